Context: an optimization exercise on an open-source flow, tuned for small area. The choices shown serve that exercise and are no tape-out recipe. Where RTL was checked, it was by simulation tests only, not by an equivalence proof against the original. The runs stand in the order in which they began. Some may have run side by side, so a run need not build on the results above it, and the first need not be the original design. Some runs may be left out. An edit can pass the tests and still lose a function that they never use. Function not checked in runs 4 to 8: the RTL went through the layout flow alone. Power figures rest on the tool's default switching activity, not on a simulated workload.

<file path="design/flow/config.mk">
export PLATFORM = sky130hd
export DESIGN_NAME = main
export DESIGN_NICKNAME = main
export VERILOG_FILES = /design/flow/design.v
export SDC_FILE = /design/flow/constraint.sdc
export NUM_CORES = 4
export LEC_CHECK = 0
export CAP_MARGIN = 20
export CORE_MARGIN = 2
export CORE_UTILIZATION = 40
export SLEW_MARGIN = 20
</file>
<file path="design/flow/constraint.sdc">
create_clock -name core_clock -period 20.0 [get_ports {clk}]
set_input_delay 4.0000 -clock core_clock [delete_from_list [all_inputs] [get_ports {clk}]]
set_output_delay 4.0000 -clock core_clock [all_outputs]
set_load 0.01 [all_outputs]
</file>
<file path="design/flow/design.v">
`timescale 1ns / 1ps
module clockDivider
	#(parameter div = 25000000)
	(
		input clk,
		input rst,
		output reg slow_clk
    );
localparam nbits = clog2b(div);
reg [nbits-1:0] cnt;
wire comp;
assign comp = (cnt == (div - 1));
always @(posedge clk, posedge rst) begin
	if(rst)
		cnt <= {nbits{1'b0}};
	else if(comp)
		cnt <= {nbits{1'b0}};
	else
		cnt <= cnt + 1;
end
always @(posedge clk, posedge rst) begin
	if(rst) slow_clk <= 1'b0;
	else if(comp)
		slow_clk <= 1'b1;
	else 
		slow_clk <= 1'b0;
end
function integer clog2b;
input reg[31:0] val;
begin
val = val - 1;
for(clog2b=0; val > 0; clog2b = clog2b + 1)
	val = val >> 1;
end
endfunction
endmodule
`timescale 1ns / 1ps
module Decoder(
	 input clk,
	 input en,
	 input rst,
	 input [3:0] row,
	 output reg [3:0] Col,
	 output reg [4:0] DecodeOut
    );
reg [2:0] Column;
reg [2:0] nextColumn;
reg state;
reg [4:0] CurrentKey;
	always @(posedge clk, posedge rst) begin
			if(rst)
				begin
					Column <= 3'd0; 
					nextColumn <= 3'd0;
					state <= 1'b1;
					CurrentKey <= 16;
					Col <= 4'b1111;
					DecodeOut <= 16;
				end
			else if(en)
			begin
				if(state) begin
					Column <= nextColumn;
					case(nextColumn)
						3'd0: Col <= 4'b0111;
						3'd1: Col <= 4'b1011;
						3'd2: Col <= 4'b1101;
						3'd3: Col <= 4'b1110;
						3'd4: 
						begin
							DecodeOut <= CurrentKey;
							CurrentKey <= 16;
							Column <= 3'd0;
						end
					endcase
				end
				else begin
					case (Column)
						3'd0:
							case(row)
								4'b0111: CurrentKey <= 1;
								4'b1011: CurrentKey <= 4;
								4'b1101: CurrentKey <= 7;
								4'b1110: CurrentKey <= 0;
							endcase
						3'd1:
							case(row)
								4'b0111: CurrentKey <= 2;
								4'b1011: CurrentKey <= 5;
								4'b1101: CurrentKey <= 8;
								4'b1110: CurrentKey <= 15;
							endcase
						3'd2:
							case(row)
								4'b0111: CurrentKey <= 3;
								4'b1011: CurrentKey <= 6;
								4'b1101: CurrentKey <= 9;
								4'b1110: CurrentKey <= 14;
							endcase
						3'd3:
							case(row)
								4'b0111: CurrentKey <= 10;
								4'b1011: CurrentKey <= 11;
								4'b1101: CurrentKey <= 12;
								4'b1110: CurrentKey <= 13;
							endcase
					endcase
					nextColumn <= nextColumn + 1;
				end
				state <= ~state;
			end
	end
endmodule
`timescale 1ns / 1ps
module KeyLedDisplay(
		input [1:0] ST,
		input [2:0] ST_L,
		output reg [6:0] segOut
    );
always @*
	if(ST == 2'd0)
	begin
		if(ST_L == 3'd0)
			segOut <= 7'd1;
		else
			segOut <= 7'd3;
	end
	else
		segOut <= 7'd0;
endmodule
`timescale 1ns / 1ps
module StateMachine
#(parameter waiter = 32)
(
			input [4:0] key,
			input clk,
			input en,
			input rst,
			input end_obl,
			output reg [1:0] ST,
			output reg [1:0] index,
			output reg [2:0] ST_L
    );
localparam nbits = clog2b(waiter) + 1;
reg [nbits - 1:0] cnt;
wire comp;
assign comp = (cnt >= (waiter - 1));	 
always @(posedge clk, posedge rst)
begin
	if(rst) begin
		ST <= 2'd0;
		ST_L <= 3'd0;
		index <= 2'd0;
		cnt <= {nbits{1'b0}};
	end
	else if(en) begin		
	case(ST)
		2'd3: begin
			cnt <= cnt + 1;
			if(comp) begin
				ST <= key == 16 ? 2'd0 : 2'd3;
				cnt  <= cnt <= {nbits{1'b0}};
			end end
		2'd0:
			begin
				if(key == 10)
				begin
					ST <= 2'd3;
					ST_L <= ST_L == 3'd0 ? 3'd1 : 3'd0;
					index <= 2'd0;
				end
				else if(key >= 0 && key <= 9)
				begin
					ST <= 2'd3;
					index <= index + 1;
				end
				else if(key != 16)
				begin
				ST <= 2'd1;
				index <= 2'd0;
					case(key)
						11:
							ST_L <= 3'd0;
						12:
							ST_L <= 3'd1;
						13:
							ST_L <= 3'd4;
						14:
							ST_L <= 3'd3;
						15:
							ST_L <= 3'd2;
					endcase
				end	
			end
		2'd1: begin
			cnt <= cnt + 1;
			if(comp) begin
			ST <= key == 16 ? 2'd2 : 2'd1;
			cnt <= cnt <= {nbits{1'b0}};
			end end
		2'd2:
			if(key == 16 && end_obl) begin
				ST <= 2'd0;
				ST_L <= 3'd0;
			end
			else
			ST <= 2'd2;
	endcase
	end
end
function integer clog2b;
input reg[31:0] val;
begin
val = val - 1;
for(clog2b=0; val > 0; clog2b = clog2b + 1)
	val = val >> 1;
end
endfunction
endmodule
`timescale 1ns / 1ps
module enabler(
		input [1:0] ST,
		input [2:0] ST_L,
		output en
    );
assign en = ST == 2'd0 && (ST_L == 3'd0 || ST_L == 3'd1);
endmodule
`timescale 1ns / 1ps
module bcd2bin(
		input [3:0] N1, N2, N3, N4,
		output [13:0] out
    );
assign out = N1 * 1000 + N2 * 100 + N3 * 10 + N4;
endmodule
`timescale 1ns / 1ps
module bin2bcd(
	input [13:0] bin,
	output reg [3:0] thousands, hundreds, tens, ones
    );
integer i;
always @* begin
	thousands = 4'd0;
	hundreds = 4'd0;
	tens = 4'd0;
	ones = 4'd0;
	for(i = 13; i >= 0; i = i-1) begin
		if(thousands >= 5)
			thousands = thousands + 3;
		if(hundreds >= 5)
			hundreds = hundreds + 3;
		if(tens >= 5)
			tens = tens + 3;
		if(ones >= 5)
			ones = ones + 3;
		thousands = thousands << 1;
		thousands[0] = hundreds[3];
		hundreds = hundreds << 1;
		hundreds[0] = tens[3];
		tens = tens << 1;
		tens[0] = ones[3];
		ones = ones << 1;
		ones[0] = bin[i];
	end
end
endmodule
`timescale 1ns / 1ps
module Calkko(
		input [3:0] A1,A2,A3,A4,
		input [3:0] B1,B2,B3,B4,
		input [1:0] ST,
		input [2:0] ST_L,
		output set,
		output reg [15:0] number
    );
wire [13:0] binaryA, binaryB;
reg [13:0] binaryResult;
assign set = ST == 2'd2;
wire [3:0] BCD1, BCD2, BCD3, BCD4;
bcd2bin bikko( .N1(A1), .N2(A2), .N3(A3), .N4(A4), .out(binaryA));
bcd2bin akko( .N1(B1), .N2(B2), .N3(B3), .N4(B4), .out(binaryB));
bin2bcd resultto (.bin(binaryResult), 
.thousands(BCD1), .hundreds(BCD2), .tens(BCD3), .ones(BCD4));
always @* begin
	if(set) begin
		case(ST_L) 
			3'd0:
				binaryResult <= binaryA + binaryB;
			3'd1:
				binaryResult <= binaryA - binaryB;
			3'd2:
				binaryResult <= binaryA ^ binaryB;
			3'd4: 
				binaryResult <= binaryA & binaryB;
			3'd3: binaryResult <= binaryA | binaryB;
			default:
				binaryResult <= 14'd0;
		endcase
		number[15:12] <= BCD4;
				number[11:8] <= BCD3;
				number [7:4] <= BCD2;
				number[3:0] <= BCD1;
	end
	else 
	begin
		number <= 16'd0;
		binaryResult <= 14'd0;
	end
end
endmodule
`timescale 1ns / 1ps
module Numerator(
		input [1:0] index,
		input enabled,
		input [4:0] key,
		input [2:0] ST_L,
		input clk,
		input en,
		input rst,
		output reg [3:0] A1,A2,A3,A4,B1,B2,B3,B4
		,
		input set,
		input [15:0] setVal 
    );
always @(posedge clk, posedge rst)
begin
	if(rst)
	begin
		A1 <= 4'd0;
		A2 <= 4'd0;
		A3 <= 4'd0;
		A4 <= 4'd0;
		B1 <= 4'd0;
		B2 <= 4'd0;
		B3 <= 4'd0;
		B4 <= 4'd0;
	end
	else if(!en) begin
	end
	else if(set) begin
		A1 <= setVal[3:0];
		A2 <= setVal[7:4];
		A3 <= setVal[11:8];
		A4 <= setVal[15:12];
		B1 <= 4'd0;
		B2 <= 4'd0;
		B3 <= 4'd0;
		B4 <= 4'd0;
	end
	else if(enabled == 1'b1 && key >= 0 && key <= 9 && (ST_L == 3'd0 || ST_L == 3'd1))
	begin
		case(index)
			2'd0: if(ST_L == 3'd0) A1 <= key[3:0]; else B1 <= key[3:0];
			2'd1: if(ST_L == 3'd0) A2 <= key[3:0]; else B2 <= key[3:0];
			2'd2: if(ST_L == 3'd0) A3 <= key[3:0]; else B3 <= key[3:0];
			2'd3: if(ST_L == 3'd0) A4 <= key[3:0]; else B4 <= key[3:0];
		endcase	
	end	
end
endmodule
`timescale 1ns / 1ps
module  kikko
#(parameter div = 100, parameter waiter = 32)
(
		input clk,					 
		input rst,
		input [3:0] row ,
		output [3:0] col ,
		output [1:0] ST,
		output [2:0] ST_L,
		output [3:0] A1,A2,A3,A4,
							  B1,B2,B3,B4,
		output [6:0] leds,
		output [1:0] index
    );
	 wire [4:0] key;
	 wire [15:0] number;
	 wire slow_clk, enableWriting, set;
	 clockDivider #(.div(div)) clokko(
		.clk(clk),
		.rst(rst),
		.slow_clk(slow_clk)
	);
	Decoder C0(
			.clk(clk), .en(slow_clk),
			.rst(rst),
			.row(row),
			.Col(col),
			.DecodeOut(key)
	);
	KeyLedDisplay display(.ST(ST), .ST_L(ST_L),
	.segOut(leds));
	StateMachine #(.waiter(waiter)) stateMachine(
			.key(key),
			.clk(clk), .en(slow_clk),
			.rst(rst),
			.end_obl(1'b1),
			.ST(ST),
			.index(index),
			.ST_L(ST_L)
		);
		enabler enabled(
		.ST(ST),
		.ST_L(ST_L),
		.en(enableWriting)
		);
		Calkko Calkko(
		.A1(A1), .A2(A2), .A3(A3), .A4(A4),
		.B1(B1), .B2(B2), .B3(B3), .B4(B4),
		.ST(ST),
		.ST_L(ST_L),
		.set(set),
		.number(number)
		);
		Numerator Numerator(
			.index(index),
			.enabled(enableWriting),
			.key(key),
			.ST_L(ST_L),
			.clk(clk), .en(slow_clk),
			.rst(rst),
			.A1(A1), .A2(A2), .A3(A3), .A4(A4),
			.B1(B1), .B2(B2), .B3(B3), .B4(B4),
			.set(set),
			.setVal(number)
		);
endmodule
`timescale 1ns / 1ps
module main_controller(
			input rst, clk, en,
			input lcd_finish,
			output reg mode,
			output reg data_sel, db_sel, lcd_enable, reg_sel,
			output reg [1:0] lcd_cnt
    );
reg [2:0] st, nst;
localparam
idle = 3'd0,
init = 3'd1,
addr = 3'd2,
addr1 = 3'd3,
refr = 3'd4,
refr1 = 3'd5;
localparam
LCD_INIT = 1,
LCD_REF = 0,
REF_DATA_NO = 4;
always @(posedge clk, posedge rst)
begin
	if(rst)
	begin
		st <= idle;
	end
	else if(en)
	begin
		st <= nst;
	end
end
always @*
begin
lcd_enable = 1'b0;
db_sel = 1'b1;
lcd_cnt = 2'd3;
data_sel = 1'b0;
reg_sel = 1'b0;
data_sel = 1'b0; 
mode = LCD_INIT;
	case(st) 
	idle:
	begin
		lcd_enable = 1'b1;
	end
	init: begin
	end
	addr:
	begin
				lcd_enable = 1'b1;
				db_sel = 1'b0;
				lcd_cnt = 2'd0;
	end
	addr1:
	begin
		db_sel = 1'b0;
		lcd_cnt = 2'd0;
	end
	refr:
	begin
		lcd_enable = 1'b1;
		reg_sel = 1'b1;
		data_sel = 1'b1;
		mode = LCD_REF;
	end
	refr1:
	begin
		reg_sel = ~lcd_finish;
		data_sel = 1'b1;
		mode = LCD_REF;
	end
	endcase
end
always @* begin
	nst <= idle;
	case(st)
		idle: nst <= init;
		init: nst <= lcd_finish ? addr : init;
		addr: nst <= addr1;
		addr1: nst <= lcd_finish ? refr : addr1;
		refr: 	nst <= refr1;
		refr1: nst <= lcd_finish ? addr : refr1;
	endcase
end
endmodule
`timescale 1ns / 1ps
module LCD_init_refresh(
			input clk, rst, en,
			input wr_finish, input lcd_enable, input [1:0] lcd_cnt, input mode, 
			output reg lcd_finish, output reg wr_enable, output reg [1:0] init_sel, output reg [1:0] mux_sel
    );
reg [1:0] st, nst;
localparam
idle = 2'd0,
data = 2'd1,
data1 = 2'd2,
endlcd = 2'd3;	 
always @(posedge clk, posedge rst)
begin
	if(rst) begin
		st <= idle;
		init_sel <= 2'd0;
		mux_sel <= 2'd0;
	end
	else if(en)
		begin
			st <= nst;
			case(st)
				idle: 
					if(mode)
						init_sel <= lcd_cnt;
					else
						mux_sel <= lcd_cnt;
				endlcd:
					if(mode)
					begin
						if(init_sel != 2'd0)
							init_sel <= init_sel - 1;
					end
					else if (mux_sel != 2'd0)
						mux_sel <= mux_sel - 1;
			endcase
		end
end
always @*
begin
lcd_finish = 1'b0;
wr_enable = 0;
case(st)
	data:
		wr_enable = 1'b1;
	endlcd: begin
	if(mode == 1'b1)
	begin
		if( init_sel == 2'd0)
			lcd_finish = 1'b1; 
	end
	else if(mux_sel == 2'd0)
			lcd_finish = 1'b1;
	end
endcase
end
always @*
	case(st)
		idle:
			if(lcd_enable)
				begin
					nst <= data;
				end
			else
				nst <= idle;
		data:
			nst <= data1;
		data1:
			if(wr_finish) 
				nst <= endlcd;
			else
				nst <= data1;
		endlcd:
			case(mode)
			 1'b0:
			 begin
				if(mux_sel > 2'd0)
					nst <= data;
				else
					nst <= idle;
			 end
			 1'b1:
				if(init_sel > 2'd0)
					nst <= data;
				else
					nst <= idle;
			 endcase
	endcase
endmodule
`timescale 1ns / 1ps
module write_cycle(
		input rst, clk, en,
		input wr_enable, reg_sel,
		output reg e_out, wr_finish,
		output rs_out, rw_out
    );
reg [1:0] st, nst;
localparam
idle = 2'd0,
init = 2'd1,
eout = 2'd2,
endwr = 2'd3;
always @(posedge clk, posedge rst)
begin
	if(rst)
		st <= idle;
	else if(en)
		st <= nst;
end
always @*
	case(st)
		idle: if(wr_enable) nst = init; else nst = idle;
		init: nst =eout;
		eout: nst = endwr;
		endwr: nst = idle;
endcase
always @*
begin
wr_finish = 1'b0;
	case(st)
		idle: begin e_out = 1'b0; end
		init: begin e_out = 1'b1; end
		eout: begin e_out = 1'b1; end
		endwr: begin
			e_out = 1'b0;
			wr_finish = 1'b1;
		end
endcase
end
assign rw_out = 1'b0;
assign rs_out = reg_sel;
endmodule
`timescale 1ns / 1ps
module LCD_dp(
			input [1:0] init_sel, input data_sel, DB_sel,
			input [1:0] state, input [2:0] statelocal, input [1:0] index,
			input [3:0] A1, input [3:0] A2, input [3:0] A3, input [3:0] A4,
			input [3:0] B1, input [3:0] B2, input [3:0] B3, input [3:0] B4,
			input [1:0] inputIndex, input blink,
			output reg [7:0] DB_out
    );
localparam [5:0] clear = 6'd1;
localparam [5:0] displayOn = 6'b001110;
localparam [5:0] entryMode = 6'b000110;
localparam [5:0] functionSet = 6'b111000;
reg [5:0] init_out;
reg [7:0] mux_out;
reg [7:0] data_out;
reg [3:0] num_out;
reg [3:0] A_out;
reg [3:0] B_out;
reg [7:0] OP_out;
always @*
	case(init_sel)
	2'd0: init_out = clear;
	2'd1: init_out = displayOn;
	2'd2: init_out = entryMode;
	2'd3: init_out = functionSet;
	endcase
always @*
	case(state)
	2'd0: 
	begin
		if((2'd3 - index) == inputIndex && blink)
			mux_out = 8'h20;
		else
			mux_out = {4'h3, num_out};
	end
	2'd1: mux_out = OP_out;
	default: mux_out = 8'h20;
	endcase
always @*
	case(statelocal)
	3'd0: num_out = A_out;
	3'd1: num_out = B_out;
	default: num_out = A_out;
	endcase
always @*
	case(index)
	2'd0: begin A_out = A4; B_out = B4; end
	2'd1: begin A_out = A3; B_out = B3; end
	2'd2: begin A_out = A2; B_out = B2; end
	2'd3: begin A_out = A1; B_out = B1; end
	endcase
always @*
	case(statelocal)
	3'd0:
		case(index)
		2'd2: OP_out = 8'h41;
		2'd0, 2'd1: OP_out = 8'h44;
		default: OP_out = 8'h20;
		endcase
	3'd1:
		case(index)
		2'd2: OP_out = 8'h53;
		2'd1: OP_out = 8'h55;
		2'd0: OP_out = 8'h42;
		default: OP_out = 8'h20;
		endcase
	3'd4:
		case(index)
		2'd2: OP_out = 8'h41;
		2'd1: OP_out = 8'h4e;
		2'd0: OP_out = 8'h44;
		default: OP_out = 8'h20;
		endcase
	3'd3: 
		case(index)
		2'd1: OP_out = 8'h4f;
		2'd0: OP_out = 8'h52;
		default: OP_out = 8'h20;
		endcase
	3'd2: 
		case(index)
		2'd2: OP_out = 8'h58;
		2'd1: OP_out = 8'h4f;
		2'd0: OP_out = 8'h52;
		default: OP_out = 8'h20;
		endcase
	default: OP_out = 8'h20;
	endcase
always @*
	case(data_sel)
	1'b0: data_out = init_out;
	1'b1: data_out = mux_out;
	endcase
always @*
	case(DB_sel)
	1'b0: DB_out = 8'hcc;
	1'b1: DB_out = data_out;
	endcase
endmodule
`timescale 1ns / 1ps
module main
#(parameter div = 16)
( input rst, input clk,
input [3:0] row,
output [3:0] col,	
output rw_out, output rs_out, output e_out, output [7:0] db_out,
		output [6:0] leds
);
localparam bcd1 = 4'd0, bcd2 = 4'd1, bcd3 = 4'd2, bcd4 = 4'd3;
wire [1:0] lcd_cnt;
wire [1:0] init_sel, mux_sel;
wire [1:0] ST;
wire  [2:0] ST_L;
wire  [3:0] A1,A2,A3,A4,
				B1,B2,B3,B4;
wire [1:0] index;
reg blink;
wire blinkClock;
wire slow_clk;
wire lcd_finish, data_sel, db_sel, lcd_enable, mode, reg_sel;
wire wr_finish, wr_enable;
always @(posedge clk, posedge rst)
begin
	if(rst)
		blink <= 1'b0;
	else if(blinkClock)
	blink <= ~blink;
end
kikko #(.div(100), .waiter(32)) kikko(
	.clk(clk),
	.rst(rst),
	.row(row),
	.col(col),
	.ST(ST),
	.ST_L(ST_L),
	.A1(A1), .A2(A2), .A3(A3), .A4(A4),
	.B1(B1), .B2(B2), .B3(B3), .B4(B4),
	.leds(leds),
	.index(index)
);
clockDivider #(.div(div)) clokko 
(
.clk(clk),
.rst(rst),
.slow_clk(slow_clk)
);
clockDivider #(.div(5000)) blinkko 
(
.clk(clk),
.rst(rst),
.slow_clk(blinkClock)
);
main_controller main_controller(
.rst(rst), .clk(clk), .en(slow_clk),
.lcd_finish(lcd_finish),
.data_sel(data_sel),
.db_sel(db_sel),
.lcd_enable(lcd_enable),
.mode(mode),
.reg_sel(reg_sel),
.lcd_cnt(lcd_cnt)
);
LCD_init_refresh lir(
.clk(clk), .en(slow_clk), .rst(rst),
.wr_finish(wr_finish),
.lcd_enable(lcd_enable),
.lcd_cnt(lcd_cnt),
.mode(mode),
.lcd_finish(lcd_finish),
.wr_enable(wr_enable),
.init_sel(init_sel),
.mux_sel(mux_sel)
);
write_cycle wr(
	.rst(rst), .clk(clk), .en(slow_clk),
	.wr_enable(wr_enable),
	.reg_sel(reg_sel),
	.e_out(e_out),
	.wr_finish(wr_finish),
	.rs_out(rs_out),
	.rw_out(rw_out)
);
LCD_dp ldp(
.init_sel(init_sel),
.data_sel(data_sel),
.DB_sel(db_sel),
.state(ST),
.statelocal(ST_L),
.index(mux_sel),
.A1(A1), .A2(A2), .A3(A3), .A4(A4),
.B1(B1), .B2(B2), .B3(B3), .B4(B4),
.inputIndex(index), .blink(blink),
.DB_out(db_out)
);
endmodule
</file>
<file path="design/flow/run.sh">
#!/bin/bash
# synth_recipe.tcl (not shown) runs the flow's synth.tcl, then flattens the netlist and writes it again
# the make line also repeats each setting of config.mk as NAME=value (left out here)
make -C /OpenROAD-flow-scripts/flow DESIGN_CONFIG=/design/flow/config.mk WORK_HOME=/design/flow/orfs CLKGATE_MAP_FILE= SYNTH_SCRIPT=/design/flow/synth_recipe.tcl finish
</file>
==> flow_metrics.tcl, run 1 <==
set metrics [dict create \
    path_max_fanout 7 \
    fin_nets 2022 \
    finalHoldViolCount 0 \
    min_period_over_period_pct 85.0 \
    grt_start_max_net_pins 60 \
    finClkSkew_ps 10.4 \
    synth_area_per_cell_um2 8.27 \
    cts_resized 0 \
    clock_latency_ps 370 \
    cp-end-kind "register" \
    core_area_um2 36300 \
    cp_data_required_time_ps 20290 \
    seqCellArea_um2 2640 \
    hp-class "reg -> reg" \
    io-pin-count 28 \
    grt_pass1_wl_um 62400 \
    arrival_ps 17300 \
    crit_path_start_kind "register" \
    track_usage_pct 19.8 \
    drc 0 \
    critical_path_buf_inv_count 11 \
    insertedDiodeCount 0 \
    cp_slowest_cell "fa_1" \
    cts_tree "yes" \
    clk_pin_slew_worst_paths_ps 90 \
    layout-drive-gt1-share_pct 8.06 \
    worst-setup-path-type "reg -> reg" \
    synth-async-reset-ratio_pct 100 \
    dp_hpwl_um 29600 \
    grt_overflow 0 \
    syn-instance-count 1767 \
    ys_types 131 \
    crit_family "compound AO/OA/AOI/OAI gates" \
    finalSetupTns_ps 0 \
    vias_per_cell 5.71 \
    ys_seq_elements 105 \
    finalSetupViolCount 0 \
    nFillCells 3669 \
    max_stage_delay_ps 680 \
    cts_hold_buf 0 \
    ys.flop_type "dfrtp_1" \
    die_x_um 195 \
    fp-row-count 70 \
    synth_top_area_share_pct 18.2 \
    cts_num_sinks 105 \
    yosysWarnings 14 \
    clock_path_buffers 2 \
    routed_wl_um 37500 \
    cts_buffers 9 \
    synth_edf_count 0 \
    ctsHtreeMaxLevel 3 \
    initial_core_util_pct 40.3 \
    critPathMostFrequentCell "ha_1" \
    wl_per_cell_um 16.7 \
    fmax_ghz 0.0588 \
    ctsRootBufferMaster "clkbuf_16" \
    multi_input_area_um2 11100 \
    die_h_um 195 \
    dieArea_um2 38100 \
    worst_pin_slew_ps 1020 \
    status "finished clean" \
    port_buffers 21 \
    synth_area_um2 14600 \
    via_count 12792 \
    dr.pass1.iters 5 \
    synth_area_leaders "ha_1 18%, dfrtp_1 17%, fa_1 4.8%" \
    cts_setup_buffers 0 \
    relSlewSlack_pct 32.2 \
    place_congestion 0.910 \
    area_delta_synth_final_pct 6.78 \
    period_minus_slack_ps 17010 \
    grt_pass1_vias 12460 \
    cap_violations 0 \
    antenna_found_initial 0 \
    maxSlewViolCount 0 \
    grt_setup_unrepaired "no" \
    synth_seq_area_share_pct 18.0 \
    drt-initial-drc-count 784 \
    detail-route-antenna-nets 0 \
    yosysTopAreaCell "ha_1" \
]
==> Yosys cell counts, types with 5 or more instances <==
| cell | n |
|---|---|
| o31ai_1 | 13 |
| nor2_1 | 152 |
| a21boi_0 | 5 |
| o211a_1 | 5 |
| and2_2 | 5 |
| a211oi_2 | 6 |
| a31oi_1 | 25 |
| a22o_1 | 5 |
| nand2_1 | 144 |
| mux2_2 | 22 |
| a21o_1 | 24 |
| nand2b_1 | 19 |
| a2bb2oi_1 | 7 |
| a21oi_1 | 105 |
| and2_1 | 8 |
| o221ai_1 | 8 |
| a211o_1 | 9 |
| clkbuf_1 | 32 |
| a211oi_1 | 28 |
| o21ai_1 | 22 |
| nor2b_1 | 27 |
| xor2_1 | 30 |
| a221oi_1 | 7 |
| o22ai_1 | 6 |
| and3_1 | 13 |
| nor4_1 | 7 |
| dfstp_2 | 7 |
| o211ai_1 | 19 |
| xnor2_1 | 53 |
| dfrtp_1 | 98 |
| mux2i_1 | 21 |
| or3_1 | 8 |
| o21ai_0 | 125 |
| nand4_1 | 12 |
| inv_1 | 173 |
| a22oi_1 | 5 |
| o21bai_1 | 6 |
| nand3_1 | 34 |
| buf_4 | 8 |
| or2_2 | 5 |
| o21a_1 | 21 |
| ha_1 | 212 |
| nor3_1 | 32 |
| fa_1 | 35 |
| nor3b_1 | 5 |
==> per-stage QoR <==
step                utilization [%]  setup slack (ps)  area [µm²]  hold WS (ps)  std cells
floorplan                         -              4800       14600           417       1772
global placement               42.2              3700       15300           424       2226
detailed placement             42.2              3100       15300           427       2226
CTS                            43.0              3060       15600           447       2242
global route                   43.0              1670       15600           480       2242
finish                         43.0              2990       15600           446       2242
==> registers in the layout (all words and copies together) (netlist names), 3 cells and up <==
name                     flops
kikko.C0.Col                 4
kikko.Numerator.A2           4
kikko.clokko.cnt             7
kikko.Numerator.B3           4
kikko.stateMachine.cnt       6
clokko.cnt                   4
kikko.Numerator.A3           4
kikko.stateMachine.ST_L      3
kikko.Numerator.A1           4
main_controller.st           3
kikko.Numerator.B4           4
kikko.C0.nextColumn          3
kikko.Numerator.B1           4
kikko.C0.DecodeOut           5
blinkko.cnt                 13
kikko.Numerator.B2           4
kikko.Numerator.A4           4
kikko.C0.Column              3
kikko.C0.CurrentKey          5
==> layout make-up <==
class	instances	area share [%]
Tap cell	468	3.75
Timing Repair Buffer	31	1.83
Inverter	178	4.31
Clock inverter	7	0.585
Multi-Input combinational cell	1444	71.2
Sequential cell	105	16.9
Clock buffer	9	1.44
==> worst paths after layout <==
check                                           start                     to  slack [ps]  cells after the start
worst min register to register       blinkko.slow_clk                  blink         450                      1
worst max register to register  kikko.Numerator.B1[1]  kikko.Numerator.A3[0]        2990                     73
worst max-delay path            kikko.Numerator.B1[1]  kikko.Numerator.A3[0]        2990                     73
min in group asynchronous                         rst        lir.init_sel[1]        4070                      2
worst min-delay path                 blinkko.slow_clk                  blink         450                      1
max in group asynchronous                         rst    kikko.clokko.cnt[2]       14740                      3
==> routing by layer <==
layer	wire length, µm	up-vias	track usage, %
li1	-	6375	-
met3	1740	46	2.54
met5	0	-	0
met2	17200	260	33.6
met1	17900	6111	26.8
met4	701	0	5.00
==> cells in the final DEF, fill, tap and decap left out, drive strengths merged, types with 8 or more instances in the layout <==
cell type	synthesis	layout
nor2b	27	27
o21ai	153	153
a21oi	109	109
or2	11	11
ha	212	212
nand2	146	146
a21o	26	26
o31ai	13	13
inv	176	179
a221oi	10	10
nor3	33	33
a211o	9	9
nand3	34	34
a211oi	35	35
xnor2	55	55
o221ai	10	10
nor4	8	8
a2bb2oi	8	8
o211ai	19	19
mux2	23	23
xor2	32	32
a31oi	26	26
mux2i	22	22
clkdlybuf4s50	0	21
and3	13	13
and2	15	15
buf	12	10
fa	35	35
nand4	12	12
dfrtp	98	98
or3	8	8
o21a	21	21
nand2b	19	19
nor2	153	153
clkbuf	33	9
==> logic make-up after synthesis <==
logic type | after synthesis | synth area share, %
xor gates and xnor gates | 90 | 5.97
other | 1 | 0.0257
and+or+nand+nor | 503 | 16.4
muxes | 46 | 3.48
buffers and inverters | 223 | 6.07
adders and majority gates | 248 | 23.0
AOI/OAI and AO/OA | 551 | 27.0
DFF | 105 | 18.0
Power of run 1 is not shown: the default activity estimate is doubtful for this run.
==> run 2, diff against run 1 <==
==> design/flow/design.v (replaced) <==
`timescale 1ns / 1ps
module main
#(parameter div = 16)
( input rst, input clk,
  input [3:0] row,
  output [3:0] col,
  output rw_out, output rs_out, output e_out, output [7:0] db_out,
  output [6:0] leds
);
reg [6:0] c100;
reg [3:0] c16;
wire ktick = c100[6] & c100[5] & ~c100[2] & c100[1] & c100[0];    
wire t0 = c100[6] & c100[5] & c100[2];                            
wire ltick = (c16 == 4'd0) & ~t0;
always @(posedge clk, posedge rst)
	if (rst) begin
		c100 <= 7'h7f;
		c16 <= 4'd0;
	end else begin
		c100 <= ktick ? 7'd0 : c100 + 7'd1;
		c16 <= c16 + 4'd1;
	end
reg [3:0] p;
reg [4:0] c25;
reg blink;
wire fresh = c25[4] & c25[3] & c25[0];                           
wire c25wrap = c25[4] & c25[3] & ~c25[0];                        
wire c25is23 = c25[4] & ~c25[3] & c25[2] & c25[1] & c25[0];
always @(posedge clk, posedge rst)
	if (rst) begin
		p <= 4'd0;
		c25 <= 5'h1f;
		blink <= 1'b0;
	end else if (ktick) begin
		p <= p + 4'd1;
		c25 <= c25wrap ? 5'd0 : c25 + 5'd1;
		if (p[0] & c25is23)
			blink <= ~blink;
	end
reg [4:0] ck, key;
reg [4:0] samp;
always @* begin
	samp = ck;
	case (p)
	4'd1, 4'd9:
		case (row)
		4'b0111: samp = 1;
		4'b1011: samp = 4;
		4'b1101: samp = 7;
		4'b1110: samp = 0;
		endcase
	4'd3:
		case (row)
		4'b0111: samp = 2;
		4'b1011: samp = 5;
		4'b1101: samp = 8;
		4'b1110: samp = 15;
		endcase
	4'd5:
		case (row)
		4'b0111: samp = 3;
		4'b1011: samp = 6;
		4'b1101: samp = 9;
		4'b1110: samp = 14;
		endcase
	4'd7:
		case (row)
		4'b0111: samp = 10;
		4'b1011: samp = 11;
		4'b1101: samp = 12;
		4'b1110: samp = 13;
		endcase
	4'd8: samp = 16;
	default: ;
	endcase
end
always @(posedge clk, posedge rst)
	if (rst) begin
		ck <= 16;
		key <= 16;
	end else if (ktick) begin
		ck <= samp;
		if (p == 4'd8)
			key <= ck;
	end
assign col = fresh ? 4'b1111 :
             (p == 4'd1 || p == 4'd2) ? 4'b0111 :
             (p == 4'd3 || p == 4'd4) ? 4'b1011 :
             (p == 4'd5 || p == 4'd6) ? 4'b1101 : 4'b1110;
reg [1:0] ST;
reg [2:0] ST_L;
reg [1:0] index;
reg half;
wire key_none = (key == 16);
wire key_digit = (key <= 5'd9);
wire comp = (p == 4'd9) & half;
always @(posedge clk, posedge rst)
	if (rst) begin
		ST <= 2'd0;
		ST_L <= 3'd0;
		index <= 2'd0;
		half <= 1'b0;
	end else if (ktick) begin
		if ((ST == 2'd3 || ST == 2'd1) && p == 4'd9)
			half <= ~half;
		case (ST)
		2'd3:
			if (comp && key_none) ST <= 2'd0;
		2'd0:
			if (key == 10) begin
				ST <= 2'd3;
				ST_L <= (ST_L == 3'd0) ? 3'd1 : 3'd0;
				index <= 2'd0;
			end else if (key_digit) begin
				ST <= 2'd3;
				index <= index + 2'd1;
			end else if (!key_none) begin
				ST <= 2'd1;
				index <= 2'd0;
				case (key)
				11: ST_L <= 3'd0;
				12: ST_L <= 3'd1;
				13: ST_L <= 3'd4;
				14: ST_L <= 3'd3;
				15: ST_L <= 3'd2;
				default: ;
				endcase
			end
		2'd1:
			if (comp && key_none) ST <= 2'd2;
		2'd2:
			if (key_none) begin
				ST <= 2'd0;
				ST_L <= 3'd0;
			end
		endcase
	end
assign leds = {5'd0, (ST == 2'd0) && (ST_L != 3'd0), ST == 2'd0};
reg [15:0] A, B;         
reg carry;
wire obl = (ST == 2'd2);
wire ph1 = obl & (c100[6:4] == 3'b001);
wire ph2 = obl & (c100[6:4] == 3'b010);
wire [3:0] k = c100[3:0];
wire sub = (ST_L == 3'd1);
wire a = A[0];
wire b = B[0];
wire bb = b ^ sub;
wire sum = a ^ bb ^ carry;
reg rop;
always @*
	case (ST_L)
	3'd0, 3'd1: rop = sum;
	3'd2: rop = a ^ b;
	3'd3: rop = a | b;
	3'd4: rop = a & b;
	default: rop = 1'b0;
	endcase
wire r = rop & ~(k[3] & k[2] & k[1]);
function [3:0] sub3;     
	input [3:0] d;
	input en;
	sub3 = (en && d[3]) ? d - 4'd3 : d;
endfunction
function [3:0] add3;     
	input [3:0] d;
	add3 = (d >= 4'd5) ? d + 4'd3 : d;
endfunction
wire [15:0] Ash = {1'b0, A[15:1]};
wire [15:0] A1n = {Ash[15:12], sub3(Ash[11:8], 1'b1), sub3(Ash[7:4], 1'b1), sub3(Ash[3:0], 1'b1)};
wire [15:0] Bsh = {r, B[15:1]};
wire [15:0] B1n = {Bsh[15:12], sub3(Bsh[11:8], k[3:2] == 2'b00), sub3(Bsh[7:4], ~k[3]),
                   sub3(Bsh[3:0], ~(k[3] & k[2]))};
wire [15:0] Ac = {add3(A[15:12]), add3(A[11:8]), add3(A[7:4]), add3(A[3:0])};
wire [15:0] A2n = {Ac[14:0], B[15]};
wire [15:0] B2n = {B[14:0], 1'b0};
wire wr = ktick && ST == 2'd0 && key_digit && ST_L[2:1] == 2'b00;
wire wrA = wr & ~ST_L[0];
wire wrB = wr & ST_L[0];
always @(posedge clk, posedge rst)
	if (rst) begin
		A <= 16'd0;
		B <= 16'd0;
	end else if (ph1) begin
		A <= A1n;
		B <= B1n;
	end else if (ph2) begin
		A <= A2n;
		B <= B2n;
	end else begin
		if (wrA)
			case (index)
			2'd0: A[15:12] <= key[3:0];
			2'd1: A[11:8] <= key[3:0];
			2'd2: A[7:4] <= key[3:0];
			2'd3: A[3:0] <= key[3:0];
			endcase
		if (wrB)
			case (index)
			2'd0: B[15:12] <= key[3:0];
			2'd1: B[11:8] <= key[3:0];
			2'd2: B[7:4] <= key[3:0];
			2'd3: B[3:0] <= key[3:0];
			endcase
	end
always @(posedge clk)
	carry <= ph1 ? ((a & bb) | (a & carry) | (bb & carry)) : sub;
reg [1:0] g;
reg [2:0] s;
reg [1:0] jj;
wire s_last = s[2] & ~s[1];
wire g_end = s_last & (jj == 2'd0);
always @(posedge clk, posedge rst)
	if (rst) begin
		g <= 2'd0;
		s <= 3'b000;
		jj <= 2'd0;
	end else if (ltick) begin
		if (g_end) begin
			s <= 3'b000;
			g <= (g == 2'd1) ? 2'd2 : 2'd1;
			jj <= (g == 2'd1) ? 2'd0 : 2'd1;
		end else if (s_last) begin
			s <= 3'b001;
			jj <= jj - 2'd1;
		end else begin
			s <= {s[1:0], ~s[2]};
			if (s == 3'b000)
				jj <= jj - 2'd1;
		end
	end
assign e_out = s[1] & s[0];
assign rw_out = 1'b0;
assign rs_out = (g == 2'd2) & ~g_end;
reg [7:0] init_out, op_out, mux_out;
wire [15:0] N = ST_L[0] ? B : A;
reg [3:0] num;
always @*
	case (jj)
	2'd0: num = N[3:0];
	2'd1: num = N[7:4];
	2'd2: num = N[11:8];
	2'd3: num = N[15:12];
	endcase
always @*
	case (jj)
	2'd0: init_out = 8'h01;
	2'd1: init_out = 8'h0e;
	2'd2: init_out = 8'h06;
	2'd3: init_out = 8'h38;
	endcase
always @*
	case (ST_L)
	3'd0: op_out = (jj == 2'd2) ? 8'h41 : (jj == 2'd3) ? 8'h20 : 8'h44;
	3'd1: op_out = (jj == 2'd2) ? 8'h53 : (jj == 2'd1) ? 8'h55 :
	                  (jj == 2'd0) ? 8'h42 : 8'h20;
	3'd4: op_out = (jj == 2'd2) ? 8'h41 : (jj == 2'd1) ? 8'h4e :
	                  (jj == 2'd0) ? 8'h44 : 8'h20;
	3'd3:  op_out = (jj == 2'd1) ? 8'h4f : (jj == 2'd0) ? 8'h52 : 8'h20;
	3'd2: op_out = (jj == 2'd2) ? 8'h58 : (jj == 2'd1) ? 8'h4f :
	                  (jj == 2'd0) ? 8'h52 : 8'h20;
	default: op_out = 8'h20;
	endcase
always @*
	case (ST)
	2'd0: mux_out = (jj == ~index && blink) ? 8'h20 : {4'h3, num};
	2'd1: mux_out = op_out;
	default: mux_out = 8'h20;
	endcase
assign db_out = (g == 2'd1) ? 8'hcc : (g == 2'd0) ? init_out : mux_out;
endmodule
==> flow_metrics.tcl, run 2 <==
set metrics [dict create \
    status "finished clean" \
    wl_per_cell_um 18.8 \
    track_usage_pct 20.7 \
    grt_pass1_vias 4827 \
    grt_setup_unrepaired "no" \
    ctsHtreeMaxLevel 3 \
    synthMostInstantiatedCell "dfrtp_1" \
    cts_tree "yes" \
    synth_area_per_cell_um2 8.88 \
    post_dp_cell_area_um2 6280 \
    min_to "ck[4]" \
    insertedDiodeCount 0 \
    final_cell_mix "64 x dfrtp_1, 60 x nand2_1, 48 x a21oi_1" \
    synthXorXnorAreaFrac_pct 5.38 \
    ctsRootBufferMaster "clkbuf_16" \
    globalRouteMet1Util_pct 28.4 \
    clock_latency_ps 350 \
    hp-class "reg -> reg" \
    startpoint "jj[1]" \
    ys_seq_elements 79 \
    cts_hold_buf 0 \
    synth_top_family_by_area "compound AO/OA/AOI/OAI gates" \
    design_area_um2 6590 \
    dp_slack_ps 13450 \
    hold-path-cell-count 2 \
    reg2reg_to "B[15]" \
    maxSlewViolCount 0 \
    synth_area_um2 6020 \
    synth_seq_area_share_pct 33.0 \
    port_buffers 21 \
    die_x_um 127 \
    drt-initial-drc-count 498 \
    reg.largest.list "A (16), B (16), c100 (7)" \
    dr.pass1.iters 7 \
    dieArea_um2 16000 \
    whs_ps 475 \
    worst-setup-path-type "reg -> out" \
    layout-drive-gt1-share_pct 12.1 \
    grt_overflow 0 \
    synth_area_leaders "dfrtp_1 27%, ha_1 7.7%, dfstp_2 6.1%" \
    final_common_cell "dfrtp_1" \
    relSlewSlack_pct 25.3 \
    synth.mux.area_fraction_pct 8.54 \
    synth_compound_area_share_pct 22.5 \
    period_minus_slack_ps 6970 \
    cap_violations 0 \
    via_count 5188 \
    grtUsageMet3_pct 4.56 \
    r2r-start "ST_L[0]" \
    max_stage_delay_ps 590 \
    met2_usage_pct 32.5 \
    io-pin-count 28 \
    cts_buffers 9 \
    path_max_fanout 14 \
    busiest_layer "met2" \
    vias_per_cell 6.03 \
    ys_types 74 \
    crit_path_start_kind "register" \
    detail-route-antenna-nets 0 \
    finalSetupTns_ps 0 \
    die_h_um 127 \
    clk_pin_slew_worst_paths_ps 70 \
    dp_hpwl_um 11200 \
    yosysWarnings 1 \
    cp-end-kind "primary output" \
    antenna_found_initial 0 \
    fp-row-count 44 \
    synth_top_area_share_pct 26.6 \
    core_area_um2 14600 \
    nFillCells 1422 \
    multi_input_area_um2 3720 \
    synth_common_cells "64 x dfrtp_1, 60 x nand2_1, 48 x a21oi_1" \
    final.setup.worst_slack_ps 13030 \
    place_congestion 0.879 \
    finClkSkew_ps 9.00 \
    fmax_ghz 0.143 \
    finalSetupViolCount 0 \
    yosysTopAreaCell "dfrtp_1" \
    min_period_over_period_pct 34.8 \
    synth_edf_count 0 \
    fin_nets 715 \
    seqCellArea_um2 1990 \
    cts_setup_buffers 0 \
    synth-simple-area-share_pct 16.9 \
    cts_num_sinks 79 \
    synth-adder-area-share_pct 8.02 \
    arrival_ps 2970 \
    worst_pin_slew_ps 1120 \
    synth-async-reset-ratio_pct 98.7 \
    initial_core_util_pct 41.1 \
    reg2reg_depth 8 \
    grt_start_max_net_pins 79 \
    drc 0 \
    area_delta_synth_final_pct 9.54 \
    routed_wl_um 16200 \
    ys.flop_type "dfrtp_1" \
    clock_path_buffers 2 \
    finalHoldViolCount 0 \
    cp_data_required_time_ps 16000 \
    cp_cell_sequence "inv_1 > ha_1 > a21oi_1 > a221o_1 > o21ai_0 > a22oi_1 > o32ai_1 > clkdlybuf4s50_1" \
    min-delay-start "ck[4]" \
    syn-instance-count 678 \
    cp_slowest_cell "clkdlybuf4s50_1" \
    grt_pass1_wl_um 26400 \
    cts_resized 0 \
    worst-r2r-setup-slack_ps 17120 \
]
==> run 2: cell types whose count changed in the layout (fill, tap and decap cells not counted), sizes merged, moves of 22 or more <==
| cell | delta |
|---|---|
| nor3 | -24 |
| xnor2 | -36 |
| nor2 | -111 |
| dfrtp | -34 |
| inv | -144 |
| nand2 | -86 |
| ha | -175 |
| a21o | -22 |
| fa | -34 |
| a21oi | -60 |
| o21ai | -109 |
| a211oi | -28 |
==> run 2: how the worst max path moves through the flow <==
stage	to	slack, ps	depth (start not counted)
after floorplan	A[0]	14030	1
after global placement	db_out[2]	13500	8
after detailed placement	db_out[1]	13450	8
after CTS	db_out[2]	13070	8
after global routing	db_out[2]	12820	8
final	db_out[2]	13030	8
==> run 2: final cells by class <==
cell class	instances	area share (%)
flip-flops and latches	79	30.2
well taps	184	3.49
clock inverters	7	1.31
repair buffers	23	3.47
multi-input cells	527	56.4
inverters	31	1.78
clock buffers	9	3.42
==> run 2: logic make-up after synthesis <==
kind of cell / after synthesis
fa+ha+maj: 38
compound gates: 201
xor+xnor: 37
flops: 79
buf+inv: 77
mux: 46
other cells: 1
simple gates: 199
==> run 2: metrics by stage <==
step	utilization (%)	std cells
floorplan	-	683
global placement	42.9	844
detailed placement	42.9	844
CTS	45.0	860
global route	45.0	860
finish	45.0	860
==> run 2: critical path: cells and delay by family (launching register included) <==
kind | cells | cell delay (ps)
compound gates | 5 | 990
buf+inv | 2 | 700
fa+ha+maj | 1 | 470
flops | 1 | 460
==> run 2: metal layers <==
layer / share of wire, % / vias to the layer above
met5: 0 / -
met4: 2.7 / 0
met3: 5.2 / 34
met2: 46 / 166
met1: 46 / 2545
li1: - / 2443
Power of run 2 is not shown: the default activity estimate is doubtful for this run.
==> run 3, diff against run 2 <==
--- a/design/flow/design.v
+++ b/design/flow/design.v
@@ -137,13 +137,19 @@
 	end
 assign leds = {5'd0, (ST == 2'd0) && (ST_L != 3'd0), ST == 2'd0};
-reg [15:0] A, B;         
+reg [15:0] X, Y;         
 reg carry;
+reg pend;
 wire obl = (ST == 2'd2);
-wire ph1 = obl & (c100[6:4] == 3'b001);
-wire ph2 = obl & (c100[6:4] == 3'b010);
+wire win1 = (c100[6:4] == 3'b001);
+wire win2 = (c100[6:4] == 3'b010);
+wire ph1 = obl & win1;
+wire ph2 = obl & win2;
 wire [3:0] k = c100[3:0];
+wire rot = pend & win1;
+wire rot_wr = rot & key_digit;
+wire rot_sw = rot & ~key_digit;
 wire sub = (ST_L == 3'd1);
-wire a = A[0];
-wire b = B[0];
+wire a = X[0];
+wire b = Y[0];
 wire bb = b ^ sub;
 wire sum = a ^ bb ^ carry;
@@ -158,52 +164,48 @@
 	endcase
 wire r = rop & ~(k[3] & k[2] & k[1]);
-function [3:0] sub3;     
+function [3:0] half4;
+	input in;
+	input [2:0] x;
+	input en;
+	half4 = (in & en) ? {x[2] | (x[1] & x[0]), ~(x[2] | (x[1] & x[0])), x[1] ^ x[0], ~x[0]}
+	                  : {in, x};
+endfunction
+function [3:0] dbl4;
 	input [3:0] d;
-	input en;
-	sub3 = (en && d[3]) ? d - 4'd3 : d;
+	input in;
+	dbl4 = {(d >= 4'd5) ? d[2:0] - 3'd5 : d[2:0], in};
 endfunction
-function [3:0] add3;     
-	input [3:0] d;
-	add3 = (d >= 4'd5) ? d + 4'd3 : d;
-endfunction
-wire [15:0] Ash = {1'b0, A[15:1]};
-wire [15:0] A1n = {Ash[15:12], sub3(Ash[11:8], 1'b1), sub3(Ash[7:4], 1'b1), sub3(Ash[3:0], 1'b1)};
-wire [15:0] Bsh = {r, B[15:1]};
-wire [15:0] B1n = {Bsh[15:12], sub3(Bsh[11:8], k[3:2] == 2'b00), sub3(Bsh[7:4], ~k[3]),
-                   sub3(Bsh[3:0], ~(k[3] & k[2]))};
-wire [15:0] Ac = {add3(A[15:12]), add3(A[11:8]), add3(A[7:4]), add3(A[3:0])};
-wire [15:0] A2n = {Ac[14:0], B[15]};
-wire [15:0] B2n = {B[14:0], 1'b0};
-wire wr = ktick && ST == 2'd0 && key_digit && ST_L[2:1] == 2'b00;
-wire wrA = wr & ~ST_L[0];
-wire wrB = wr & ST_L[0];
-always @(posedge clk, posedge rst)
-	if (rst) begin
-		A <= 16'd0;
-		B <= 16'd0;
-	end else if (ph1) begin
-		A <= A1n;
-		B <= B1n;
-	end else if (ph2) begin
-		A <= A2n;
-		B <= B2n;
+wire [1:0] q = {index[1] ^ index[0], index[0]};
+wire ins = (k[3:2] == q) ? key[k[1:0]] : X[0];
+wire xtop = ph1 ? 1'b0 : rot_sw ? Y[0] : ins;
+wire ytop = ph1 ? r : X[0];
+wire [15:0] Xr = {xtop, X[15:13], half4(X[12], X[11:9], ph1), half4(X[8], X[7:5], ph1),
+                  half4(X[4], X[3:1], ph1)};
+wire [15:0] Yr = {ytop, Y[15:13], half4(Y[12], Y[11:9], ph1 & (k[3:2] == 2'b00)),
+                  half4(Y[8], Y[7:5], ph1 & ~k[3]), half4(Y[4], Y[3:1], ph1 & ~(k[3] & k[2]))};
+wire [15:0] Xl = {dbl4(X[15:12], X[11] | X[10] & (X[9] | X[8])), dbl4(X[11:8], X[7] | X[6] & (X[5] | X[4])),
+                  dbl4(X[7:4], X[3] | X[2] & (X[1] | X[0])), dbl4(X[3:0], Y[15])};
+wire [15:0] Yl = {Y[14:0], 1'b0};
+always @(posedge clk, posedge rst)
+	if (rst) begin
+		X <= 16'd0;
+		Y <= 16'd0;
 	end else begin
-		if (wrA)
-			case (index)
-			2'd0: A[15:12] <= key[3:0];
-			2'd1: A[11:8] <= key[3:0];
-			2'd2: A[7:4] <= key[3:0];
-			2'd3: A[3:0] <= key[3:0];
-			endcase
-		if (wrB)
-			case (index)
-			2'd0: B[15:12] <= key[3:0];
-			2'd1: B[11:8] <= key[3:0];
-			2'd2: B[7:4] <= key[3:0];
-			2'd3: B[3:0] <= key[3:0];
-			endcase
+		if (ph1 | rot)
+			X <= Xr;
+		else if (ph2)
+			X <= Xl;
+		if (ph1 | rot_sw)
+			Y <= Yr;
+		else if (ph2)
+			Y <= Yl;
 	end
 always @(posedge clk)
 	carry <= ph1 ? ((a & bb) | (a & carry) | (bb & carry)) : sub;
+always @(posedge clk, posedge rst)
+	if (rst)
+		pend <= 1'b0;
+	else if (ktick)
+		pend <= (ST == 2'd0) & (key_digit | key == 10 | (~key_none & ST_L[0]));
 reg [1:0] g;
 reg [2:0] s;
@@ -234,5 +236,5 @@
 assign rs_out = (g == 2'd2) & ~g_end;
 reg [7:0] init_out, op_out, mux_out;
-wire [15:0] N = ST_L[0] ? B : A;
+wire [15:0] N = X;
 reg [3:0] num;
 always @*
==> flow_metrics.tcl, run 3 <==
set metrics [dict create \
    synth_area_um2 5640 \
    die_x_um 123 \
    grt_start_max_net_pins 80 \
    yosysWarnings 1 \
    utilization_pct 45.1 \
    grt_pass1_wl_um 22400 \
    synth_area_per_cell_um2 8.85 \
    reg.largest.list "X (16), Y (16), c100 (7)" \
    final_common_cell "dfrtp_1" \
    ctsHtreeMaxLevel 3 \
    hp-class "reg -> reg" \
    pwr_density_cell_nw_per_um2 56.5 \
    cts_setup_buffers 0 \
    grt_pass1_vias 4470 \
    synth-async-reset-ratio_pct 98.8 \
    place_congestion 0.890 \
    synth_top_area_share_pct 28.8 \
    dr.pass1.iters 7 \
    clock_path_buffers 2 \
    io-pin-count 28 \
    ctsRootBufferMaster "clkbuf_16" \
    cap_violations 0 \
    cp_data_required_time_ps 16000 \
    worst_pin_slew_ps 805 \
    worstSetupEndpoint "db_out[1]" \
    ys_types 73 \
    power_mw 0.352 \
    cts_resized 0 \
    finalHoldViolCount 0 \
    post_dp_cell_area_um2 5900 \
    grt_overflow 0 \
    yosysTopAreaCell "dfrtp_1" \
    layout.cells.non_filler 816 \
    drt-initial-drc-count 462 \
    ys_seq_elements 80 \
    fp-row-count 43 \
    arrival_ps 2770 \
    via_count 4655 \
    grt_setup_unrepaired "no" \
    cts_tree "yes" \
    detail-route-antenna-nets 0 \
    worst-setup-path-type "reg -> out" \
    synth_seq_area_share_pct 35.7 \
    fmax_ghz 0.148 \
    irDropWorstVdd_uv 36.4 \
    p_leak_nw 2.74 \
    status "finished clean" \
    cts_num_sinks 80 \
    clk_pin_slew_worst_paths_ps 60 \
    drc 0 \
    track_usage_pct 18.7 \
    antenna_found_initial 0 \
    dp_slack_ps 13610 \
    worst-r2r-setup-slack_ps 17220 \
    syn-instance-count 637 \
    path_max_fanout 18 \
    finalSetupTns_ps 0 \
    reg2reg_to "Y[11]" \
    dp_hpwl_um 9020 \
    dieArea_um2 15100 \
    hold-path-cell-count 2 \
    cp-end-kind "primary output" \
    ys.flop_type "dfrtp_1" \
    wl_per_cell_um 16.0 \
    reg2reg_depth 5 \
    die_h_um 123 \
    final_cell_mix "65 x dfrtp_1, 56 x nand2_1, 48 x o21ai_0" \
    design_area_um2 6230 \
    initial_core_util_pct 40.8 \
    finalSetupViolCount 0 \
    r2r-start "ST[1]" \
    core_area_um2 13800 \
    fin_nets 671 \
    period_minus_slack_ps 6770 \
    maxSlewViolCount 0 \
    synth_common_cells "65 x dfrtp_1, 56 x nand2_1, 49 x o21ai_0" \
    clock_latency_ps 350 \
    routed_wl_um 13000 \
    dpl.cell_count 800 \
    whs_ps 466 \
    port_buffers 21 \
    layout-drive-gt1-share_pct 10.7 \
    cts_buffers 9 \
    insertedDiodeCount 0 \
    relSlewSlack_pct 46.2 \
    synthMostInstantiatedCell "dfrtp_1" \
    area_delta_synth_final_pct 10.5 \
    min_period_over_period_pct 33.9 \
    crit_path_start_kind "register" \
    finClkSkew_ps 9.28 \
    cts_hold_buf 0 \
    synth_area_leaders "dfrtp_1 29%, ha_1 7.3%, dfstp_2 6.5%" \
    startpoint "jj[0]" \
    synth_edf_count 0 \
    vias_per_cell 5.70 \
    final.setup.worst_slack_ps 13230 \
]
## run 3: layout make-up
type | count | area, µm²
multi-input cells | 480 | 3290
inverters | 35 | 133
repair buffers | 25 | 244
clock inverters | 3 | 65.1
fillers | 1350 | 7600
flip-flops and latches | 80 | 2010
well taps | 180 | 225
clock buffers | 13 | 260
## run 3: cell families after synthesis
kind of cell | synth area share [%]
other cells | 0.0665
flops | 35.7
simple gates | 17.8
compound gates | 20.5
mux | 7.74
xor+xnor | 4.19
fa+ha+maj | 7.68
buf+inv | 6.39
## run 3: worst max-delay path: stages, from the launching register on
cell	delay, ps
dfrtp_1	450
inv_1	160
ha_1	520
o21ba_2	220
a2bb2oi_1	70
o22ai_1	150
a22oi_1	120
a21oi_1	190
clkdlybuf4s50_1	550
## run 3: per-layer routing
| layer | vias up | share of wire (%) | wire length (µm) | global-route usage, % |
|---|---|---|---|---|
| met3 | 13 | 4.2 | 541 | 3.95 |
| li1 | 2280 | - | - | - |
| met5 | - | 0 | 0 | 0 |
| met2 | 106 | 47 | 6130 | 29.8 |
| met1 | 2256 | 48 | 6190 | 25.5 |
| met4 | 0 | 1.2 | 155 | 5.46 |
## run 3: worst min-delay path by stage
| stage | from | slack (ps) | to |
|---|---|---|---|
| after CTS | ck[4] | 470 | ck[4] |
| after global routing | ck[4] | 490 | ck[4] |
| after floorplan | c16[0] | 440 | c16[0] |
| after detailed placement | half | 460 | half |
| final | ck[4] | 470 | ck[4] |
| after global placement | c16[0] | 460 | c16[0] |
## run 3: report_power, final
part | switching (mW) | internal, mW | leakage [nW]
registers | 0 | 0.162 | 1.04
logic | 0.00563 | 0.00209 | 1.54
clock network | 0.0662 | 0.116 | 0.160
total | 0.0718 | 0.280 | 2.74
==> run 4, diff against run 3 <==
--- a/design/flow/design.v
+++ b/design/flow/design.v
@@ -13,4 +13,7 @@
 wire t0 = c100[6] & c100[5] & c100[2];                            
 wire ltick = (c16 == 4'd0) & ~t0;
+wire win1 = (c100[6:4] == 3'b001);
+wire win2 = (c100[6:4] == 3'b010);
+wire [3:0] k = c100[3:0];
 always @(posedge clk, posedge rst)
 	if (rst) begin
@@ -38,49 +41,21 @@
 			blink <= ~blink;
 	end
-reg [4:0] ck, key;
-reg [4:0] samp;
-always @* begin
-	samp = ck;
-	case (p)
-	4'd1, 4'd9:
-		case (row)
-		4'b0111: samp = 1;
-		4'b1011: samp = 4;
-		4'b1101: samp = 7;
-		4'b1110: samp = 0;
+reg [4:0] K;
+reg [2:0] Q;
+wire rowv = (row == 4'b0111) | (row == 4'b1011) | (row == 4'b1101) | (row == 4'b1110);
+wire [1:0] rowi = {~row[1] | ~row[0], ~row[2] | ~row[0]};
+always @(posedge clk, posedge rst)
+	if (rst) begin
+		K <= 5'd0;
+		Q <= 3'd0;
+	end else if (ktick) begin
+		case (p)
+		4'd1, 4'd9: if (rowv) Q <= {1'b1, rowi};
+		4'd3: K <= rowv ? {3'b101, rowi} : {Q[2], 2'b00, Q[1:0]};
+		4'd5: if (rowv) K <= {3'b110, rowi};
+		4'd7: if (rowv) K <= {3'b111, rowi};
+		4'd8: Q <= 3'd0;
+		default: ;
 		endcase
-	4'd3:
-		case (row)
-		4'b0111: samp = 2;
-		4'b1011: samp = 5;
-		4'b1101: samp = 8;
-		4'b1110: samp = 15;
-		endcase
-	4'd5:
-		case (row)
-		4'b0111: samp = 3;
-		4'b1011: samp = 6;
-		4'b1101: samp = 9;
-		4'b1110: samp = 14;
-		endcase
-	4'd7:
-		case (row)
-		4'b0111: samp = 10;
-		4'b1011: samp = 11;
-		4'b1101: samp = 12;
-		4'b1110: samp = 13;
-		endcase
-	4'd8: samp = 16;
-	default: ;
-	endcase
-end
-always @(posedge clk, posedge rst)
-	if (rst) begin
-		ck <= 16;
-		key <= 16;
-	end else if (ktick) begin
-		ck <= samp;
-		if (p == 4'd8)
-			key <= ck;
 	end
 assign col = fresh ? 4'b1111 :
@@ -88,11 +63,33 @@
              (p == 4'd3 || p == 4'd4) ? 4'b1011 :
              (p == 4'd5 || p == 4'd6) ? 4'b1101 : 4'b1110;
+wire [1:0] kc = K[3:2];
+wire [1:0] kr = K[1:0];
+wire key_none = ~K[4];
+wire key_A = K[4] & (kc == 2'd3) & (kr == 2'd0);
+wire key_digit = K[4] & (kc != 2'd3) & ~((kc != 2'd0) & (kr == 2'd3));
+reg [3:0] kval;
+always @*
+	case ({kc, kr})
+	4'h0: kval = 4'd1;  4'h1: kval = 4'd4;  4'h2: kval = 4'd7;  4'h3: kval = 4'd0;
+	4'h4: kval = 4'd2;  4'h5: kval = 4'd5;  4'h6: kval = 4'd8;
+	4'h8: kval = 4'd3;  4'h9: kval = 4'd6;  4'ha: kval = 4'd9;
+	default: kval = 4'd0;
+	endcase
+reg [2:0] kop;
+always @*
+	case ({kc, kr})
+	4'hd: kop = 3'd0;
+	4'he: kop = 3'd1;
+	4'hf: kop = 3'd4;
+	4'hb: kop = 3'd3;
+	4'h7: kop = 3'd2;
+	default: kop = 3'd0;
+	endcase
 reg [1:0] ST;
 reg [2:0] ST_L;
 reg [1:0] index;
 reg half;
-wire key_none = (key == 16);
-wire key_digit = (key <= 5'd9);
-wire comp = (p == 4'd9) & half;
+wire p9 = (p == 4'd9);
+wire comp = p9 & half;
 always @(posedge clk, posedge rst)
 	if (rst) begin
@@ -102,5 +99,5 @@
 		half <= 1'b0;
 	end else if (ktick) begin
-		if ((ST == 2'd3 || ST == 2'd1) && p == 4'd9)
+		if ((ST == 2'd3 || ST == 2'd1) && p9)
 			half <= ~half;
 		case (ST)
@@ -108,22 +105,17 @@
 			if (comp && key_none) ST <= 2'd0;
 		2'd0:
-			if (key == 10) begin
-				ST <= 2'd3;
-				ST_L <= (ST_L == 3'd0) ? 3'd1 : 3'd0;
-				index <= 2'd0;
-			end else if (key_digit) begin
-				ST <= 2'd3;
-				index <= index + 2'd1;
-			end else if (!key_none) begin
-				ST <= 2'd1;
-				index <= 2'd0;
-				case (key)
-				11: ST_L <= 3'd0;
-				12: ST_L <= 3'd1;
-				13: ST_L <= 3'd4;
-				14: ST_L <= 3'd3;
-				15: ST_L <= 3'd2;
-				default: ;
-				endcase
+			if (p9) begin
+				if (key_A) begin
+					ST <= 2'd3;
+					ST_L <= {2'b00, ~ST_L[0]};
+					index <= 2'd0;
+				end else if (key_digit) begin
+					ST <= 2'd3;
+					index <= index + 2'd1;
+				end else if (!key_none) begin
+					ST <= 2'd1;
+					index <= 2'd0;
+					ST_L <= kop;
+				end
 			end
 		2'd1:
@@ -136,14 +128,11 @@
 		endcase
 	end
-assign leds = {5'd0, (ST == 2'd0) && (ST_L != 3'd0), ST == 2'd0};
+assign leds = {5'd0, (ST == 2'd0) && ST_L[0], ST == 2'd0};
 reg [15:0] X, Y;         
 reg carry;
 reg pend;
 wire obl = (ST == 2'd2);
-wire win1 = (c100[6:4] == 3'b001);
-wire win2 = (c100[6:4] == 3'b010);
 wire ph1 = obl & win1;
 wire ph2 = obl & win2;
-wire [3:0] k = c100[3:0];
 wire rot = pend & win1;
 wire rot_wr = rot & key_digit;
@@ -176,6 +165,10 @@
 	dbl4 = {(d >= 4'd5) ? d[2:0] - 3'd5 : d[2:0], in};
 endfunction
+function ge5;
+	input [3:0] d;
+	ge5 = d[3] | d[2] & (d[1] | d[0]);
+endfunction
 wire [1:0] q = {index[1] ^ index[0], index[0]};
-wire ins = (k[3:2] == q) ? key[k[1:0]] : X[0];
+wire ins = (k[3:2] == q) ? kval[k[1:0]] : X[0];
 wire xtop = ph1 ? 1'b0 : rot_sw ? Y[0] : ins;
 wire ytop = ph1 ? r : X[0];
@@ -184,6 +177,6 @@
 wire [15:0] Yr = {ytop, Y[15:13], half4(Y[12], Y[11:9], ph1 & (k[3:2] == 2'b00)),
                   half4(Y[8], Y[7:5], ph1 & ~k[3]), half4(Y[4], Y[3:1], ph1 & ~(k[3] & k[2]))};
-wire [15:0] Xl = {dbl4(X[15:12], X[11] | X[10] & (X[9] | X[8])), dbl4(X[11:8], X[7] | X[6] & (X[5] | X[4])),
-                  dbl4(X[7:4], X[3] | X[2] & (X[1] | X[0])), dbl4(X[3:0], Y[15])};
+wire [15:0] Xl = {dbl4(X[15:12], ge5(X[11:8])), dbl4(X[11:8], ge5(X[7:4])),
+                  dbl4(X[7:4], ge5(X[3:0])), dbl4(X[3:0], Y[15])};
 wire [15:0] Yl = {Y[14:0], 1'b0};
 always @(posedge clk, posedge rst)
@@ -196,8 +189,5 @@
 		else if (ph2)
 			X <= Xl;
-		if (ph1 | rot_sw)
-			Y <= Yr;
-		else if (ph2)
-			Y <= Yl;
+		if (ph1 | rot_sw) Y <= Yr; else if (ph2) Y <= Yl;
 	end
 always @(posedge clk)
@@ -207,5 +197,5 @@
 		pend <= 1'b0;
 	else if (ktick)
-		pend <= (ST == 2'd0) & (key_digit | key == 10 | (~key_none & ST_L[0]));
+		pend <= (ST == 2'd0) & p9 & (key_digit | key_A | (~key_none & ST_L[0]));
 reg [1:0] g;
 reg [2:0] s;
@@ -236,12 +226,11 @@
 assign rs_out = (g == 2'd2) & ~g_end;
 reg [7:0] init_out, op_out, mux_out;
-wire [15:0] N = X;
 reg [3:0] num;
 always @*
 	case (jj)
-	2'd0: num = N[3:0];
-	2'd1: num = N[7:4];
-	2'd2: num = N[11:8];
-	2'd3: num = N[15:12];
+	2'd0: num = X[3:0];
+	2'd1: num = X[7:4];
+	2'd2: num = X[11:8];
+	2'd3: num = X[15:12];
 	endcase
 always @*
--- a/design/flow/config.mk
+++ b/design/flow/config.mk
@@ -9,3 +9,4 @@
 export CORE_MARGIN = 2
 export CORE_UTILIZATION = 40
+export CTS_BUF_LIST = sky130_fd_sc_hd__clkbuf_8
 export SLEW_MARGIN = 20
==> flow_metrics.tcl, run 4 <==
set metrics [dict create \
    status "finished clean" \
    track_usage_pct 18.3 \
    synth_edf_count 0 \
    worst-setup-path-type "reg -> out" \
    max_stage_delay_ps 560 \
    synth_area_leaders "dfrtp_1 29%, ha_1 8.2%, dfstp_2 5.6%" \
    synth_seq_area_share_pct 34.7 \
    grt_start_max_net_pins 78 \
    finalHoldViolCount 0 \
    worst-r2r-setup-slack_ps 17460 \
    initial_core_util_pct 40.9 \
    clock_latency_ps 370 \
    io-pin-count 28 \
    path_max_fanout 18 \
    yosysWarnings 1 \
    cts_setup_buffers 0 \
    cts_num_sinks 78 \
    die_x_um 123 \
    dr.pass1.iters 6 \
    min_period_over_period_pct 34.8 \
    cts_hold_buf 0 \
    cts_buffers 9 \
    dieArea_um2 15100 \
    antenna_found_initial 0 \
    reg.largest.list "X (16), Y (16), c100 (7)" \
    critPathMostFrequentCell "o21ai_0" \
    cp-end-kind "primary output" \
    ctsHtreeMaxLevel 3 \
    reg2reg_to "Y[15]" \
    ys_seq_elements 78 \
    ys_types 71 \
    hold-path-cell-count 2 \
    drt-initial-drc-count 349 \
    yosysTopAreaCell "dfrtp_1" \
    r2r-start "ST[1]" \
    synth_area_per_cell_um2 8.62 \
    syn-instance-count 657 \
    port_buffers 21 \
    final_cell_mix "73 x nand2_1, 65 x dfrtp_1, 52 x o21ai_0" \
    routed_wl_um 13100 \
    post_dp_cell_area_um2 5940 \
    dp_hpwl_um 9240 \
    min_to "c25[1]" \
    die_h_um 123 \
    fmax_ghz 0.144 \
    maxSlewViolCount 0 \
    drc 0 \
    insertedDiodeCount 0 \
    ctsRootBufferMaster "clkbuf_8" \
    finalSetupViolCount 0 \
    grt_pass1_wl_um 21900 \
    cp_data_required_time_ps 16000 \
    grt_overflow 0 \
    final_common_cell "nand2_1" \
    min-delay-start "c25[1]" \
    finalSetupTns_ps 0 \
    synth_top_area_share_pct 28.7 \
    cap_violations 0 \
    place_congestion 0.853 \
    clock_path_buffers 2 \
    synth_area_um2 5660 \
    layout-drive-gt1-share_pct 8.90 \
    area_delta_synth_final_pct 9.13 \
    irDropWorstVdd_uv 34.1 \
    fin_nets 702 \
    arrival_ps 2950 \
    vias_per_cell 5.59 \
    grt_pass1_vias 4426 \
    detail-route-antenna-nets 0 \
    cp_slowest_cell "clkdlybuf4s50_1" \
    synth-async-reset-ratio_pct 98.7 \
    cp_cell_sequence "inv_1 > ha_1 > o21ai_0 > a2111oi_0 > o21ai_0 > o21ai_0 > clkdlybuf4s50_1" \
    worst_pin_slew_ps 1060 \
    cts_resized 0 \
    pwr_density_cell_nw_per_um2 49.3 \
    design_area_um2 6180 \
    hp-class "reg -> reg" \
    finClkSkew_ps 12.6 \
    grt_setup_unrepaired "no" \
    core_area_um2 13800 \
    fp-row-count 43 \
    relSlewSlack_pct 29.2 \
    reg2reg_depth 5 \
    clk_pin_slew_worst_paths_ps 80 \
    wl_per_cell_um 15.6 \
    cts_tree "yes" \
    ys.flop_type "dfrtp_1" \
    synth_common_cells "73 x nand2_1, 65 x dfrtp_1, 53 x o21ai_0" \
    via_count 4711 \
    crit_path_start_kind "register" \
    period_minus_slack_ps 6950 \
    p_leak_nw 2.65 \
    synthMostInstantiatedCell "nand2_1" \
]
run 4: cell count changes after synthesis, sizes merged, moves of 4 or more:
| cell | delta |
|---|---|
| a21o | -4 |
| and3 | -4 |
| buf | +7 |
| clkbuf | -15 |
| ha | +4 |
| mux2 | -6 |
| nand2 | +17 |
| nand2b | +4 |
| nand3 | +9 |
| nor2 | +7 |
| o21ai | +4 |
| o32ai | +4 |
run 4: worst max-delay path by stage:
stage | start | endpoint | slack, ps | cells past startpoint
final | jj[0] | db_out[4] | 13050 | 7
after global routing | jj[0] | db_out[4] | 12790 | 7
after CTS | jj[0] | db_out[4] | 13040 | 7
after detailed placement | jj[0] | db_out[4] | 13460 | 7
after global placement | jj[0] | db_out[4] | 13500 | 7
after floorplan | rst | K[0] | 14050 | 1
run 4: cell type report:
class                           instances  area [µm²]
Clock inverter                          5        81.3
Inverter                               38         143
Timing Repair Buffer                   24         236
Tap cell                              180         225
Multi-Input combinational cell        507        3380
Clock buffer                           11         151
Fill cell                            1355        7650
Sequential cell                        78        1960
run 4: where the power goes:
part,internal [mW],switching (mW)
logic,0.00196,0.00538
clock network,0.0771,0.0626
registers,0.158,0
run 4: critical path, delay by kind of cell (launching register included):
family                   cells  cell delay, ps
flip-flops                   1             470
adder cells (fa/ha/maj)      1             520
buffers and inverters        2             700
AO/OA/AOI/OAI                4             910
run 4: routing by layer:
layer | up-vias | GRT usage [%] | part of all wire [%]
met5 | - | 0 | 0
met3 | 13 | 4.24 | 3.9
li1 | 2346 | - | -
met1 | 2254 | 24.5 | 49
met4 | 0 | 4.90 | 1.3
met2 | 98 | 29.8 | 46
run 4: cells by family after synthesis:
kind of cell,synth area share [%]
mux,5.77
other cells,0.0662
flops,34.7
fa+ha+maj,8.71
buf+inv,6.08
simple gates,20.9
compound gates,19.9
xor+xnor,3.87
run 4: stage by stage:
stage | power (mW) | utilization [%] | setup slack (ps) | hold WS [ps] | instances
finish | 0.305 | 44.7 | 13050 | 474 | 843
floorplan | 0.166 | - | 14050 | 442 | 662
detailed placement | 0.168 | 43.0 | 13460 | 465 | 827
CTS | 0.310 | 44.7 | 13040 | 477 | 843
global placement | 0.168 | 43.0 | 13500 | 456 | 827
global route | 0.317 | 44.7 | 12790 | 498 | 843
==> run 5, diff against run 4 <==
==> design/flow/flow/run.sh (new file) <==
#!/bin/bash
# Layout flow: the standard synthesis with an area-oriented ABC mapping
# script in place of ORFS's delay-oriented one (flow/synth.tcl), then the standard flow's
# standard layout for every later step.  Each tool's output goes to a log here.
set -euo pipefail
W=$PWD
export MY_ABC_SCRIPT=$W/flow/area.abc
export FLOW_SYNTH_TCL=$W/synth_recipe.tcl
bash standard.sh SYNTH_SCRIPT=$W/flow/synth.tcl synth > $W/flow_synth.log 2>&1
# Clock tree: no dummy loads, mid-size buffers; every register is still
# clocked through the tree with balanced insertion delay.
bash standard.sh "CTS_ARGS=-sink_clustering_enable -repair_clock_nets -dont_use_dummy_load -buf_list sky130_fd_sc_hd__clkbuf_8" > $W/flow_layout.log 2>&1
==> design/flow/flow/area.abc (new file) <==
strash; &get -n; &st; &synch2; &dch -f; &nf -R 1000; &put
==> design/flow/flow/synth.tcl (new file) <==
# synth_recipe.tcl (the standard synthesis script) with one change: ORFS's
# synth.tcl is run with the ABC mapping script replaced by flow/area.abc.
# Everything before and after ABC, and so every register, is unchanged.
set f [open $::env(FLOW_SYNTH_TCL) r]; set bs [read $f]; close $f
set f [open $::env(SCRIPTS_DIR)/synth.tcl r]; set st [read $f]; close $f
set pre {source $::env(SCRIPTS_DIR)/synth_preamble.tcl}
set n [string first $pre $st]
if { $n < 0 } { error "synth_preamble not found in synth.tcl" }
set st [string map [list $pre "$pre\nset abc_args \[lreplace \$abc_args 1 1 \$::env(MY_ABC_SCRIPT)\]"] $st]
set src {source $::env(SCRIPTS_DIR)/synth.tcl}
if { [string first $src $bs] < 0 } { error "synth.tcl not sourced in synth_recipe.tcl" }
set bs [string map [list $src $st] $bs]
eval $bs
==> design/flow/standard.sh (new file) <==
#!/bin/bash
# synth_recipe.tcl (not shown) runs the flow's synth.tcl, then flattens the netlist and writes it again
# the make line also repeats each setting of config.mk as NAME=value (left out here)
make -C /OpenROAD-flow-scripts/flow DESIGN_CONFIG=/design/flow/config.mk WORK_HOME=/design/flow/orfs CLKGATE_MAP_FILE= SYNTH_SCRIPT=/design/flow/synth_recipe.tcl "${@:-finish}"
--- a/design/flow/config.mk
+++ b/design/flow/config.mk
@@ -9,4 +9,3 @@
 export CORE_MARGIN = 2
 export CORE_UTILIZATION = 40
-export CTS_BUF_LIST = sky130_fd_sc_hd__clkbuf_8
 export SLEW_MARGIN = 20
removed: design/flow/run.sh
==> flow_metrics.tcl, run 5 <==
set metrics [dict create \
    grt_overflow 0 \
    period_minus_slack_ps 6780 \
    relSlewSlack_pct 28.9 \
    synth_area_leaders "dfrtp_1 33%, ha_1 9.3%, dfstp_2 6.3%" \
    synth_area_per_cell_um2 8.68 \
    finalSetupTns_ps 0 \
    grt_setup_unrepaired "no" \
    die_h_um 116 \
    worst_pin_slew_ps 1060 \
    utilization_pct 45.9 \
    whs_ps 479 \
    nFillCells 1190 \
    hp-class "reg -> reg" \
    cp_slowest_cell "dfrtp_1" \
    dp_hpwl_um 8260 \
    critPathMostFrequentCell "o21ai_0" \
    cp_cell_sequence "clkinv_1 > ha_1 > o21ai_0 > nor3_1 > a211oi_1 > o21ai_0 > a22o_1 > clkdlybuf4s50_1" \
    synth-async-reset-ratio_pct 98.7 \
    reg.largest.list "X (16), Y (16), c100 (7)" \
    dieArea_um2 13400 \
    yosysWarnings 1 \
    ys.flop_type "dfrtp_1" \
    min_to "c16[3]" \
    final_cell_mix "73 x nand2_1, 65 x dfrtp_1, 62 x a21oi_1" \
    cp_data_required_time_ps 16000 \
    initial_core_util_pct 41.3 \
    finalSetupViolCount 0 \
    min_period_over_period_pct 33.9 \
    finalHoldViolCount 0 \
    layout-drive-gt1-share_pct 4.43 \
    port_buffers 21 \
    cts_hold_buf 0 \
    hold-path-cell-count 1 \
    fin_nets 655 \
    critical_path_buf_inv_count 2 \
    drc 0 \
    grt_pass1_wl_um 20200 \
    r2r-start "ST[0]" \
    cts_tree "yes" \
    clock_path_buffers 2 \
    layout.cells.non_filler 777 \
    grt_start_max_net_pins 78 \
    reg2reg_depth 7 \
    io-pin-count 28 \
    cp-end-kind "primary output" \
    clock_latency_ps 370 \
    max_stage_delay_ps 470 \
    grt_pass1_vias 4240 \
    ctsHtreeMaxLevel 3 \
    die_x_um 116 \
    fmax_ghz 0.148 \
    place_congestion 0.872 \
    yosysTopAreaCell "dfrtp_1" \
    ctsRootBufferMaster "clkbuf_8" \
    wl_per_cell_um 15.0 \
    path_max_fanout 17 \
    crit_family "compound AO/OA/AOI/OAI gates" \
    ys_types 50 \
    antenna_found_initial 0 \
    crit_path_start_kind "register" \
    detail-route-antenna-nets 0 \
    synthMostInstantiatedCell "nand2_1" \
    arrival_ps 2780 \
    fp-row-count 40 \
    cts_buffers 9 \
    routed_wl_um 11600 \
    maxSlewViolCount 0 \
    min-delay-start "c16[3]" \
    cts_setup_buffers 0 \
    synth_seq_area_share_pct 39.2 \
    dpl.cell_count 768 \
    synth_edf_count 0 \
    cap_violations 0 \
    synth_top_area_share_pct 32.5 \
    worst-setup-path-type "reg -> out" \
    track_usage_pct 19.0 \
    clk_pin_slew_worst_paths_ps 80 \
    core_area_um2 12100 \
    cts_resized 0 \
    synth_area_um2 5000 \
    final_common_cell "nand2_1" \
    status "finished clean" \
    syn-instance-count 576 \
    area_delta_synth_final_pct 11.2 \
    insertedDiodeCount 0 \
    synth_common_cells "73 x nand2_1, 65 x dfrtp_1, 62 x a21oi_1" \
    vias_per_cell 5.59 \
    finClkSkew_ps 25.7 \
    worst-r2r-setup-slack_ps 16920 \
    drt-initial-drc-count 252 \
    via_count 4340 \
    ys_seq_elements 78 \
    cts_num_sinks 78 \
    dr.pass1.iters 7 \
    reg2reg_to "X[4]" \
]
==> run 5: layout make-up <==
type                       count  area (µm²)  area share, %
multi-input combinational    468        2910           52.3
sequential                    78        1960           35.3
timing repair buffer          25         244           4.39
tap                          168         210           3.78
clock buffer                   9         124           2.23
inverter                      29         110           1.98
==> run 5: routing by layer <==
metal	GRT usage, %	vias to the layer above	wire [µm]
met5	0	-	0
met4	8.49	0	271
met3	3.03	21	319
met2	30.4	77	5300
met1	25.5	2095	5730
li1	-	2147	-
==> run 5: per-stage QoR <==
step                worst slack (ps)  area [µm²]
global route                   13020        5560
finish                         13220        5560
floorplan                      14310        5020
CTS                            13230        5550
detailed placement             13610        5430
global placement               13700        5430
==> run 5: worst max-delay path by stage <==
stage / start / end / slack [ps] / cells after the start
global placement: jj[0] / db_out[1] / 13700 / 8
CTS: jj[0] / db_out[1] / 13230 / 8
finish: jj[0] / db_out[1] / 13220 / 8
global route: jj[0] / db_out[1] / 13020 / 8
floorplan: jj[0] / db_out[1] / 14310 / 7
detailed placement: jj[0] / db_out[1] / 13610 / 8
==> run 5: worst reg2reg max path, cell delays in order (launching register included) <==
cell and delay, ps:
dfrtp_1 570, nor2b_1 190, nand2_1 280, nand2_1 290, nor2_1 880, clkinv_1 380, o311ai_0 200, o21ai_0 130
==> run 5: logic make-up (layout without fill, tap and decap cells) <==
kind of cell	count (synthesis)	in the layout	synth area share (%)
DFF	78	78	39.2
adders and majority gates	38	38	9.66
other	1	6	0.0750
muxes	15	15	3.05
AOI/OAI and AO/OA	184	184	22.3
and+or+nand+nor	203	203	18.7
buffers and inverters	35	63	3.08
xor gates and xnor gates	22	22	3.85
Power of run 5 is not shown: the default activity estimate is doubtful for this run.
==> run 6, diff against run 5 <==
==> design/flow/flow/run.sh (replaced) <==
#!/bin/bash
# Layout flow: the standard synthesis with an area-oriented ABC mapping
# script in place of ORFS's delay-oriented one (flow/synth.tcl), then the standard flow's
# standard layout for every later step, with two changes:
#  - port buffers are the smallest buffer (every port still gets one);
#  - the clock tree uses mid-size buffers and no dummy loads (every register
#    is still clocked through the tree, insertion delay balanced by CTS).
# Each tool's output goes to a log file here.
set -euo pipefail
W=$PWD
export MY_ABC_SCRIPT=$W/flow/area.abc
export FLOW_SYNTH_TCL=$W/synth_recipe.tcl
CTS="$(cat $W/flow/cts_args)"
bash standard.sh SYNTH_SCRIPT=$W/flow/synth.tcl synth > $W/flow_synth.log 2>&1
bash standard.sh "BUFFER_PORTS_ARGS=-buffer_cell sky130_fd_sc_hd__buf_1" "CTS_ARGS=$CTS" > $W/flow_layout.log 2>&1
==> design/flow/flow/cts_args (new file) <==
-sink_clustering_enable -repair_clock_nets -dont_use_dummy_load -buf_list sky130_fd_sc_hd__clkbuf_8 -sink_clustering_size 30 -sink_clustering_max_diameter 150
--- a/design/flow/config.mk
+++ b/design/flow/config.mk
@@ -8,4 +8,4 @@
 export CAP_MARGIN = 20
 export CORE_MARGIN = 2
-export CORE_UTILIZATION = 40
+export CORE_UTILIZATION = 60
 export SLEW_MARGIN = 20
==> flow_metrics.tcl, run 6 <==
set metrics [dict create \
    status "finished clean" \
    grt_pass1_wl_um 18600 \
    synth_area_per_cell_um2 8.68 \
    insertedDiodeCount 0 \
    startpoint "jj[0]" \
    maxSlewViolCount 0 \
    grt_start_max_net_pins 78 \
    dp_hpwl_um 7710 \
    r2r-start "ST[1]" \
    p_leak_nw 2.30 \
    clk_pin_slew_worst_paths_ps 80 \
    cp_slowest_cell "dfrtp_1" \
    synth_seq_area_share_pct 39.2 \
    yosysWarnings 1 \
    synth-async-reset-ratio_pct 98.7 \
    fin_nets 655 \
    crit_family "compound AO/OA/AOI/OAI gates" \
    worst-r2r-setup-slack_ps 16960 \
    dpl.cell_count 705 \
    ys_types 50 \
    cp_cell_sequence "clkinv_1 > ha_1 > o21ai_0 > nor3_1 > a211oi_1 > o21ai_0 > a22o_1 > buf_1" \
    drc 0 \
    critical_path_buf_inv_count 2 \
    synth_edf_count 0 \
    antenna_found_initial 0 \
    finClkSkew_ps 34.8 \
    period_minus_slack_ps 6370 \
    synthMostInstantiatedCell "nand2_1" \
    cap_violations 0 \
    fp-row-count 33 \
    clock_path_buffers 2 \
    synth_top_area_share_pct 32.5 \
    cts_num_sinks 78 \
    clock_latency_ps 350 \
    finalHoldViolCount 0 \
    dr.pass1.iters 5 \
    synth_common_cells "73 x nand2_1, 65 x dfrtp_1, 62 x a21oi_1" \
    grt_setup_unrepaired "no" \
    worst-setup-path-type "reg -> out" \
    min_period_over_period_pct 31.9 \
    hp-class "reg -> reg" \
    synth_area_um2 5000 \
    synth_area_leaders "dfrtp_1 33%, ha_1 9.3%, dfstp_2 6.3%" \
    arrival_ps 2370 \
    cts_buffers 9 \
    track_usage_pct 25.8 \
    layout-drive-gt1-share_pct 4.43 \
    die_h_um 95.3 \
    whs_ps 474 \
    cp_data_required_time_ps 16000 \
    io-pin-count 28 \
    place_congestion 0.909 \
    cts_tree "yes" \
    cts_hold_buf 0 \
    grt_pass1_vias 3964 \
    initial_core_util_pct 61.5 \
    cts_setup_buffers 0 \
    vias_per_cell 6.11 \
    worst_pin_slew_ps 1010 \
    core_area_um2 8130 \
    area_delta_synth_final_pct 6.93 \
    min-delay-start "c16[3]" \
    cts_resized 0 \
    finalSetupViolCount 0 \
    port_buffers 21 \
    final_cell_mix "73 x nand2_1, 65 x dfrtp_1, 62 x a21oi_1" \
    layout.cells.non_filler 714 \
    critPathMostFrequentCell "o21ai_0" \
    routed_wl_um 10900 \
    yosysTopAreaCell "dfrtp_1" \
    crit_path_start_kind "register" \
    drt-initial-drc-count 245 \
    fmax_ghz 0.157 \
    path_max_fanout 17 \
    wl_per_cell_um 15.3 \
    final_common_cell "nand2_1" \
    cp-end-kind "primary output" \
    ctsRootBufferMaster "clkbuf_8" \
    ys_seq_elements 78 \
    max_stage_delay_ps 460 \
    ctsHtreeMaxLevel 3 \
    reg.largest.list "X (16), Y (16), c100 (7)" \
    syn-instance-count 576 \
    via_count 4363 \
    irDropWorstVdd_uv 27.7 \
    detail-route-antenna-nets 0 \
    ys.flop_type "dfrtp_1" \
    finalSetupTns_ps 0 \
    power_mw 0.254 \
    dieArea_um2 9080 \
    die_x_um 95.3 \
    pwr_density_cell_nw_per_um2 47.4 \
    grt_overflow 0 \
    relSlewSlack_pct 32.1 \
]
[run 6: cell counts after synthesis]
No cell type changed its count.
[run 6: where the power goes]
| part | leakage [nW] | switching (mW) | internal (mW) | total (mW) |
|---|---|---|---|---|
| Clock | 0.0647 | 0.0499 | 0.0402 | 0.0901 |
| Sequential | 1.02 | 0 | 0.158 | 0.158 |
| Combinational | 1.22 | 0.00471 | 0.00102 | 0.00574 |
| Total | 2.30 | 0.0546 | 0.199 | 0.254 |
[run 6: kinds of logic (layout without fill, tap and decap cells)]
| logic type | Yosys count | after routing | synth area share (%) |
|---|---|---|---|
| adder cells (fa/ha/maj) | 38 | 38 | 9.66 |
| buffers and inverters | 35 | 63 | 3.08 |
| other | 1 | 6 | 0.0750 |
| multiplexers | 15 | 15 | 3.05 |
| AO/OA/AOI/OAI | 184 | 184 | 22.3 |
| flip-flops | 78 | 78 | 39.2 |
| AND/OR/NAND/NOR | 203 | 203 | 18.7 |
| XOR/XNOR | 22 | 22 | 3.85 |
[run 6: per-layer routing]
layer / part of all wire, % / GRT usage, % / vias up
li1: - / - / 2155
met1: 49 / 37.1 / 2089
met2: 46 / 40.7 / 99
met4: 1.9 / 8.94 / 0
met5: 0 / 0 / -
met3: 3.7 / 2.92 / 20
[run 6: path summary, 6_finish.rpt]
check / to / cells past startpoint
worst max register to register: X[15] / 7
worst min-delay path: c16[3] / 1
min in group asynchronous: Y[8] / 3
max in group asynchronous: K[2] / 3
worst max-delay path: db_out[1] / 8
worst min register to register: c16[3] / 1
[run 6: through the flow]
stage	utilization [%]	cell area, µm²	setup WS (ps)
after floorplan	-	5020	14310
after global placement	64.2	5220	14100
after detailed placement	64.2	5220	14010
after CTS	65.7	5340	13640
after global routing	65.7	5350	13340
final	65.7	5350	13630
[run 6: layout make-up]
type / count / area (µm²)
Clock buffer: 9 / 124
Fill cell: 718 / 2790
Inverter: 29 / 109
Multi-Input combinational cell: 468 / 2910
Sequential cell: 78 / 1960
Tap cell: 105 / 131
Timing Repair Buffer: 25 / 113
==> run 7, diff against run 6 <==
--- a/design/flow/design.v
+++ b/design/flow/design.v
@@ -13,7 +13,4 @@
 wire t0 = c100[6] & c100[5] & c100[2];                            
 wire ltick = (c16 == 4'd0) & ~t0;
-wire win1 = (c100[6:4] == 3'b001);
-wire win2 = (c100[6:4] == 3'b010);
-wire [3:0] k = c100[3:0];
 always @(posedge clk, posedge rst)
 	if (rst) begin
@@ -133,12 +130,19 @@
 reg pend;
 wire obl = (ST == 2'd2);
-wire ph1 = obl & win1;
-wire ph2 = obl & win2;
-wire rot = pend & win1;
+wire w1 = (c100[6:4] == 3'd1);
+wire w2 = (c100[6:4] == 3'd2);
+wire w3 = (c100[6:4] == 3'd3);
+wire w4 = (c100[6:4] == 3'd4);
+wire [3:0] k = c100[3:0];
+wire rot = pend & w1;
 wire rot_wr = rot & key_digit;
 wire rot_sw = rot & ~key_digit;
+wire half_x = obl & (w1 | w3);           
+wire swap = obl & w2 | rot_sw;           
+wire calc = obl & w3;
+wire dd = obl & w4;
 wire sub = (ST_L == 3'd1);
-wire a = X[0];
-wire b = Y[0];
+wire a = Y[0];
+wire b = X[0];
 wire bb = b ^ sub;
 wire sum = a ^ bb ^ carry;
@@ -171,10 +175,9 @@
 wire [1:0] q = {index[1] ^ index[0], index[0]};
 wire ins = (k[3:2] == q) ? kval[k[1:0]] : X[0];
-wire xtop = ph1 ? 1'b0 : rot_sw ? Y[0] : ins;
-wire ytop = ph1 ? r : X[0];
-wire [15:0] Xr = {xtop, X[15:13], half4(X[12], X[11:9], ph1), half4(X[8], X[7:5], ph1),
-                  half4(X[4], X[3:1], ph1)};
-wire [15:0] Yr = {ytop, Y[15:13], half4(Y[12], Y[11:9], ph1 & (k[3:2] == 2'b00)),
-                  half4(Y[8], Y[7:5], ph1 & ~k[3]), half4(Y[4], Y[3:1], ph1 & ~(k[3] & k[2]))};
+wire xtop = swap ? Y[0] : (obl & w1) ? X[0] : (obl & w3) ? 1'b0 : ins;
+wire ytop = calc ? r : X[0];
+wire [15:0] Xr = {xtop, X[15:13], half4(X[12], X[11:9], half_x & (k[3:2] == 2'b00)),
+                  half4(X[8], X[7:5], half_x & ~k[3]), half4(X[4], X[3:1], half_x & ~(k[3] & k[2]))};
+wire [15:0] Yr = {ytop, Y[15:1]};
 wire [15:0] Xl = {dbl4(X[15:12], ge5(X[11:8])), dbl4(X[11:8], ge5(X[7:4])),
                   dbl4(X[7:4], ge5(X[3:0])), dbl4(X[3:0], Y[15])};
@@ -185,12 +188,15 @@
 		Y <= 16'd0;
 	end else begin
-		if (ph1 | rot)
+		if (half_x | swap | rot_wr)
 			X <= Xr;
-		else if (ph2)
+		else if (dd)
 			X <= Xl;
-		if (ph1 | rot_sw) Y <= Yr; else if (ph2) Y <= Yl;
+		if (swap | calc)
+			Y <= Yr;
+		else if (dd)
+			Y <= Yl;
 	end
 always @(posedge clk)
-	carry <= ph1 ? ((a & bb) | (a & carry) | (bb & carry)) : sub;
+	carry <= calc ? ((a & bb) | (a & carry) | (bb & carry)) : sub;
 always @(posedge clk, posedge rst)
 	if (rst)
==> flow_metrics.tcl, run 7 <==
set metrics [dict create \
    status "finished clean" \
    place_congestion 0.846 \
    critical_path_buf_inv_count 2 \
    grt_overflow 0 \
    grt_pass1_wl_um 19000 \
    cts_buffers 9 \
    wl_per_cell_um 15.4 \
    critPathMostFrequentCell "a21oi_1" \
    syn-instance-count 579 \
    fp-row-count 33 \
    synth_top_area_share_pct 33.0 \
    grt_pass1_vias 4061 \
    detail-route-antenna-nets 0 \
    p_leak_nw 2.18 \
    r2r-start "K[1]" \
    cp_slowest_cell "ha_1" \
    finalSetupViolCount 0 \
    clk_pin_slew_worst_paths_ps 60 \
    cp_data_required_time_ps 16000 \
    dp_hpwl_um 7780 \
    synthMostInstantiatedCell "nand2_1" \
    clock_latency_ps 360 \
    ctsHtreeMaxLevel 3 \
    final_cell_mix "81 x nand2_1, 65 x dfrtp_1, 56 x o21ai_0" \
    fin_nets 656 \
    port_buffers 21 \
    io-pin-count 28 \
    cp_cell_sequence "clkinv_1 > ha_1 > a21oi_1 > a2111oi_0 > a31oi_1 > nor2_1 > a21oi_1 > o21ai_0 > buf_1" \
    crit_path_start_kind "register" \
    arrival_ps 2450 \
    insertedDiodeCount 0 \
    crit_family "compound AO/OA/AOI/OAI gates" \
    dr.pass1.iters 5 \
    worst-r2r-setup-slack_ps 16860 \
    reg2reg_depth 8 \
    irDropWorstVdd_uv 46.4 \
    area_delta_synth_final_pct 7.53 \
    vias_per_cell 6.06 \
    core_area_um2 8090 \
    die_x_um 94.7 \
    clock_path_buffers 2 \
    reg.largest.list "X (16), Y (16), c100 (7)" \
    ys.flop_type "dfrtp_1" \
    cts_setup_buffers 0 \
    design_area_um2 5300 \
    pwr_density_cell_nw_per_um2 49.2 \
    grt_setup_unrepaired "no" \
    finalSetupTns_ps 0 \
    relSlewSlack_pct 28.7 \
    ctsRootBufferMaster "clkbuf_8" \
    startpoint "jj[0]" \
    synth_area_leaders "dfrtp_1 33%, ha_1 8.6%, dfstp_2 6.4%" \
    path_max_fanout 18 \
    reg2reg_to "Y[14]" \
    worst-setup-path-type "reg -> out" \
    worstSetupPathDepth 9 \
    period_minus_slack_ps 6450 \
    worstSetupEndpoint "db_out[1]" \
    synth-async-reset-ratio_pct 98.7 \
    synth_edf_count 0 \
    post_dp_cell_area_um2 5150 \
    finClkSkew_ps 39.6 \
    min_period_over_period_pct 32.3 \
    cap_violations 0 \
    ys_seq_elements 78 \
    synth_seq_area_share_pct 39.8 \
    synth_common_cells "81 x nand2_1, 65 x dfrtp_1, 56 x o21ai_0" \
    yosysTopAreaCell "dfrtp_1" \
    dieArea_um2 8960 \
    via_count 4354 \
    maxSlewViolCount 0 \
    max_stage_delay_ps 500 \
    synth_area_per_cell_um2 8.52 \
    cp-end-kind "primary output" \
    worst_pin_slew_ps 1070 \
    initial_core_util_pct 60.9 \
    cts_resized 0 \
    layout-drive-gt1-share_pct 4.57 \
    cts_tree "yes" \
    die_h_um 94.7 \
    track_usage_pct 26.7 \
    cts_hold_buf 0 \
    fmax_ghz 0.155 \
    ys_types 49 \
    yosysWarnings 1 \
    drc 0 \
    routed_wl_um 11100 \
    hp-class "reg -> reg" \
    grt_start_max_net_pins 78 \
    antenna_found_initial 0 \
    final_common_cell "nand2_1" \
    drt-initial-drc-count 191 \
    finalHoldViolCount 0 \
    synth_area_um2 4930 \
    cts_num_sinks 78 \
]
[run 7: cell types whose count changed in the layout (fill, tap and decap cells not counted), sizes merged, moves of 5 or more]
cell / change
nand3: +26
nor3: -10
nand2: +8
a221o: -6
o211ai: +6
a21oi: -21
nor2: +8
clkinv: +5
o311ai: +6
mux2i: -5
[run 7: cells by family (layout without fill, tap and decap cells)]
kind of cell | after synthesis | after routing | share of synthesized area, %
XOR/XNOR | 18 | 18 | 3.20
multiplexers | 11 | 11 | 2.31
AND/OR/NAND/NOR | 226 | 226 | 20.6
AO/OA/AOI/OAI | 170 | 170 | 21.5
adder cells (fa/ha/maj) | 35 | 35 | 9.03
flip-flops | 78 | 78 | 39.8
other | 1 | 6 | 0.0760
buffers and inverters | 40 | 69 | 3.50
[run 7: area by class of cell]
cell class                 instances  area, µm²
inverter                          34        128
tap                              105        131
clock buffer                       9        124
timing repair buffer              26        136
sequential                        78       1960
multi-input combinational        466       2820
fill                             732       2790
[run 7: worst register-to-register path, stage by stage (launching register included)]
cell and delay (ps):
dfrtp_1 420, ha_1 240, o21ai_0 100, nand3_1 230, a32oi_1 260, nor2_1 120, nand2b_1 440, nor2_1 940
o21ai_0 230
[run 7: how the worst min path moves through the flow]
stage           from  depth (start not counted)     to  slack, ps
2_1_floorplan  blink                          1  blink        440
6_report        half                          1   half        480
3_5_place_dp    pend                          2   pend        470
4_1_cts        Y[13]                          2  Y[12]        480
5_1_grt         half                          1   half        500
3_3_place_gp    pend                          2   pend        460
[run 7: per-stage QoR]
stage	power [mW]	hold slack (ps)	setup slack, ps	utilization, %	instances
detailed placement	0.171	470	13930	63.7	708
global placement	0.171	461	13960	63.7	708
finish	0.261	477	13550	65.5	718
global route	0.270	500	13290	65.5	718
floorplan	0.169	439	14010	-	584
CTS	0.262	476	13560	65.2	717
[run 7: report_power, final]
group | switching (mW) | leakage (nW) | total [mW] | internal [mW]
registers | 0.000671 | 0.997 | 0.159 | 0.158
clock network | 0.0520 | 0.0647 | 0.0923 | 0.0403
logic | 0.00701 | 1.12 | 0.0100 | 0.00299
[run 7: layer usage]
layer  vias up  part of all wire [%]  global-route usage [%]
li1       2160                     -                       -
met5         -                     0                       0
met1      2081                    48                    37.4
met2       103                    47                    43.4
met3        10                   4.2                    4.47
met4         0                   1.0                    6.28
==> run 8, diff against run 7 <==
==> design/flow/design.v (replaced) <==
`timescale 1ns / 1ps
module main
#(parameter div = 16)
( input rst, input clk,
  input [3:0] row,
  output [3:0] col,
  output rw_out, output rs_out, output e_out, output [7:0] db_out,
  output [6:0] leds
);
reg [3:0] c16;
reg [4:0] c25;
reg [2:0] wb;
wire t0 = c25[4] & c25[3] & c25[0];                              
wire c25wrap = c25[4] & c25[3] & ~c25[0];                        
wire ktick = (c16[1:0] == 2'd0) & c25wrap;                       
wire ltick = (c16 == 4'd0) & ~t0;
wire [3:0] k = c16;
always @(posedge clk, posedge rst)
	if (rst) begin
		c16 <= 4'd0;
		c25 <= 5'h1f;
		wb <= 3'd0;
	end else begin
		c16 <= c16 + 4'd1;
		c25 <= c25wrap ? 5'd0 : c25 + 5'd1;
		if (ktick)
			wb <= 3'd0;
		else if (c16 == 4'd15)
			wb <= wb + 3'd1;
	end
reg [3:0] pc;            
reg [4:0] m25;
reg blink;
wire fresh = m25[4] & m25[3] & m25[0];                           
wire m25wrap = m25[4] & m25[3] & ~m25[0];                        
wire m25is23 = m25[4] & ~m25[3] & m25[2] & m25[1] & m25[0];
always @(posedge clk, posedge rst)
	if (rst) begin
		pc <= 4'd0;
		m25 <= 5'h1f;
		blink <= 1'b0;
	end else if (ktick) begin
		pc <= pc - 4'd1;
		m25 <= m25wrap ? 5'd0 : m25 + 5'd1;
		if (pc[0] & m25is23)
			blink <= ~blink;
	end
reg [4:0] K;
reg [2:0] Q;
wire rowv = (row == 4'b0111) | (row == 4'b1011) | (row == 4'b1101) | (row == 4'b1110);
wire [1:0] rowi = {~row[1] | ~row[0], ~row[2] | ~row[0]};
always @(posedge clk, posedge rst)
	if (rst) begin
		K <= 5'd0;
		Q <= 3'd0;
	end else if (ktick) begin
		case (pc)
		4'd15, 4'd7: if (rowv) Q <= {1'b1, rowi};
		4'd13: K <= rowv ? {3'b101, rowi} : {Q[2], 2'b00, Q[1:0]};
		4'd11: if (rowv) K <= {3'b110, rowi};
		4'd9: if (rowv) K <= {3'b111, rowi};
		4'd8: Q <= 3'd0;
		default: ;
		endcase
	end
assign col = fresh ? 4'b1111 :
             (pc[3:1] == 3'b111) ? 4'b0111 :
             (pc[3:1] == 3'b110) ? 4'b1011 :
             (pc[3:1] == 3'b101) ? 4'b1101 : 4'b1110;
wire [1:0] kc = K[3:2];
wire [1:0] kr = K[1:0];
wire key_none = ~K[4];
wire key_A = K[4] & (kc == 2'd3) & (kr == 2'd0);
wire key_digit = K[4] & (kc != 2'd3) & ~((kc != 2'd0) & (kr == 2'd3));
reg [3:0] kval;
always @*
	case ({kc, kr})
	4'h0: kval = 4'd1;  4'h1: kval = 4'd4;  4'h2: kval = 4'd7;  4'h3: kval = 4'd0;
	4'h4: kval = 4'd2;  4'h5: kval = 4'd5;  4'h6: kval = 4'd8;
	4'h8: kval = 4'd3;  4'h9: kval = 4'd6;  4'ha: kval = 4'd9;
	default: kval = 4'd0;
	endcase
reg [2:0] kop;
always @*
	case ({kc, kr})
	4'hd: kop = 3'd0;
	4'he: kop = 3'd1;
	4'hf: kop = 3'd4;
	4'hb: kop = 3'd3;
	4'h7: kop = 3'd2;
	default: kop = 3'd0;
	endcase
reg [1:0] ST;
reg [2:0] ST_L;
reg [1:0] index;
reg half;
wire p9 = (pc == 4'd7);      
wire comp = p9 & half;
always @(posedge clk, posedge rst)
	if (rst) begin
		ST <= 2'd0;
		ST_L <= 3'd0;
		index <= 2'd0;
		half <= 1'b0;
	end else if (ktick) begin
		if ((ST == 2'd3 || ST == 2'd1) && p9)
			half <= ~half;
		case (ST)
		2'd3:
			if (comp && key_none) ST <= 2'd0;
		2'd0:
			if (p9) begin
				if (key_A) begin
					ST <= 2'd3;
					ST_L <= {2'b00, ~ST_L[0]};
					index <= 2'd0;
				end else if (key_digit) begin
					ST <= 2'd3;
					index <= index + 2'd1;
				end else if (!key_none) begin
					ST <= 2'd1;
					index <= 2'd0;
					ST_L <= kop;
				end
			end
		2'd1:
			if (comp && key_none) ST <= 2'd2;
		2'd2:
			if (key_none) begin
				ST <= 2'd0;
				ST_L <= 3'd0;
			end
		endcase
	end
assign leds = {5'd0, (ST == 2'd0) && ST_L[0], ST == 2'd0};
reg [15:0] X, Y;         
reg carry;
reg pend;
wire obl = (ST == 2'd2);
wire b1 = (wb == 3'd1);
wire b2 = (wb == 3'd2);
wire b3 = (wb == 3'd3);
wire b4 = (wb == 3'd4);
wire b5 = (wb == 3'd5);
wire rot = pend & b1;
wire rot_wr = rot & key_digit;
wire rot_sw = rot & ~key_digit;
wire swap = obl & (b2 | b5) | rot_sw;    
wire halfy = obl & (b1 | b3);            
wire calc = obl & b3;
wire dd = obl & b4;
wire sub = (ST_L == 3'd1);
wire a = Y[0];
wire b = X[0];
wire bb = b ^ sub;
wire sum = a ^ bb ^ carry;
reg rop;
always @*
	case (ST_L)
	3'd0, 3'd1: rop = sum;
	3'd2: rop = a ^ b;
	3'd3: rop = a | b;
	3'd4: rop = a & b;
	default: rop = 1'b0;
	endcase
wire r = rop & ~(k[3] & k[2] & k[1]);
function [3:0] half4;
	input in;
	input [2:0] x;
	input en;
	half4 = (in & en) ? {x[2] | (x[1] & x[0]), ~(x[2] | (x[1] & x[0])), x[1] ^ x[0], ~x[0]}
	                  : {in, x};
endfunction
function [3:0] dbl4;
	input [3:0] d;
	input in;
	dbl4 = {d[3] & d[0] | d[2] & ~d[1] & ~d[0],
	        d[3] & ~d[0] | ~d[2] & d[1] | d[2] & d[1] & d[0],
	        d[3] & ~d[0] | ~d[3] & ~d[2] & d[0] | d[2] & d[1] & ~d[0],
	        in};
endfunction
function ge5;
	input [3:0] d;
	ge5 = d[3] | d[2] & (d[1] | d[0]);
endfunction
wire [1:0] q = {index[1] ^ index[0], index[0]};
wire ins = (k[3:2] == q) ? kval[k[1:0]] : X[0];
wire xtop = swap ? Y[0] : calc ? r : ins;
wire selR = swap | calc | rot_wr;
wire selH = ~selR & ~dd;
wire ytop = swap ? X[0] : (obl & b3) ? 1'b0 : Y[0];
wire [15:0] Yr = {ytop, Y[15:13], half4(Y[12], Y[11:9], halfy & (k[3:2] == 2'b00)),
                  half4(Y[8], Y[7:5], halfy & ~k[3]), half4(Y[4], Y[3:1], halfy & ~(k[3] & k[2]))};
wire [15:0] Yl = {dbl4(Y[15:12], ge5(Y[11:8])), dbl4(Y[11:8], ge5(Y[7:4])),
                  dbl4(Y[7:4], ge5(Y[3:0])), dbl4(Y[3:0], X[15])};
always @(posedge clk, posedge rst)
	if (rst) begin
		X <= 16'd0;
		Y <= 16'd0;
	end else begin
		X <= ({16{selR}} & {xtop, X[15:1]}) | ({16{dd}} & {X[14:0], 1'b0}) | ({16{selH}} & X);
		Y <= dd ? Yl : Yr;
	end
always @(posedge clk)
	carry <= calc ? ((a & bb) | (a & carry) | (bb & carry)) : sub;
always @(posedge clk, posedge rst)
	if (rst)
		pend <= 1'b0;
	else if (ktick)
		pend <= (ST == 2'd0) & p9 & (key_digit | key_A | (~key_none & ST_L[0]));
reg [1:0] g;
reg [2:0] s;
reg [1:0] jj;
wire s_last = s[2] & ~s[1];
wire g_end = s_last & (jj == 2'd0);
always @(posedge clk, posedge rst)
	if (rst) begin
		g <= 2'd0;
		s <= 3'b000;
		jj <= 2'd0;
	end else if (ltick) begin
		if (g_end) begin
			s <= 3'b000;
			g <= (g == 2'd1) ? 2'd2 : 2'd1;
			jj <= (g == 2'd1) ? 2'd0 : 2'd1;
		end else if (s_last) begin
			s <= 3'b001;
			jj <= jj - 2'd1;
		end else begin
			s <= {s[1:0], ~s[2]};
			if (s == 3'b000)
				jj <= jj - 2'd1;
		end
	end
assign e_out = s[1] & s[0];
assign rw_out = 1'b0;
assign rs_out = (g == 2'd2) & ~g_end;
wire G0 = ~g[1] & ~g[0];
wire G1 = g[0];
wire G2 = g[1];
reg [3:0] num;
always @*
	case (jj)
	2'd0: num = X[3:0];
	2'd1: num = X[7:4];
	2'd2: num = X[11:8];
	2'd3: num = X[15:12];
	endcase
reg [4:0] L;
reg lv;
always @*
	case ({ST_L, jj})
	{3'd0, 2'd2}: {lv, L} = 6'h21;                            
	{3'd0, 2'd1}, {3'd0, 2'd0}: {lv, L} = 6'h24;           
	{3'd1, 2'd2}: {lv, L} = 6'h33;                            
	{3'd1, 2'd1}: {lv, L} = 6'h35;                            
	{3'd1, 2'd0}: {lv, L} = 6'h22;                            
	{3'd2, 2'd2}: {lv, L} = 6'h38;                            
	{3'd2, 2'd1}, {3'd3, 2'd1}: {lv, L} = 6'h2f;            
	{3'd2, 2'd0}, {3'd3, 2'd0}: {lv, L} = 6'h32;            
	{3'd4, 2'd2}: {lv, L} = 6'h21;                            
	{3'd4, 2'd1}: {lv, L} = 6'h2e;                            
	{3'd4, 2'd0}: {lv, L} = 6'h24;                            
	default: {lv, L} = 6'h00;
	endcase
wire dig = G2 & (ST == 2'd0) & ~(jj == ~index & blink);
wire ltr = G2 & (ST == 2'd1) & lv;
wire j12 = jj[1] ^ jj[0];
assign db_out[7] = G1;
assign db_out[6] = G1 | ltr;
assign db_out[5] = G0 & jj[1] & jj[0] | G2 & ~ltr;
assign db_out[4] = G0 & jj[1] & jj[0] | dig | ltr & L[4];
assign db_out[3] = G1 | G0 & jj[0] | dig & num[3] | ltr & L[3];
assign db_out[2] = G1 | G0 & j12 | dig & num[2] | ltr & L[2];
assign db_out[1] = G0 & j12 | dig & num[1] | ltr & L[1];
assign db_out[0] = G0 & ~jj[1] & ~jj[0] | dig & num[0] | ltr & L[0];
endmodule
==> design/flow/flow/cts_args (replaced) <==
-sink_clustering_enable -repair_clock_nets -dont_use_dummy_load -buf_list sky130_fd_sc_hd__clkbuf_4 sky130_fd_sc_hd__clkbuf_8 -sink_clustering_size 10 -sink_clustering_max_diameter 60
--- a/design/flow/config.mk
+++ b/design/flow/config.mk
@@ -8,4 +8,4 @@
 export CAP_MARGIN = 20
 export CORE_MARGIN = 2
-export CORE_UTILIZATION = 60
+export CORE_UTILIZATION = 70
 export SLEW_MARGIN = 20
==> flow_metrics.tcl, run 8 <==
set metrics [dict create \
    ys_seq_elements 79 \
    synth-async-reset-ratio_pct 98.7 \
    place_congestion 0.916 \
    synth_area_um2 4660 \
    dp_hpwl_um 6860 \
    synth_area_leaders "dfrtp_1 37%, ha_1 8.3%, nand2_1 6.3%" \
    die_x_um 85.6 \
    ys_types 53 \
    status "stopped before the end" \
    yosysWarnings 1 \
    synthMostInstantiatedCell "nand2_1" \
    fp-row-count 29 \
    synth_area_per_cell_um2 8.84 \
    ys.flop_type "dfrtp_1" \
    synth_top_area_share_pct 36.5 \
    io-pin-count 28 \
    port_buffers 21 \
    yosysTopAreaCell "dfrtp_1" \
    synth_seq_area_share_pct 42.6 \
    die_h_um 85.6 \
    dp_slack_ps 13800 \
    synth_edf_count 0 \
    syn-instance-count 527 \
    initial_core_util_pct 72.9 \
    stop_error "[ERROR STA-0564] clock_tree_synthesis positional arguments not supported." \
    stop_stage "4_1_cts" \
    synth_common_cells "78 x nand2_1, 68 x dfrtp_1, 49 x o21ai_0" \
]
-- run 8: cell count changes after synthesis, sizes merged, moves of 6 or more --
cell / delta
a21oi: +7
o21ai: -7
a22oi: +15
nor2: -11
xnor2: -6
nand3: -20
-- run 8: kinds of logic after synthesis --
logic type,after synthesis,share of synthesized area [%]
buffers and inverters,36,3.46
muxes,10,2.28
AOI/OAI and AO/OA,162,21.6
other,1,0.0805
xor gates and xnor gates,13,2.44
DFF,79,42.6
adders and majority gates,32,8.76
and+or+nand+nor,194,18.7
-- run 8: power by group through the flow --
stage	logic, mW	clock network (mW)	registers (mW)
2_1_floorplan	0.00759	0	0.164
3_3_place_gp	0.00906	0	0.164
3_5_place_dp	0.00925	0	0.164
-- run 8: worst min-delay path by stage --
stage	cells after the start	endpoint
floorplan	2	Q[1]
global placement	1	half
detailed placement	2	Q[1]
-- run 8: metrics by stage --
step / area (µm²) / cells / hold WS (ps)
2_1_floorplan: 4680 / 532 / 443
3_3_place_gp: 4810 / 625 / 460
3_5_place_dp: 4810 / 625 / 472
==> run 9, diff against run 8 <==
--- a/design/flow/design.v
+++ b/design/flow/design.v
@@ -175,8 +175,15 @@
 	input [3:0] d;
 	input in;
-	dbl4 = {d[3] & d[0] | d[2] & ~d[1] & ~d[0],
-	        d[3] & ~d[0] | ~d[2] & d[1] | d[2] & d[1] & d[0],
-	        d[3] & ~d[0] | ~d[3] & ~d[2] & d[0] | d[2] & d[1] & ~d[0],
-	        in};
+	reg [2:0] m;
+	begin
+		case (d)
+		4'd1, 4'd6: m = 3'd1;
+		4'd2, 4'd7: m = 3'd2;
+		4'd3, 4'd8: m = 3'd3;
+		4'd4, 4'd9: m = 3'd4;
+		default: m = 3'd0;
+		endcase
+		dbl4 = {m, in};
+	end
 endfunction
 function ge5;
--- a/design/flow/flow/run.sh
+++ b/design/flow/flow/run.sh
@@ -6,10 +6,25 @@
 #  - the clock tree uses mid-size buffers and no dummy loads (every register
 #    is still clocked through the tree, insertion delay balanced by CTS).
+# The standard synthesis is run first as a reference: if the registers of
+# the area-oriented synthesis (instance names and cell types) differ from
+# it in any way, the standard synthesis is used instead.
 # Each tool's output goes to a log file here.
 set -euo pipefail
 W=$PWD
+R=$W/orfs/results/${FLOW_PLATFORM}/main/base
 export MY_ABC_SCRIPT=$W/flow/area.abc
 export FLOW_SYNTH_TCL=$W/synth_recipe.tcl
 CTS="$(cat $W/flow/cts_args)"
+
+regs() { grep -E '^ *sky130_fd_sc_hd__(df|edf|sdf|dl)[a-z]*_[0-9]+ ' "$1" | awk '{print $1, $2}' | sort; }
+
+bash standard.sh synth > $W/flow_synth_std.log 2>&1
+cp $R/1_2_yosys.v $W/std_1_2_yosys.v
+rm -f $R/1_2_yosys.v $R/1_2_yosys.sdc $R/1_synth.odb $R/1_synth.sdc
 bash standard.sh SYNTH_SCRIPT=$W/flow/synth.tcl synth > $W/flow_synth.log 2>&1
+if ! diff <(regs $W/std_1_2_yosys.v) <(regs $R/1_2_yosys.v) > $W/flow_regs_diff.log 2>&1; then
+	echo "registers differ from the standard synthesis; using it" >> $W/flow_regs_diff.log
+	rm -f $R/1_2_yosys.v $R/1_2_yosys.sdc $R/1_synth.odb $R/1_synth.sdc
+	bash standard.sh synth > $W/flow_synth_fallback.log 2>&1
+fi
 bash standard.sh "BUFFER_PORTS_ARGS=-buffer_cell sky130_fd_sc_hd__buf_1" "CTS_ARGS=$CTS" > $W/flow_layout.log 2>&1
==> design/flow/flow/cts_args (replaced) <==
-sink_clustering_enable -repair_clock_nets -dont_use_dummy_load -buf_list sky130_fd_sc_hd__clkbuf_4 -sink_buffer_max_cap_derate 0.5
==> flow_metrics.tcl, run 9 <==
set metrics [dict create \
    via_count 4046 \
    cp_data_required_time_ps 16000 \
    fp-row-count 29 \
    p_leak_nw 2.16 \
    nFillCells 495 \
    swShare_pct 22.6 \
    r2r-start "wb[1]" \
    worst-setup-path-type "reg -> out" \
    dr.pass1.iters 10 \
    finalSetupViolCount 0 \
    fin_nets 599 \
    final_cell_mix "84 x nand2_1, 68 x dfrtp_1, 59 x o21ai_0" \
    finalSetupTns_ps 0 \
    ctsHtreeMaxLevel 3 \
    seq_power_share_pct 67.7 \
    die_x_um 85.8 \
    dpl.cell_count 632 \
    io-pin-count 28 \
    p_int_mw 0.184 \
    crit_path_start_kind "register" \
    synth_area_leaders "dfrtp_1 36%, ha_1 6.9%, nand2_1 6.7%" \
    synth_edf_count 0 \
    fmax_ghz 0.156 \
    worst_pin_slew_ps 973 \
    place_congestion 0.892 \
    ys_seq_elements 79 \
    synth_top_area_share_pct 36.3 \
    max_stage_delay_ps 520 \
    synth_seq_area_share_pct 42.3 \
    clock_latency_ps 410 \
    grt_pass1_vias 3612 \
    clk_pin_slew_worst_paths_ps 100 \
    grt_overflow 0 \
    relSlewSlack_pct 34.9 \
    grt_setup_unrepaired "no" \
    dieArea_um2 7370 \
    p_sw_mw 0.0537 \
    status "finished clean" \
    cp_slowest_cell "dfrtp_1" \
    combPwrFrac_pct 4.1 \
    grt_pass1_wl_um 16300 \
    die_h_um 85.8 \
    yosysTopAreaCell "dfrtp_1" \
    cts_setup_buffers 0 \
    cts_num_sinks 79 \
    critPathMostFrequentCell "o21ai_0" \
    ctsRootBufferMaster "clkbuf_4" \
    drt-initial-drc-count 275 \
    arrival_ps 2430 \
    yosysWarnings 1 \
    final_common_cell "nand2_1" \
    clock_power_share_pct 28.2 \
    layout.cells.non_filler 641 \
    detail-route-antenna-nets 0 \
    irDropWorstVdd_uv 41.2 \
    port_buffers 21 \
    insertedDiodeCount 0 \
    syn-instance-count 533 \
    period_minus_slack_ps 6430 \
    layout-drive-gt1-share_pct 4.08 \
    dp_hpwl_um 7030 \
    synth_area_um2 4690 \
    ys.flop_type "dfrtp_1" \
    synth-async-reset-ratio_pct 98.7 \
    cp-end-kind "primary output" \
    cts_resized 0 \
    synth_common_cells "84 x nand2_1, 68 x dfrtp_1, 59 x o21ai_0" \
    vias_per_cell 6.31 \
    track_usage_pct 27.6 \
    drc 0 \
    core_area_um2 6420 \
    cts_tree "yes" \
    cp_cell_sequence "clkinv_1 > ha_1 > a222oi_1 > o21ai_0 > a221oi_1 > o21ai_0 > buf_1" \
    min-delay-start "half" \
    cap_violations 0 \
    finalHoldViolCount 0 \
    hp-class "reg -> reg" \
    routed_wl_um 9790 \
    path_max_fanout 9 \
    wl_per_cell_um 15.3 \
    cts_hold_buf 0 \
    synth_area_per_cell_um2 8.80 \
    clock_path_buffers 2 \
    startpoint "jj[0]" \
    synthMostInstantiatedCell "nand2_1" \
    pwr_density_cell_nw_per_um2 48.3 \
    maxSlewViolCount 0 \
    reg.largest.list "X (16), Y (16)" \
    cts_buffers 9 \
    final.setup.worst_slack_ps 13570 \
    dp_slack_ps 14000 \
    area_delta_synth_final_pct 4.94 \
    finClkSkew_ps 26.0 \
    initial_core_util_pct 73.0 \
    grt_start_max_net_pins 79 \
    antenna_found_initial 0 \
    min_period_over_period_pct 32.2 \
    ys_types 54 \
]
run 9: critical path: cells and delay by family, from the launching register on:
kind            cells  cell delay [ps]
compound gates      4              840
flops               1              520
buf+inv             2              340
fa+ha+maj           1              340
run 9: cells by family after synthesis:
group | share of synthesized area [%]
muxes | 1.79
other | 0.0800
buffers and inverters | 2.72
and+or+nand+nor | 20.6
adders and majority gates | 7.58
AOI/OAI and AO/OA | 22.3
DFF | 42.3
xor gates and xnor gates | 2.62
run 9: final timing paths:
check | to | depth (start not counted) | slack (ps)
setup reg to reg | X[13] | 8 | 17180
min in group asynchronous | g[0] | 3 | 3850
hold reg to reg | half | 1 | 480
max in group asynchronous | X[15] | 3 | 15530
hold / removal | half | 1 | 480
setup / recovery | db_out[3] | 7 | 13570
run 9: layer usage:
layer | share of wire, % | up-vias | wire (µm) | global-route usage [%]
met5 | 0 | - | 0 | 0
met4 | 2.3 | 0 | 222 | 11.5
met3 | 3.9 | 21 | 379 | 3.27
met2 | 48 | 103 | 4730 | 45.7
met1 | 46 | 1930 | 4460 | 37.1
li1 | - | 1992 | - | -
run 9: stage by stage:
step / hold slack, ps / area (µm²) / power (mW) / utilization [%]
after global placement: 454 / 4850 / 0.173 / 75.6
final: 476 / 4920 / 0.238 / 76.6
after detailed placement: 460 / 4850 / 0.174 / 75.6
after floorplan: 441 / 4710 / 0.172 / -
after global routing: 485 / 4920 / 0.246 / 76.6
after CTS: 476 / 4920 / 0.239 / 76.6
run 9: area by class of cell:
cell class                 instances  area (µm²)  share of cell area, %
multi-input combinational        432        2590                   52.7
sequential                        79        1980                   40.3
timing repair buffer              24         101                   2.06
tap                               77        96.3                   1.96
inverter                          20        75.1                   1.53
clock buffer                       9        67.6                   1.37
run 9: power groups by stage:
stage / combinational (mW) / sequential [mW] / clock (mW)
floorplan: 0.00817 / 0.164 / 0
global placement: 0.00958 / 0.164 / 0
detailed placement: 0.00985 / 0.164 / 0
CTS: 0.00989 / 0.161 / 0.0684
global route: 0.0114 / 0.161 / 0.0733
finish: 0.00976 / 0.161 / 0.0671
==> run 10, diff against run 9 <==
==> design/flow/flow/cts_args (replaced) <==
-sink_clustering_enable -repair_clock_nets -dont_use_dummy_load -buf_list sky130_fd_sc_hd__clkbuf_8
==> flow_metrics.tcl, run 10 <==
set metrics [dict create \
    io-pin-count 28 \
    die_h_um 85.8 \
    fp-row-count 29 \
    whs_ps 470 \
    track_usage_pct 27.8 \
    cp_slowest_cell "dfrtp_1" \
    fmax_ghz 0.157 \
    cts_buffers 9 \
    vias_per_cell 6.35 \
    drt-initial-drc-count 324 \
    core_area_um2 6420 \
    ctsHtreeMaxLevel 3 \
    synth_top_area_share_pct 36.3 \
    yosysWarnings 1 \
    cts_resized 0 \
    irDropWorstVdd_uv 41.3 \
    routed_wl_um 9940 \
    grt_pass1_wl_um 16400 \
    syn-instance-count 533 \
    final.setup.worst_slack_ps 13640 \
    synth_common_cells "84 x nand2_1, 68 x dfrtp_1, 59 x o21ai_0" \
    clock_latency_ps 340 \
    cts_hold_buf 0 \
    worst-r2r-setup-slack_ps 17210 \
    seqCellArea_um2 1980 \
    final_cell_mix "84 x nand2_1, 68 x dfrtp_1, 59 x o21ai_0" \
    synth_area_leaders "dfrtp_1 36%, ha_1 6.9%, nand2_1 6.7%" \
    finClkSkew_ps 16.9 \
    synth-async-reset-ratio_pct 98.7 \
    synth_edf_count 0 \
    final_common_cell "nand2_1" \
    synth_area_per_cell_um2 8.80 \
    critPathMostFrequentCell "o21ai_0" \
    ys_seq_elements 79 \
    swShare_pct 21.7 \
    arrival_ps 2360 \
    dp_hpwl_um 7030 \
    seq_power_share_pct 62.0 \
    period_minus_slack_ps 6360 \
    cts_setup_buffers 0 \
    p_leak_nw 2.18 \
    dr.pass1.iters 17 \
    cts_tree "yes" \
    multi_input_area_um2 2590 \
    dieArea_um2 7370 \
    synth_seq_area_share_pct 42.3 \
    cp_data_required_time_ps 16000 \
    fin_nets 599 \
    status "finished clean" \
    max_stage_delay_ps 510 \
    combPwrFrac_pct 3.8 \
    grt_setup_unrepaired "no" \
    drc 0 \
    initial_core_util_pct 73.0 \
    ys_types 54 \
    ys.flop_type "dfrtp_1" \
    detail-route-antenna-nets 0 \
    reg2reg_depth 8 \
    r2r-start "wb[1]" \
    min_period_over_period_pct 31.8 \
    cap_violations 0 \
    worstSetupEndpoint "db_out[3]" \
    reg2reg_to "X[14]" \
    maxSlewViolCount 0 \
    pwr_density_cell_nw_per_um2 52.1 \
    synthMostInstantiatedCell "nand2_1" \
    wl_per_cell_um 15.5 \
    layout-drive-gt1-share_pct 4.08 \
    cts_num_sinks 79 \
    hp-class "reg -> reg" \
    crit_path_start_kind "register" \
    dp_slack_ps 14000 \
    die_x_um 85.8 \
    yosysTopAreaCell "dfrtp_1" \
    worst_pin_slew_ps 966 \
    path_max_fanout 9 \
    via_count 4071 \
    grt_pass1_vias 3654 \
    p_int_mw 0.203 \
    cp_cell_sequence "clkinv_1 > ha_1 > a222oi_1 > o21ai_0 > a221oi_1 > o21ai_0 > buf_1" \
    nFillCells 484 \
    cp-end-kind "primary output" \
    grt_overflow 0 \
    startpoint "jj[0]" \
    design_area_um2 4980 \
    place_congestion 0.892 \
    clock_path_buffers 2 \
    finalSetupViolCount 0 \
    grt_start_max_net_pins 79 \
    relSlewSlack_pct 35.3 \
    worst-setup-path-type "reg -> out" \
    reg.largest.list "X (16), Y (16)" \
    p_sw_mw 0.0562 \
    ctsRootBufferMaster "clkbuf_8" \
    clock_power_share_pct 34.2 \
    area_delta_synth_final_pct 6.14 \
    clk_pin_slew_worst_paths_ps 60 \
    min-delay-start "half" \
    finalSetupTns_ps 0 \
    insertedDiodeCount 0 \
    finalHoldViolCount 0 \
    post_dp_cell_area_um2 4850 \
    port_buffers 21 \
    antenna_found_initial 0 \
    synth_area_um2 4690 \
]
run 10: cell families (layout without fill, tap and decap cells):
logic type / count (synthesis) / after routing / share of synthesized area (%)
and+or+nand+nor: 210 / 210 / 20.6
AOI/OAI and AO/OA: 166 / 166 / 22.3
DFF: 79 / 79 / 42.3
adders and majority gates: 28 / 28 / 7.58
buffers and inverters: 27 / 53 / 2.72
xor gates and xnor gates: 14 / 14 / 2.62
muxes: 8 / 8 / 1.79
other: 1 / 6 / 0.0800
run 10: worst min path at each step:
stage            end  slack [ps]  cells after the start
6_report        half         470                      1
5_1_grt         half         480                      1
4_1_cts         half         470                      1
3_5_place_dp    half         460                      1
3_3_place_gp    half         450                      1
2_1_floorplan  blink         440                      1
run 10: critical path: cells and delay by family, from the launching register on:
kind	cells	cell delay [ps]
AO/OA/AOI/OAI	4	840
flip-flops	1	510
buffers and inverters	2	340
adder cells (fa/ha/maj)	1	330
run 10: through the flow:
step / utilization, % / std cells / total power, mW
after floorplan: - / 538 / 0.172
after global placement: 75.6 / 632 / 0.173
after detailed placement: 75.6 / 632 / 0.174
after CTS: 77.5 / 641 / 0.261
after global routing: 77.5 / 641 / 0.267
final: 77.5 / 641 / 0.259
run 10: final cells by class:
| cell class | instances | share of cell area, % |
|---|---|---|
| repair buffers | 24 | 2.04 |
| flip-flops and latches | 79 | 39.9 |
| clock buffers | 9 | 2.49 |
| inverters | 20 | 1.51 |
| multi-input cells | 432 | 52.1 |
| well taps | 77 | 1.94 |
run 10: per-layer routing:
layer | up-vias | wire length (µm) | GRT usage (%)
met5 | - | 0 | 0
met4 | 0 | 206 | 11.4
met3 | 19 | 359 | 3.56
met2 | 100 | 4820 | 45.9
met1 | 1961 | 4550 | 37.4
li1 | 1991 | - | -
run 10: power by group through the flow:
stage          sequential [mW]  clock (mW)  combinational (mW)
3_5_place_dp             0.164           0             0.00985
3_3_place_gp             0.164           0             0.00958
4_1_cts                  0.161      0.0901             0.00990
5_1_grt                  0.161      0.0951              0.0114
2_1_floorplan            0.164           0             0.00817
6_report                 0.161      0.0888             0.00977
==> run 11, diff against run 10 <==
--- a/design/flow/flow/run.sh
+++ b/design/flow/flow/run.sh
@@ -4,4 +4,5 @@
 # standard layout for every later step, with two changes:
 #  - port buffers are the smallest buffer (every port still gets one);
+#  - one tie cell drives all constant outputs;
 #  - the clock tree uses mid-size buffers and no dummy loads (every register
 #    is still clocked through the tree, insertion delay balanced by CTS).
@@ -28,3 +29,3 @@
 	bash standard.sh synth > $W/flow_synth_fallback.log 2>&1
 fi
-bash standard.sh "BUFFER_PORTS_ARGS=-buffer_cell sky130_fd_sc_hd__buf_1" "CTS_ARGS=$CTS" > $W/flow_layout.log 2>&1
+bash standard.sh SKIP_REPAIR_TIE_FANOUT=1 "BUFFER_PORTS_ARGS=-buffer_cell sky130_fd_sc_hd__buf_1" "CTS_ARGS=$CTS" > $W/flow_layout.log 2>&1
==> design/flow/flow/cts_args (replaced) <==
-sink_clustering_enable -repair_clock_nets -dont_use_dummy_load -buf_list sky130_fd_sc_hd__clkbuf_4 -sink_buffer_max_cap_derate 0.5
==> flow_metrics.tcl, run 11 <==
set metrics [dict create \
    antenna_found_initial 0 \
    synth_top_family_by_area "compound AO/OA/AOI/OAI gates" \
    layout-drive-gt1-share_pct 4.11 \
    place_congestion 0.881 \
    grt_overflow 0 \
    finClkSkew_ps 31.3 \
    wl_met1_um 4460 \
    whs_ps 489 \
    synthXorXnorAreaFrac_pct 2.62 \
    fp-row-count 29 \
    hp-class "reg -> reg" \
    synth_edf_count 0 \
    cts_hold_buf 0 \
    grt_pass1_wl_um 16100 \
    track_usage_pct 27.1 \
    grt_start_max_net_pins 79 \
    wl_met3_um 313 \
    synth_top_area_share_pct 36.3 \
    syn-instance-count 533 \
    max_stage_delay_ps 520 \
    arrival_ps 2500 \
    p_leak_nw 2.14 \
    io-pin-count 28 \
    die_x_um 85.8 \
    cts_setup_buffers 0 \
    cts_buffers 9 \
    cts_num_sinks 79 \
    ctsHtreeMaxLevel 3 \
    clock_power_share_pct 28.4 \
    path_max_fanout 9 \
    ys.flop_type "dfrtp_1" \
    fin_nets 594 \
    detail-route-antenna-nets 0 \
    period_minus_slack_ps 6500 \
    ctsRootBufferMaster "clkbuf_4" \
    clock_latency_ps 420 \
    pwr_density_cell_nw_per_um2 48.6 \
    cp_data_required_time_ps 16000 \
    seqCellArea_um2 1980 \
    synth_area_per_cell_um2 8.80 \
    ys_types 54 \
    insertedDiodeCount 0 \
    dr.pass1.iters 6 \
    synth_area_um2 4690 \
    swShare_pct 22.8 \
    synth_area_leaders "dfrtp_1 36%, ha_1 6.9%, nand2_1 6.7%" \
    utilization_pct 76.3 \
    combPwrFrac_pct 4.1 \
    crit_path_start_kind "register" \
    synth_compound_area_share_pct 22.3 \
    maxSlewViolCount 0 \
    dr_wl_met2_um 4570 \
    seq_power_share_pct 67.5 \
    cap_violations 0 \
    area_delta_synth_final_pct 4.54 \
    relSlewSlack_pct 35.5 \
    synth-simple-area-share_pct 20.6 \
    worst-setup-path-type "reg -> out" \
    grt_setup_unrepaired "no" \
    port_buffers 21 \
    die_h_um 85.8 \
    min-delay-start "Q[1]" \
    synth_seq_area_share_pct 42.3 \
    synth.mux.area_fraction_pct 1.79 \
    finalSetupViolCount 0 \
    synth-adder-area-share_pct 7.58 \
    cp-end-kind "primary output" \
    vias_per_cell 6.31 \
    cts_resized 0 \
    status "finished clean" \
    grt_pass1_vias 3635 \
    critical_path_buf_inv_count 2 \
    reg.largest.list "X (16), Y (16)" \
    r2r-start "wb[1]" \
    ys_seq_elements 79 \
    multi_input_area_um2 2580 \
    via_count 4014 \
    drc 0 \
    startpoint "jj[0]" \
    final_cell_mix "84 x nand2_1, 68 x dfrtp_1, 59 x o21ai_0" \
    wl_per_cell_um 14.9 \
    yosysTopAreaCell "dfrtp_1" \
    synthMostInstantiatedCell "nand2_1" \
    dieArea_um2 7370 \
    drt-initial-drc-count 235 \
    fmax_ghz 0.154 \
    nFillCells 473 \
    finalSetupTns_ps 0 \
    p_sw_mw 0.0542 \
    crit_family "compound AO/OA/AOI/OAI gates" \
    final_common_cell "nand2_1" \
    finalHoldViolCount 0 \
    yosysWarnings 1 \
    p_int_mw 0.184 \
    irDropWorstVdd_uv 34.9 \
    cp_slowest_cell "dfrtp_1" \
    core_area_um2 6420 \
    routed_wl_um 9470 \
    worst_pin_slew_ps 967 \
    clock_path_buffers 2 \
    dp_hpwl_um 6760 \
    critPathMostFrequentCell "o21ai_0" \
    synth-async-reset-ratio_pct 98.7 \
    synth_common_cells "84 x nand2_1, 68 x dfrtp_1, 59 x o21ai_0" \
    routed.top_layer "met4" \
    min_period_over_period_pct 32.5 \
    clk_pin_slew_worst_paths_ps 110 \
    initial_core_util_pct 73.0 \
    cp_cell_sequence "clkinv_1 > ha_1 > a222oi_1 > o21ai_0 > a221oi_1 > o21ai_0 > buf_1" \
    cts_tree "yes" \
]
==> run 11: cell counts after synthesis <==
No cell type changed its count.
==> run 11: worst reg2reg max path, delay by kind of cell, from the launching register on <==
kind	cells	cell delay [ps]
compound gates	4	560
flops	1	400
simple gates	2	1360
fa+ha+maj	1	220
buf+inv	1	110
==> run 11: layout make-up <==
type	count	area share [%]
flip-flops and latches	79	40.5
inverters	20	1.53
repair buffers	24	2.07
clock buffers	9	1.38
well taps	77	1.97
multi-input cells	427	52.6
==> run 11: stage by stage <==
step           cells  power, mW  instance area [µm²]  setup slack, ps
3_5_place_dp     627      0.174                 4830            13980
4_1_cts          636      0.239                 4900            13520
6_report         636      0.238                 4900            13500
5_1_grt          636      0.245                 4900            13340
3_3_place_gp     627      0.173                 4830            14060
2_1_floorplan    533      0.172                 4690            14300
==> run 11: kinds of logic (layout without fill, tap and decap cells) <==
group | after synthesis | count (layout)
and+or+nand+nor | 210 | 210
muxes | 8 | 8
AOI/OAI and AO/OA | 166 | 166
DFF | 79 | 79
other | 1 | 1
adders and majority gates | 28 | 28
buffers and inverters | 27 | 53
xor gates and xnor gates | 14 | 14
==> run 11: worst paths after layout <==
kind / endpoint / slack [ps] / depth (start not counted)
min in group asynchronous: s[0] / 3830 / 3
setup / recovery: db_out[2] / 13500 / 7
max in group asynchronous: K[4] / 15510 / 3
setup reg to reg: X[1] / 17240 / 8
hold reg to reg: Q[1] / 490 / 2
hold / removal: Q[1] / 490 / 2
==> run 11: layer usage <==
layer / up-vias / global-route usage [%]
met5: - / 0
met4: 0 / 8.80
met3: 13 / 3.46
met2: 88 / 44.2
met1: 1920 / 37.9
li1: 1993 / -
==> run 11: power by group through the flow <==
stage | logic (mW) | clock network [mW] | registers (mW)
detailed placement | 0.00993 | 0 | 0.164
CTS | 0.00995 | 0.0682 | 0.161
global route | 0.0113 | 0.0729 | 0.161
global placement | 0.00961 | 0 | 0.164
finish | 0.00986 | 0.0675 | 0.161
floorplan | 0.00817 | 0 | 0.164
==> run 12, diff against run 11 <==
--- a/design/flow/flow/run.sh
+++ b/design/flow/flow/run.sh
@@ -2,5 +2,5 @@
 # Layout flow: the standard synthesis with an area-oriented ABC mapping
 # script in place of ORFS's delay-oriented one (flow/synth.tcl), then the standard flow's
-# standard layout for every later step, with two changes:
+# standard layout for every later step, with these changes:
 #  - port buffers are the smallest buffer (every port still gets one);
 #  - one tie cell drives all constant outputs;
==> flow_metrics.tcl, run 12 <==
set metrics [dict create \
    synth_edf_count 0 \
    worst-setup-path-type "reg -> out" \
    synth_area_um2 4690 \
    final.setup.worst_slack_ps 13500 \
    p_sw_mw 0.0542 \
    synthMostInstantiatedCell "nand2_1" \
    dp_hpwl_um 6760 \
    cap_violations 0 \
    port_buffers 21 \
    design_area_um2 4900 \
    seq_power_share_pct 67.5 \
    initial_core_util_pct 73.0 \
    place_congestion 0.881 \
    relSlewSlack_pct 35.5 \
    cts_tree "yes" \
    dieArea_um2 7370 \
    cp_slowest_cell "dfrtp_1" \
    synth_area_per_cell_um2 8.80 \
    p_int_mw 0.184 \
    path_max_fanout 9 \
    final_cell_mix "84 x nand2_1, 68 x dfrtp_1, 59 x o21ai_0" \
    layout-drive-gt1-share_pct 4.11 \
    finalSetupViolCount 0 \
    synth_common_cells "84 x nand2_1, 68 x dfrtp_1, 59 x o21ai_0" \
    cp_cell_sequence "clkinv_1 > ha_1 > a222oi_1 > o21ai_0 > a221oi_1 > o21ai_0 > buf_1" \
    irDropWorstVdd_uv 34.9 \
    critical_path_buf_inv_count 2 \
    ctsRootBufferMaster "clkbuf_4" \
    finalSetupTns_ps 0 \
    track_usage_pct 27.1 \
    wl_per_cell_um 14.9 \
    core_area_um2 6420 \
    cts_hold_buf 0 \
    synth_seq_area_share_pct 42.3 \
    dp_slack_ps 13980 \
    maxSlewViolCount 0 \
    syn-instance-count 533 \
    insertedDiodeCount 0 \
    cts_num_sinks 79 \
    synth_area_leaders "dfrtp_1 36%, ha_1 6.9%, nand2_1 6.7%" \
    area_delta_synth_final_pct 4.54 \
    fin_nets 594 \
    detail-route-antenna-nets 0 \
    die_x_um 85.8 \
    cts_buffers 9 \
    max_stage_delay_ps 520 \
    dr.pass1.iters 6 \
    power_mw 0.238 \
    cp-end-kind "primary output" \
    synth_top_area_share_pct 36.3 \
    whs_ps 489 \
    nFillCells 473 \
    status "finished clean" \
    antenna_found_initial 0 \
    die_h_um 85.8 \
    swShare_pct 22.8 \
    crit_family "compound AO/OA/AOI/OAI gates" \
    cts_resized 0 \
    cp_data_required_time_ps 16000 \
    clock_path_buffers 2 \
    clock_latency_ps 420 \
    pwr_density_cell_nw_per_um2 48.6 \
    drc 0 \
    finClkSkew_ps 31.3 \
    finalHoldViolCount 0 \
    io-pin-count 28 \
    grt_pass1_vias 3635 \
    crit_path_start_kind "register" \
    yosysWarnings 1 \
    fmax_ghz 0.154 \
    vias_per_cell 6.31 \
    ys.flop_type "dfrtp_1" \
    ctsHtreeMaxLevel 3 \
    multi_input_area_um2 2580 \
    yosysTopAreaCell "dfrtp_1" \
    p_leak_nw 2.14 \
    final_common_cell "nand2_1" \
    worst_pin_slew_ps 967 \
    seqCellArea_um2 1980 \
    routed_wl_um 9470 \
    cts_setup_buffers 0 \
    reg.largest.list "X (16), Y (16)" \
    worst-r2r-setup-slack_ps 17240 \
    grt_start_max_net_pins 79 \
    combPwrFrac_pct 4.1 \
    clk_pin_slew_worst_paths_ps 110 \
    ys_types 54 \
    fp-row-count 29 \
    grt_overflow 0 \
    grt_setup_unrepaired "no" \
    drt-initial-drc-count 235 \
    post_dp_cell_area_um2 4830 \
    arrival_ps 2500 \
    via_count 4014 \
    grt_pass1_wl_um 16100 \
    hp-class "reg -> reg" \
    critPathMostFrequentCell "o21ai_0" \
    synth-async-reset-ratio_pct 98.7 \
    clock_power_share_pct 28.4 \
    ys_seq_elements 79 \
    min_period_over_period_pct 32.5 \
    period_minus_slack_ps 6500 \
]
==> run 12: cell counts after synthesis <==
Identical to the previous run, type by type.
==> run 12: power by group through the flow <==
stage,Combinational (mW),Sequential (mW),Clock (mW)
2_1_floorplan,0.00817,0.164,0
3_3_place_gp,0.00961,0.164,0
3_5_place_dp,0.00993,0.164,0
4_1_cts,0.00995,0.161,0.0682
5_1_grt,0.0113,0.161,0.0729
6_report,0.00986,0.161,0.0675
==> run 12: logic make-up (layout without fill, tap and decap cells) <==
kind of cell	count (synthesis)	in the layout	share of synthesized area, %
simple gates	210	210	20.6
other cells	1	1	0.0800
compound gates	166	166	22.3
flops	79	79	42.3
mux	8	8	1.79
xor+xnor	14	14	2.62
buf+inv	27	53	2.72
fa+ha+maj	28	28	7.58
==> run 12: routing by layer <==
layer	global-route usage (%)	vias up	routed length, µm	share of wire, %
met5	0	-	0	0
li1	-	1993	-	-
met1	37.9	1920	4460	47
met2	44.2	88	4570	48
met4	8.80	0	129	1.4
met3	3.46	13	313	3.3
==> run 12: worst min-delay path, cell delays in order, from the launching register on <==
cell	delay, ps
dfrtp_1	350
nand2_1	40
o21ai_0	60
==> run 12: metrics by stage <==
stage | instances | util [%]
2_1_floorplan | 533 | -
3_3_place_gp | 627 | 75.3
3_5_place_dp | 627 | 75.3
4_1_cts | 636 | 76.3
5_1_grt | 636 | 76.3
6_report | 636 | 76.3
==> run 12: path summary, 6_finish.rpt <==
kind	start	end	depth (start not counted)
worst max-delay path	jj[0]	db_out[2]	7
worst min-delay path	Q[1]	Q[1]	2
worst max register to register	wb[1]	X[1]	8
worst min register to register	Q[1]	Q[1]	2
max in group asynchronous	rst	K[4]	3
min in group asynchronous	rst	s[0]	3
==> run 12: cell type report <==
| class | count | share of cell area (%) |
|---|---|---|
| clock buffer | 9 | 1.38 |
| tap | 77 | 1.97 |
| sequential | 79 | 40.5 |
| timing repair buffer | 24 | 2.07 |
| multi-input combinational | 427 | 52.6 |
| inverter | 20 | 1.53 |
==> run 13, diff against run 12 <==
--- a/design/flow/design.v
+++ b/design/flow/design.v
@@ -24,8 +24,5 @@
 		c16 <= c16 + 4'd1;
 		c25 <= c25wrap ? 5'd0 : c25 + 5'd1;
-		if (ktick)
-			wb <= 3'd0;
-		else if (c16 == 4'd15)
-			wb <= wb + 3'd1;
+		wb <= ktick ? 3'd0 : wb + {2'd0, c16 == 4'd15};
 	end
 reg [3:0] pc;            
@@ -40,9 +37,8 @@
 		m25 <= 5'h1f;
 		blink <= 1'b0;
-	end else if (ktick) begin
-		pc <= pc - 4'd1;
-		m25 <= m25wrap ? 5'd0 : m25 + 5'd1;
-		if (pc[0] & m25is23)
-			blink <= ~blink;
+	end else begin
+		pc <= pc - {3'd0, ktick};
+		m25 <= (ktick & m25wrap) ? 5'd0 : m25 + {4'd0, ktick};
+		blink <= blink ^ (ktick & pc[0] & m25is23);
 	end
 reg [4:0] K;
@@ -103,8 +99,9 @@
 		index <= 2'd0;
 		half <= 1'b0;
-	end else if (ktick) begin
-		if ((ST == 2'd3 || ST == 2'd1) && p9)
-			half <= ~half;
-		case (ST)
+	end else begin
+		half <= half ^ (ktick & (ST == 2'd3 || ST == 2'd1) & p9);
+		index <= (ktick & (ST == 2'd0) & p9 & ~key_none & ~key_digit) ? 2'd0 :
+		         index + {1'b0, ktick & (ST == 2'd0) & p9 & key_digit};
+		if (ktick) case (ST)
 		2'd3:
 			if (comp && key_none) ST <= 2'd0;
@@ -114,11 +111,8 @@
 					ST <= 2'd3;
 					ST_L <= {2'b00, ~ST_L[0]};
-					index <= 2'd0;
 				end else if (key_digit) begin
 					ST <= 2'd3;
-					index <= index + 2'd1;
 				end else if (!key_none) begin
 					ST <= 2'd1;
-					index <= 2'd0;
 					ST_L <= kop;
 				end
==> flow_metrics.tcl, run 13 <==
set metrics [dict create \
    wl_per_cell_um 15.3 \
    syn-instance-count 514 \
    initial_core_util_pct 72.0 \
    reg2reg_depth 8 \
    final.setup.worst_slack_ps 13470 \
    fin_nets 573 \
    cp-end-kind "primary output" \
    min-delay-start "Q[0]" \
    p_leak_nw 2.06 \
    final_cell_mix "71 x nand2_1, 68 x dfrtp_1, 54 x nor2_1" \
    clock_path_buffers 2 \
    crit_path_start_kind "register" \
    pwr_density_cell_nw_per_um2 48.5 \
    worst-setup-path-type "reg -> out" \
    cts_num_sinks 79 \
    whs_ps 490 \
    drt-initial-drc-count 292 \
    layout.cells.non_filler 617 \
    fp-row-count 29 \
    hold-path-cell-count 1 \
    ys_types 49 \
    place_congestion 0.863 \
    antenna_found_initial 0 \
    finalSetupViolCount 0 \
    finalHoldViolCount 0 \
    area_delta_synth_final_pct 4.76 \
    min_to "Q[0]" \
    yosysTopAreaCell "dfrtp_1" \
    port_buffers 21 \
    dpl.cell_count 608 \
    dieArea_um2 7200 \
    design_area_um2 4790 \
    path_max_fanout 9 \
    worst-r2r-setup-slack_ps 17340 \
    period_minus_slack_ps 6530 \
    synth_area_um2 4570 \
    min_period_over_period_pct 32.7 \
    dp_hpwl_um 6740 \
    insertedDiodeCount 0 \
    cts_buffers 9 \
    relSlewSlack_pct 32.6 \
    synth_top_area_share_pct 37.2 \
    dr.pass1.iters 5 \
    worst_pin_slew_ps 1010 \
    grt_overflow 0 \
    cts_setup_buffers 0 \
    finClkSkew_ps 19.2 \
    drc 0 \
    status "finished clean" \
    clk_pin_slew_worst_paths_ps 110 \
    arrival_ps 2530 \
    via_count 3891 \
    synthMostInstantiatedCell "nand2_1" \
    core_area_um2 6350 \
    cp_data_required_time_ps 16000 \
    cap_violations 0 \
    grt_pass1_vias 3679 \
    synth-async-reset-ratio_pct 98.7 \
    grt_setup_unrepaired "no" \
    grt_start_max_net_pins 79 \
    reg2reg_to "ST_L[1]" \
    detail-route-antenna-nets 0 \
    r2r-start "c25[3]" \
    final_common_cell "nand2_1" \
    ys_seq_elements 79 \
    cts_resized 0 \
    grt_pass1_wl_um 16500 \
    dp_slack_ps 14020 \
    synth_edf_count 0 \
    ctsHtreeMaxLevel 3 \
    utilization_pct 75.5 \
    synth_area_leaders "dfrtp_1 37%, ha_1 6.6%, nand2_1 5.8%" \
    synth_area_per_cell_um2 8.90 \
    track_usage_pct 28.2 \
    cts_hold_buf 0 \
    nFillCells 455 \
    ctsRootBufferMaster "clkbuf_4" \
    post_dp_cell_area_um2 4720 \
    fmax_ghz 0.153 \
    routed_wl_um 9460 \
    vias_per_cell 6.31 \
    power_mw 0.233 \
    maxSlewViolCount 0 \
    die_x_um 84.8 \
    io-pin-count 28 \
    layout-drive-gt1-share_pct 4.44 \
    finalSetupTns_ps 0 \
    synth_seq_area_share_pct 43.4 \
    hp-class "reg -> reg" \
    die_h_um 84.8 \
    cts_tree "yes" \
    synth_common_cells "71 x nand2_1, 68 x dfrtp_1, 54 x nor2_1" \
    clock_latency_ps 420 \
    reg.largest.list "X (16), Y (16)" \
    ys.flop_type "dfrtp_1" \
    irDropWorstVdd_uv 33.9 \
    yosysWarnings 1 \
]
run 13: cell types whose count changed in the layout (fill, tap and decap cells not counted), moves of 5 or more:
cell	before	now
nand2_1	84	71
o21ai_0	59	46
nand3_1	18	23
a211oi_1	1	9
clkinv_1	19	24
nor2_1	48	54
a21oi_1	33	27
o21a_1	9	2
a221oi_1	5	0
a31oi_1	8	13
run 13: worst max-delay path by stage:
stage                       start        end  slack (ps)
after CTS                   jj[1]  db_out[3]       13530
after global placement    ST_L[0]  db_out[2]       14140
final                       jj[1]  db_out[3]       13470
after global routing        jj[1]  db_out[3]       13340
after detailed placement    jj[1]  db_out[3]       14020
after floorplan             jj[0]  db_out[3]       14370
run 13: cell type report:
type / count / area (µm²) / area share (%)
Clock buffer: 9 / 67.6 / 1.41
Tap cell: 77 / 96.3 / 2.01
Sequential cell: 79 / 1980 / 41.4
Multi-Input combinational cell: 403 / 2450 / 51.1
Inverter: 25 / 93.8 / 1.96
Timing Repair Buffer: 24 / 101 / 2.11
run 13: worst max-delay path, stage by stage, from the launching register on:
cell,delay [ps]
dfrtp_1,530
clkinv_1,250
ha_1,340
nand3_1,130
o21ai_0,110
a31oi_1,210
nor2_1,60
a211oi_1,220
o21ai_0,120
buf_1,140
run 13: power breakdown:
part / switching (mW) / internal [mW] / leakage, nW
clock: 0.0466 / 0.0210 / 0.0414
combinational: 0.00451 / 0.000859 / 1.01
sequential: 0 / 0.160 / 1.01
total: 0.0511 / 0.182 / 2.06
run 13: cell families after synthesis:
logic type      synth area share [%]
mux                             1.83
buf+inv                         3.20
simple gates                    20.5
compound gates                  20.8
other cells                   0.0820
flops                           43.4
xor+xnor                        3.25
fa+ha+maj                       7.00
run 13: per-layer routing:
| metal | up-vias | global-route usage (%) | wire, µm |
|---|---|---|---|
| met5 | - | 0 | 0 |
| met4 | 0 | 11.0 | 178 |
| met3 | 20 | 4.18 | 411 |
| met2 | 125 | 46.1 | 4530 |
| met1 | 1817 | 38.3 | 4340 |
| li1 | 1929 | - | - |
==> run 14, diff against run 13 <==
--- a/design/flow/design.v
+++ b/design/flow/design.v
@@ -43,18 +43,16 @@
 	end
 reg [4:0] K;
-reg [2:0] Q;
 wire rowv = (row == 4'b0111) | (row == 4'b1011) | (row == 4'b1101) | (row == 4'b1110);
 wire [1:0] rowi = {~row[1] | ~row[0], ~row[2] | ~row[0]};
 always @(posedge clk, posedge rst)
-	if (rst) begin
+	if (rst)
 		K <= 5'd0;
-		Q <= 3'd0;
-	end else if (ktick) begin
+	else if (ktick) begin
 		case (pc)
-		4'd15, 4'd7: if (rowv) Q <= {1'b1, rowi};
-		4'd13: K <= rowv ? {3'b101, rowi} : {Q[2], 2'b00, Q[1:0]};
+		4'd7: K <= {rowv, 2'b00, rowi};
+		4'd15: if (rowv) K <= {3'b100, rowi};
+		4'd13: if (rowv) K <= {3'b101, rowi};
 		4'd11: if (rowv) K <= {3'b110, rowi};
 		4'd9: if (rowv) K <= {3'b111, rowi};
-		4'd8: Q <= 3'd0;
 		default: ;
 		endcase
@@ -120,9 +118,8 @@
 		2'd1:
 			if (comp && key_none) ST <= 2'd2;
-		2'd2:
-			if (key_none) begin
-				ST <= 2'd0;
-				ST_L <= 3'd0;
-			end
+		2'd2: begin
+			ST <= 2'd0;
+			ST_L <= 3'd0;
+		end
 		endcase
 	end
@@ -138,6 +135,5 @@
 wire b5 = (wb == 3'd5);
 wire rot = pend & b1;
-wire rot_wr = rot & key_digit;
-wire rot_sw = rot & ~key_digit;
+wire rot_sw = rot;
 wire swap = obl & (b2 | b5) | rot_sw;    
 wire halfy = obl & (b1 | b3);            
@@ -185,8 +181,9 @@
 	ge5 = d[3] | d[2] & (d[1] | d[0]);
 endfunction
-wire [1:0] q = {index[1] ^ index[0], index[0]};
-wire ins = (k[3:2] == q) ? kval[k[1:0]] : X[0];
-wire xtop = swap ? Y[0] : calc ? r : ins;
-wire selR = swap | calc | rot_wr;
+wire xtop = swap ? Y[0] : r;
+wire selR = swap | calc;
+wire wr = ktick & (ST == 2'd0) & p9 & key_digit;
+wire [3:0] wrd = {4{wr}} & {index == 2'd0, index == 2'd1, index == 2'd2, index == 2'd3};
+wire [15:0] wrm = {{4{wrd[3]}}, {4{wrd[2]}}, {4{wrd[1]}}, {4{wrd[0]}}};
 wire selH = ~selR & ~dd;
 wire ytop = swap ? X[0] : (obl & b3) ? 1'b0 : Y[0];
@@ -200,5 +197,5 @@
 		Y <= 16'd0;
 	end else begin
-		X <= ({16{selR}} & {xtop, X[15:1]}) | ({16{dd}} & {X[14:0], 1'b0}) | ({16{selH}} & X);
+		X <= ({16{selR}} & {xtop, X[15:1]}) | ({16{dd}} & {X[14:0], 1'b0}) | ({16{selH}} & ~wrm & X) | (wrm & {4{kval}});
 		Y <= dd ? Yl : Yr;
 	end
@@ -209,5 +206,5 @@
 		pend <= 1'b0;
 	else if (ktick)
-		pend <= (ST == 2'd0) & p9 & (key_digit | key_A | (~key_none & ST_L[0]));
+		pend <= (ST == 2'd0) & p9 & (key_A | (~key_none & ~key_digit & ST_L[0]));
 reg [1:0] g;
 reg [2:0] s;
==> flow_metrics.tcl, run 14 <==
set metrics [dict create \
    place_congestion 1.02 \
    cp_data_required_time_ps 16000 \
    die_h_um 84.2 \
    period_minus_slack_ps 6680 \
    finalHoldViolCount 0 \
    area_delta_synth_final_pct 4.72 \
    finalSetupViolCount 0 \
    ys.flop_type "dfrtp_1" \
    synth_area_um2 4500 \
    reg2reg_to "X[15]" \
    cp_cell_sequence "ha_1 > a21oi_1 > a21oi_1 > or4_1 > a21oi_1 > o21ai_0 > nand2_1 > buf_1" \
    yosysTopAreaCell "dfrtp_1" \
    cts_num_sinks 76 \
    r2r-start "c25[3]" \
    syn-instance-count 505 \
    synth_common_cells "65 x dfrtp_1, 62 x o21ai_0, 52 x nand2_1" \
    worst-r2r-setup-slack_ps 17350 \
    fp-row-count 29 \
    detail-route-antenna-nets 0 \
    grt_start_max_net_pins 76 \
    grt_overflow 0 \
    layout-drive-gt1-share_pct 4.53 \
    ctsRootBufferMaster "clkbuf_4" \
    ys_types 48 \
    antenna_found_initial 0 \
    dr.pass1.iters 6 \
    drt-initial-drc-count 319 \
    multi_input_area_um2 2450 \
    grt_setup_unrepaired "no" \
    io-pin-count 28 \
    synth_area_leaders "dfrtp_1 36%, o21ai_0 6.9%, ha_1 6.7%" \
    cp-end-kind "primary output" \
    fmax_ghz 0.150 \
    min-delay-start "blink" \
    finClkSkew_ps 34.9 \
    status "finished clean" \
    port_buffers 21 \
    arrival_ps 2680 \
    core_area_um2 6280 \
    synth_top_area_share_pct 36.1 \
    clk_pin_slew_worst_paths_ps 120 \
    cts_tree "yes" \
    clock_latency_ps 440 \
    synth-async-reset-ratio_pct 98.7 \
    synthMostInstantiatedCell "dfrtp_1" \
    synth_edf_count 0 \
    maxSlewViolCount 0 \
    min_period_over_period_pct 33.4 \
    vias_per_cell 6.54 \
    track_usage_pct 30.5 \
    max_stage_delay_ps 540 \
    final_cell_mix "65 x dfrtp_1, 62 x o21ai_0, 52 x nand2_1" \
    cts_resized 0 \
    yosysWarnings 1 \
    die_x_um 84.2 \
    synth_seq_area_share_pct 42.4 \
    ys_seq_elements 76 \
    cts_setup_buffers 0 \
    dp_hpwl_um 7490 \
    fin_nets 563 \
    insertedDiodeCount 0 \
    worst-setup-path-type "reg -> out" \
    final_common_cell "dfrtp_1" \
    synth_area_per_cell_um2 8.92 \
    initial_core_util_pct 71.8 \
    grt_pass1_wl_um 17300 \
    seqCellArea_um2 1910 \
    critPathMostFrequentCell "a21oi_1" \
    cts_buffers 9 \
    nFillCells 468 \
    grt_pass1_vias 3644 \
    dp_slack_ps 13850 \
    cp_slowest_cell "or4_1" \
    finalSetupTns_ps 0 \
    routed_wl_um 10300 \
    cts_hold_buf 0 \
    worst_pin_slew_ps 915 \
    dieArea_um2 7090 \
    cap_violations 0 \
    hold-path-cell-count 1 \
    relSlewSlack_pct 39.0 \
    wl_per_cell_um 16.9 \
    crit_path_start_kind "register" \
    reg.largest.list "X (16), Y (16)" \
    via_count 3969 \
    final.setup.worst_slack_ps 13320 \
    hp-class "reg -> reg" \
    min_to "blink" \
    path_max_fanout 10 \
    drc 0 \
    ctsHtreeMaxLevel 3 \
    reg2reg_depth 11 \
    clock_path_buffers 2 \
]
==> run 14: cell count changes in the layout (fill, tap and decap cells not counted), sizes merged, moves of 3 or more <==
cell / delta
a211oi: -9
nor2: -6
a31oi: +11
mux2: +3
o31ai: -3
nor2b: -4
nand2: -19
o22ai: +5
o21ai: +16
a22o: +11
o211ai: +4
a22oi: -15
dfrtp: -3
==> run 14: area by class of cell <==
type                            instances  share of cell area [%]
Sequential cell                        76                    40.5
Inverter                               26                    2.07
Tap cell                               77                    2.04
Multi-Input combinational cell        396                    52.0
Clock buffer                            9                    1.43
Timing Repair Buffer                   23                    1.99
==> run 14: logic make-up after synthesis <==
kind of cell	synth area share, %
simple gates	18.2
compound gates	22.9
flops	42.4
buf+inv	3.33
fa+ha+maj	7.11
xor+xnor	3.11
mux	2.83
other cells	0.0833
==> run 14: metrics by stage <==
stage               hold slack, ps  area [µm²]  std cells  utilization [%]
detailed placement             482        4650        598             74.0
floorplan                      442        4500        505                -
global route                   522        4720        607             75.1
CTS                            498        4710        607             75.1
global placement               468        4650        598             74.0
finish                         493        4720        607             75.1
==> run 14: critical path: cells and delay by family (launching register included) <==
family                   cells  cell delay, ps
flip-flops                   1             520
AO/OA/AOI/OAI                4             550
adder cells (fa/ha/maj)      1             330
AND/OR/NAND/NOR              2             660
buffers and inverters        1             170
==> run 14: routing by layer <==
metal	vias up	track usage, %	wire length, µm
met5	-	0	0
met1	1857	42.6	4620
met4	0	14.2	338
li1	1913	-	-
met2	165	47.3	4710
met3	34	4.52	611
==> run 14: worst max-delay path by stage <==
stage	from	endpoint	slack (ps)	depth (start not counted)
CTS	jj[1]	db_out[1]	13360	8
global route	jj[1]	db_out[1]	13170	8
floorplan	jj[1]	db_out[4]	14240	5
detailed placement	jj[1]	db_out[1]	13850	8
finish	jj[1]	db_out[1]	13320	8
global placement	jj[1]	db_out[1]	13920	8
Power of run 14 is not shown: the default activity estimate is doubtful for this run.
==> run 15, diff against run 14 <==
--- a/design/flow/design.v
+++ b/design/flow/design.v
@@ -45,17 +45,10 @@
 wire rowv = (row == 4'b0111) | (row == 4'b1011) | (row == 4'b1101) | (row == 4'b1110);
 wire [1:0] rowi = {~row[1] | ~row[0], ~row[2] | ~row[0]};
+wire ksamp = ktick & pc[0] & (pc[3] | pc[2] & pc[1]) & (rowv | ~pc[3]);
 always @(posedge clk, posedge rst)
 	if (rst)
 		K <= 5'd0;
-	else if (ktick) begin
-		case (pc)
-		4'd7: K <= {rowv, 2'b00, rowi};
-		4'd15: if (rowv) K <= {3'b100, rowi};
-		4'd13: if (rowv) K <= {3'b101, rowi};
-		4'd11: if (rowv) K <= {3'b110, rowi};
-		4'd9: if (rowv) K <= {3'b111, rowi};
-		default: ;
-		endcase
-	end
+	else if (ksamp)
+		K <= {rowv, ~pc[2:1], rowi};
 assign col = fresh ? 4'b1111 :
              (pc[3:1] == 3'b111) ? 4'b0111 :
@@ -134,7 +127,5 @@
 wire b4 = (wb == 3'd4);
 wire b5 = (wb == 3'd5);
-wire rot = pend & b1;
-wire rot_sw = rot;
-wire swap = obl & (b2 | b5) | rot_sw;    
+wire swap = obl & (b2 | b5) | pend & b1;    
 wire halfy = obl & (b1 | b3);            
 wire calc = obl & b3;
==> flow_metrics.tcl, run 15 <==
set metrics [dict create \
    cp_slowest_cell "dfrtp_1" \
    synth_common_cells "65 x dfrtp_1, 63 x o21ai_0, 55 x nand2_1" \
    critical_path_buf_inv_count 2 \
    initial_core_util_pct 71.7 \
    critPathMostFrequentCell "o21ai_0" \
    hold-path-cell-count 1 \
    place_congestion 0.922 \
    track_usage_pct 29.9 \
    yosysTopAreaCell "dfrtp_1" \
    cts_buffers 9 \
    dieArea_um2 7080 \
    cts_setup_buffers 0 \
    antenna_found_initial 0 \
    cts_hold_buf 0 \
    status "finished clean" \
    r2r-start "c25[3]" \
    drt-initial-drc-count 278 \
    worst_pin_slew_ps 927 \
    ys_types 50 \
    ys_seq_elements 76 \
    synth_top_area_share_pct 36.2 \
    insertedDiodeCount 0 \
    fmax_ghz 0.151 \
    hp-class "reg -> reg" \
    clock_latency_ps 440 \
    wl_per_cell_um 16.8 \
    cp-end-kind "primary output" \
    final_common_cell "dfrtp_1" \
    syn-instance-count 501 \
    grt_overflow 0 \
    period_minus_slack_ps 6620 \
    synth_seq_area_share_pct 42.4 \
    grt_pass1_vias 3676 \
    worst-setup-path-type "reg -> out" \
    synthMostInstantiatedCell "dfrtp_1" \
    min_period_over_period_pct 33.1 \
    synth_edf_count 0 \
    grt_start_max_net_pins 76 \
    core_area_um2 6280 \
    finalSetupViolCount 0 \
    yosysWarnings 1 \
    cts_resized 0 \
    reg.largest.list "X (16), Y (16)" \
    io-pin-count 28 \
    ctsRootBufferMaster "clkbuf_4" \
    crit_family "compound AO/OA/AOI/OAI gates" \
    relSlewSlack_pct 38.2 \
    cp_cell_sequence "clkinv_1 > ha_1 > a222oi_1 > o21ai_0 > a221oi_1 > o21ai_0 > buf_1" \
    layout-drive-gt1-share_pct 4.74 \
    worst-r2r-setup-slack_ps 17350 \
    die_x_um 84.2 \
    clk_pin_slew_worst_paths_ps 90 \
    fin_nets 560 \
    via_count 3914 \
    cap_violations 0 \
    drc 0 \
    min_to "half" \
    reg2reg_to "X[15]" \
    crit_path_start_kind "register" \
    design_area_um2 4720 \
    synth_area_leaders "dfrtp_1 36%, o21ai_0 7.0%, ha_1 6.7%" \
    grt_setup_unrepaired "no" \
    min-delay-start "half" \
    cp_data_required_time_ps 16000 \
    synth_area_um2 4500 \
    finalHoldViolCount 0 \
    routed_wl_um 10100 \
    final_cell_mix "65 x dfrtp_1, 63 x o21ai_0, 55 x nand2_1" \
    dp_hpwl_um 7220 \
    ctsHtreeMaxLevel 3 \
    area_delta_synth_final_pct 4.98 \
    fp-row-count 29 \
    die_h_um 84.2 \
    utilization_pct 75.2 \
    synth-async-reset-ratio_pct 98.7 \
    finalSetupTns_ps 0 \
    max_stage_delay_ps 550 \
    synth_area_per_cell_um2 8.98 \
    reg2reg_depth 9 \
    post_dp_cell_area_um2 4640 \
    ys.flop_type "dfrtp_1" \
    dr.pass1.iters 6 \
    port_buffers 21 \
    cts_tree "yes" \
    arrival_ps 2620 \
    maxSlewViolCount 0 \
    clock_path_buffers 2 \
    path_max_fanout 10 \
    detail-route-antenna-nets 0 \
    grt_pass1_wl_um 17200 \
    vias_per_cell 6.48 \
    cts_num_sinks 76 \
    finClkSkew_ps 32.0 \
]
-- run 15: changes by cell type after synthesis, sizes merged, moves of 4 or more --
cell and delta:
a31oi -7, nor2 -5, clkinv +4, mux2 +4
o31ai +4
-- run 15: worst max path at each step --
stage	startpoint	to	cells past startpoint
5_1_grt	jj[1]	db_out[2]	7
2_1_floorplan	jj[0]	db_out[2]	6
6_report	jj[0]	db_out[2]	7
3_5_place_dp	jj[0]	db_out[2]	7
3_3_place_gp	jj[0]	db_out[2]	7
4_1_cts	jj[0]	db_out[2]	7
-- run 15: kinds of logic after synthesis --
| family | count (synthesis) | synth area share, % |
|---|---|---|
| AOI/OAI and AO/OA | 158 | 21.9 |
| xor gates and xnor gates | 17 | 3.31 |
| adders and majority gates | 25 | 7.12 |
| buffers and inverters | 37 | 3.67 |
| DFF | 76 | 42.4 |
| muxes | 15 | 3.62 |
| other | 1 | 0.0833 |
| and+or+nand+nor | 172 | 17.9 |
-- run 15: layout make-up --
type,instances,area (µm²)
Sequential cell,76,1910
Inverter,30,113
Clock buffer,9,67.6
Fill cell,485,1550
Multi-Input combinational cell,388,2440
Timing Repair Buffer,24,101
Tap cell,77,96.3
-- run 15: layer usage --
metal	GRT usage (%)	share of wire, %	up-vias
met2	46.2	46	166
met1	42.3	45	1841
met5	0	0	-
met4	11.9	2.0	0
li1	-	-	1889
met3	5.60	7.4	18
-- run 15: stage by stage --
stage	hold slack, ps	instances	setup WS, ps
global route	541	604	13280
finish	485	604	13380
CTS	485	603	13420
detailed placement	468	594	13900
global placement	478	594	14000
floorplan	442	501	14340
Power of run 15 is not shown: the default activity estimate is doubtful for this run.
==> run 16, diff against run 15 <==
==> design/flow/flow/cts_args (replaced) <==
-sink_clustering_enable -repair_clock_nets -dont_use_dummy_load -buf_list sky130_fd_sc_hd__clkbuf_8
==> flow_metrics.tcl, run 16 <==
set metrics [dict create \
    period_minus_slack_ps 6570 \
    grt_start_max_net_pins 76 \
    ctsHtreeMaxLevel 3 \
    max_stage_delay_ps 550 \
    finalSetupViolCount 0 \
    synth_top_area_share_pct 36.2 \
    arrival_ps 2570 \
    cp_slowest_cell "dfrtp_1" \
    reg2reg_to "X[15]" \
    cp-end-kind "primary output" \
    final_cell_mix "65 x dfrtp_1, 63 x o21ai_0, 55 x nand2_1" \
    min-delay-start "half" \
    insertedDiodeCount 0 \
    cts_hold_buf 0 \
    area_delta_synth_final_pct 6.23 \
    ys.flop_type "dfrtp_1" \
    wl_per_cell_um 16.8 \
    design_area_um2 4780 \
    critPathMostFrequentCell "o21ai_0" \
    die_x_um 84.2 \
    fp-row-count 29 \
    layout-drive-gt1-share_pct 4.74 \
    initial_core_util_pct 71.7 \
    status "finished clean" \
    grt_pass1_wl_um 17200 \
    worst-setup-path-type "reg -> out" \
    core_area_um2 6280 \
    post_dp_cell_area_um2 4640 \
    finalSetupTns_ps 0 \
    ctsRootBufferMaster "clkbuf_8" \
    synth_area_um2 4500 \
    path_max_fanout 10 \
    layout.cells.non_filler 604 \
    hold-path-cell-count 1 \
    cap_violations 0 \
    ys_types 50 \
    fin_nets 560 \
    min_period_over_period_pct 32.9 \
    yosysWarnings 1 \
    crit_path_start_kind "register" \
    vias_per_cell 6.50 \
    synth_area_leaders "dfrtp_1 36%, o21ai_0 7.0%, ha_1 6.7%" \
    antenna_found_initial 0 \
    worst_pin_slew_ps 919 \
    routed_wl_um 10100 \
    clock_latency_ps 360 \
    die_h_um 84.2 \
    dr.pass1.iters 6 \
    synth-async-reset-ratio_pct 98.7 \
    cts_num_sinks 76 \
    grt_overflow 0 \
    synth_area_per_cell_um2 8.98 \
    dieArea_um2 7080 \
    finClkSkew_ps 20.4 \
    yosysTopAreaCell "dfrtp_1" \
    finalHoldViolCount 0 \
    detail-route-antenna-nets 0 \
    port_buffers 21 \
    io-pin-count 28 \
    synth_common_cells "65 x dfrtp_1, 63 x o21ai_0, 55 x nand2_1" \
    cts_setup_buffers 0 \
    relSlewSlack_pct 38.7 \
    grt_pass1_vias 3684 \
    reg2reg_depth 9 \
    cts_buffers 9 \
    maxSlewViolCount 0 \
    cts_resized 0 \
    final_common_cell "dfrtp_1" \
    fmax_ghz 0.152 \
    dp_hpwl_um 7220 \
    dpl.cell_count 594 \
    ys_seq_elements 76 \
    drt-initial-drc-count 284 \
    grt_setup_unrepaired "no" \
    track_usage_pct 30.0 \
    synthMostInstantiatedCell "dfrtp_1" \
    nFillCells 478 \
    min_to "half" \
    drc 0 \
    place_congestion 0.922 \
    reg.largest.list "X (16), Y (16)" \
    synth_seq_area_share_pct 42.4 \
    hp-class "reg -> reg" \
    cts_tree "yes" \
    cp_cell_sequence "clkinv_1 > ha_1 > a222oi_1 > o21ai_0 > a221oi_1 > o21ai_0 > buf_1" \
    syn-instance-count 501 \
    synth_edf_count 0 \
    clk_pin_slew_worst_paths_ps 60 \
    worst-r2r-setup-slack_ps 17320 \
    clock_path_buffers 2 \
    r2r-start "c25[3]" \
    via_count 3926 \
    cp_data_required_time_ps 16000 \
]
-- run 16: cell counts after synthesis --
No cell type changed its count.
-- run 16: critical path: cells and delay by family (launching register included) --
family,cells,cell delay (ps)
compound gates,4,1000
flops,1,550
fa+ha+maj,1,320
buf+inv,2,350
-- run 16: worst max-delay path by stage --
stage	depth (start not counted)	slack [ps]	startpoint	end
floorplan	6	14340	jj[0]	db_out[2]
global placement	7	14000	jj[0]	db_out[2]
detailed placement	7	13900	jj[0]	db_out[2]
CTS	7	13510	jj[0]	db_out[2]
global route	7	13360	jj[1]	db_out[2]
finish	7	13430	jj[0]	db_out[2]
-- run 16: layout make-up --
type / count / area, µm² / share of cell area [%]
flip-flops and latches: 76 / 1910 / 39.9
clock buffers: 9 / 124 / 2.59
multi-input cells: 388 / 2440 / 51.0
inverters: 30 / 113 / 2.36
well taps: 77 / 96.3 / 2.02
repair buffers: 24 / 101 / 2.12
-- run 16: routing by layer --
metal | GRT usage (%) | vias to the layer above | wire (µm)
li1 | - | 1895 | -
met1 | 42.4 | 1841 | 4540
met2 | 46.5 | 172 | 4650
met3 | 6.88 | 18 | 788
met4 | 9.68 | 0 | 152
met5 | 0 | - | 0
-- run 16: kinds of logic after synthesis --
family / Yosys count / synth area share, %
flip-flops: 76 / 42.4
multiplexers: 15 / 3.62
buffers and inverters: 37 / 3.67
adder cells (fa/ha/maj): 25 / 7.12
AO/OA/AOI/OAI: 158 / 21.9
other: 1 / 0.0833
XOR/XNOR: 17 / 3.31
AND/OR/NAND/NOR: 172 / 17.9
-- run 16: per-stage QoR --
stage	util (%)	hold slack (ps)	setup slack, ps
3_3_place_gp	73.9	478	14000
2_1_floorplan	-	442	14340
5_1_grt	76.1	536	13360
4_1_cts	75.9	480	13510
6_report	76.1	481	13430
3_5_place_dp	73.9	468	13900
Power of run 16 is not shown: the default activity estimate is doubtful for this run.
==> run 17, diff against run 16 <==
--- a/design/flow/design.v
+++ b/design/flow/design.v
@@ -9,8 +9,8 @@
 );
 reg [3:0] c16;
-reg [4:0] c25;
+reg [4:0] lf;
 reg [2:0] wb;
-wire t0 = c25[4] & c25[3] & c25[0];                              
-wire c25wrap = c25[4] & c25[3] & ~c25[0];                        
+wire t0 = (lf[3:0] == 4'd0);                                     
+wire c25wrap = (lf == 5'b01001);                                 
 wire ktick = (c16[1:0] == 2'd0) & c25wrap;                       
 wire ltick = (c16 == 4'd0) & ~t0;
@@ -19,9 +19,9 @@
 	if (rst) begin
 		c16 <= 4'd0;
-		c25 <= 5'h1f;
+		lf <= 5'd0;
 		wb <= 3'd0;
 	end else begin
 		c16 <= c16 + 4'd1;
-		c25 <= c25wrap ? 5'd0 : c25 + 5'd1;
+		lf <= c25wrap ? 5'b00001 : {lf[3:0], ~(lf[4] ^ lf[2])};
 		wb <= ktick ? 3'd0 : wb + {2'd0, c16 == 4'd15};
 	end
==> design/flow/flow/cts_args (replaced) <==
-sink_clustering_enable -repair_clock_nets -dont_use_dummy_load -buf_list {sky130_fd_sc_hd__clkbuf_4 sky130_fd_sc_hd__clkbuf_8}
==> flow_metrics.tcl, run 17 <==
set metrics [dict create \
    layout-drive-gt1-share_pct 3.73 \
    fp-row-count 29 \
    crit_path_start_kind "register" \
    nFillCells 467 \
    ys.flop_type "dfrtp_1" \
    grt_setup_unrepaired "no" \
    drc 0 \
    relSlewSlack_pct 38.4 \
    finalHoldViolCount 0 \
    dr.pass1.iters 5 \
    grt_overflow 0 \
    grt_pass1_wl_um 16900 \
    core_area_um2 6240 \
    grt_start_max_net_pins 76 \
    area_delta_synth_final_pct 5.90 \
    cp_data_required_time_ps 16000 \
    arrival_ps 2410 \
    finClkSkew_ps 25.5 \
    critical_path_buf_inv_count 2 \
    synth_top_area_share_pct 39.5 \
    cts_num_sinks 76 \
    vias_per_cell 6.49 \
    clock_latency_ps 350 \
    synth-simple-area-share_pct 19.1 \
    io-pin-count 28 \
    period_minus_slack_ps 6410 \
    final_common_cell "dfrtp_1" \
    synth_seq_area_share_pct 42.9 \
    fin_nets 542 \
    hp-class "reg -> reg" \
    drt-initial-drc-count 328 \
    cts_resized 0 \
    reg2reg_to "X[0]" \
    ys_seq_elements 76 \
    crit_family "compound AO/OA/AOI/OAI gates" \
    ctsRootBufferMaster "clkbuf_8" \
    ys_types 53 \
    track_usage_pct 29.9 \
    synth_common_cells "70 x dfrtp_1, 51 x nor2_1, 45 x o21ai_0" \
    cp_slowest_cell "dfrtp_1" \
    r2r-start "lf[2]" \
    die_x_um 83.6 \
    worst-setup-path-type "reg -> out" \
    reg2reg_depth 7 \
    synth_edf_count 0 \
    synth-async-reset-ratio_pct 98.7 \
    fmax_ghz 0.156 \
    maxSlewViolCount 0 \
    max_stage_delay_ps 520 \
    synth-adder-area-share_pct 6.94 \
    hold-path-cell-count 0 \
    yosysWarnings 1 \
    routed_wl_um 9940 \
    cts_hold_buf 0 \
    cts_setup_buffers 0 \
    cp-end-kind "primary output" \
    place_congestion 0.988 \
    port_buffers 21 \
    cts_buffers 9 \
    min-delay-start "lf[1]" \
    initial_core_util_pct 71.1 \
    grt_pass1_vias 3537 \
    die_h_um 83.6 \
    reg.largest.list "X (16), Y (16)" \
    synth_area_um2 4440 \
    yosysTopAreaCell "dfrtp_1" \
    path_max_fanout 10 \
    final_cell_mix "70 x dfrtp_1, 50 x nor2_1, 45 x o21ai_0" \
    worst_pin_slew_ps 924 \
    status "finished clean" \
    dp_hpwl_um 7000 \
    ctsHtreeMaxLevel 3 \
    critPathMostFrequentCell "o21ai_0" \
    detail-route-antenna-nets 0 \
    antenna_found_initial 0 \
    synth_area_leaders "dfrtp_1 39%, ha_1 6.5%, o21ai_0 5.1%" \
    synthXorXnorAreaFrac_pct 3.36 \
    synth.mux.area_fraction_pct 3.39 \
    syn-instance-count 487 \
    min_period_over_period_pct 32.0 \
    clock_path_buffers 2 \
    synth_compound_area_share_pct 20.6 \
    cts_tree "yes" \
    seqCellArea_um2 1900 \
    dieArea_um2 6990 \
    cp_cell_sequence "clkinv_1 > ha_1 > a222oi_1 > o21ai_0 > a221oi_1 > o21ai_0 > buf_1" \
    via_count 3807 \
    finalSetupTns_ps 0 \
    cap_violations 0 \
    finalSetupViolCount 0 \
    wl_per_cell_um 16.9 \
    clk_pin_slew_worst_paths_ps 90 \
    min_to "lf[2]" \
    synth_top_family_by_area "compound AO/OA/AOI/OAI gates" \
    multi_input_area_um2 2380 \
    insertedDiodeCount 0 \
    synthMostInstantiatedCell "dfrtp_1" \
    synth_area_per_cell_um2 9.11 \
    worst-r2r-setup-slack_ps 17090 \
]
-- run 17: cell count changes after synthesis, sizes merged, moves of 3 or more --
cell	change
a31oi	-11
a22oi	+15
a21oi	-4
a222oi	-3
a22o	-10
dfrtp	+5
dfstp	-5
o21ai	-18
o211ai	+15
clkinv	-3
or3	-3
nor2	+8
nand3	+7
nand2	-13
-- run 17: layer usage --
metal	vias to the layer above	share of wire, %	GRT usage, %
met5	-	0	0
met4	0	1.7	10.9
met3	17	5.4	4.55
met2	130	48	47.5
met1	1830	45	42.0
li1	1830	-	-
-- run 17: area by class of cell --
class / instances / area share, %
Clock buffer: 9 / 2.64
Inverter: 27 / 2.16
Multi-Input combinational cell: 375 / 50.6
Sequential cell: 76 / 40.5
Tap cell: 77 / 2.05
Timing Repair Buffer: 23 / 2.00
-- run 17: logic make-up after synthesis --
group | after synthesis
flip-flops | 76
other | 1
adder cells (fa/ha/maj) | 24
buffers and inverters | 36
AO/OA/AOI/OAI | 142
AND/OR/NAND/NOR | 177
multiplexers | 14
XOR/XNOR | 17
-- run 17: how the worst max path moves through the flow --
stage          start  cells past startpoint  slack (ps)        end
2_1_floorplan  jj[1]                      6       14300  db_out[2]
3_3_place_gp   jj[1]                      7       14040  db_out[2]
3_5_place_dp   jj[1]                      7       14000  db_out[2]
4_1_cts        jj[1]                      7       13620  db_out[2]
5_1_grt        jj[1]                      7       13400  db_out[3]
6_report       jj[1]                      7       13590  db_out[2]
-- run 17: worst register-to-register path: cells and delay by family, from the launching register on --
kind               cells  cell delay [ps]
DFF                    1              440
and+or+nand+nor        5             1900
AOI/OAI and AO/OA      2              390
-- run 17: metrics by stage --
| stage | instances | cell area [µm²] | setup WS [ps] | hold WS [ps] | util, % |
|---|---|---|---|---|---|
| 3_5_place_dp | 578 | 4570 | 14000 | 425 | 73.2 |
| 3_3_place_gp | 578 | 4570 | 14040 | 401 | 73.2 |
| 6_report | 587 | 4700 | 13590 | 437 | 75.3 |
| 2_1_floorplan | 487 | 4440 | 14300 | 442 | - |
| 4_1_cts | 587 | 4690 | 13620 | 443 | 75.2 |
| 5_1_grt | 587 | 4700 | 13400 | 466 | 75.3 |
Power of run 17 is not shown: the default activity estimate is doubtful for this run.
==> run 18, diff against run 17 <==
==> design/flow/flow/cts_args (replaced) <==
-sink_clustering_enable -repair_clock_nets -dont_use_dummy_load -buf_list sky130_fd_sc_hd__buf_6
==> flow_metrics.tcl, run 18 <==
set metrics [dict create \
    status "finished clean" \
    cts_num_sinks 76 \
    routed_wl_um 9840 \
    cts_buffers 9 \
    cp_data_required_time_ps 16000 \
    utilization_pct 74.9 \
    initial_core_util_pct 71.1 \
    synth_top_area_share_pct 39.5 \
    track_usage_pct 29.7 \
    arrival_ps 2390 \
    detail-route-antenna-nets 0 \
    crit_path_start_kind "register" \
    finalSetupViolCount 0 \
    yosysWarnings 1 \
    cts_resized 0 \
    antenna_found_initial 0 \
    grt_start_max_net_pins 76 \
    wl_per_cell_um 16.8 \
    drc 0 \
    synth_area_leaders "dfrtp_1 39%, ha_1 6.5%, o21ai_0 5.1%" \
    insertedDiodeCount 0 \
    ys_seq_elements 76 \
    synth-async-reset-ratio_pct 98.7 \
    grt_setup_unrepaired "no" \
    clock_latency_ps 330 \
    reg.largest.list "X (16), Y (16)" \
    relSlewSlack_pct 38.6 \
    syn-instance-count 487 \
    worst-setup-path-type "reg -> out" \
    place_congestion 0.988 \
    ys_types 53 \
    synth_common_cells "70 x dfrtp_1, 51 x nor2_1, 45 x o21ai_0" \
    nFillCells 472 \
    vias_per_cell 6.50 \
    dr.pass1.iters 5 \
    final_common_cell "dfrtp_1" \
    layout-drive-gt1-share_pct 3.73 \
    port_buffers 21 \
    core_area_um2 6240 \
    drt-initial-drc-count 377 \
    synthMostInstantiatedCell "dfrtp_1" \
    area_delta_synth_final_pct 5.39 \
    fmax_ghz 0.156 \
    clock_path_buffers 2 \
    grt_overflow 0 \
    final_cell_mix "70 x dfrtp_1, 50 x nor2_1, 45 x o21ai_0" \
    fin_nets 542 \
    finalSetupTns_ps 0 \
    grt_pass1_vias 3504 \
    cap_violations 0 \
    worst-r2r-setup-slack_ps 17110 \
    die_x_um 83.6 \
    yosysTopAreaCell "dfrtp_1" \
    synth_seq_area_share_pct 42.9 \
    die_h_um 83.6 \
    clk_pin_slew_worst_paths_ps 90 \
    maxSlewViolCount 0 \
    synth_area_per_cell_um2 9.11 \
    cts_tree "yes" \
    ctsRootBufferMaster "buf_6" \
    io-pin-count 28 \
    fp-row-count 29 \
    synth_area_um2 4440 \
    period_minus_slack_ps 6390 \
    finClkSkew_ps 28.0 \
    finalHoldViolCount 0 \
    ys.flop_type "dfrtp_1" \
    dp_hpwl_um 7000 \
    whs_ps 440 \
    synth_edf_count 0 \
    cp-end-kind "primary output" \
    ctsHtreeMaxLevel 3 \
    worst_pin_slew_ps 921 \
    dieArea_um2 6990 \
    min_period_over_period_pct 32.0 \
    cts_hold_buf 0 \
    via_count 3813 \
    cts_setup_buffers 0 \
    hp-class "reg -> reg" \
    grt_pass1_wl_um 16800 \
    path_max_fanout 10 \
]
[run 18: cell counts after synthesis]
No cell type changed its count.
[run 18: final timing paths]
kind,to,depth (start not counted),startpoint
worst max-delay path,db_out[3],7,jj[1]
max in group asynchronous,X[1],3,rst
worst min-delay path,lf[2],0,lf[1]
worst max register to register,X[0],7,lf[2]
worst min register to register,lf[2],0,lf[1]
min in group asynchronous,lf[1],3,rst
[run 18: area by class of cell]
cell class / instances / area, µm² / area share [%]
Clock buffer: 9 / 101 / 2.17
Tap cell: 77 / 96.3 / 2.06
Inverter: 27 / 101 / 2.17
Multi-Input combinational cell: 375 / 2380 / 50.9
Timing Repair Buffer: 23 / 93.8 / 2.01
Sequential cell: 76 / 1900 / 40.7
[run 18: critical path: stages (launching register included)]
cell	delay, ps
dfrtp_1	530
clkinv_1	210
ha_1	310
a222oi_1	330
o21ai_0	120
a221oi_1	340
nand2_1	110
buf_1	130
[run 18: cells by family after synthesis]
| group | count (synthesis) | synth area share [%] |
|---|---|---|
| adder cells (fa/ha/maj) | 24 | 6.94 |
| XOR/XNOR | 17 | 3.36 |
| flip-flops | 76 | 42.9 |
| AO/OA/AOI/OAI | 142 | 20.6 |
| buffers and inverters | 36 | 3.64 |
| AND/OR/NAND/NOR | 177 | 19.1 |
| multiplexers | 14 | 3.39 |
| other | 1 | 0.0845 |
[run 18: metrics by stage]
stage | instances | instance area (µm²) | worst slack (ps)
floorplan | 487 | 4440 | 14300
global placement | 578 | 4570 | 14040
detailed placement | 578 | 4570 | 14000
CTS | 587 | 4670 | 13650
global route | 587 | 4670 | 13430
finish | 587 | 4670 | 13610
[run 18: routing by layer]
layer  share of wire, %  track usage [%]  routed length, µm  vias up
met3                5.2             4.65                511       16
met4                1.8             11.3                176        0
li1                   -                -                  -     1832
met5                  0                0                  0        -
met1                 45             41.7               4440     1827
met2                 48             46.9               4720      138
Power of run 18 is not shown: the default activity estimate is doubtful for this run.
==> run 19, diff against run 18 <==
--- a/design/flow/flow/run.sh
+++ b/design/flow/flow/run.sh
@@ -5,6 +5,7 @@
 #  - port buffers are the smallest buffer (every port still gets one);
 #  - one tie cell drives all constant outputs;
-#  - the clock tree uses mid-size buffers and no dummy loads (every register
-#    is still clocked through the tree, insertion delay balanced by CTS).
+#  - the clock tree uses mid-size buffers (flow/cts_args) and no dummy loads
+#    (every register is still clocked through the tree, insertion delay
+#    balanced by CTS).
 # The standard synthesis is run first as a reference: if the registers of
 # the area-oriented synthesis (instance names and cell types) differ from
==> design/flow/flow/area.abc (replaced) <==
strash; &get -n; &st; &synch2; &dch -f; &nf -R 1000; &put; strash; &get -n; &st; &deepsyn -T 60; &dch -f; &nf -R 1000; &put
==> flow_metrics.tcl, run 19 <==
set metrics [dict create \
    clk_pin_slew_worst_paths_ps 80 \
    synth_area_leaders "dfrtp_1 41%, ha_1 6.7%, nand2_1 5.7%" \
    synth_compound_area_share_pct 18.5 \
    design_area_um2 4510 \
    cts_resized 0 \
    arrival_ps 2570 \
    grt_overflow 0 \
    drt-initial-drc-count 299 \
    synth_top_area_share_pct 40.9 \
    dr.pass1.iters 9 \
    detail-route-antenna-nets 0 \
    clock_path_buffers 2 \
    synth_top_family_by_area "simple AND/OR/NAND/NOR gates" \
    grt_pass1_vias 3350 \
    initial_core_util_pct 72.3 \
    ys_types 50 \
    synth.mux.area_fraction_pct 1.73 \
    syn-instance-count 460 \
    cp-end-kind "primary output" \
    finalHoldViolCount 0 \
    cts_num_sinks 76 \
    area_delta_synth_final_pct 5.47 \
    critPathMostFrequentCell "a21oi_1" \
    fp-row-count 28 \
    vias_per_cell 6.58 \
    cp_slowest_cell "dfrtp_1" \
    routed_wl_um 9420 \
    dieArea_um2 6750 \
    max_stage_delay_ps 470 \
    track_usage_pct 30.3 \
    cts_setup_buffers 0 \
    clock_latency_ps 320 \
    synth_seq_area_share_pct 44.5 \
    post_dp_cell_area_um2 4410 \
    synth-async-reset-ratio_pct 98.7 \
    ctsHtreeMaxLevel 3 \
    utilization_pct 76.2 \
    relSlewSlack_pct 38.3 \
    multi_input_area_um2 2250 \
    reg.largest.list "X (16), Y (16)" \
    layout.cells.non_filler 558 \
    ys.flop_type "dfrtp_1" \
    die_x_um 82.2 \
    layout-drive-gt1-share_pct 3.73 \
    io-pin-count 28 \
    core_area_um2 5920 \
    ys_seq_elements 76 \
    cap_violations 0 \
    wl_per_cell_um 16.9 \
    hp-class "reg -> reg" \
    cts_tree "yes" \
    synth_common_cells "70 x dfrtp_1, 65 x nand2_1, 44 x nor2_1" \
    status "finished clean" \
    cp_data_required_time_ps 16000 \
    drc 0 \
    insertedDiodeCount 0 \
    finClkSkew_ps 20.0 \
    nFillCells 428 \
    yosysTopAreaCell "dfrtp_1" \
    cp_cell_sequence "ha_1 > a21oi_1 > a21oi_1 > nor3b_1 > and2_0 > a22o_1 > a222oi_1 > nand4_1 > buf_1" \
    grt_start_max_net_pins 76 \
    path_max_fanout 8 \
    final_cell_mix "70 x dfrtp_1, 65 x nand2_1, 44 x nor2_1" \
    synthMostInstantiatedCell "dfrtp_1" \
    synth_area_per_cell_um2 9.30 \
    place_congestion 0.928 \
    worst_pin_slew_ps 926 \
    finalSetupTns_ps 0 \
    dp_hpwl_um 6750 \
    synth_edf_count 0 \
    synth-simple-area-share_pct 22.0 \
    final_common_cell "dfrtp_1" \
    synth-adder-area-share_pct 7.19 \
    fmax_ghz 0.152 \
    fin_nets 515 \
    cts_buffers 9 \
    finalSetupViolCount 0 \
    port_buffers 21 \
    yosysWarnings 1 \
    period_minus_slack_ps 6570 \
    maxSlewViolCount 0 \
    grt_pass1_wl_um 15500 \
    synthXorXnorAreaFrac_pct 2.87 \
    seqCellArea_um2 1900 \
    via_count 3670 \
    dpl.cell_count 549 \
    crit_path_start_kind "register" \
    antenna_found_initial 0 \
    grt_setup_unrepaired "no" \
    synth_area_um2 4280 \
    worst-setup-path-type "reg -> out" \
    die_h_um 82.2 \
    min_period_over_period_pct 32.8 \
    ctsRootBufferMaster "buf_6" \
    critical_path_buf_inv_count 1 \
    crit_family "compound AO/OA/AOI/OAI gates" \
    cts_hold_buf 0 \
]
[run 19: stage by stage]
step | worst slack [ps] | hold slack, ps
after detailed placement | 13850 | 383
after global routing | 13210 | 428
after floorplan | 14190 | 435
final | 13430 | 401
after CTS | 13490 | 403
after global placement | 13940 | 377
[run 19: area by class of cell]
cell class | instances | share of cell area (%)
well taps | 75 | 2.08
clock buffers | 9 | 2.25
repair buffers | 23 | 2.08
flip-flops and latches | 76 | 42.2
multi-input cells | 355 | 49.8
inverters | 20 | 1.66
[run 19: path summary, 6_finish.rpt]
kind                            slack, ps  start  depth (start not counted)   endpoint
worst max register to register      16910  lf[2]                          8      X[15]
max in group asynchronous           15450    rst                          3       X[2]
worst min register to register        400  lf[1]                          0      lf[2]
worst min-delay path                  400  lf[1]                          0      lf[2]
min in group asynchronous            3930    rst                          3      lf[2]
worst max-delay path                13430  jj[0]                          9  db_out[0]
[run 19: logic make-up after synthesis]
| logic type | count (synthesis) |
|---|---|
| simple gates | 198 |
| flops | 76 |
| compound gates | 111 |
| fa+ha+maj | 24 |
| xor+xnor | 14 |
| other cells | 1 |
| buf+inv | 29 |
| mux | 7 |
[run 19: layer usage]
metal	GRT usage [%]	part of all wire, %
met1	38.1	43
met2	51.3	49
met3	5.65	6.1
met4	13.2	1.5
met5	0	0
Power of run 19 is not shown: the default activity estimate is doubtful for this run.
==> run 20, diff against run 19 <==
==> design/flow/flow/area.abc (replaced) <==
strash; &get -n; &st; &synch2; &dch -f; &nf -R 1000; &put; strash; &get -n; &st; &deepsyn -T 150; &dch -f; &nf -R 1000; &put
==> flow_metrics.tcl, run 20 <==
set metrics [dict create \
    core_area_um2 5890 \
    ys_types 55 \
    ys_seq_elements 76 \
    period_minus_slack_ps 6530 \
    ys.flop_type "dfrtp_1" \
    grt_pass1_vias 3517 \
    detail-route-antenna-nets 0 \
    fmax_ghz 0.153 \
    hp-class "reg -> reg" \
    crit_family "compound AO/OA/AOI/OAI gates" \
    die_h_um 82.0 \
    initial_core_util_pct 72.4 \
    worst-setup-path-type "reg -> out" \
    finalSetupViolCount 0 \
    cts_hold_buf 0 \
    grt_start_max_net_pins 76 \
    vias_per_cell 6.74 \
    crit_path_start_kind "register" \
    cap_violations 0 \
    design_area_um2 4490 \
    synth_area_leaders "dfrtp_1 41%, ha_1 6.8%, nand2_1 6.0%" \
    routed_wl_um 10300 \
    grt_pass1_wl_um 16400 \
    worst_pin_slew_ps 1030 \
    layout-drive-gt1-share_pct 3.73 \
    cts_tree "yes" \
    worstSetupPathDepth 7 \
    synth-async-reset-ratio_pct 98.7 \
    synth_common_cells "70 x dfrtp_1, 68 x nand2_1, 41 x nor2_1" \
    layout.cells.non_filler 558 \
    finClkSkew_ps 34.1 \
    fp-row-count 28 \
    cp_cell_sequence "clkinv_1 > ha_1 > a222oi_1 > o22ai_1 > a2111oi_0 > o21ai_0 > buf_1" \
    place_congestion 0.939 \
    clock_latency_ps 320 \
    cp_slowest_cell "dfrtp_1" \
    synth_area_um2 4260 \
    final_cell_mix "70 x dfrtp_1, 68 x nand2_1, 41 x nor2_1" \
    post_dp_cell_area_um2 4390 \
    synth_seq_area_share_pct 44.7 \
    area_delta_synth_final_pct 5.49 \
    min_period_over_period_pct 32.6 \
    cts_num_sinks 76 \
    max_stage_delay_ps 540 \
    cts_resized 0 \
    dieArea_um2 6730 \
    finalSetupTns_ps 0 \
    io-pin-count 28 \
    path_max_fanout 10 \
    port_buffers 21 \
    cp_data_required_time_ps 16000 \
    reg.largest.list "X (16), Y (16)" \
    status "finished clean" \
    ctsRootBufferMaster "buf_6" \
    antenna_found_initial 0 \
    synth_edf_count 0 \
    insertedDiodeCount 0 \
    synth_top_area_share_pct 41.1 \
    final_common_cell "dfrtp_1" \
    dpl.cell_count 549 \
    syn-instance-count 460 \
    cts_buffers 9 \
    yosysWarnings 1 \
    arrival_ps 2530 \
    drt-initial-drc-count 426 \
    critical_path_buf_inv_count 2 \
    fin_nets 515 \
    drc 0 \
    die_x_um 82.0 \
    wl_per_cell_um 18.5 \
    yosysTopAreaCell "dfrtp_1" \
    clk_pin_slew_worst_paths_ps 100 \
    synthMostInstantiatedCell "dfrtp_1" \
    track_usage_pct 32.4 \
    maxSlewViolCount 0 \
    relSlewSlack_pct 30.5 \
    dp_hpwl_um 7250 \
    grt_setup_unrepaired "no" \
    via_count 3763 \
    finalHoldViolCount 0 \
    cp-end-kind "primary output" \
    dr.pass1.iters 6 \
    clock_path_buffers 2 \
    ctsHtreeMaxLevel 3 \
    cts_setup_buffers 0 \
    reg2reg_depth 8 \
    hold-path-cell-count 0 \
    grt_overflow 0 \
    synth_area_per_cell_um2 9.26 \
]
run 20: cell types whose count changed after synthesis, moves of 3 or more:
cell and delta:
nor2_1 -3, a22oi_1 +3, o21ai_0 +5, o311a_1 -3, nand3_1 -5, nand2_1 +3, mux2i_1 -3, and2_0 -3
nand4_1 -6, o31ai_1 +3, a22o_1 -3, nand2b_1 -4, clkinv_1 +3
run 20: kinds of logic after synthesis:
| family | count (synthesis) | synth area share, % |
|---|---|---|
| simple gates | 187 | 20.6 |
| compound gates | 120 | 19.6 |
| buf+inv | 32 | 3.44 |
| fa+ha+maj | 24 | 7.22 |
| xor+xnor | 16 | 3.29 |
| flops | 76 | 44.7 |
| other cells | 1 | 0.0880 |
| mux | 4 | 1.03 |
run 20: area by class of cell:
type | count | area (µm²)
Timing Repair Buffer | 23 | 93.8
Inverter | 23 | 86.3
Clock buffer | 9 | 101
Multi-Input combinational cell | 352 | 2220
Tap cell | 75 | 93.8
Fill cell | 413 | 1390
Sequential cell | 76 | 1900
run 20: path summary, 6_finish.rpt:
check | start | to | slack [ps]
max | jj[1] | db_out[3] | 13470
min | lf[1] | lf[2] | 410
max reg2reg | lf[2] | X[15] | 16800
min reg2reg | lf[1] | lf[2] | 410
max in group asynchronous | rst | Y[12] | 15420
min in group asynchronous | rst | pc[1] | 3940
run 20: routing by layer:
layer,vias to the layer above,wire [µm],global-route usage [%]
met3,19,848,6.26
met1,1826,4280,42.3
met2,183,5020,54.4
met4,0,165,10.3
li1,1735,-,-
met5,-,0,0
run 20: through the flow:
stage / worst slack [ps] / utilization [%] / hold WS [ps]
after CTS: 13560 / 76.4 / 412
after global placement: 13950 / 74.6 / 389
after floorplan: 14220 / - / 435
after detailed placement: 13880 / 74.6 / 390
after global routing: 13290 / 76.4 / 421
final: 13470 / 76.4 / 411
Power of run 20 is not shown: the default activity estimate is doubtful for this run.
==> run 21, diff against run 20 <==
--- a/design/flow/flow/run.sh
+++ b/design/flow/flow/run.sh
@@ -1,5 +1,7 @@
 #!/bin/bash
 # Layout flow: the standard synthesis with an area-oriented ABC mapping
-# script in place of ORFS's delay-oriented one (flow/synth.tcl), then the standard flow's
+# script in place of ORFS's delay-oriented one (flow/synth.tcl) and without
+# mapping adders to half/full-adder cells before ABC (ADDER_MAP_FILE empty,
+# so ABC maps all the logic), then the standard flow's
 # standard layout for every later step, with these changes:
 #  - port buffers are the smallest buffer (every port still gets one);
@@ -24,5 +26,5 @@
 cp $R/1_2_yosys.v $W/std_1_2_yosys.v
 rm -f $R/1_2_yosys.v $R/1_2_yosys.sdc $R/1_synth.odb $R/1_synth.sdc
-bash standard.sh SYNTH_SCRIPT=$W/flow/synth.tcl synth > $W/flow_synth.log 2>&1
+bash standard.sh SYNTH_SCRIPT=$W/flow/synth.tcl ADDER_MAP_FILE= synth > $W/flow_synth.log 2>&1
 if ! diff <(regs $W/std_1_2_yosys.v) <(regs $R/1_2_yosys.v) > $W/flow_regs_diff.log 2>&1; then
 	echo "registers differ from the standard synthesis; using it" >> $W/flow_regs_diff.log
==> flow_metrics.tcl, run 21 <==
set metrics [dict create \
    worst_pin_slew_ps 994 \
    cts_setup_buffers 0 \
    ys_types 49 \
    wl_per_cell_um 16.4 \
    design_area_um2 4230 \
    r2r-start "lf[2]" \
    fin_nets 485 \
    clock_latency_ps 310 \
    insertedDiodeCount 0 \
    min_period_over_period_pct 30.4 \
    cts_hold_buf 0 \
    cp_data_required_time_ps 16000 \
    track_usage_pct 29.7 \
    antenna_found_initial 0 \
    synth_common_cells "70 x dfrtp_1, 65 x nand2_1, 48 x nor2_1" \
    fmax_ghz 0.165 \
    synth-async-reset-ratio_pct 98.7 \
    grt_pass1_vias 3165 \
    arrival_ps 2070 \
    hp-class "reg -> reg" \
    reg2reg_depth 7 \
    clock_path_buffers 2 \
    synth_top_area_share_pct 43.8 \
    cts_tree "yes" \
    nFillCells 416 \
    drc 0 \
    synth_area_per_cell_um2 8.82 \
    fp-row-count 27 \
    grt_setup_unrepaired "no" \
    period_minus_slack_ps 6070 \
    cts_num_sinks 76 \
    finalHoldViolCount 0 \
    relSlewSlack_pct 33.3 \
    reg.largest.list "X (16), Y (16)" \
    dp_hpwl_um 6150 \
    die_h_um 79.5 \
    vias_per_cell 6.47 \
    ys.flop_type "dfrtp_1" \
    worst-r2r-setup-slack_ps 16580 \
    ys_seq_elements 76 \
    grt_pass1_wl_um 14700 \
    initial_core_util_pct 72.6 \
    synthMostInstantiatedCell "dfrtp_1" \
    clk_pin_slew_worst_paths_ps 80 \
    cap_violations 0 \
    dp_slack_ps 14280 \
    finalSetupViolCount 0 \
    detail-route-antenna-nets 0 \
    worst-setup-path-type "reg -> out" \
    final_cell_mix "70 x dfrtp_1, 65 x nand2_1, 48 x nor2_1" \
    synth_edf_count 0 \
    ctsRootBufferMaster "buf_6" \
    die_x_um 79.5 \
    finClkSkew_ps 17.2 \
    synth_seq_area_share_pct 47.6 \
    drt-initial-drc-count 485 \
    power_mw 0.243 \
    irDropWorstVdd_uv 38.4 \
    cp-end-kind "primary output" \
    cts_buffers 9 \
    ctsHtreeMaxLevel 3 \
    routed_wl_um 9000 \
    post_dp_cell_area_um2 4130 \
    maxSlewViolCount 0 \
    synth_area_um2 4000 \
    synth_area_leaders "dfrtp_1 44%, nand2_1 6.1%, a21oi_1 5.3%" \
    yosysWarnings 1 \
    crit_path_start_kind "register" \
    core_area_um2 5510 \
    layout-drive-gt1-share_pct 3.98 \
    path_max_fanout 14 \
    status "finished clean" \
    dieArea_um2 6330 \
    grt_start_max_net_pins 76 \
    reg2reg_to "X[15]" \
    final_common_cell "dfrtp_1" \
    area_delta_synth_final_pct 5.95 \
    final.setup.worst_slack_ps 13930 \
    syn-instance-count 453 \
    port_buffers 21 \
    pwr_density_cell_nw_per_um2 57.4 \
    worstSetupEndpoint "db_out[2]" \
    grt_overflow 0 \
    utilization_pct 76.9 \
    io-pin-count 28 \
    yosysTopAreaCell "dfrtp_1" \
    p_leak_nw 1.78 \
    finalSetupTns_ps 0 \
    startpoint "jj[0]" \
    multi_input_area_um2 1980 \
    place_congestion 0.887 \
    via_count 3553 \
    dr.pass1.iters 8 \
    cts_resized 0 \
    seqCellArea_um2 1900 \
]
## run 21: cell types whose count changed after synthesis, moves of 4 or more
cell / previous run / this run
ha_1: 23 / 0
a21oi_1: 20 / 42
nand2b_1: 3 / 13
clkinv_1: 23 / 16
nand3_1: 17 / 10
nor2_1: 41 / 48
o211ai_1: 7 / 2
nor3b_1: 5 / 1
## run 21: worst min-delay path by stage
stage | from | end | slack (ps) | cells after the start
global route | lf[1] | lf[2] | 450 | 0
global placement | lf[1] | lf[2] | 380 | 0
finish | lf[1] | lf[2] | 420 | 0
CTS | lf[1] | lf[2] | 430 | 0
floorplan | lf[4] | lf[0] | 440 | 1
detailed placement | lf[1] | lf[2] | 400 | 0
## run 21: layout make-up
| cell class | instances | area share, % |
|---|---|---|
| flip-flops and latches | 76 | 45.0 |
| multi-input cells | 352 | 46.7 |
| inverters | 16 | 1.42 |
| well taps | 72 | 2.13 |
| clock buffers | 9 | 2.39 |
| repair buffers | 24 | 2.39 |
## run 21: metal layers
| layer | up-vias | wire length (µm) | global-route usage [%] | share of wire, % |
|---|---|---|---|---|
| met4 | 0 | 164 | 10.3 | 1.8 |
| met1 | 1678 | 3960 | 42.3 | 44 |
| met5 | - | 0 | 0 | 0 |
| met2 | 158 | 4270 | 46.6 | 47 |
| met3 | 17 | 607 | 4.41 | 6.7 |
| li1 | 1700 | - | - | - |
## run 21: power breakdown
part           total [mW]  internal, mW  switching [mW]
clock network      0.0844        0.0346          0.0498
registers           0.154         0.154               0
logic             0.00460      0.000663         0.00394
## run 21: kinds of logic after synthesis
logic type | count (synthesis) | synth area share (%)
compound gates | 140 | 23.0
xor+xnor | 12 | 2.63
buf+inv | 25 | 3.01
flops | 76 | 47.6
mux | 2 | 0.501
other cells | 1 | 0.0939
simple gates | 197 | 23.2
## run 21: critical path, stage by stage (launching register included)
cell and delay (ps):
dfrtp_1 510, and2_0 320, a222oi_1 410, a21oi_1 130, nor3_1 160, o21ai_0 100, buf_1 140
## run 21: through the flow
stage,cells,hold WS (ps)
2_1_floorplan,453,439
3_3_place_gp,540,384
3_5_place_dp,540,404
4_1_cts,549,426
5_1_grt,549,448
6_report,549,425

## afterwards: timing with drivers on the ports
The flow's constraints put no driver on any port. The routed layouts listed below were extracted and timed again, unchanged, in two steps.
Step 1, drivers: a clkbuf_16 drives clk and a buf_2 each remaining input, both assumed.
Step 2 adds t to the input delays and takes it off the output delays; t is the mean of the earliest and latest rising clock arrival at the registers after step 1. Input paths then give back, and output paths get back, about the clock's delay inside the block.
Three values: ideal ports, drivers, drivers and shift; two values: the first two.
| run | t, ns | setup WS [ns] | hold slack, ns | worst setup path after step 2 | slew at the worst register clock pin (ns) |
|---|---|---|---|---|---|
| run 1 | 0.408 | 2.992 / 2.992 / 2.992 | 0.446 / 0.446 / 0.446 | register to register | 0.09 / 0.09 |
| run 2 | 0.390 | 13.030 / 12.989 / 13.379 | 0.475 / 0.475 / 0.475 | register to output | 0.07 / 0.07 |
| run 3 | 0.381 | 13.230 / 13.191 / 13.572 | 0.466 / 0.466 / 0.466 | register to output | 0.06 / 0.06 |
| run 4 | 0.400 | 13.047 / 13.012 / 13.412 | 0.474 / 0.474 / 0.474 | register to output | 0.09 / 0.09 |
| run 5 | 0.384 | 13.221 / 13.189 / 13.573 | 0.479 / 0.479 / 0.479 | register to output | 0.09 / 0.09 |
| run 6 | 0.364 | 13.628 / 13.593 / 13.957 | 0.474 / 0.474 / 0.474 | register to output | 0.09 / 0.09 |
| run 7 | 0.375 | 13.549 / 13.512 / 13.887 | 0.477 / 0.477 / 0.477 | register to output | 0.10 / 0.10 |
| run 9 | 0.429 | 13.570 / 13.540 / 13.969 | 0.476 / 0.476 / 0.476 | register to output | 0.12 / 0.12 |
| run 10 | 0.366 | 13.643 / 13.611 / 13.977 | 0.470 / 0.470 / 0.470 | register to output | 0.08 / 0.08 |
| run 11 | 0.433 | 13.502 / 13.475 / 13.908 | 0.489 / 0.489 / 0.489 | register to output | 0.12 / 0.12 |
| run 12 | 0.433 | 13.502 / 13.475 / 13.908 | 0.489 / 0.489 / 0.489 | register to output | 0.12 / 0.12 |
| run 13 | 0.436 | 13.470 / 13.440 / 13.877 | 0.490 / 0.490 / 0.490 | register to output | 0.11 / 0.11 |
| run 14 | 0.452 | 13.320 / 13.291 / 13.743 | 0.493 / 0.493 / 0.493 | register to output | 0.12 / 0.12 |
| run 15 | 0.457 | 13.383 / 13.353 / 13.810 | 0.485 / 0.485 / 0.485 | register to output | 0.12 / 0.12 |
| run 16 | 0.377 | 13.428 / 13.396 / 13.773 | 0.481 / 0.481 / 0.481 | register to output | 0.08 / 0.08 |
| run 17 | 0.372 | 13.594 / 13.561 / 13.934 | 0.437 / 0.437 / 0.437 | register to output | 0.09 / 0.09 |
| run 18 | 0.345 | 13.606 / 13.572 / 13.917 | 0.440 / 0.440 / 0.440 | register to output | 0.09 / 0.09 |
| run 19 | 0.344 | 13.432 / 13.401 / 13.745 | 0.401 / 0.401 / 0.401 | register to output | 0.08 / 0.08 |
| run 20 | 0.335 | 13.471 / 13.439 / 13.773 | 0.411 / 0.411 / 0.411 | register to output | 0.10 / 0.10 |
| run 21 | 0.337 | 13.928 / 13.898 / 14.234 | 0.425 / 0.425 / 0.425 | register to output | 0.08 / 0.08 |
After both steps setup and hold are still met in every run listed.
